What follows belongs to an exercise in optimizing a design on an open flow for small area; a production flow would make more cautious choices.
At most, simulation tests tie the RTL to the original design; equivalence was not proved.
Order is by start time. A run may have started before the one above it ended, and the first run may already hold edits.
Some runs may be left out. An edit can pass the tests and still lose a function that they never use.
Function not checked in runs 1 to 4: the RTL went through the layout flow alone.
In runs 11 to 15 the design's own scripts or RTL, not TritonCTS, make the clock network.
No driver is modelled on the clock port, so clock power and skew are understated where the tree is cut down; a real chip needs a root buffer or a tree.
Power and IR drop assume default switching activity.

==> design/flow/config.mk <==
export PLATFORM = sky130hd
export DESIGN_NAME = DigitalClock
export DESIGN_NICKNAME = DigitalClock
export VERILOG_FILES = /design/flow/design.v
export SDC_FILE = /design/flow/constraint.sdc
export NUM_CORES = 4
export LEC_CHECK = 0
export ABC_AREA = 1
export ABC_CLOCK_PERIOD_IN_PS = 10000
export CAP_MARGIN = 20
export CORE_MARGIN = 2
export CORE_UTILIZATION = 40
export PLACE_DENSITY = 0.6
export SLEW_MARGIN = 20
==> design/flow/design.v <==
`timescale 1ns / 1ps
module DigitalClock(
    input M_CLOCK,
    input RST,           
    input [3:0] IO_PB,
    input [7:0] IO_DSW,
    output [3:0] IO_SSEGD,
    output [7:0] IO_SSEG,
    output IO_SSEG_COL,
    output [3:0] F_LED,
    output [7:0] IO_LED,
    output reg TX
    );
  assign IO_SSEG_COL = 1'b1;
  assign F_LED = 4'b0000;
  assign IO_LED = ~IO_DSW;
  reg [12:0] SecondsCounter;
  reg [5:0]  HowManySeconds;
  reg        HALFSECONDFLAG;
  reg [2:0]  DigitONE;
  reg [3:0]  DigitTWO;
  reg [2:0]  DigitTHREE;
  reg [3:0]  DigitFOUR;
  wire tick  = SecondsCounter[12] & SecondsCounter[9] & SecondsCounter[8] &
               SecondsCounter[7] & SecondsCounter[3];
  wire pbsmp = (SecondsCounter == 13'd10);
  wire m_clk  = (IO_DSW == 8'b00111111);
  wire m_down = (IO_DSW == 8'b11001110);
  wire m_set  = (IO_DSW == 8'b11001111);
  wire m_sw   = (IO_DSW == 8'b11110010);
  wire m_clr  = (IO_DSW == 8'b11110011);
  wire h60 = HowManySeconds[5] & HowManySeconds[4] & HowManySeconds[3] & HowManySeconds[2];
  wire z4  = (DigitFOUR == 4'd0);
  wire e4  = (DigitFOUR == 4'd9);
  wire z3  = (DigitTHREE == 3'd0);
  wire e3  = (DigitTHREE == 3'd5);
  wire z2  = (DigitTWO == 4'd0);
  wire e2  = (DigitTWO == 4'd9);
  wire ge2 = (DigitTWO >= 4'd2);
  wire z1  = (DigitONE == 3'd0);
  wire tk_clk = tick & m_clk & h60;         
  wire tk_up  = tk_clk | (tick & m_sw);     
  wire tk_dn  = tick & m_down;              
  wire pb_clk = pbsmp & m_clk;
  wire pb_set = pbsmp & m_set;
  wire clr    = pbsmp & m_clr & ~(&IO_PB);
  wire allz = z4 & z3 & z2 & z1;
  wire s4_up10 = tk_up | (pb_set & ~IO_PB[3]);      
  wire s4_up16 = pb_clk & ~IO_PB[3];                 
  wire c4 = tk_up & e4;                              
  wire b4 = tk_dn & z4;                              
  wire i4 = s4_up16 | (s4_up10 & ~e4);
  wire d4 = tk_dn & ~z4;
  wire l4_0 = (s4_up10 & e4) | clr | (tk_dn & allz);
  wire l4_9 = b4 & ~allz;
  wire s3_up6 = c4 | (pb_set & ~IO_PB[2]);
  wire s3_up8 = pb_clk & ~IO_PB[2];
  wire c3 = c4 & e3;
  wire b3 = b4 & z3;
  wire i3 = s3_up8 | (s3_up6 & ~e3);
  wire d3 = b4 & ~z3;
  wire l3_0 = (s3_up6 & e3) | clr | (tk_dn & allz);
  wire l3_5 = b3 & ~allz;
  wire c3clk = c3 & m_clk;
  wire c3sw  = c3 & ~m_clk;
  wire pb2c  = pb_clk & ~IO_PB[1];
  wire pb2s  = pb_set & ~IO_PB[1];
  wire l2_1 = c3clk & ~z1 & ge2;
  wire l2_0 = (c3clk & z1 & e2) | (c3sw & e2) | (pb2s & e2) |
              (pb2c & (DigitONE == 3'd1) & ge2) | clr | (b3 & z2 & z1);
  wire i2 = (c3 | pb2c | pb2s) & ~l2_1 & ~l2_0;
  wire d2 = b3 & ~z2;
  wire l2_9 = b3 & z2 & ~z1;
  wire pb1c = pb_clk & ~IO_PB[0];
  wire pb1s = pb_set & ~IO_PB[0];
  wire l1_0 = l2_1 | (pb1c & (DigitONE == 3'd1)) | (pb1s & (DigitONE == 3'd6)) | clr;
  wire i1 = (c3clk & z1 & e2) | (c3sw & e2) | (pb1c & (DigitONE != 3'd1)) |
            (pb1s & (DigitONE != 3'd6));
  wire d1 = l2_9;
  wire [3:0] n4 = l4_0 ? 4'd0 : l4_9 ? 4'd9 : i4 ? DigitFOUR + 1'b1 : d4 ? DigitFOUR - 1'b1 : DigitFOUR;
  wire [2:0] n3 = l3_0 ? 3'd0 : l3_5 ? 3'd5 : i3 ? DigitTHREE + 1'b1 : d3 ? DigitTHREE - 1'b1 : DigitTHREE;
  wire [3:0] n2 = l2_0 ? 4'd0 : l2_1 ? 4'd1 : l2_9 ? 4'd9 : i2 ? DigitTWO + 1'b1 : d2 ? DigitTWO - 1'b1 : DigitTWO;
  wire [2:0] n1 = l1_0 ? 3'd0 : i1 ? DigitONE + 1'b1 : d1 ? DigitONE - 1'b1 : DigitONE;
  always @(posedge M_CLOCK) begin
    if (RST) begin
      TX <= 1'b0;
      SecondsCounter <= 13'd0;
      HowManySeconds <= 6'd1;
      HALFSECONDFLAG <= 1'b0;
      DigitONE <= 3'd1;
      DigitTWO <= 4'd2;
      DigitTHREE <= 3'd0;
      DigitFOUR <= 4'd0;
    end else begin
      TX <= HALFSECONDFLAG;
      SecondsCounter <= tick ? 13'd0 : SecondsCounter + 1'b1;
      HALFSECONDFLAG <= (SecondsCounter >= 13'd2500);
      if (tick & m_clk) HowManySeconds <= h60 ? 6'd1 : HowManySeconds + 1'b1;
      DigitONE <= n1; DigitTWO <= n2; DigitTHREE <= n3; DigitFOUR <= n4;
    end
  end
  reg  [6:0] P;
  reg  [3:0] V;      
  wire pwrap = P[6] & P[5] & P[2];           
  wire [6:0] M = pwrap ? 7'd0 : P + 1'b1;    
  function [1:0] qpos(input [6:0] m);
    qpos = (m < 7'd25) ? 2'd0 : (m < 7'd50) ? 2'd1 : (m < 7'd75) ? 2'd2 : 2'd3;
  endfunction
  wire [1:0] qm = qpos(M);
  reg  [3:0] vn;
  always @* begin
    case (qm)
      2'd0: vn = (DigitONE == 3'd7) ? 4'd1 : {1'b0, DigitONE};
      2'd1: vn = (DigitTWO > 4'd9) ? 4'd2 : DigitTWO;
      2'd2: vn = (DigitTHREE > 3'd5) ? 4'd0 : {1'b0, DigitTHREE};
      default: vn = (DigitFOUR > 4'd9) ? 4'd0 : DigitFOUR;
    endcase
  end
  always @(posedge M_CLOCK) begin
    if (RST) P <= 7'd101;
    else P <= M;
    V <= vn;
  end
  wire blank = pwrap & P[0];
  wire [1:0] qp = qpos(P);
  assign IO_SSEGD = blank ? 4'b1111 : ~(4'b0001 << qp);
  wire [6:0] seg =
    (V == 4'd0) ? 7'b1000000 :
    (V == 4'd1) ? 7'b1111001 :
    (V == 4'd2) ? 7'b0100100 :
    (V == 4'd3) ? 7'b0110000 :
    (V == 4'd4) ? 7'b0011001 :
    (V == 4'd5) ? 7'b0010010 :
    (V == 4'd6) ? 7'b0000010 :
    (V == 4'd7) ? 7'b1011000 :
    (V == 4'd8) ? 7'b0000000 : 7'b0010000;
  assign IO_SSEG = blank ? 8'hff : {~(TX & (qp == 2'd3)), seg};
endmodule
==> design/flow/run.sh <==
#!/bin/bash
# synth_recipe.tcl (not shown) runs the flow's synth.tcl, then flattens the netlist and writes it again
# the make line also repeats each setting of config.mk as NAME=value (left out here)
make -C /OpenROAD-flow-scripts/flow DESIGN_CONFIG=/design/flow/config.mk WORK_HOME=/design/flow/orfs CLKGATE_MAP_FILE= SYNTH_SCRIPT=/design/flow/synth_recipe.tcl finish
==> design/flow/constraint.sdc <==
create_clock -name core_clock -period 10.0 [get_ports {M_CLOCK}]
set_input_delay 2.0000 -clock core_clock [delete_from_list [all_inputs] [get_ports {M_CLOCK}]]
set_output_delay 2.0000 -clock core_clock [all_outputs]
set_load 0.01 [all_outputs]
==> qor.log, run 1 <==
[status] run status timing/DRC/antenna clean
[placement] Final Wtd Congestion 0.904
[sta] Tightest Pin Transition 550 ps
[worst_hold_path] class of the most critical hold timing path flop to flop
[clocking] maximum level of the CTS H-tree 2
[pwr] peak supply drop 0.0485 mV
[placement] sum of net half-perimeters after detailed placement 6.74 mm
[routing] drt wl/cell 11.6 um
[placement] post-placement setup slack 4950 ps
[clocking] Sinks on Clock Net 46
[worst_setup_path] Worst Setup Start Kind input pin
[placement] PortBufs 34
[sta] summed negative setup slack over all endpoints 0 ps
[sta] final cycle utilization of the critical path 0.505
[worst_setup_path] category of the worst setup path capture point output port
[floorplan] Boundary Pins 40
[pwr] Design Power 492 uW
[clocking] CTS tree built
[logic_synthesis] register bit count reported by yosys 46
[worst_setup_path] classification of the worst setup path input pin to output port
[finish] final-stage net count 626
[logic_synthesis] synth top area cells sky130_fd_sc_hd__dfxtp_1 26%, sky130_fd_sc_hd__nand2_1 12%, sky130_fd_sc_hd__inv_1 12%, sky130_fd_sc_hd__nor2_1 8.7%, sky130_fd_sc_hd__ha_1 5.8%
[clocking] number of CTS-inserted buffers 5
[pwr] Gate power share 0.333
[finish] antenna diode count 0
[worst_setup_path] required arrival time at the worst endpoint 8000 ps
[routing] residual antenna-violating net count after detailed routing 0
[sta] endpoints failing hold 0
[floorplan] die footprint 9460 um^2
[finish] layout cell share with drive strength beyond 1 0.0791
[pwr] power spent charging and discharging nets 176 uW
[pwr] Pint 317 uW
[pwr] total power per unit cell area 122 nW/um^2
[clocking] number of buffers inserted by hold repair at cts 0
[logic_synthesis] share of synthesized area occupied by flip-flops and latches 0.265
[run] count of max-cap constraint violations 0
[floorplan] initial cell density of the core 0.405
[worst_setup_path] critical-path maximum fanout 3
[finish] commonest cells after routing, fill and taps aside 113 x sky130_fd_sc_hd__nand2_1, 108 x sky130_fd_sc_hd__inv_1, 81 x sky130_fd_sc_hd__nor2_1, 46 x sky130_fd_sc_hd__dfxtp_1, 34 x sky130_fd_sc_hd__clkdlybuf4s50_1
[sta] worst clock skew on the final layout 4.74 ps
[worst_setup_path] number of cell instances on the worst register-to-register path 19
[sta] highest attainable clock frequency 198 MHz
[pwr] cell leakage power 0.00193 uW
[global_route] via count of the first global-routing pass 3238
[clocking] post-CTS sizing 0
[routing] Vias 3452
[floorplan] height of the chip 97.3 um
[clocking] clock root buffer master sky130_fd_sc_hd__clkbuf_8
[floorplan] core footprint 8590 um^2
[finish] Layout Area Growth over Synthesis 15.5%
[sta] total count of max-transition violations in the final report 0
[routing] Via density 4.92
[routing] total wire length 8.17 mm
[routing] number of remaining DRC errors 0
[worst_hold_path] number of instances on the worst hold path 2
[clocking] Worst-Skew Late Latency 300 ps
[sta] setup repair after global routing missed its margin false
[global_route] first-pass GRT wire length 14.5 mm
[logic_synthesis] mapped cell area 3480 um^2
[logic_synthesis] post-synthesis instance total 555
[sta] worst hold slack 422 ps
[global_route] total global routing track utilization 0.180
[routing] drt initial violations 170
[pwr] part of the power in registers 0.420
[global_route] leftover overflow at the end of global routing 0
[pwr] Sw Share 0.357
[pwr] share of total power in the clock network 0.247
[logic_synthesis] average size of a mapped cell 6.27 um^2
[logic_synthesis] count of distinct cell types in the synthesized netlist 40
[floorplan] total number of placement rows 34
[clocking] post-CTS setup repair buffer count 0
[routing] total iterations of the first detailed-routing run 5
[global_route] maximum number of pins on one net before global-route repair 17
[logic_synthesis] Synth top area share 0.265
[clocking] CTS clk-pin slew, worst paths 90 ps
[sta] minimum clock period after layout 5050 ps
[global_route] antenna violations before repair 0
[finish] most common cell after layout, fill and taps aside sky130_fd_sc_hd__nand2_1
[logic_synthesis] number of warnings printed during yosys synthesis 1
[sta] number of endpoints failing setup at the final stage 0
[worst_setup_path] critical path arrival 3050 ps
[sta] slew margin rel. 0.630
[floorplan] horizontal die dimension 97.3 um
[clocking] maximum buffer depth of the clock tree 2
[sta] Worst Setup Slack, final 4950 ps
[logic_synthesis] Synth area leader sky130_fd_sc_hd__dfxtp_1
[Yosys cell counts (all sizes together)]
| library cell | instances |
|---|---|
| or2 | 2 |
| nor2 | 92 |
| o21a | 1 |
| nand3b | 3 |
| xor2 | 5 |
| clkinv | 1 |
| nand3 | 41 |
| clkbuf | 1 |
| o221ai | 1 |
| a211oi | 2 |
| conb | 2 |
| nand4 | 16 |
| fa | 3 |
| buf | 5 |
| o21bai | 1 |
| nand2 | 119 |
| ha | 16 |
| nor4 | 3 |
| dfxtp | 46 |
| a31oi | 3 |
| inv | 116 |
| nor3 | 11 |
| a21oi | 23 |
| o21ai | 31 |
| nor3b | 3 |
| a22oi | 1 |
| o211ai | 3 |
| o2111ai | 3 |
| xnor2 | 1 |
[final cells by class]
cell class	count	area, um^2
multi-input combinational	389	2090
tap	108	135
timing repair buffer	34	340
fill	901	4570
sequential	46	921
clock buffer	5	68.8
inverter	117	439
clock inverter	3	23.8
[logic make-up after synthesis]
logic type               count (synthesis)  share of synthesized area
flip-flops                              46                      0.265
AO/OA/AOI/OAI                           69                      0.113
adder cells (fa/ha/maj)                 19                     0.0748
AND/OR/NAND/NOR                        290                      0.393
XOR/XNOR                                 6                     0.0151
buffers and inverters                  123                      0.138
other                                    2                    0.00216
[through the flow]
| step | utilization | cells | area [um^2] |
|---|---|---|---|
| final | 0.468 | 702 | 4020 |
| after global routing | 0.468 | 702 | 4020 |
| after CTS | 0.468 | 702 | 4020 |
| after detailed placement | 0.457 | 694 | 3930 |
| after global placement | 0.457 | 694 | 3930 |
| after floorplan | - | 558 | 3490 |
[worst paths after layout]
path,from,end,slack [ps]
worst max register to register,SecondsCounter[0],DigitFOUR[3],7120
worst min-delay path,HALFSECONDFLAG,TX,420
worst max-delay path,IO_DSW[5],IO_LED[5],4950
worst min register to register,HALFSECONDFLAG,TX,420
[power by group through the flow]
stage | Combinational, uW | Sequential, uW | Clock [uW]
global route | 185 | 209 | 134
global placement | 161 | 211 | 0
finish | 164 | 207 | 122
detailed placement | 164 | 211 | 0
floorplan | 98.0 | 208 | 0
CTS | 164 | 207 | 127
[critical path, stage by stage]
cell and delay [ps]:
sky130_fd_sc_hd__clkdlybuf4s50_1 440, sky130_fd_sc_hd__inv_1 70, sky130_fd_sc_hd__clkdlybuf4s50_1 540
[flip-flops by register name (all words and copies together) (netlist names)]
| signal | cells |
|---|---|
| HowManySeconds | 6 |
| DigitTHREE | 3 |
| DigitTWO | 4 |
| TX | 1 |
| DigitFOUR | 4 |
| SecondsCounter | 13 |
| DigitONE | 3 |
| HALFSECONDFLAG | 1 |
| V | 4 |
| P | 7 |
[metal layers]
metal | part of all wire | GRT usage | vias up
li1 | - | - | 1817
met1 | 0.48 | 0.234 | 1552
met2 | 0.47 | 0.320 | 75
met3 | 0.039 | 0.0273 | 8
met4 | 0.0092 | 0.0342 | 0
met5 | 0 | 0 | -
==> run 2: changes to the inputs <==
--- a/design/flow/design.v
+++ b/design/flow/design.v
@@ -30,57 +30,67 @@
   wire m_sw   = (IO_DSW == 8'b11110010);
   wire m_clr  = (IO_DSW == 8'b11110011);
   wire h60 = HowManySeconds[5] & HowManySeconds[4] & HowManySeconds[3] & HowManySeconds[2];
-  wire z4  = (DigitFOUR == 4'd0);
-  wire e4  = (DigitFOUR == 4'd9);
-  wire z3  = (DigitTHREE == 3'd0);
-  wire e3  = (DigitTHREE == 3'd5);
-  wire z2  = (DigitTWO == 4'd0);
-  wire e2  = (DigitTWO == 4'd9);
-  wire ge2 = (DigitTWO >= 4'd2);
-  wire z1  = (DigitONE == 3'd0);
+  wire [2:0] q1 = DigitONE;
+  wire [3:0] q2 = DigitTWO;
+  wire [2:0] q3 = DigitTHREE;
+  wire [3:0] q4 = DigitFOUR;
+  wire z4  = ~|q4;
+  wire e4  = q4 == 4'd9;
+  wire z3  = ~|q3;
+  wire e3  = q3 == 3'd5;
+  wire z2  = ~|q2;
+  wire e2  = q2 == 4'd9;
+  wire ge2 = |q2[3:1];
+  wire z1  = ~|q1;
+  wire o1  = q1 == 3'd1;
+  wire s1  = q1 == 3'd6;
   wire tk_clk = tick & m_clk & h60;         
   wire tk_up  = tk_clk | (tick & m_sw);     
   wire tk_dn  = tick & m_down;              
   wire pb_clk = pbsmp & m_clk;
   wire pb_set = pbsmp & m_set;
   wire clr    = pbsmp & m_clr & ~(&IO_PB);
-  wire allz = z4 & z3 & z2 & z1;
-  wire s4_up10 = tk_up | (pb_set & ~IO_PB[3]);      
-  wire s4_up16 = pb_clk & ~IO_PB[3];                 
-  wire c4 = tk_up & e4;                              
-  wire b4 = tk_dn & z4;                              
-  wire i4 = s4_up16 | (s4_up10 & ~e4);
-  wire d4 = tk_dn & ~z4;
-  wire l4_0 = (s4_up10 & e4) | clr | (tk_dn & allz);
-  wire l4_9 = b4 & ~allz;
-  wire s3_up6 = c4 | (pb_set & ~IO_PB[2]);
-  wire s3_up8 = pb_clk & ~IO_PB[2];
-  wire c3 = c4 & e3;
-  wire b3 = b4 & z3;
-  wire i3 = s3_up8 | (s3_up6 & ~e3);
-  wire d3 = b4 & ~z3;
-  wire l3_0 = (s3_up6 & e3) | clr | (tk_dn & allz);
-  wire l3_5 = b3 & ~allz;
-  wire c3clk = c3 & m_clk;
-  wire c3sw  = c3 & ~m_clk;
-  wire pb2c  = pb_clk & ~IO_PB[1];
-  wire pb2s  = pb_set & ~IO_PB[1];
-  wire l2_1 = c3clk & ~z1 & ge2;
-  wire l2_0 = (c3clk & z1 & e2) | (c3sw & e2) | (pb2s & e2) |
-              (pb2c & (DigitONE == 3'd1) & ge2) | clr | (b3 & z2 & z1);
-  wire i2 = (c3 | pb2c | pb2s) & ~l2_1 & ~l2_0;
-  wire d2 = b3 & ~z2;
-  wire l2_9 = b3 & z2 & ~z1;
+  wire allz   = z4 & z3 & z2 & z1;
+  wire dnok   = tk_dn & ~allz;
+  wire w4  = tk_up | (pb_set & ~IO_PB[3]);           
+  wire up4 = w4 | (pb_clk & ~IO_PB[3]);
+  wire b4  = dnok & z4;                               
+  wire c4  = tk_up & e4;                              
+  wire [3:0] t4; assign t4[0] = up4 | dnok;
+  assign t4[1] = t4[0] & (q4[0] ^ dnok);
+  assign t4[2] = t4[1] & (q4[1] ^ dnok);
+  assign t4[3] = t4[2] & (q4[2] ^ dnok);
+  wire zall4 = clr | (w4 & e4);
+  wire [3:0] n4 = (q4 ^ t4) & ~{zall4, zall4 | b4, zall4 | b4, zall4};
+  wire w3  = c4 | (pb_set & ~IO_PB[2]);
+  wire up3 = w3 | (pb_clk & ~IO_PB[2]);
+  wire b3  = b4 & z3;
+  wire c3  = c4 & e3;
+  wire [2:0] t3; assign t3[0] = up3 | b4;
+  assign t3[1] = t3[0] & (q3[0] ^ b4);
+  assign t3[2] = t3[1] & (q3[1] ^ b4);
+  wire zall3 = clr | (w3 & e3);
+  wire [2:0] n3 = (q3 ^ t3) & ~{zall3, zall3 | b3, zall3};
+  wire c3h = c3 & m_clk & ~z1;                        
+  wire pb2c = pb_clk & ~IO_PB[1];
+  wire pb2s = pb_set & ~IO_PB[1];
+  wire set1 = c3h & ge2;                              
+  wire up2 = c3 | pb2c | pb2s;
+  wire b2  = b3 & z2;
+  wire [3:0] t2; assign t2[0] = up2 | b3;
+  assign t2[1] = t2[0] & (q2[0] ^ b3);
+  assign t2[2] = t2[1] & (q2[1] ^ b3);
+  assign t2[3] = t2[2] & (q2[2] ^ b3);
+  wire zall2 = clr | set1 | (((c3 & ~c3h) | pb2s) & e2) | (pb2c & o1 & ge2);
+  wire [3:0] n2 = ((q2 ^ t2) & ~{zall2, zall2 | b2, zall2 | b2, zall2}) | {3'b000, set1};
   wire pb1c = pb_clk & ~IO_PB[0];
   wire pb1s = pb_set & ~IO_PB[0];
-  wire l1_0 = l2_1 | (pb1c & (DigitONE == 3'd1)) | (pb1s & (DigitONE == 3'd6)) | clr;
-  wire i1 = (c3clk & z1 & e2) | (c3sw & e2) | (pb1c & (DigitONE != 3'd1)) |
-            (pb1s & (DigitONE != 3'd6));
-  wire d1 = l2_9;
-  wire [3:0] n4 = l4_0 ? 4'd0 : l4_9 ? 4'd9 : i4 ? DigitFOUR + 1'b1 : d4 ? DigitFOUR - 1'b1 : DigitFOUR;
-  wire [2:0] n3 = l3_0 ? 3'd0 : l3_5 ? 3'd5 : i3 ? DigitTHREE + 1'b1 : d3 ? DigitTHREE - 1'b1 : DigitTHREE;
-  wire [3:0] n2 = l2_0 ? 4'd0 : l2_1 ? 4'd1 : l2_9 ? 4'd9 : i2 ? DigitTWO + 1'b1 : d2 ? DigitTWO - 1'b1 : DigitTWO;
-  wire [2:0] n1 = l1_0 ? 3'd0 : i1 ? DigitONE + 1'b1 : d1 ? DigitONE - 1'b1 : DigitONE;
+  wire up1 = (c3 & ~c3h & e2) | pb1c | pb1s;
+  wire [2:0] t1; assign t1[0] = up1 | b2;
+  assign t1[1] = t1[0] & (q1[0] ^ b2);
+  assign t1[2] = t1[1] & (q1[1] ^ b2);
+  wire zall1 = clr | set1 | (pb1c & o1) | (pb1s & s1);
+  wire [2:0] n1 = (q1 ^ t1) & ~{3{zall1}};
   always @(posedge M_CLOCK) begin
     if (RST) begin
       TX <= 1'b0;
==> design/flow/flow/run.sh (new file) <==
#!/bin/bash
# Own layout flow: the standard ORFS flow with two changes,
#  - synthesis maps logic with an area-oriented ABC script (flow/abc_area.script),
#  - port buffers use the smallest buffer cell (sky130_fd_sc_hd__buf_1).
# Everything else (synthesis script, floorplan, power grid, taps, CTS, routing) is
# the standard flow. Each tool's output goes to ORFS's logs under orfs/logs, and
# make's full output to make_finish.log here.
set -euo pipefail
work=$(pwd)
rm -rf "$work/scripts_local"
mkdir -p "$work/scripts_local"
cp -r "$FLOW_HOME/scripts/." "$work/scripts_local/"
cp "$work/flow/abc_area.script" "$work/scripts_local/abc_area.script"
bash "$work/standard.sh" \
  "SCRIPTS_DIR=$work/scripts_local" \
  ABC_AREA=1 \
  "BUFFER_PORTS_ARGS=-buffer_cell sky130_fd_sc_hd__buf_1" \
  finish > "$work/make_finish.log" 2>&1
==> design/flow/flow/abc_area.script (new file) <==
strash
ifraig
dc2
balance; rewrite; refactor; balance; rewrite; rewrite -z; balance; refactor -z; rewrite -z; balance
dch -f
amap
topo
==> design/flow/standard.sh (new file) <==
#!/bin/bash
# synth_recipe.tcl (not shown) runs the flow's synth.tcl, then flattens the netlist and writes it again
# the make line also repeats each setting of config.mk as NAME=value (left out here)
make -C /OpenROAD-flow-scripts/flow DESIGN_CONFIG=/design/flow/config.mk WORK_HOME=/design/flow/orfs CLKGATE_MAP_FILE= SYNTH_SCRIPT=/design/flow/synth_recipe.tcl "${@:-finish}"
--- a/design/flow/config.mk
+++ b/design/flow/config.mk
@@ -5,8 +5,6 @@
 export SDC_FILE = /design/flow/constraint.sdc
 export NUM_CORES = 4
 export LEC_CHECK = 0
-export ABC_AREA = 1
-export ABC_CLOCK_PERIOD_IN_PS = 10000
 export CAP_MARGIN = 20
 export CORE_MARGIN = 2
 export CORE_UTILIZATION = 40
removed: design/flow/run.sh
==> run 2 against run 1 <==
  * Via count down 23%
  * Non-clock buffer count unchanged
  * Fmax up 2.5%
  * First-iteration DRC count down 29%
  * Hold slack better by 46 ps
  * Critical path type is now input pin to flop
  * Critical endpoint is now DigitTWO[2]
==> qor.log, run 2 <==
[status] run status timing/DRC/antenna clean
[worst_setup_path] launch point of the worst reg-to-reg path SecondsCounter[3]
[clocking] number of buffers inserted by hold repair at cts 0
[logic_synthesis] synth top area cells sky130_fd_sc_hd__dfxtp_1 35%, sky130_fd_sc_hd__nor2_1 9.4%, sky130_fd_sc_hd__clkinv_1 8.9%, sky130_fd_sc_hd__nor3_1 5.3%, sky130_fd_sc_hd__o21ai_0 4.3%
[placement] post-placement setup slack 4790 ps
[sta] number of endpoints failing setup at the final stage 0
[worst_setup_path] slowest CP cell sky130_fd_sc_hd__or4_1
[logic_synthesis] Synth top area share 0.346
[worst_setup_path] classification of the worst setup path input pin to flop
[finish] registers with the highest flip-flop counts SecondsCounter (13), P (7), HowManySeconds (6)
[sta] total count of max-transition violations in the final report 0
[sta] worst clock skew on the final layout 8.73 ps
[clocking] CTS clk-pin slew, worst paths 90 ps
[floorplan] die footprint 7330 um^2
[placement] Final Wtd Congestion 0.856
[sta] setup repair after global routing missed its margin false
[finish] Biggest register SecondsCounter
[worst_setup_path] Worst Setup Start Kind input pin
[routing] total iterations of the first detailed-routing run 4
[routing] Via density 5.37
[global_route] first-pass GRT wire length 10.4 mm
[logic_synthesis] Async SR Flop Fraction 0
[logic_synthesis] register bit count reported by yosys 46
[logic_synthesis] mapped cell area 2660 um^2
[clocking] CTS tree built
[logic_synthesis] number of enable flip-flop cells after synthesis 0
[floorplan] height of the chip 85.6 um
[finish] Layout Area Growth over Synthesis 10.9%
[logic_synthesis] count of distinct cell types in the synthesized netlist 39
[worst_setup_path] R2R setup slack 6470 ps
[placement] PortBufs 34
[finish] Sequential Area 921 um^2
[worst_setup_path] category of the worst setup path capture point flop
[clocking] clock root buffer master sky130_fd_sc_hd__clkbuf_8
[floorplan] horizontal die dimension 85.6 um
[global_route] maximum number of pins on one net before global-route repair 14
[logic_synthesis] Synth area leader sky130_fd_sc_hd__dfxtp_1
[worst_setup_path] critical path arrival 5110 ps
[worst_setup_path] critical-path maximum fanout 5
[global_route] via count of the first global-routing pass 2372
[finish] antenna diode count 0
[pwr] peak supply drop 0.0850 mV
[floorplan] initial cell density of the core 0.417
[worst_setup_path] CP dominant cell by count sky130_fd_sc_hd__nor2_1
[floorplan] total number of placement rows 29
[finish] commonest cells after routing, fill and taps aside 67 x sky130_fd_sc_hd__nor2_1, 63 x sky130_fd_sc_hd__clkinv_1, 46 x sky130_fd_sc_hd__dfxtp_1, 34 x sky130_fd_sc_hd__buf_1, 28 x sky130_fd_sc_hd__nor3_1
[worst_hold_path] class of the most critical hold timing path flop to flop
[routing] number of remaining DRC errors 0
[global_route] antenna violations before repair 0
[clocking] maximum level of the CTS H-tree 2
[clocking] post-CTS setup repair buffer count 0
[sta] minimum clock period after layout 4930 ps
[clocking] number of CTS-inserted buffers 5
[clocking] Worst-Skew Late Latency 300 ps
[finish] max FFs per register 13
[logic_synthesis] number of warnings printed during yosys synthesis 1
[routing] total wire length 6.06 mm
[routing] drt initial violations 121
[finish] total area of multi-input combinational cells 1480 um^2
[clocking] maximum buffer depth of the clock tree 2
[placement] sum of net half-perimeters after detailed placement 4.73 mm
[logic_synthesis] dominant register cell in the synthesized netlist sky130_fd_sc_hd__dfxtp_1
[pwr] cell leakage power 0.000942 uW
[pwr] total power per unit cell area 158 nW/um^2
[logic_synthesis] share of synthesized area occupied by flip-flops and latches 0.346
[routing] drt wl/cell 12.2 um
[sta] summed negative setup slack over all endpoints 0 ps
[sta] Tightest Pin Transition 724 ps
[sta] highest attainable clock frequency 203 MHz
[logic_synthesis] post-synthesis instance total 380
[clocking] Sinks on Clock Net 46
[sta] final cycle utilization of the critical path 0.493
[logic_synthesis] most repeated cell in the gate-level netlist after synthesis sky130_fd_sc_hd__nor2_1
[worst_setup_path] Critical Path Source IO_DSW[1]
[clocking] post-CTS sizing 0
[sta] Worst Setup Slack, final 5070 ps
[logic_synthesis] average size of a mapped cell 7.01 um^2
[logic_synthesis] list of most frequent post-synthesis cells 67 x sky130_fd_sc_hd__nor2_1, 63 x sky130_fd_sc_hd__clkinv_1, 46 x sky130_fd_sc_hd__dfxtp_1
[sta] endpoints failing hold 0
[worst_setup_path] required arrival time at the worst endpoint 10180 ps
[global_route] leftover overflow at the end of global routing 0
[worst_hold_path] launch point of the worst hold path HALFSECONDFLAG
[global_route] total global routing track utilization 0.172
[floorplan] Boundary Pins 40
[worst_setup_path] critical path's largest stage delay 520 ps
[finish] most common cell after layout, fill and taps aside sky130_fd_sc_hd__nor2_1
[worst_setup_path] sequence of cells on the critical path buf_1 -> nand4_1 -> or4_1 -> nor2_1 -> clkinv_1 -> nor3_1 -> nor2_1 -> or3_1 -> nor2_1 -> nor4_1 -> clkinv_1 -> o221ai_1 -> a211oi_1 -> nor2_1 -> a2111oi_0
[finish] filler cell count 676
[finish] layout cell share with drive strength beyond 1 0.0167
[sta] slew margin rel. 0.517
[finish] final-stage net count 438
[run] count of max-cap constraint violations 0
[floorplan] core footprint 6390 um^2
[routing] residual antenna-violating net count after detailed routing 0
[routing] Vias 2669
[run 2: per-stage QoR]
step / hold slack [ps] / util / std cells / area (um^2) / total power, uW
after floorplan: 414 / - / 383 / 2680 / 313
after global placement: 450 / 0.448 / 489 / 2860 / 352
after detailed placement: 455 / 0.448 / 489 / 2860 / 353
after CTS: 468 / 0.462 / 497 / 2950 / 472
after global routing: 485 / 0.462 / 497 / 2950 / 501
final: 467 / 0.462 / 497 / 2950 / 466
[run 2: where the power goes]
group	internal (uW)	leakage (uW)	switching [uW]
clock network	55.9	0.0000482	61.8
logic	50.7	0.000521	92.5
registers	194	0.000373	11.0
[run 2: layer usage]
layer,part of all wire,global-route usage,vias to the layer above
met4,0.011,0.0534,0
li1,-,-,1423
met5,0,0,-
met3,0.043,0.0269,7
met1,0.52,0.241,1182
met2,0.43,0.271,57
[run 2: critical path: cells and delay by family]
family	cells	cell delay [ps]
AO/OA/AOI/OAI	3	750
buffers and inverters	3	370
AND/OR/NAND/NOR	9	1970
[run 2: cells by family after synthesis]
kind of cell | count (synthesis) | synth area share
AO/OA/AOI/OAI | 90 | 0.226
XOR/XNOR | 1 | 0.00329
adder cells (fa/ha/maj) | 5 | 0.0235
buffers and inverters | 68 | 0.103
flip-flops | 46 | 0.346
other | 2 | 0.00282
AND/OR/NAND/NOR | 168 | 0.295
[run 2: layout make-up]
type,count,share of cell area
multi-input combinational,269,0.501
timing repair buffer,34,0.0432
tap,77,0.0326
clock buffer,7,0.0292
clock inverter,1,0.00169
inverter,63,0.0801
sequential,46,0.312
[run 2: path summary, 6_finish.rpt]
| kind | end | depth (start not counted) |
|---|---|---|
| min reg2reg | TX | 1 |
| max reg2reg | DigitTWO[2] | 15 |
| min | TX | 1 |
| max | DigitTWO[2] | 15 |
==> run 3: changes to the inputs <==
--- a/design/flow/design.v
+++ b/design/flow/design.v
@@ -109,17 +109,15 @@
       DigitONE <= n1; DigitTWO <= n2; DigitTHREE <= n3; DigitFOUR <= n4;
     end
   end
-  reg  [6:0] P;
-  reg  [3:0] V;      
-  wire pwrap = P[6] & P[5] & P[2];           
-  wire [6:0] M = pwrap ? 7'd0 : P + 1'b1;    
-  function [1:0] qpos(input [6:0] m);
-    qpos = (m < 7'd25) ? 2'd0 : (m < 7'd50) ? 2'd1 : (m < 7'd75) ? 2'd2 : 2'd3;
-  endfunction
-  wire [1:0] qm = qpos(M);
+  reg  [1:0] PP;
+  reg  [4:0] PS;
+  reg  [3:0] V;
+  wire ps_last = PS[4] & PS[3] & (PS[0] | PS[1] | ~(PP[1] & PP[0]));  
+  wire blank = PS[4] & PS[3] & PS[1];
+  wire [1:0] dsel = ps_last ? PP + 1'b1 : PP;    
   reg  [3:0] vn;
   always @* begin
-    case (qm)
+    case (dsel)
       2'd0: vn = (DigitONE == 3'd7) ? 4'd1 : {1'b0, DigitONE};
       2'd1: vn = (DigitTWO > 4'd9) ? 4'd2 : DigitTWO;
       2'd2: vn = (DigitTHREE > 3'd5) ? 4'd0 : {1'b0, DigitTHREE};
@@ -127,13 +125,20 @@
     endcase
   end
   always @(posedge M_CLOCK) begin
-    if (RST) P <= 7'd101;
-    else P <= M;
-    V <= vn;
+    if (RST) begin
+      PP <= 2'd3;
+      PS <= 5'd26;
+      V <= 4'd15;
+    end else begin
+      if (ps_last) begin
+        PS <= 5'd0;
+        PP <= PP + 1'b1;
+      end else
+        PS <= PS + 1'b1;
+      V <= vn;
+    end
   end
-  wire blank = pwrap & P[0];
-  wire [1:0] qp = qpos(P);
-  assign IO_SSEGD = blank ? 4'b1111 : ~(4'b0001 << qp);
+  assign IO_SSEGD = ~(4'b0001 << PP) | {4{blank}};
   wire [6:0] seg =
     (V == 4'd0) ? 7'b1000000 :
     (V == 4'd1) ? 7'b1111001 :
@@ -143,6 +148,7 @@
     (V == 4'd5) ? 7'b0010010 :
     (V == 4'd6) ? 7'b0000010 :
     (V == 4'd7) ? 7'b1011000 :
-    (V == 4'd8) ? 7'b0000000 : 7'b0010000;
-  assign IO_SSEG = blank ? 8'hff : {~(TX & (qp == 2'd3)), seg};
+    (V == 4'd8) ? 7'b0000000 :
+    (V == 4'd9) ? 7'b0010000 : 7'b1111111;
+  assign IO_SSEG = {~(TX & PP[1] & PP[0]), seg};
 endmodule
==> design/flow/flow/abc_area.script (replaced) <==
strash
ifraig
dc2
balance; rewrite; refactor; balance; rewrite; rewrite -z; balance; refactor -z; rewrite -z; balance
balance; rewrite; refactor; balance; rewrite; rewrite -z; balance; refactor -z; rewrite -z; balance
dch -f
amap
topo
--- a/design/flow/config.mk
+++ b/design/flow/config.mk
@@ -8,5 +8,7 @@
 export CAP_MARGIN = 20
 export CORE_MARGIN = 2
 export CORE_UTILIZATION = 40
+export CTS_CLUSTER_DIAMETER = 100
+export CTS_CLUSTER_SIZE = 50
 export PLACE_DENSITY = 0.6
 export SLEW_MARGIN = 20
==> run 3 against run 2 <==
  * Non-clock buffer count did not move
  * Total power rose by 8.0%
  * Global-route usage rose by 0.10 points
  * Sequential power rose by 6%
  * Synthesized cell count fell by 2.6%
  * First-iteration DRC count rose by 5.0%
  * Register-to-register slack got worse by 150 ps
  * Via count fell by 3.6%
  * Die area fell by 1.8%
  * Cell area fell by 1.1%
  * Critical path depth fell by 1
  * Critical path type unchanged
  * Largest power group unchanged
  * Highest routed layer unchanged
==> qor.log, run 3 <==
[sta] worst clock skew on the final layout 8.09 ps
[logic_synthesis] Synth area leader sky130_fd_sc_hd__dfxtp_1
[placement] # placed instances 479
[clocking] Sinks on Clock Net 46
[finish] number of standard cells in the final layout excluding fillers 487
[placement] post-place instance area 2810 um^2
[clocking] Worst-Skew Late Latency 300 ps
[pwr] cell leakage power 0.000997 uW
[placement] PortBufs 34
[routing] met2 wire length 2.47 mm
[worst_setup_path] classification of the worst setup path input pin to flop
[worst_setup_path] critical path's largest stage delay 500 ps
[status] run status timing/DRC/antenna clean
[logic_synthesis] number of warnings printed during yosys synthesis 1
[worst_setup_path] category of the worst setup path capture point flop
[logic_synthesis] count of distinct cell types in the synthesized netlist 39
[clocking] number of buffers inserted by hold repair at cts 0
[routing] drt initial violations 127
[floorplan] horizontal die dimension 84.8 um
[placement] post-placement setup slack 4820 ps
[run] count of max-cap constraint violations 0
[sta] highest attainable clock frequency 204 MHz
[floorplan] die footprint 7190 um^2
[global_route] leftover overflow at the end of global routing 0
[clocking] CTS tree built
[sta] Worst Setup Slack, final 5100 ps
[routing] drt wl/cell 11.7 um
[pwr] share of total power in the clock network 0.273
[pwr] Pint 324 uW
[finish] commonest cells after routing, fill and taps aside 61 x sky130_fd_sc_hd__nor2_1, 52 x sky130_fd_sc_hd__clkinv_1, 46 x sky130_fd_sc_hd__dfxtp_1, 35 x sky130_fd_sc_hd__nand2_1, 34 x sky130_fd_sc_hd__buf_1
[routing] highest metal layer used by the detailed router met4
[sta] minimum clock period after layout 4900 ps
[floorplan] initial cell density of the core 0.411
[worst_setup_path] sequence of cells on the critical path buf_1 -> nand4_1 -> or4_1 -> nor2b_1 -> clkinv_1 -> nor3_1 -> o21ai_0 -> or3_1 -> nor3_1 -> or4_1 -> o211ai_1 -> a211oi_1 -> o21ai_0 -> a21oi_1
[worst_setup_path] slowest CP cell sky130_fd_sc_hd__or4_1
[placement] Final Wtd Congestion 0.852
[sta] final cycle utilization of the critical path 0.490
[pwr] Design Power 504 uW
[global_route] total global routing track utilization 0.173
[finish] Layout Area Growth over Synthesis 11.8%
[finish] design area 2920 um^2
[sta] number of endpoints failing setup at the final stage 0
[routing] Via density 5.28
[clocking] number of CTS-inserted buffers 5
[sta] setup repair after global routing missed its margin false
[pwr] part of the power in registers 0.431
[floorplan] core footprint 6350 um^2
[pwr] power spent charging and discharging nets 179 uW
[routing] DR WL met3 252 um
[floorplan] Boundary Pins 40
[pwr] peak supply drop 0.117 mV
[logic_synthesis] dominant register cell in the synthesized netlist sky130_fd_sc_hd__dfxtp_1
[logic_synthesis] list of most frequent post-synthesis cells 61 x sky130_fd_sc_hd__nor2_1, 52 x sky130_fd_sc_hd__clkinv_1, 46 x sky130_fd_sc_hd__dfxtp_1
[clocking] clock root buffer master sky130_fd_sc_hd__clkbuf_8
[finish] filler cell count 647
[global_route] via count of the first global-routing pass 2384
[pwr] Gate power share 0.296
[sta] total count of max-transition violations in the final report 0
[global_route] first-pass GRT wire length 10.4 mm
[sta] Tightest Pin Transition 649 ps
[logic_synthesis] Synth top area share 0.352
[routing] total wire length 5.71 mm
[logic_synthesis] share of synthesized area occupied by flip-flops and latches 0.352
[global_route] antenna violations before repair 0
[worst_setup_path] required arrival time at the worst endpoint 10240 ps
[logic_synthesis] post-synthesis instance total 370
[clocking] maximum level of the CTS H-tree 2
[logic_synthesis] synth top area cells sky130_fd_sc_hd__dfxtp_1 35%, sky130_fd_sc_hd__nor2_1 8.8%, sky130_fd_sc_hd__clkinv_1 7.5%, sky130_fd_sc_hd__o21ai_0 5.9%, sky130_fd_sc_hd__nand2_1 5.0%
[worst_hold_path] class of the most critical hold timing path flop to flop
[placement] sum of net half-perimeters after detailed placement 4.49 mm
[sta] endpoints failing hold 0
[finish] Biggest register SecondsCounter
[logic_synthesis] most repeated cell in the gate-level netlist after synthesis sky130_fd_sc_hd__nor2_1
[finish] layout cell share with drive strength beyond 1 0.0171
[finish] antenna diode count 0
[floorplan] total number of placement rows 29
[finish] registers with the highest flip-flop counts SecondsCounter (13), HowManySeconds (6), PS (5)
[logic_synthesis] mapped cell area 2610 um^2
[finish] final-stage net count 433
[sta] slew margin rel. 0.568
[worst_setup_path] Worst Setup Start Kind input pin
[clocking] post-CTS setup repair buffer count 0
[finish] most common cell after layout, fill and taps aside sky130_fd_sc_hd__nor2_1
[routing] Vias 2572
[clocking] CTS clk-pin slew, worst paths 90 ps
[pwr] total power per unit cell area 173 nW/um^2
[logic_synthesis] Async SR Flop Fraction 0
[global_route] maximum number of pins on one net before global-route repair 15
[pwr] Sw Share 0.356
[routing] total iterations of the first detailed-routing run 6
[clocking] maximum buffer depth of the clock tree 2
[clocking] post-CTS sizing 0
[worst_setup_path] critical-path maximum fanout 5
[worst_setup_path] critical path arrival 5140 ps
[floorplan] height of the chip 84.8 um
[routing] routed length on met1 2.92 mm
[finish] max FFs per register 13
[logic_synthesis] average size of a mapped cell 7.06 um^2
[logic_synthesis] register bit count reported by yosys 46
[routing] number of remaining DRC errors 0
[sta] summed negative setup slack over all endpoints 0 ps
[routing] residual antenna-violating net count after detailed routing 0
[logic_synthesis] number of enable flip-flop cells after synthesis 0
[run 3: cell count changes in the layout (fill, tap and decap cells not counted), moves of 6 or more]
cell	before	now
sky130_fd_sc_hd__a21oi_1	13	23
sky130_fd_sc_hd__clkinv_1	63	52
sky130_fd_sc_hd__nand2_1	22	35
sky130_fd_sc_hd__nor2_1	67	61
sky130_fd_sc_hd__nor3_1	28	19
sky130_fd_sc_hd__o21ai_0	23	31
[run 3: final timing paths]
check                                  startpoint  depth (start not counted)  slack, ps            to
worst max-delay path                    IO_DSW[1]                         14       5100   DigitONE[2]
worst max register to register  SecondsCounter[3]                         15       6320   DigitONE[2]
worst min register to register       DigitFOUR[0]                          1        450  DigitFOUR[0]
worst min-delay path                 DigitFOUR[0]                          1        450  DigitFOUR[0]
[run 3: cell families (layout without fill, tap and decap cells)]
family / Yosys count / in the layout / share of synthesized area
and+or+nand+nor: 162 / 162 / 0.287
buffers and inverters: 57 / 94 / 0.0891
DFF: 46 / 46 / 0.352
adders and majority gates: 10 / 10 / 0.0479
other: 2 / 5 / 0.00287
AOI/OAI and AO/OA: 93 / 93 / 0.220
[run 3: area by class of cell]
| type | count | area [um^2] | area share |
|---|---|---|---|
| Inverter | 52 | 195 | 0.0668 |
| Sequential cell | 46 | 921 | 0.315 |
| Multi-Input combinational cell | 270 | 1470 | 0.503 |
| Timing Repair Buffer | 34 | 128 | 0.0437 |
| Clock buffer | 6 | 72.6 | 0.0249 |
| Tap cell | 77 | 96.3 | 0.0330 |
| Clock inverter | 2 | 37.5 | 0.0129 |
[run 3: routing by layer]
metal  track usage  up-vias
met5             0        -
met4        0.0534        0
met3        0.0282        5
met2         0.279       62
met1         0.238     1137
li1              -     1368
[run 3: through the flow]
| stage | utilization | hold WS, ps |
|---|---|---|
| 6_report | 0.460 | 447 |
| 3_3_place_gp | 0.443 | 434 |
| 5_1_grt | 0.460 | 464 |
| 2_1_floorplan | - | 414 |
| 3_5_place_dp | 0.443 | 433 |
| 4_1_cts | 0.460 | 449 |
[run 3: critical path, delay by kind of cell]
family / cells / cell delay [ps]
compound gates: 5 / 750
buf+inv: 2 / 320
simple gates: 7 / 2080
[run 3: power by group through the flow]
stage | combinational, uW | sequential [uW] | clock, uW
after global placement | 145 | 221 | 0
final | 149 | 217 | 138
after floorplan | 111 | 218 | 0
after detailed placement | 148 | 222 | 0
after global routing | 174 | 220 | 150
after CTS | 149 | 217 | 142
==> run 4: changes to the inputs <==
--- a/design/flow/config.mk
+++ b/design/flow/config.mk
@@ -8,7 +8,7 @@
 export CAP_MARGIN = 20
 export CORE_MARGIN = 2
 export CORE_UTILIZATION = 40
-export CTS_CLUSTER_DIAMETER = 100
-export CTS_CLUSTER_SIZE = 50
+export CTS_BUF_LIST = sky130_fd_sc_hd__clkbuf_8
+export CTS_CLUSTER_SIZE = 30
 export PLACE_DENSITY = 0.6
 export SLEW_MARGIN = 20
==> run 4 against run 3 <==
  * Still clean on timing, DRC and antenna
  * Critical path depth is the same
  * Sequential share of layout area is the same
  * Global-route usage is the same
  * Area after synthesis did not move
  * First-iteration DRC count unchanged
  * Clock skew about the same
  * Routed wire length barely moved
  * Die area did not move
  * Largest cell class unchanged
==> qor.log, run 4 <==
[worst_hold_path] number of instances on the worst hold path 1
[logic_synthesis] synth top area cells sky130_fd_sc_hd__dfxtp_1 35%, sky130_fd_sc_hd__nor2_1 8.8%, sky130_fd_sc_hd__clkinv_1 7.5%, sky130_fd_sc_hd__o21ai_0 5.9%, sky130_fd_sc_hd__nand2_1 5.0%
[routing] total iterations of the first detailed-routing run 6
[sta] total count of max-transition violations in the final report 0
[logic_synthesis] mapped cell area 2610 um^2
[floorplan] initial cell density of the core 0.411
[worst_setup_path] critical path arrival 5140 ps
[pwr] peak supply drop 0.117 mV
[worst_setup_path] critical-path maximum fanout 5
[routing] drt wl/cell 11.7 um
[worst_hold_path] worst min-delay path endpoint DigitFOUR[0]
[finish] commonest cells after routing, fill and taps aside 61 x sky130_fd_sc_hd__nor2_1, 52 x sky130_fd_sc_hd__clkinv_1, 46 x sky130_fd_sc_hd__dfxtp_1, 35 x sky130_fd_sc_hd__nand2_1, 34 x sky130_fd_sc_hd__buf_1
[routing] number of remaining DRC errors 0
[sta] number of endpoints failing setup at the final stage 0
[worst_setup_path] slowest CP cell sky130_fd_sc_hd__or4_1
[global_route] via count of the first global-routing pass 2384
[clocking] post-CTS setup repair buffer count 0
[routing] Vias 2572
[sta] Tightest Pin Transition 648 ps
[status] run status timing/DRC/antenna clean
[logic_synthesis] number of enable flip-flop cells after synthesis 0
[routing] Via density 5.28
[logic_synthesis] list of most frequent post-synthesis cells 61 x sky130_fd_sc_hd__nor2_1, 52 x sky130_fd_sc_hd__clkinv_1, 46 x sky130_fd_sc_hd__dfxtp_1
[sta] highest attainable clock frequency 204 MHz
[sta] summed negative setup slack over all endpoints 0 ps
[run] count of max-cap constraint violations 0
[worst_setup_path] launch point of the worst reg-to-reg path SecondsCounter[3]
[worst_hold_path] launch point of the worst hold path DigitFOUR[0]
[logic_synthesis] post-synthesis instance total 370
[sta] endpoints failing hold 0
[placement] post-place instance area 2810 um^2
[clocking] maximum level of the CTS H-tree 2
[finish] most common cell after layout, fill and taps aside sky130_fd_sc_hd__nor2_1
[worst_setup_path] classification of the worst setup path input pin to flop
[logic_synthesis] dominant register cell in the synthesized netlist sky130_fd_sc_hd__dfxtp_1
[pwr] cell leakage power 0.00100 uW
[finish] design area 2920 um^2
[floorplan] Boundary Pins 40
[floorplan] die footprint 7190 um^2
[logic_synthesis] share of synthesized area occupied by flip-flops and latches 0.352
[logic_synthesis] most repeated cell in the gate-level netlist after synthesis sky130_fd_sc_hd__nor2_1
[worst_setup_path] category of the worst setup path capture point flop
[global_route] leftover overflow at the end of global routing 0
[worst_setup_path] required arrival time at the worst endpoint 10240 ps
[global_route] antenna violations before repair 0
[global_route] total global routing track utilization 0.173
[worst_setup_path] number of cell instances on the worst register-to-register path 15
[finish] final core occ 0.460
[logic_synthesis] count of distinct cell types in the synthesized netlist 39
[finish] layout cell share with drive strength beyond 1 0.0171
[routing] drt initial violations 127
[worst_hold_path] class of the most critical hold timing path flop to flop
[logic_synthesis] average size of a mapped cell 7.06 um^2
[sta] Worst Setup Slack, final 5100 ps
[logic_synthesis] Async SR Flop Fraction 0
[worst_setup_path] Worst Setup Start Kind input pin
[finish] antenna diode count 0
[floorplan] height of the chip 84.8 um
[sta] slew margin rel. 0.568
[routing] residual antenna-violating net count after detailed routing 0
[worst_setup_path] terminus of the critical flop-to-flop path DigitONE[2]
[worst_setup_path] R2R setup slack 6320 ps
[clocking] Sinks on Clock Net 46
[worst_setup_path] sequence of cells on the critical path buf_1 -> nand4_1 -> or4_1 -> nor2b_1 -> clkinv_1 -> nor3_1 -> o21ai_0 -> or3_1 -> nor3_1 -> or4_1 -> o211ai_1 -> a211oi_1 -> o21ai_0 -> a21oi_1
[sta] worst clock skew on the final layout 7.65 ps
[sta] minimum clock period after layout 4900 ps
[placement] sum of net half-perimeters after detailed placement 4.49 mm
[floorplan] horizontal die dimension 84.8 um
[logic_synthesis] Synth top area share 0.352
[placement] Final Wtd Congestion 0.852
[pwr] total power per unit cell area 172 nW/um^2
[global_route] maximum number of pins on one net before global-route repair 15
[finish] max FFs per register 13
[floorplan] total number of placement rows 29
[placement] PortBufs 34
[logic_synthesis] number of warnings printed during yosys synthesis 1
[finish] Layout Area Growth over Synthesis 11.8%
[clocking] clock root buffer master sky130_fd_sc_hd__clkbuf_8
[clocking] CTS tree built
[routing] total wire length 5.70 mm
[floorplan] core footprint 6350 um^2
[clocking] number of buffers inserted by hold repair at cts 0
[finish] registers with the highest flip-flop counts SecondsCounter (13), HowManySeconds (6), PS (5)
[clocking] CTS clk-pin slew, worst paths 90 ps
[logic_synthesis] register bit count reported by yosys 46
[finish] final-stage net count 433
[clocking] maximum buffer depth of the clock tree 2
[sta] setup repair after global routing missed its margin false
[clocking] number of CTS-inserted buffers 5
[logic_synthesis] Synth area leader sky130_fd_sc_hd__dfxtp_1
[sta] final cycle utilization of the critical path 0.490
[placement] post-placement setup slack 4820 ps
[global_route] first-pass GRT wire length 10.4 mm
[clocking] post-CTS sizing 0
[sta] worst hold slack 447 ps
[finish] Biggest register SecondsCounter
[clocking] Worst-Skew Late Latency 300 ps
[worst_setup_path] critical path's largest stage delay 500 ps
[run 4: cell counts after synthesis]
No cell type changed its count.
[run 4: worst max path at each step]
stage,startpoint,endpoint,slack (ps),depth (start not counted)
after floorplan,IO_DSW[7],DigitONE[2],5340,12
after global placement,IO_DSW[1],DigitONE[2],4930,14
after detailed placement,IO_DSW[1],DigitONE[2],4820,14
after CTS,IO_DSW[1],DigitONE[2],5120,14
after global routing,IO_DSW[1],DigitONE[2],4670,14
final,IO_DSW[1],DigitONE[2],5100,14
[run 4: layout make-up]
| type | instances | area (um^2) |
|---|---|---|
| multi-input combinational | 270 | 1470 |
| sequential | 46 | 921 |
| clock inverter | 3 | 41.3 |
| tap | 77 | 96.3 |
| clock buffer | 5 | 68.8 |
| fill | 647 | 3430 |
| timing repair buffer | 34 | 128 |
| inverter | 52 | 195 |
[run 4: power breakdown]
part           internal, uW  switching [uW]  total, uW  leakage (uW)
clock                  73.6            63.2        137     0.0000556
combinational          48.8             100        149      0.000571
sequential              201            16.2        217      0.000375
[run 4: worst max-delay path, delay by kind of cell]
kind | cells | cell delay, ps
AOI/OAI and AO/OA | 5 | 750
and+or+nand+nor | 7 | 2080
buffers and inverters | 2 | 320
[run 4: logic make-up (layout without fill, tap and decap cells)]
| family | count (synthesis) | count (layout) | synth area share |
|---|---|---|---|
| simple gates | 162 | 162 | 0.287 |
| other cells | 2 | 5 | 0.00287 |
| flops | 46 | 46 | 0.352 |
| compound gates | 93 | 93 | 0.220 |
| fa+ha+maj | 10 | 10 | 0.0479 |
| buf+inv | 57 | 94 | 0.0891 |
[run 4: through the flow]
step	std cells	power, uW
5_1_grt	487	543
6_report	487	503
3_5_place_dp	479	369
3_3_place_gp	479	367
4_1_cts	487	508
2_1_floorplan	373	329
[run 4: layer usage]
layer / vias up / GRT usage / share of wire
met5: - / 0 / 0
met4: 0 / 0.0534 / 0.011
met3: 5 / 0.0282 / 0.049
met2: 65 / 0.279 / 0.43
met1: 1134 / 0.238 / 0.51
li1: 1368 / - / -
==> run 5: changes to the inputs <==
--- a/design/flow/design.v
+++ b/design/flow/design.v
@@ -9,21 +9,23 @@
     output IO_SSEG_COL,
     output [3:0] F_LED,
     output [7:0] IO_LED,
-    output reg TX
+    output TX
     );
   assign IO_SSEG_COL = 1'b1;
   assign F_LED = 4'b0000;
   assign IO_LED = ~IO_DSW;
   reg [12:0] SecondsCounter;
   reg [5:0]  HowManySeconds;
-  reg        HALFSECONDFLAG;
   reg [2:0]  DigitONE;
   reg [3:0]  DigitTWO;
   reg [2:0]  DigitTHREE;
   reg [3:0]  DigitFOUR;
-  wire tick  = SecondsCounter[12] & SecondsCounter[9] & SecondsCounter[8] &
-               SecondsCounter[7] & SecondsCounter[3];
+  wire sc_hi = SecondsCounter[12] & SecondsCounter[9] & SecondsCounter[8] &
+               SecondsCounter[7] & SecondsCounter[3];             
+  wire tick  = sc_hi & ~SecondsCounter[1] & ~SecondsCounter[0];  
+  wire sc_wrap = sc_hi & SecondsCounter[1];                      
   wire pbsmp = (SecondsCounter == 13'd10);
+  assign TX = (SecondsCounter >= 13'd2502);
   wire m_clk  = (IO_DSW == 8'b00111111);
   wire m_down = (IO_DSW == 8'b11001110);
   wire m_set  = (IO_DSW == 8'b11001111);
@@ -93,18 +95,14 @@
   wire [2:0] n1 = (q1 ^ t1) & ~{3{zall1}};
   always @(posedge M_CLOCK) begin
     if (RST) begin
-      TX <= 1'b0;
       SecondsCounter <= 13'd0;
       HowManySeconds <= 6'd1;
-      HALFSECONDFLAG <= 1'b0;
       DigitONE <= 3'd1;
       DigitTWO <= 4'd2;
       DigitTHREE <= 3'd0;
       DigitFOUR <= 4'd0;
     end else begin
-      TX <= HALFSECONDFLAG;
-      SecondsCounter <= tick ? 13'd0 : SecondsCounter + 1'b1;
-      HALFSECONDFLAG <= (SecondsCounter >= 13'd2500);
+      SecondsCounter <= sc_wrap ? 13'd2 : SecondsCounter + 1'b1;
       if (tick & m_clk) HowManySeconds <= h60 ? 6'd1 : HowManySeconds + 1'b1;
       DigitONE <= n1; DigitTWO <= n2; DigitTHREE <= n3; DigitFOUR <= n4;
     end
==> design/flow/flow/run.sh (replaced) <==
#!/bin/bash
# Own layout flow: the standard ORFS flow (standard.sh) with these changes:
#  - synthesis maps logic with an area-oriented ABC script (flow/abc_area.script),
#  - port buffers use the smallest buffer cell (sky130_fd_sc_hd__buf_1),
#  - clock tree synthesis takes its arguments from flow/cts_args.txt
#    (no dummy loads, chosen buffer list and clustering).
# Synthesis script, floorplan, power grid, taps, placement and routing are the
# standard flow's. Each tool's output goes to ORFS's logs under orfs/logs, and
# make's full output to make_finish.log here.
set -euo pipefail
work=$(pwd)
rm -rf "$work/scripts_local"
mkdir -p "$work/scripts_local"
cp -r "$FLOW_HOME/scripts/." "$work/scripts_local/"
cp "$work/flow/abc_area.script" "$work/scripts_local/abc_area.script"
cts_args=$(tr '\n' ' ' < "$work/flow/cts_args.txt")
bash "$work/standard.sh" \
  "SCRIPTS_DIR=$work/scripts_local" \
  ABC_AREA=1 \
  "BUFFER_PORTS_ARGS=-buffer_cell sky130_fd_sc_hd__buf_1" \
  "CTS_ARGS=$cts_args" \
  finish > "$work/make_finish.log" 2>&1
==> design/flow/flow/cts_args.txt (new file) <==
-sink_clustering_enable -repair_clock_nets -dont_use_dummy_load -buf_list sky130_fd_sc_hd__clkbuf_8 -sink_clustering_size 50
--- a/design/flow/config.mk
+++ b/design/flow/config.mk
@@ -8,7 +8,5 @@
 export CAP_MARGIN = 20
 export CORE_MARGIN = 2
 export CORE_UTILIZATION = 40
-export CTS_BUF_LIST = sky130_fd_sc_hd__clkbuf_8
-export CTS_CLUSTER_SIZE = 30
 export PLACE_DENSITY = 0.6
 export SLEW_MARGIN = 20
==> run 5 against run 4 <==
  * Critical path depth did not move
  * Register-to-register slack got worse by 380 ps
  * Non-clock buffer count did not move
  * Fmax fell by 0.14%
  * Clock power fell by 27%
  * Worst setup slack got worse by 6.7 ps
  * Sequential power fell by 3%
  * Still clean
  * Die area fell by 0.68%
  * Utilization fell by 0.69 points
  * Via count rose by 2.3%
==> qor.log, run 5 <==
[worst_setup_path] R2R setup slack 5940 ps
[clocking] CTS tree built
[pwr] peak supply drop 0.0889 mV
[routing] drt initial violations 123
[clocking] maximum level of the CTS H-tree 2
[worst_hold_path] class of the most critical hold timing path flop to flop
[finish] registers with the highest flip-flop counts SecondsCounter (13), HowManySeconds (6), PS (5)
[worst_setup_path] sequence of cells on the critical path buf_1 -> nand4_1 -> or2_0 -> nor2_1 -> clkinv_1 -> nor3_1 -> a41oi_1 -> or2_0 -> nor2_1 -> nor2_1 -> nor3_1 -> o22ai_1 -> a221o_1 -> a211oi_1
[global_route] via count of the first global-routing pass 2317
[worst_setup_path] classification of the worst setup path input pin to flop
[logic_synthesis] number of enable flip-flop cells after synthesis 0
[clocking] maximum buffer depth of the clock tree 2
[logic_synthesis] number of warnings printed during yosys synthesis 1
[pwr] cell leakage power 0.000954 uW
[logic_synthesis] most repeated cell in the gate-level netlist after synthesis sky130_fd_sc_hd__nor2_1
[worst_setup_path] Critical Path Source IO_DSW[1]
[worst_setup_path] required arrival time at the worst endpoint 10200 ps
[global_route] total global routing track utilization 0.170
[placement] Final Wtd Congestion 0.825
[sta] endpoints failing hold 0
[finish] most common cell after layout, fill and taps aside sky130_fd_sc_hd__nor2_1
[clocking] post-CTS setup repair buffer count 0
[worst_setup_path] category of the worst setup path capture point flop
[routing] Via density 5.38
[worst_setup_path] critical-path maximum fanout 6
[placement] PortBufs 34
[clocking] Worst-Skew Late Latency 300 ps
[logic_synthesis] synth top area cells sky130_fd_sc_hd__dfxtp_1 34%, sky130_fd_sc_hd__nor2_1 9.1%, sky130_fd_sc_hd__clkinv_1 7.7%, sky130_fd_sc_hd__o21ai_0 5.8%, sky130_fd_sc_hd__nand2_1 5.6%
[sta] minimum clock period after layout 4910 ps
[worst_setup_path] cell family with most CP delay simple AND/OR/NAND/NOR gates
[clocking] number of CTS-inserted buffers 5
[routing] Vias 2632
[sta] total count of max-transition violations in the final report 0
[finish] Biggest register SecondsCounter
[global_route] maximum number of pins on one net before global-route repair 14
[routing] total iterations of the first detailed-routing run 5
[floorplan] core footprint 6310 um^2
[floorplan] initial cell density of the core 0.411
[status] run status timing/DRC/antenna clean
[finish] commonest cells after routing, fill and taps aside 63 x sky130_fd_sc_hd__nor2_1, 53 x sky130_fd_sc_hd__clkinv_1, 44 x sky130_fd_sc_hd__dfxtp_1, 39 x sky130_fd_sc_hd__nand2_1, 34 x sky130_fd_sc_hd__buf_1
[logic_synthesis] average size of a mapped cell 6.92 um^2
[worst_setup_path] WP buf/inv 2
[sta] Tightest Pin Transition 763 ps
[logic_synthesis] register bit count reported by yosys 44
[worst_setup_path] end of the critical path DigitTWO[3]
[sta] worst hold slack 473 ps
[sta] final cycle utilization of the critical path 0.491
[logic_synthesis] share of synthesized area occupied by flip-flops and latches 0.340
[finish] Layout Area Growth over Synthesis 10.3%
[worst_setup_path] Stages on worst setup path 14
[logic_synthesis] count of distinct cell types in the synthesized netlist 36
[logic_synthesis] mapped cell area 2590 um^2
[routing] residual antenna-violating net count after detailed routing 0
[pwr] Design Power 451 uW
[finish] max FFs per register 13
[logic_synthesis] dominant register cell in the synthesized netlist sky130_fd_sc_hd__dfxtp_1
[worst_setup_path] slowest CP cell sky130_fd_sc_hd__or2_0
[clocking] post-CTS sizing 0
[logic_synthesis] list of most frequent post-synthesis cells 63 x sky130_fd_sc_hd__nor2_1, 53 x sky130_fd_sc_hd__clkinv_1, 44 x sky130_fd_sc_hd__dfxtp_1
[sta] worst clock skew on the final layout 15.6 ps
[logic_synthesis] post-synthesis instance total 375
[finish] antenna diode count 0
[worst_setup_path] terminus of the critical flop-to-flop path DigitTWO[3]
[floorplan] Boundary Pins 40
[clocking] Sinks on Clock Net 44
[sta] setup repair after global routing missed its margin false
[sta] number of endpoints failing setup at the final stage 0
[clocking] CTS clk-pin slew, worst paths 80 ps
[global_route] first-pass GRT wire length 10.1 mm
[worst_setup_path] launch point of the worst reg-to-reg path SecondsCounter[3]
[placement] sum of net half-perimeters after detailed placement 4.71 mm
[floorplan] height of the chip 84.5 um
[sta] slew margin rel. 0.478
[pwr] total power per unit cell area 158 nW/um^2
[clocking] clock root buffer master sky130_fd_sc_hd__clkbuf_8
[floorplan] die footprint 7140 um^2
[run] count of max-cap constraint violations 0
[sta] summed negative setup slack over all endpoints 0 ps
[clocking] number of buffers inserted by hold repair at cts 0
[global_route] leftover overflow at the end of global routing 0
[routing] total wire length 5.84 mm
[finish] layout cell share with drive strength beyond 1 0.0121
[floorplan] horizontal die dimension 84.5 um
[routing] drt wl/cell 11.9 um
[routing] number of remaining DRC errors 0
[logic_synthesis] Synth area leader sky130_fd_sc_hd__dfxtp_1
[sta] highest attainable clock frequency 204 MHz
[finish] final-stage net count 437
[worst_setup_path] CP dominant cell by count sky130_fd_sc_hd__nor2_1
[logic_synthesis] Synth top area share 0.340
[floorplan] total number of placement rows 29
[worst_setup_path] critical path arrival 5110 ps
[global_route] antenna violations before repair 0
[worst_setup_path] number of cell instances on the worst register-to-register path 15
[worst_setup_path] Worst Setup Start Kind input pin
[logic_synthesis] Async SR Flop Fraction 0
[worst_setup_path] critical path's largest stage delay 320 ps
==> run 5: cell families after synthesis <==
kind of cell | Yosys count | share of synthesized area
AOI/OAI and AO/OA | 91 | 0.223
xor gates and xnor gates | 1 | 0.00338
adders and majority gates | 9 | 0.0434
buffers and inverters | 58 | 0.0912
DFF | 44 | 0.340
other | 2 | 0.00290
and+or+nand+nor | 170 | 0.296
==> run 5: per-layer routing <==
metal / vias up / routed length, um / track usage / share of wire
li1: 1388 / - / - / -
met1: 1175 / 2990 / 0.237 / 0.51
met2: 59 / 2480 / 0.263 / 0.42
met3: 10 / 271 / 0.0275 / 0.046
met4: 0 / 107 / 0.0664 / 0.018
met5: - / 0 / 0 / 0
==> run 5: power breakdown <==
group	switching (uW)	internal, uW
clock	54.4	45.1
combinational	95.3	46.2
sequential	17.0	193
==> run 5: stage by stage <==
step	instance area, um^2	util	cells	worst slack, ps
6_report	2860	0.453	489	5090
3_3_place_gp	2790	0.442	484	4960
4_1_cts	2860	0.453	489	5140
5_1_grt	2860	0.453	489	4650
3_5_place_dp	2790	0.442	484	4820
2_1_floorplan	2610	-	378	5450
==> run 5: worst min path at each step <==
stage,from,endpoint,slack [ps],cells past startpoint
finish,SecondsCounter[0],SecondsCounter[0],470,1
global route,SecondsCounter[0],SecondsCounter[0],510,1
CTS,SecondsCounter[0],SecondsCounter[0],480,1
detailed placement,SecondsCounter[0],SecondsCounter[0],460,1
global placement,HowManySeconds[5],HowManySeconds[5],450,2
floorplan,SecondsCounter[0],SecondsCounter[0],430,1
==> run 5: final cells by class <==
type	instances	area [um^2]
fillers	671	3450
multi-input cells	276	1490
flip-flops and latches	44	881
inverters	53	199
repair buffers	34	128
well taps	77	96.3
clock buffers	5	68.8
==> run 6: changes to the inputs <==
==> design/flow/flow/cts_args.txt (replaced) <==
-sink_clustering_enable -repair_clock_nets -dont_use_dummy_load -buf_list sky130_fd_sc_hd__clkbuf_16 -sink_clustering_size 50 -sink_clustering_max_diameter 500
==> run 6 against run 5 <==
  * Non-clock buffer count did not move
  * Critical path depth did not move
  * Register-to-register slack barely moved
  * Cell area rose by 2.0%
  * Worst setup slack got worse by 38 ps
  * Cell count did not move
  * Die area did not move
  * Critical path type unchanged
  * Largest cell class unchanged
  * Highest routed layer unchanged
==> qor.log, run 6 <==
[status] run status timing/DRC/antenna clean
[clocking] number of buffers inserted by hold repair at cts 0
[sta] total count of max-transition violations in the final report 0
[worst_hold_path] worst min-delay path endpoint SecondsCounter[0]
[logic_synthesis] Synth area leader sky130_fd_sc_hd__dfxtp_1
[global_route] leftover overflow at the end of global routing 0
[logic_synthesis] most repeated cell in the gate-level netlist after synthesis sky130_fd_sc_hd__nor2_1
[sta] setup repair after global routing missed its margin false
[global_route] first-pass GRT wire length 10.1 mm
[global_route] GRT met2 Usage 0.266
[routing] residual antenna-violating net count after detailed routing 0
[worst_setup_path] Worst Setup Start Kind input pin
[pwr] power spent charging and discharging nets 172 uW
[logic_synthesis] average size of a mapped cell 6.92 um^2
[clocking] CTS clk-pin slew, worst paths 60 ps
[worst_setup_path] terminus of the critical flop-to-flop path DigitTWO[3]
[pwr] share of total power in the clock network 0.296
[finish] antenna diode count 0
[floorplan] height of the chip 84.5 um
[worst_setup_path] launch point of the worst reg-to-reg path SecondsCounter[3]
[finish] commonest cells after routing, fill and taps aside 63 x sky130_fd_sc_hd__nor2_1, 53 x sky130_fd_sc_hd__clkinv_1, 44 x sky130_fd_sc_hd__dfxtp_1, 39 x sky130_fd_sc_hd__nand2_1, 34 x sky130_fd_sc_hd__buf_1
[clocking] maximum buffer depth of the clock tree 2
[worst_setup_path] critical-path maximum fanout 6
[placement] post-place instance area 2790 um^2
[logic_synthesis] share of synthesized area occupied by flip-flops and latches 0.340
[finish] design area 2920 um^2
[worst_hold_path] number of instances on the worst hold path 1
[sta] endpoints failing hold 0
[clocking] post-CTS setup repair buffer count 0
[finish] Biggest register SecondsCounter
[finish] registers with the highest flip-flop counts SecondsCounter (13), HowManySeconds (6), PS (5)
[logic_synthesis] dominant register cell in the synthesized netlist sky130_fd_sc_hd__dfxtp_1
[worst_setup_path] number of cell instances on the worst register-to-register path 15
[worst_setup_path] category of the worst setup path capture point flop
[sta] summed negative setup slack over all endpoints 0 ps
[pwr] Design Power 500 uW
[logic_synthesis] count of distinct cell types in the synthesized netlist 36
[routing] total wire length 5.84 mm
[floorplan] horizontal die dimension 84.5 um
[floorplan] total number of placement rows 29
[pwr] Pint 328 uW
[logic_synthesis] list of most frequent post-synthesis cells 63 x sky130_fd_sc_hd__nor2_1, 53 x sky130_fd_sc_hd__clkinv_1, 44 x sky130_fd_sc_hd__dfxtp_1
[worst_setup_path] R2R setup slack 5950 ps
[sta] worst clock skew on the final layout 8.41 ps
[sta] final cycle utilization of the critical path 0.494
[placement] sum of net half-perimeters after detailed placement 4.71 mm
[global_route] met3 Usage GRT 0.0305
[worst_setup_path] classification of the worst setup path input pin to flop
[finish] number of standard cells in the final layout excluding fillers 489
[finish] Layout Area Growth over Synthesis 12.4%
[logic_synthesis] number of enable flip-flop cells after synthesis 0
[global_route] antenna violations before repair 0
[global_route] GRT busiest layer met2
[pwr] total power per unit cell area 171 nW/um^2
[routing] number of remaining DRC errors 0
[logic_synthesis] Async SR Flop Fraction 0
[finish] Sequential Area 881 um^2
[global_route] maximum number of pins on one net before global-route repair 14
[run] count of max-cap constraint violations 0
[clocking] clock root buffer master sky130_fd_sc_hd__clkbuf_16
[floorplan] Boundary Pins 40
[routing] Vias 2622
[routing] total iterations of the first detailed-routing run 4
[clocking] maximum level of the CTS H-tree 2
[worst_setup_path] Critical Path Source IO_DSW[1]
[logic_synthesis] number of warnings printed during yosys synthesis 1
[floorplan] initial cell density of the core 0.411
[pwr] part of the power in registers 0.421
[worst_hold_path] launch point of the worst hold path SecondsCounter[0]
[clocking] post-CTS sizing 0
[floorplan] die footprint 7140 um^2
[pwr] Gate power share 0.283
[global_route] via count of the first global-routing pass 2329
[clocking] number of CTS-inserted buffers 5
[clocking] Sinks on Clock Net 44
[logic_synthesis] mapped cell area 2590 um^2
[pwr] cell leakage power 0.000979 uW
[worst_hold_path] class of the most critical hold timing path flop to flop
[pwr] peak supply drop 0.106 mV
[routing] drt initial violations 110
[pwr] Sw Share 0.344
[global_route] GR met1 Demand/Resource 0.235
[sta] minimum clock period after layout 4940 ps
[finish] final-stage net count 437
[logic_synthesis] Synth top area share 0.340
[placement] # placed instances 484
[placement] Final Wtd Congestion 0.825
[worst_setup_path] required arrival time at the worst endpoint 10190 ps
[sta] Tightest Pin Transition 763 ps
[sta] highest attainable clock frequency 202 MHz
[logic_synthesis] register bit count reported by yosys 44
[finish] total area of multi-input combinational cells 1490 um^2
[logic_synthesis] post-synthesis instance total 375
[finish] layout cell share with drive strength beyond 1 0.0121
[finish] max FFs per register 13
[sta] number of endpoints failing setup at the final stage 0
[global_route] total global routing track utilization 0.169
[routing] Via density 5.36
[clocking] Worst-Skew Late Latency 280 ps
[routing] drt wl/cell 11.9 um
[floorplan] core footprint 6310 um^2
[placement] PortBufs 34
[finish] filler cell count 659
[finish] most common cell after layout, fill and taps aside sky130_fd_sc_hd__nor2_1
[logic_synthesis] synth top area cells sky130_fd_sc_hd__dfxtp_1 34%, sky130_fd_sc_hd__nor2_1 9.1%, sky130_fd_sc_hd__clkinv_1 7.7%, sky130_fd_sc_hd__o21ai_0 5.8%, sky130_fd_sc_hd__nand2_1 5.6%
[clocking] CTS tree built
[worst_setup_path] critical path arrival 5130 ps
[sta] slew margin rel. 0.478
-- run 6: cell counts after synthesis --
Identical to the previous run, type by type.
-- run 6: per-layer routing --
metal  wire, um  part of all wire
met1       2970              0.51
met3        275             0.047
met4        108             0.018
met2       2480              0.43
met5          0                 0
-- run 6: metrics by stage --
step | utilization | setup slack (ps) | hold WS [ps]
6_report | 0.462 | 5060 | 468
5_1_grt | 0.462 | 4630 | 502
4_1_cts | 0.462 | 5110 | 474
3_5_place_dp | 0.442 | 4820 | 459
3_3_place_gp | 0.442 | 4960 | 453
2_1_floorplan | - | 5450 | 434
-- run 6: power by group through the flow --
| stage | combinational (uW) | clock (uW) | sequential (uW) |
|---|---|---|---|
| after CTS | 144 | 151 | 210 |
| after detailed placement | 143 | 0 | 214 |
| after floorplan | 106 | 0 | 210 |
| after global placement | 141 | 0 | 213 |
| final | 141 | 148 | 210 |
| after global routing | 166 | 160 | 213 |
-- run 6: worst max path at each step --
stage                              to  cells after the start
after CTS                 DigitONE[2]                     13
after detailed placement  DigitONE[2]                     13
after floorplan           DigitONE[2]                     12
after global placement    DigitONE[2]                     13
after global routing      DigitONE[2]                     13
final                     DigitTWO[3]                     14
-- run 6: worst max-delay path: stages --
cell	delay, ps
sky130_fd_sc_hd__buf_1	160
sky130_fd_sc_hd__nand4_1	230
sky130_fd_sc_hd__or2_0	330
sky130_fd_sc_hd__nor2_1	300
sky130_fd_sc_hd__clkinv_1	140
sky130_fd_sc_hd__nor3_1	260
sky130_fd_sc_hd__a41oi_1	100
sky130_fd_sc_hd__or2_0	270
sky130_fd_sc_hd__nor2_1	250
sky130_fd_sc_hd__nor2_1	90
sky130_fd_sc_hd__nor3_1	280
sky130_fd_sc_hd__o22ai_1	180
sky130_fd_sc_hd__a221o_1	310
sky130_fd_sc_hd__a211oi_1	230
-- run 6: cell type report --
type | instances | share of cell area
Timing Repair Buffer | 34 | 0.0438
Multi-Input combinational cell | 276 | 0.510
Sequential cell | 44 | 0.302
Tap cell | 77 | 0.0330
Clock buffer | 5 | 0.0429
Inverter | 53 | 0.0682
-- run 6: cells by family after synthesis --
family,synth area share
xor gates and xnor gates,0.00338
buffers and inverters,0.0912
AOI/OAI and AO/OA,0.223
adders and majority gates,0.0434
other,0.00290
and+or+nand+nor,0.296
DFF,0.340
==> run 7: changes to the inputs <==
==> design/flow/flow/cts_args.txt (replaced) <==
-sink_clustering_enable -repair_clock_nets -dont_use_dummy_load -buf_list {sky130_fd_sc_hd__clkbuf_4 sky130_fd_sc_hd__clkbuf_8}
==> run 7 against run 6 <==
  * Global-route usage grew 0.12 points
  * Utilization decreased by 0.89 points
  * Hold slack gained 5.1 ps
  * Via count is 0.38% higher
  * Critical endpoint unchanged
==> qor.log, run 7 <==
[worst_setup_path] R2R setup slack 5940 ps
[routing] number of remaining DRC errors 0
[clocking] post-CTS setup repair buffer count 0
[placement] post-place instance area 2790 um^2
[finish] number of standard cells in the final layout excluding fillers 489
[worst_setup_path] sequence of cells on the critical path buf_1 -> nand4_1 -> or2_0 -> nor2_1 -> clkinv_1 -> nor3_1 -> a41oi_1 -> or2_0 -> nor2_1 -> nor2_1 -> nor3_1 -> o22ai_1 -> a221o_1 -> a211oi_1
[logic_synthesis] Async SR Flop Fraction 0
[clocking] post-CTS sizing 0
[sta] minimum clock period after layout 4910 ps
[worst_setup_path] Critical Path Source IO_DSW[1]
[logic_synthesis] mapped cell area 2590 um^2
[worst_setup_path] Worst Setup Start Kind input pin
[logic_synthesis] count of distinct cell types in the synthesized netlist 36
[placement] # placed instances 484
[clocking] maximum buffer depth of the clock tree 2
[routing] Vias 2632
[clocking] maximum level of the CTS H-tree 2
[clocking] clock root buffer master sky130_fd_sc_hd__clkbuf_8
[logic_synthesis] average size of a mapped cell 6.92 um^2
[finish] most common cell after layout, fill and taps aside sky130_fd_sc_hd__nor2_1
[worst_setup_path] required arrival time at the worst endpoint 10200 ps
[sta] Tightest Pin Transition 763 ps
[sta] setup repair after global routing missed its margin false
[floorplan] die footprint 7140 um^2
[finish] Layout Area Growth over Synthesis 10.3%
[pwr] cell leakage power 0.000954 uW
[global_route] via count of the first global-routing pass 2317
[finish] max FFs per register 13
[routing] total wire length 5.84 mm
[worst_setup_path] CP dominant cell by count sky130_fd_sc_hd__nor2_1
[finish] final core occ 0.453
[worst_setup_path] slowest CP cell sky130_fd_sc_hd__or2_0
[worst_setup_path] critical-path maximum fanout 6
[routing] drt initial violations 123
[floorplan] height of the chip 84.5 um
[sta] summed negative setup slack over all endpoints 0 ps
[logic_synthesis] Synth top area share 0.340
[logic_synthesis] most repeated cell in the gate-level netlist after synthesis sky130_fd_sc_hd__nor2_1
[pwr] total power per unit cell area 158 nW/um^2
[placement] sum of net half-perimeters after detailed placement 4.71 mm
[finish] commonest cells after routing, fill and taps aside 63 x sky130_fd_sc_hd__nor2_1, 53 x sky130_fd_sc_hd__clkinv_1, 44 x sky130_fd_sc_hd__dfxtp_1, 39 x sky130_fd_sc_hd__nand2_1, 34 x sky130_fd_sc_hd__buf_1
[clocking] number of buffers inserted by hold repair at cts 0
[logic_synthesis] Synth area leader sky130_fd_sc_hd__dfxtp_1
[worst_hold_path] worst min-delay path endpoint SecondsCounter[0]
[finish] Biggest register SecondsCounter
[worst_setup_path] classification of the worst setup path input pin to flop
[finish] final-stage net count 437
[pwr] peak supply drop 0.0889 mV
[worst_setup_path] critical path's largest stage delay 320 ps
[finish] registers with the highest flip-flop counts SecondsCounter (13), HowManySeconds (6), PS (5)
[worst_hold_path] number of instances on the worst hold path 1
[placement] PortBufs 34
[finish] layout cell share with drive strength beyond 1 0.0121
[finish] antenna diode count 0
[floorplan] initial cell density of the core 0.411
[worst_setup_path] critical path arrival 5110 ps
[sta] endpoints failing hold 0
[worst_setup_path] terminus of the critical flop-to-flop path DigitTWO[3]
[logic_synthesis] post-synthesis instance total 375
[finish] design area 2860 um^2
[global_route] total global routing track utilization 0.170
[floorplan] total number of placement rows 29
[status] run status timing/DRC/antenna clean
[clocking] Sinks on Clock Net 44
[sta] highest attainable clock frequency 204 MHz
[routing] Via density 5.38
[sta] slew margin rel. 0.478
[logic_synthesis] dominant register cell in the synthesized netlist sky130_fd_sc_hd__dfxtp_1
[worst_setup_path] WP buf/inv 2
[worst_setup_path] cell family with most CP delay simple AND/OR/NAND/NOR gates
[floorplan] Boundary Pins 40
[placement] Final Wtd Congestion 0.825
[sta] total count of max-transition violations in the final report 0
[routing] drt wl/cell 11.9 um
[sta] final cycle utilization of the critical path 0.491
[placement] post-placement setup slack 4820 ps
[global_route] maximum number of pins on one net before global-route repair 14
[sta] worst clock skew on the final layout 15.6 ps
[logic_synthesis] register bit count reported by yosys 44
[logic_synthesis] list of most frequent post-synthesis cells 63 x sky130_fd_sc_hd__nor2_1, 53 x sky130_fd_sc_hd__clkinv_1, 44 x sky130_fd_sc_hd__dfxtp_1
[routing] total iterations of the first detailed-routing run 5
[logic_synthesis] number of enable flip-flop cells after synthesis 0
[floorplan] core footprint 6310 um^2
[clocking] CTS tree built
[logic_synthesis] number of warnings printed during yosys synthesis 1
[clocking] CTS clk-pin slew, worst paths 80 ps
[clocking] Worst-Skew Late Latency 300 ps
[logic_synthesis] synth top area cells sky130_fd_sc_hd__dfxtp_1 34%, sky130_fd_sc_hd__nor2_1 9.1%, sky130_fd_sc_hd__clkinv_1 7.7%, sky130_fd_sc_hd__o21ai_0 5.8%, sky130_fd_sc_hd__nand2_1 5.6%
[clocking] number of CTS-inserted buffers 5
[worst_hold_path] class of the most critical hold timing path flop to flop
[global_route] antenna violations before repair 0
[worst_hold_path] launch point of the worst hold path SecondsCounter[0]
[routing] residual antenna-violating net count after detailed routing 0
[sta] number of endpoints failing setup at the final stage 0
[worst_setup_path] launch point of the worst reg-to-reg path SecondsCounter[3]
[worst_setup_path] number of cell instances on the worst register-to-register path 15
[sta] Worst Setup Slack, final 5090 ps
[global_route] leftover overflow at the end of global routing 0
[floorplan] horizontal die dimension 84.5 um
[worst_setup_path] category of the worst setup path capture point flop
[global_route] first-pass GRT wire length 10.1 mm
[logic_synthesis] share of synthesized area occupied by flip-flops and latches 0.340
[run] count of max-cap constraint violations 0
run 7: cell counts after synthesis:
No cell type changed its count.
run 7: area by class of cell:
class / instances / area (um^2)
clock buffer: 5 / 68.8
fill: 671 / 3450
inverter: 53 / 199
multi-input combinational: 276 / 1490
sequential: 44 / 881
tap: 77 / 96.3
timing repair buffer: 34 / 128
run 7: through the flow:
stage	hold WS (ps)	total power, uW
detailed placement	459	357
finish	473	451
global placement	453	354
global route	507	491
floorplan	434	317
CTS	479	457
run 7: worst max-delay path by stage:
stage	to	depth (start not counted)	slack (ps)
CTS	DigitONE[2]	13	5140
global route	DigitTWO[3]	14	4650
global placement	DigitONE[2]	13	4960
finish	DigitTWO[3]	14	5090
floorplan	DigitONE[2]	12	5450
detailed placement	DigitONE[2]	13	4820
run 7: report_power, final:
group | switching [uW] | internal, uW | total (uW)
clock network | 54.4 | 45.1 | 99.5
registers | 17.0 | 193 | 210
logic | 95.3 | 46.2 | 142
run 7: cells by family after synthesis:
kind of cell	Yosys count	share of synthesized area
AOI/OAI and AO/OA	91	0.223
other	2	0.00290
xor gates and xnor gates	1	0.00338
and+or+nand+nor	170	0.296
buffers and inverters	58	0.0912
adders and majority gates	9	0.0434
DFF	44	0.340
run 7: per-layer routing:
metal  GRT usage  vias up  wire length (um)
li1            -     1388                 -
met1       0.237     1175              2990
met2       0.263       59              2480
met3      0.0275       10               271
met4      0.0664        0               107
met5           0        -                 0
==> run 8: changes to the inputs <==
==> design/flow/flow/abc_area.script (replaced) <==
strash
ifraig
dc2
balance; rewrite; refactor; balance; rewrite; rewrite -z; balance; refactor -z; rewrite -z; balance
&get -n
&deepsyn -T 30
&put
dch -f
amap
topo
==> design/flow/flow/cts_args.txt (replaced) <==
-sink_clustering_enable -repair_clock_nets -dont_use_dummy_load -buf_list sky130_fd_sc_hd__clkbuf_4 -root_buf sky130_fd_sc_hd__clkbuf_8
--- a/design/flow/config.mk
+++ b/design/flow/config.mk
@@ -7,6 +7,6 @@
 export LEC_CHECK = 0
 export CAP_MARGIN = 20
 export CORE_MARGIN = 2
-export CORE_UTILIZATION = 40
-export PLACE_DENSITY = 0.6
+export CORE_UTILIZATION = 65
+export PLACE_DENSITY = 0.8
 export SLEW_MARGIN = 20
==> run 8 against run 7 <==
  * Routed wire length is 8.1% lower
  * Sequential cell count did not move
  * First-iteration DRC count down 9.8%
  * Critical path depth is 2 higher
  * Critical endpoint is now DigitONE[2]
  * Largest power group unchanged
==> qor.log, run 8 <==
[sta] minimum clock period after layout 5110 ps
[logic_synthesis] mapped cell area 2540 um^2
[logic_synthesis] dominant register cell in the synthesized netlist sky130_fd_sc_hd__dfxtp_1
[logic_synthesis] post-synthesis instance total 365
[logic_synthesis] average size of a mapped cell 6.97 um^2
[logic_synthesis] synth top area cells sky130_fd_sc_hd__dfxtp_1 35%, sky130_fd_sc_hd__nor2_1 10%, sky130_fd_sc_hd__clkinv_1 8.7%, sky130_fd_sc_hd__nand2_1 4.7%, sky130_fd_sc_hd__ha_1 4.4%
[sta] endpoints failing hold 0
[floorplan] height of the chip 66.6 um
[global_route] leftover overflow at the end of global routing 0
[global_route] maximum number of pins on one net before global-route repair 14
[worst_setup_path] category of the worst setup path capture point flop
[worst_setup_path] Worst Setup Start Kind input pin
[finish] commonest cells after routing, fill and taps aside 71 x sky130_fd_sc_hd__nor2_1, 59 x sky130_fd_sc_hd__clkinv_1, 44 x sky130_fd_sc_hd__dfxtp_1, 34 x sky130_fd_sc_hd__buf_1, 32 x sky130_fd_sc_hd__nand2_1
[finish] layout cell share with drive strength beyond 1 0.0124
[finish] antenna diode count 0
[routing] Via density 5.71
[worst_setup_path] CP dominant cell by count sky130_fd_sc_hd__nor2_1
[routing] total wire length 5.37 mm
[logic_synthesis] most repeated cell in the gate-level netlist after synthesis sky130_fd_sc_hd__nor2_1
[floorplan] core footprint 3720 um^2
[global_route] via count of the first global-routing pass 2247
[pwr] peak supply drop 0.101 mV
[worst_setup_path] critical-path maximum fanout 6
[placement] Final Wtd Congestion 0.916
[routing] Vias 2569
[clocking] CTS clk-pin slew, worst paths 70 ps
[worst_setup_path] slowest CP cell sky130_fd_sc_hd__or4_1
[worst_hold_path] class of the most critical hold timing path flop to flop
[floorplan] horizontal die dimension 66.6 um
[clocking] post-CTS sizing 0
[placement] # placed instances 445
[worst_setup_path] sequence of cells on the critical path buf_1 -> nand2_1 -> or4_1 -> nor2_1 -> clkinv_1 -> nor4_1 -> nor2_1 -> or2_0 -> or3_1 -> o32ai_1 -> nand2_1 -> clkinv_1 -> nor3_1 -> nor2_1 -> nor2_1 -> a211oi_1
[finish] total area of multi-input combinational cells 1420 um^2
[global_route] antenna violations before repair 0
[clocking] CTS tree built
[clocking] number of CTS-inserted buffers 5
[sta] number of endpoints failing setup at the final stage 0
[routing] total iterations of the first detailed-routing run 7
[floorplan] total number of placement rows 22
[logic_synthesis] list of most frequent post-synthesis cells 71 x sky130_fd_sc_hd__nor2_1, 59 x sky130_fd_sc_hd__clkinv_1, 44 x sky130_fd_sc_hd__dfxtp_1
[clocking] post-CTS setup repair buffer count 0
[routing] number of remaining DRC errors 0
[floorplan] die footprint 4430 um^2
[logic_synthesis] Synth area leader sky130_fd_sc_hd__dfxtp_1
[sta] highest attainable clock frequency 196 MHz
[logic_synthesis] Synth top area share 0.346
[placement] PortBufs 34
[sta] total count of max-transition violations in the final report 0
[routing] drt initial violations 111
[sta] worst clock skew on the final layout 15.3 ps
[finish] registers with the highest flip-flop counts SecondsCounter (13), HowManySeconds (6), PS (5)
[sta] Tightest Pin Transition 697 ps
[global_route] first-pass GRT wire length 9.32 mm
[logic_synthesis] count of distinct cell types in the synthesized netlist 37
[worst_setup_path] required arrival time at the worst endpoint 10210 ps
[finish] number of standard cells in the final layout excluding fillers 450
[sta] setup repair after global routing missed its margin false
[logic_synthesis] number of enable flip-flop cells after synthesis 0
[status] run status timing/DRC/antenna clean
[pwr] total power per unit cell area 172 nW/um^2
[placement] sum of net half-perimeters after detailed placement 4.39 mm
[worst_setup_path] classification of the worst setup path input pin to flop
[clocking] clock root buffer master sky130_fd_sc_hd__clkbuf_8
[finish] most common cell after layout, fill and taps aside sky130_fd_sc_hd__nor2_1
[floorplan] Boundary Pins 40
[logic_synthesis] share of synthesized area occupied by flip-flops and latches 0.346
[finish] filler cell count 304
[finish] max FFs per register 13
[clocking] maximum buffer depth of the clock tree 2
[worst_setup_path] critical path arrival 5320 ps
[clocking] maximum level of the CTS H-tree 2
[floorplan] initial cell density of the core 0.685
[clocking] Worst-Skew Late Latency 290 ps
[routing] residual antenna-violating net count after detailed routing 0
[sta] summed negative setup slack over all endpoints 0 ps
[global_route] total global routing track utilization 0.273
[finish] Sequential Area 881 um^2
[logic_synthesis] register bit count reported by yosys 44
[routing] drt wl/cell 11.9 um
[pwr] cell leakage power 0.000939 uW
[clocking] Sinks on Clock Net 44
[logic_synthesis] number of warnings printed during yosys synthesis 1
[sta] slew margin rel. 0.529
[sta] final cycle utilization of the critical path 0.511
[worst_setup_path] critical path's largest stage delay 580 ps
[clocking] number of buffers inserted by hold repair at cts 0
[logic_synthesis] Async SR Flop Fraction 0
[finish] Layout Area Growth over Synthesis 9.05%
[finish] final-stage net count 427
[run] count of max-cap constraint violations 0
[finish] Biggest register SecondsCounter
## run 8: cell count changes in the layout (fill, tap and decap cells not counted), moves of 3 or more
cell / previous run / this run
sky130_fd_sc_hd__nor3_1: 28 / 16
sky130_fd_sc_hd__nand2_1: 39 / 32
sky130_fd_sc_hd__nor2_1: 63 / 71
sky130_fd_sc_hd__nand2b_1: 0 / 5
sky130_fd_sc_hd__o21ai_0: 30 / 21
sky130_fd_sc_hd__a211oi_1: 9 / 13
sky130_fd_sc_hd__clkinv_1: 53 / 59
sky130_fd_sc_hd__or4_1: 6 / 3
## run 8: path summary, 6_finish.rpt
check / start / endpoint / slack [ps] / cells past startpoint
worst max-delay path: IO_DSW[5] / DigitONE[2] / 4890 / 16
worst min-delay path: PS[0] / PS[0] / 480 / 1
worst max register to register: SecondsCounter[3] / DigitONE[2] / 6250 / 17
worst min register to register: PS[0] / PS[0] / 480 / 1
## run 8: cell type report
| class | instances | share of cell area |
|---|---|---|
| sequential | 44 | 0.317 |
| multi-input combinational | 260 | 0.510 |
| inverter | 59 | 0.0798 |
| timing repair buffer | 34 | 0.0460 |
| tap | 48 | 0.0216 |
| clock buffer | 5 | 0.0248 |
## run 8: cell families (layout without fill, tap and decap cells)
group,Yosys count,count (layout),share of synthesized area
other,2,5,0.00295
and+or+nand+nor,162,162,0.286
buffers and inverters,64,98,0.102
AOI/OAI and AO/OA,84,84,0.219
DFF,44,44,0.346
adders and majority gates,9,9,0.0442
## run 8: critical path, delay by kind of cell
kind | cells | cell delay [ps]
AOI/OAI and AO/OA | 2 | 450
buffers and inverters | 3 | 410
and+or+nand+nor | 11 | 2450
## run 8: power by group
group / internal (uW) / switching (uW) / leakage [uW]
registers: 197 / 19.9 / 0.000358
logic: 63.1 / 102 / 0.000544
clock network: 44.9 / 50.5 / 0.0000359
total: 305 / 172 / 0.000939
## run 8: metrics by stage
| step | utilization | hold WS, ps | total power [uW] | setup slack [ps] | instance area, um^2 |
|---|---|---|---|---|---|
| 4_1_cts | 0.747 | 487 | 481 | 4930 | 2780 |
| 3_5_place_dp | 0.728 | 469 | 387 | 4630 | 2710 |
| 2_1_floorplan | - | 429 | 342 | 5130 | 2560 |
| 6_report | 0.747 | 482 | 477 | 4890 | 2780 |
| 5_1_grt | 0.747 | 499 | 518 | 4430 | 2780 |
| 3_3_place_gp | 0.728 | 443 | 382 | 4810 | 2710 |
## run 8: per-layer routing
metal | GRT usage | vias to the layer above | share of wire
met3 | 0.0659 | 9 | 0.060
met4 | 0.0791 | 0 | 0.014
met5 | 0 | - | 0
met2 | 0.458 | 89 | 0.45
li1 | - | 1335 | -
met1 | 0.347 | 1136 | 0.48
==> run 9: changes to the inputs <==
==> design/flow/flow/cts_args.txt (replaced) <==
-sink_clustering_enable -repair_clock_nets -dont_use_dummy_load -buf_list sky130_fd_sc_hd__clkbuf_8
==> run 9 against run 8 <==
  * Largest power group unchanged
  * Worst setup slack did not move
  * Cell area did not move
  * Total power did not move
  * Area after synthesis did not move
==> qor.log, run 9 <==
[worst_setup_path] critical-path maximum fanout 6
[global_route] GRT met2 Usage 0.458
[logic_synthesis] count of distinct cell types in the synthesized netlist 37
[finish] antenna diode count 0
[worst_setup_path] number of cell instances on the worst register-to-register path 17
[clocking] maximum buffer depth of the clock tree 2
[pwr] cell leakage power 0.000939 uW
[sta] minimum clock period after layout 5110 ps
[finish] layout cell share with drive strength beyond 1 0.0124
[worst_setup_path] Critical Path Source IO_DSW[5]
[sta] Tightest Pin Transition 697 ps
[run] count of max-cap constraint violations 0
[floorplan] total number of placement rows 22
[logic_synthesis] share of synthesized area occupied by flip-flops and latches 0.346
[global_route] leftover overflow at the end of global routing 0
[floorplan] initial cell density of the core 0.685
[routing] Vias 2569
[placement] post-placement setup slack 4630 ps
[floorplan] core footprint 3720 um^2
[finish] Layout Area Growth over Synthesis 9.05%
[global_route] maximum number of pins on one net before global-route repair 14
[finish] max FFs per register 13
[worst_setup_path] required arrival time at the worst endpoint 10210 ps
[sta] endpoints failing hold 0
[logic_synthesis] dominant register cell in the synthesized netlist sky130_fd_sc_hd__dfxtp_1
[finish] filler cell count 304
[routing] residual antenna-violating net count after detailed routing 0
[clocking] number of CTS-inserted buffers 5
[logic_synthesis] synth top area cells sky130_fd_sc_hd__dfxtp_1 35%, sky130_fd_sc_hd__nor2_1 10%, sky130_fd_sc_hd__clkinv_1 8.7%, sky130_fd_sc_hd__nand2_1 4.7%, sky130_fd_sc_hd__ha_1 4.4%
[worst_setup_path] launch point of the worst reg-to-reg path SecondsCounter[3]
[global_route] GR met1 Demand/Resource 0.347
[clocking] CTS tree built
[sta] slew margin rel. 0.529
[pwr] total power per unit cell area 172 nW/um^2
[floorplan] Boundary Pins 40
[sta] number of endpoints failing setup at the final stage 0
[sta] worst hold slack 482 ps
[routing] Via density 5.71
[global_route] total global routing track utilization 0.273
[sta] final cycle utilization of the critical path 0.511
[floorplan] die footprint 4430 um^2
[finish] final-stage net count 427
[global_route] via count of the first global-routing pass 2247
[worst_setup_path] terminus of the critical flop-to-flop path DigitONE[2]
[clocking] post-CTS sizing 0
[worst_setup_path] Worst Setup Start Kind input pin
[clocking] post-CTS setup repair buffer count 0
[sta] Worst Setup Slack, final 4890 ps
[routing] total wire length 5.37 mm
[worst_setup_path] R2R setup slack 6250 ps
[routing] total iterations of the first detailed-routing run 7
[global_route] first-pass GRT wire length 9.32 mm
[placement] post-place instance area 2710 um^2
[logic_synthesis] most repeated cell in the gate-level netlist after synthesis sky130_fd_sc_hd__nor2_1
[clocking] number of buffers inserted by hold repair at cts 0
[worst_setup_path] category of the worst setup path capture point flop
[clocking] Worst-Skew Late Latency 290 ps
[floorplan] horizontal die dimension 66.6 um
[placement] # placed instances 445
[sta] worst clock skew on the final layout 15.3 ps
[worst_hold_path] worst min-delay path endpoint PS[0]
[logic_synthesis] register bit count reported by yosys 44
[finish] commonest cells after routing, fill and taps aside 71 x sky130_fd_sc_hd__nor2_1, 59 x sky130_fd_sc_hd__clkinv_1, 44 x sky130_fd_sc_hd__dfxtp_1, 34 x sky130_fd_sc_hd__buf_1, 32 x sky130_fd_sc_hd__nand2_1
[finish] Biggest register SecondsCounter
[sta] highest attainable clock frequency 196 MHz
[status] run status timing/DRC/antenna clean
[logic_synthesis] average size of a mapped cell 6.97 um^2
[routing] number of remaining DRC errors 0
[clocking] Sinks on Clock Net 44
[placement] sum of net half-perimeters after detailed placement 4.39 mm
[global_route] antenna violations before repair 0
[logic_synthesis] mapped cell area 2540 um^2
[finish] number of standard cells in the final layout excluding fillers 450
[worst_hold_path] class of the most critical hold timing path flop to flop
[finish] design area 2780 um^2
[clocking] maximum level of the CTS H-tree 2
[finish] most common cell after layout, fill and taps aside sky130_fd_sc_hd__nor2_1
[logic_synthesis] post-synthesis instance total 365
[global_route] met3 Usage GRT 0.0659
[floorplan] height of the chip 66.6 um
[clocking] CTS clk-pin slew, worst paths 70 ps
[sta] setup repair after global routing missed its margin false
[global_route] GRT busiest layer met2
[pwr] peak supply drop 0.101 mV
[worst_hold_path] number of instances on the worst hold path 1
[sta] total count of max-transition violations in the final report 0
[logic_synthesis] number of enable flip-flop cells after synthesis 0
[sta] summed negative setup slack over all endpoints 0 ps
[logic_synthesis] list of most frequent post-synthesis cells 71 x sky130_fd_sc_hd__nor2_1, 59 x sky130_fd_sc_hd__clkinv_1, 44 x sky130_fd_sc_hd__dfxtp_1
[routing] drt wl/cell 11.9 um
[logic_synthesis] Synth top area share 0.346
[logic_synthesis] Async SR Flop Fraction 0
[placement] PortBufs 34
[logic_synthesis] Synth area leader sky130_fd_sc_hd__dfxtp_1
[finish] registers with the highest flip-flop counts SecondsCounter (13), HowManySeconds (6), PS (5)
[worst_setup_path] critical path arrival 5320 ps
[clocking] clock root buffer master sky130_fd_sc_hd__clkbuf_8
[routing] drt initial violations 111
[worst_setup_path] classification of the worst setup path input pin to flop
[worst_hold_path] launch point of the worst hold path PS[0]
[logic_synthesis] number of warnings printed during yosys synthesis 1
[placement] Final Wtd Congestion 0.916
## run 9: critical path, stage by stage
cell,delay [ps]
sky130_fd_sc_hd__buf_1,130
sky130_fd_sc_hd__nand2_1,80
sky130_fd_sc_hd__or4_1,580
sky130_fd_sc_hd__nor2_1,330
sky130_fd_sc_hd__clkinv_1,190
sky130_fd_sc_hd__nor4_1,390
sky130_fd_sc_hd__nor2_1,130
sky130_fd_sc_hd__or2_0,240
sky130_fd_sc_hd__or3_1,330
sky130_fd_sc_hd__o32ai_1,310
sky130_fd_sc_hd__nand2_1,120
sky130_fd_sc_hd__clkinv_1,90
sky130_fd_sc_hd__nor3_1,60
sky130_fd_sc_hd__nor2_1,130
sky130_fd_sc_hd__nor2_1,60
sky130_fd_sc_hd__a211oi_1,140
## run 9: worst max-delay path by stage
stage                        to  cells past startpoint
floorplan           DigitONE[2]                     16
global placement    DigitONE[2]                     16
detailed placement  DigitONE[2]                     16
CTS                 DigitONE[2]                     16
global route        DigitONE[2]                     16
finish              DigitONE[2]                     16
## run 9: logic make-up (layout without fill, tap and decap cells)
kind of cell    after synthesis  after routing  share of synthesized area
compound gates               84             84                      0.219
fa+ha+maj                     9              9                     0.0442
buf+inv                      64             98                      0.102
flops                        44             44                      0.346
other cells                   2              5                    0.00295
simple gates                162            162                      0.286
## run 9: layout make-up
| type | instances | area, um^2 | share of cell area |
|---|---|---|---|
| multi-input cells | 260 | 1420 | 0.510 |
| flip-flops and latches | 44 | 881 | 0.317 |
| inverters | 59 | 221 | 0.0798 |
| repair buffers | 34 | 128 | 0.0460 |
| clock buffers | 5 | 68.8 | 0.0248 |
| well taps | 48 | 60.1 | 0.0216 |
## run 9: metrics by stage
stage,power [uW],utilization
floorplan,342,-
global placement,382,0.728
detailed placement,387,0.728
CTS,481,0.747
global route,518,0.747
finish,477,0.747
## run 9: where the power goes
group | internal [uW] | switching [uW]
clock | 44.9 | 50.5
sequential | 197 | 19.9
combinational | 63.1 | 102
total | 305 | 172
## run 9: per-layer routing
metal / part of all wire / up-vias
li1: - / 1335
met1: 0.48 / 1136
met2: 0.45 / 89
met3: 0.060 / 9
met4: 0.014 / 0
met5: 0 / -
==> run 10: changes to the inputs <==
==> design/flow/flow/cts_args.txt (replaced) <==
-sink_clustering_enable -repair_clock_nets -dont_use_dummy_load -buf_list sky130_fd_sc_hd__clkbuf_4 -root_buf sky130_fd_sc_hd__clkbuf_8
--- a/design/flow/config.mk
+++ b/design/flow/config.mk
@@ -7,6 +7,6 @@
 export LEC_CHECK = 0
 export CAP_MARGIN = 20
 export CORE_MARGIN = 2
-export CORE_UTILIZATION = 65
-export PLACE_DENSITY = 0.8
+export CORE_UTILIZATION = 40
+export PLACE_DENSITY = 0.6
 export SLEW_MARGIN = 20
==> run 10 against run 9 <==
  * Sequential cell count stayed put
  * Worst setup slack worse by 7.7 ps
  * Synthesized cell count stayed put
  * Area after synthesis stayed put
  * Largest power group unchanged
  * Largest cell class unchanged
  * Clock power is 4.2% higher
==> qor.log, run 10 <==
[clocking] maximum level of the CTS H-tree 2
[pwr] Gate power share 0.344
[clocking] Sinks on Clock Net 44
[logic_synthesis] register bit count reported by yosys 44
[sta] slew margin rel. 0.526
[logic_synthesis] count of distinct cell types in the synthesized netlist 37
[sta] Worst Setup Slack, final 4880 ps
[finish] registers with the highest flip-flop counts SecondsCounter (13), HowManySeconds (6), PS (5)
[placement] post-placement setup slack 4630 ps
[worst_setup_path] classification of the worst setup path input pin to flop
[logic_synthesis] Async SR Flop Fraction 0
[logic_synthesis] Synth area leader sky130_fd_sc_hd__dfxtp_1
[sta] endpoints failing hold 0
[placement] PortBufs 34
[finish] max FFs per register 13
[clocking] number of buffers inserted by hold repair at cts 0
[placement] post-place instance area 2740 um^2
[routing] drt initial violations 81
[pwr] peak supply drop 0.158 mV
[sta] number of endpoints failing setup at the final stage 0
[clocking] post-CTS sizing 0
[finish] Biggest register SecondsCounter
[pwr] total power per unit cell area 171 nW/um^2
[logic_synthesis] average size of a mapped cell 6.97 um^2
[global_route] first-pass GRT wire length 10.1 mm
[floorplan] die footprint 7020 um^2
[worst_setup_path] critical-path maximum fanout 6
[routing] drt wl/cell 11.7 um
[pwr] power spent charging and discharging nets 177 uW
[finish] total area of multi-input combinational cells 1420 um^2
[finish] Layout Area Growth over Synthesis 10.5%
[floorplan] total number of placement rows 29
[global_route] leftover overflow at the end of global routing 0
[finish] commonest cells after routing, fill and taps aside 71 x sky130_fd_sc_hd__nor2_1, 59 x sky130_fd_sc_hd__clkinv_1, 44 x sky130_fd_sc_hd__dfxtp_1, 34 x sky130_fd_sc_hd__buf_1, 32 x sky130_fd_sc_hd__nand2_1
[routing] total iterations of the first detailed-routing run 4
[worst_setup_path] Worst Setup Start Kind input pin
[worst_setup_path] number of cell instances on the worst register-to-register path 17
[floorplan] initial cell density of the core 0.408
[finish] filler cell count 646
[pwr] Sw Share 0.367
[global_route] via count of the first global-routing pass 2306
[worst_setup_path] critical path arrival 5320 ps
[logic_synthesis] number of enable flip-flop cells after synthesis 0
[pwr] share of total power in the clock network 0.206
[routing] total wire length 5.59 mm
[logic_synthesis] share of synthesized area occupied by flip-flops and latches 0.346
[logic_synthesis] synth top area cells sky130_fd_sc_hd__dfxtp_1 35%, sky130_fd_sc_hd__nor2_1 10%, sky130_fd_sc_hd__clkinv_1 8.7%, sky130_fd_sc_hd__nand2_1 4.7%, sky130_fd_sc_hd__ha_1 4.4%
[worst_hold_path] worst min-delay path endpoint SecondsCounter[0]
[clocking] Worst-Skew Late Latency 290 ps
[pwr] part of the power in registers 0.450
[placement] sum of net half-perimeters after detailed placement 4.47 mm
[routing] residual antenna-violating net count after detailed routing 0
[clocking] number of CTS-inserted buffers 5
[routing] Via density 5.21
[logic_synthesis] list of most frequent post-synthesis cells 71 x sky130_fd_sc_hd__nor2_1, 59 x sky130_fd_sc_hd__clkinv_1, 44 x sky130_fd_sc_hd__dfxtp_1
[floorplan] horizontal die dimension 83.8 um
[status] run status timing/DRC/antenna clean
[finish] layout cell share with drive strength beyond 1 0.0124
[sta] final cycle utilization of the critical path 0.512
[worst_setup_path] terminus of the critical flop-to-flop path DigitONE[2]
[routing] Vias 2497
[placement] # placed instances 474
[worst_hold_path] number of instances on the worst hold path 1
[sta] highest attainable clock frequency 195 MHz
[pwr] Pint 305 uW
[finish] design area 2810 um^2
[sta] Tightest Pin Transition 702 ps
[run] count of max-cap constraint violations 0
[floorplan] Boundary Pins 40
[routing] number of remaining DRC errors 0
[clocking] maximum buffer depth of the clock tree 2
[finish] final-stage net count 427
[global_route] total global routing track utilization 0.172
[finish] number of standard cells in the final layout excluding fillers 479
[clocking] post-CTS setup repair buffer count 0
[logic_synthesis] most repeated cell in the gate-level netlist after synthesis sky130_fd_sc_hd__nor2_1
[sta] worst clock skew on the final layout 7.05 ps
[worst_hold_path] class of the most critical hold timing path flop to flop
[worst_hold_path] launch point of the worst hold path SecondsCounter[0]
[floorplan] height of the chip 83.8 um
[global_route] antenna violations before repair 0
[worst_setup_path] required arrival time at the worst endpoint 10210 ps
[floorplan] core footprint 6240 um^2
[pwr] cell leakage power 0.000939 uW
[clocking] CTS tree built
[logic_synthesis] mapped cell area 2540 um^2
[sta] setup repair after global routing missed its margin false
[clocking] CTS clk-pin slew, worst paths 80 ps
[clocking] clock root buffer master sky130_fd_sc_hd__clkbuf_8
[sta] minimum clock period after layout 5120 ps
[logic_synthesis] Synth top area share 0.346
[finish] most common cell after layout, fill and taps aside sky130_fd_sc_hd__nor2_1
[worst_setup_path] category of the worst setup path capture point flop
[finish] Sequential Area 881 um^2
[global_route] maximum number of pins on one net before global-route repair 13
[worst_setup_path] launch point of the worst reg-to-reg path SecondsCounter[3]
[logic_synthesis] dominant register cell in the synthesized netlist sky130_fd_sc_hd__dfxtp_1
[placement] Final Wtd Congestion 0.881
[logic_synthesis] number of warnings printed during yosys synthesis 1
[worst_setup_path] R2R setup slack 6280 ps
[sta] total count of max-transition violations in the final report 0
[finish] antenna diode count 0
[sta] summed negative setup slack over all endpoints 0 ps
[logic_synthesis] post-synthesis instance total 365
## run 10: how the worst max path moves through the flow
stage          startpoint          end  slack, ps
4_1_cts         IO_DSW[4]  DigitONE[2]       4930
3_3_place_gp    IO_DSW[4]  DigitONE[2]       4790
3_5_place_dp    IO_DSW[4]  DigitONE[2]       4630
2_1_floorplan   IO_DSW[6]  DigitONE[2]       5130
5_1_grt         IO_DSW[5]  DigitONE[2]       4500
6_report        IO_DSW[4]  DigitONE[2]       4880
## run 10: critical path, stage by stage
cell	delay, ps
sky130_fd_sc_hd__buf_1	130
sky130_fd_sc_hd__nand2_1	70
sky130_fd_sc_hd__or4_1	580
sky130_fd_sc_hd__nor2_1	320
sky130_fd_sc_hd__clkinv_1	180
sky130_fd_sc_hd__nor4_1	380
sky130_fd_sc_hd__nor2_1	110
sky130_fd_sc_hd__or2_0	240
sky130_fd_sc_hd__or3_1	340
sky130_fd_sc_hd__o32ai_1	330
sky130_fd_sc_hd__nand2_1	120
sky130_fd_sc_hd__clkinv_1	90
sky130_fd_sc_hd__nor3_1	60
sky130_fd_sc_hd__nor2_1	140
sky130_fd_sc_hd__nor2_1	70
sky130_fd_sc_hd__a211oi_1	160
## run 10: per-stage QoR
step	power (uW)	hold slack, ps	util
after floorplan	342	429	-
after global placement	385	447	0.439
after detailed placement	389	454	0.439
after CTS	490	472	0.450
after global routing	529	495	0.450
final	482	461	0.450
## run 10: per-layer routing
layer  up-vias  global-route usage  share of wire
met4         0              0.0587         0.0095
met5         -                   0              0
met2        72               0.270           0.43
met3         4              0.0366          0.051
li1       1322                   -              -
met1      1099               0.235           0.51
## run 10: power groups by stage
stage,clock network (uW),registers (uW),logic [uW]
floorplan,0,217,125
global placement,0,221,164
detailed placement,0,221,168
CTS,105,217,168
global route,113,222,195
finish,99.5,217,166
## run 10: kinds of logic after synthesis
logic type | Yosys count | synth area share
flops | 44 | 0.346
simple gates | 162 | 0.286
buf+inv | 64 | 0.102
fa+ha+maj | 9 | 0.0442
other cells | 2 | 0.00295
compound gates | 84 | 0.219
## run 10: area by class of cell
| type | instances | area share |
|---|---|---|
| clock buffer | 5 | 0.0245 |
| inverter | 59 | 0.0788 |
| multi-input combinational | 260 | 0.504 |
| sequential | 44 | 0.313 |
| tap | 77 | 0.0343 |
| timing repair buffer | 34 | 0.0454 |
==> run 11: changes to the inputs <==
==> design/flow/flow/run.sh (replaced) <==
#!/bin/bash
# Own layout flow: the standard ORFS flow (standard.sh) with these changes:
#  - synthesis maps logic with an area-oriented ABC script (flow/abc_area.script),
#  - port buffers use the smallest buffer cell (sky130_fd_sc_hd__buf_1),
#  - the clock tree is built by flow/manual_cts.tcl (a root buffer and a few leaf
#    buffers, as set in flow/clock_tree.txt) instead of TritonCTS;
#    the rest of the CTS step (placement legalisation, timing repair) is unchanged.
# Synthesis script, floorplan, power grid, taps, placement and routing are the
# standard flow's. Each tool's output goes to ORFS's logs under orfs/logs, and
# make's full output to make_finish.log here.
set -euo pipefail
work=$(pwd)
rm -rf "$work/scripts_local"
mkdir -p "$work/scripts_local"
cp -r "$FLOW_HOME/scripts/." "$work/scripts_local/"
cp "$work/flow/abc_area.script" "$work/scripts_local/abc_area.script"
read -r nleaf leaf root < "$work/flow/clock_tree.txt"
sed -e "s/@NLEAF@/$nleaf/g" -e "s/@LEAF@/$leaf/g" -e "s/@ROOT@/$root/g" \
  "$work/flow/manual_cts.tcl" > "$work/scripts_local/manual_cts.tcl"
sed -i 's|^log_cmd clock_tree_synthesis {\*}\$cts_args$|source $::env(SCRIPTS_DIR)/manual_cts.tcl|' "$work/scripts_local/cts.tcl"
grep -q 'manual_cts.tcl' "$work/scripts_local/cts.tcl"
bash "$work/standard.sh" \
  "SCRIPTS_DIR=$work/scripts_local" \
  ABC_AREA=1 \
  "BUFFER_PORTS_ARGS=-buffer_cell sky130_fd_sc_hd__buf_1" \
  finish > "$work/make_finish.log" 2>&1
==> design/flow/flow/clock_tree.txt (new file) <==
2 sky130_fd_sc_hd__clkbuf_8 sky130_fd_sc_hd__clkbuf_4
==> design/flow/flow/manual_cts.tcl (new file) <==
# Clock distribution for a small design, used instead of TritonCTS: the clock
# pins are split into @NLEAF@ groups by position (columns of the core), each
# group is driven by one @LEAF@ placed at the centre of its flip-flops, and
# the leaf buffers are driven by one @ROOT@ on the clock port (or, with one
# group, the leaf buffer takes the clock port directly).
set mcts_block [ord::get_db_block]
set mcts_port_net [$mcts_block findNet M_CLOCK]
set mcts_nleaf @NLEAF@
set mcts_leaf [[ord::get_db] findMaster @LEAF@]
set mcts_root [[ord::get_db] findMaster @ROOT@]
set sinks {}
foreach iterm [$mcts_port_net getITerms] {
  set loc [[$iterm getInst] getLocation]
  lappend sinks [list [lindex $loc 0] [lindex $loc 1] $iterm]
}
set sinks [lsort -integer -index 0 $sinks]
set n [llength $sinks]
set per [expr {int(ceil(double($n) / $mcts_nleaf))}]
if { $mcts_nleaf > 1 } {
  set rinst [odb::dbInst_create $mcts_block $mcts_root clkbuf_manual_root]
  set rnet [odb::dbNet_create $mcts_block clknet_manual_root]
  $rnet setSigType CLOCK
  [$rinst findITerm A] connect $mcts_port_net
  [$rinst findITerm X] connect $rnet
  set leaf_in $rnet
} else {
  set leaf_in $mcts_port_net
}
set rx 0
set ry 0
for {set g 0} {$g < $mcts_nleaf} {incr g} {
  set group [lrange $sinks [expr {$g * $per}] [expr {($g + 1) * $per - 1}]]
  if { [llength $group] == 0 } { continue }
  set inst [odb::dbInst_create $mcts_block $mcts_leaf clkbuf_manual_$g]
  set net [odb::dbNet_create $mcts_block clknet_manual_$g]
  $net setSigType CLOCK
  set sx 0
  set sy 0
  foreach s $group {
    set iterm [lindex $s 2]
    set sx [expr {$sx + [lindex $s 0]}]
    set sy [expr {$sy + [lindex $s 1]}]
    $iterm disconnect
    $iterm connect $net
  }
  set cx [expr {int($sx / [llength $group])}]
  set cy [expr {int($sy / [llength $group])}]
  [$inst findITerm A] connect $leaf_in
  [$inst findITerm X] connect $net
  $inst setLocation $cx $cy
  $inst setPlacementStatus PLACED
  set rx [expr {$rx + $cx}]
  set ry [expr {$ry + $cy}]
  puts "manual CTS: group $g has [llength $group] clock pins"
}
if { $mcts_nleaf > 1 } {
  $rinst setLocation [expr {int($rx / $mcts_nleaf)}] [expr {int($ry / $mcts_nleaf)}]
  $rinst setPlacementStatus PLACED
}
set_propagated_clock [all_clocks]
--- a/design/flow/config.mk
+++ b/design/flow/config.mk
@@ -7,6 +7,6 @@
 export LEC_CHECK = 0
 export CAP_MARGIN = 20
 export CORE_MARGIN = 2
-export CORE_UTILIZATION = 40
-export PLACE_DENSITY = 0.6
+export CORE_UTILIZATION = 70
+export PLACE_DENSITY = 0.85
 export SLEW_MARGIN = 20
removed: design/flow/flow/cts_args.txt
==> run 11 against run 10 <==
  * Area after synthesis unchanged
  * Combinational power about the same
  * Synthesized cell count unchanged
  * Cell count down 6.9%
  * Cell area down 2.6%
  * Critical path depth unchanged
  * Largest cell class unchanged
  * Highest routed layer unchanged
  * Sequential power about the same
  * Sequential share of layout area up 0.83 points
  * Register-to-register slack better by 50 ps
  * First-iteration DRC count up 62%
  * Global-route usage up 11 points
  * Die area down 41%
==> qor.log, run 11 <==
[floorplan] die footprint 4130 um^2
[sta] total count of max-transition violations in the final report 0
[sta] Tightest Pin Transition 770 ps
[logic_synthesis] post-synthesis instance total 365
[routing] total wire length 5.34 mm
[finish] most common cell after layout, fill and taps aside sky130_fd_sc_hd__nor2_1
[worst_setup_path] classification of the worst setup path input pin to flop
[routing] Via density 5.70
[routing] number of remaining DRC errors 0
[run] count of max-cap constraint violations 0
[finish] antenna diode count 0
[logic_synthesis] Synth area leader sky130_fd_sc_hd__dfxtp_1
[worst_setup_path] required arrival time at the worst endpoint 10260 ps
[pwr] total power per unit cell area 166 nW/um^2
[logic_synthesis] number of enable flip-flop cells after synthesis 0
[routing] total iterations of the first detailed-routing run 4
[placement] post-place instance area 2700 um^2
[worst_hold_path] worst min-delay path endpoint SecondsCounter[0]
[floorplan] horizontal die dimension 64.3 um
[worst_setup_path] slowest CP cell sky130_fd_sc_hd__or4_1
[worst_setup_path] WP buf/inv 3
[worst_setup_path] Worst Setup Start Kind input pin
[worst_setup_path] number of cell instances on the worst register-to-register path 17
[pwr] peak supply drop 0.112 mV
[logic_synthesis] most repeated cell in the gate-level netlist after synthesis sky130_fd_sc_hd__nor2_1
[clocking] post-CTS sizing 0
[pwr] cell leakage power 0.000922 uW
[worst_setup_path] launch point of the worst reg-to-reg path SecondsCounter[3]
[finish] filler cell count 266
[worst_hold_path] class of the most critical hold timing path flop to flop
[routing] Vias 2543
[sta] summed negative setup slack over all endpoints 0 ps
[logic_synthesis] dominant register cell in the synthesized netlist sky130_fd_sc_hd__dfxtp_1
[worst_setup_path] terminus of the critical flop-to-flop path DigitONE[2]
[floorplan] initial cell density of the core 0.745
[placement] # placed instances 443
[logic_synthesis] register bit count reported by yosys 44
[finish] Biggest register SecondsCounter
[logic_synthesis] number of warnings printed during yosys synthesis 1
[clocking] post-CTS setup repair buffer count 0
[sta] slew margin rel. 0.480
[clocking] Worst-Skew Late Latency 330 ps
[finish] final-stage net count 425
[finish] max FFs per register 13
[worst_setup_path] CP dominant cell by count sky130_fd_sc_hd__nor2_1
[clocking] number of buffers inserted by hold repair at cts 0
[floorplan] total number of placement rows 21
[finish] number of standard cells in the final layout excluding fillers 446
[sta] worst clock skew on the final layout 7.87 ps
[global_route] first-pass GRT wire length 9.58 mm
[sta] final cycle utilization of the critical path 0.499
[worst_setup_path] category of the worst setup path capture point flop
[pwr] Design Power 455 uW
[global_route] via count of the first global-routing pass 2278
[status] run status timing/DRC/antenna clean
[finish] Sequential Area 881 um^2
[routing] drt initial violations 131
[worst_setup_path] sequence of cells on the critical path buf_1 -> nand2_1 -> or4_1 -> nor2_1 -> clkinv_1 -> nor4_1 -> nor2_1 -> or2_0 -> or3_1 -> o32ai_1 -> nand2_1 -> clkinv_1 -> nor3_1 -> nor2_1 -> nor2_1 -> a211oi_1
[finish] commonest cells after routing, fill and taps aside 71 x sky130_fd_sc_hd__nor2_1, 59 x sky130_fd_sc_hd__clkinv_1, 44 x sky130_fd_sc_hd__dfxtp_1, 34 x sky130_fd_sc_hd__buf_1, 32 x sky130_fd_sc_hd__nand2_1
[logic_synthesis] average size of a mapped cell 6.97 um^2
[logic_synthesis] mapped cell area 2540 um^2
[finish] registers with the highest flip-flop counts SecondsCounter (13), HowManySeconds (6), PS (5)
[logic_synthesis] Synth top area share 0.346
[worst_setup_path] R2R setup slack 6330 ps
[logic_synthesis] share of synthesized area occupied by flip-flops and latches 0.346
[placement] Final Wtd Congestion 0.871
[sta] endpoints failing hold 0
[worst_setup_path] critical path's largest stage delay 570 ps
[logic_synthesis] Async SR Flop Fraction 0
[global_route] antenna violations before repair 0
[finish] design area 2740 um^2
[logic_synthesis] synth top area cells sky130_fd_sc_hd__dfxtp_1 35%, sky130_fd_sc_hd__nor2_1 10%, sky130_fd_sc_hd__clkinv_1 8.7%, sky130_fd_sc_hd__nand2_1 4.7%, sky130_fd_sc_hd__ha_1 4.4%
[global_route] total global routing track utilization 0.278
[clocking] CTS clk-pin slew, worst paths 130 ps
[worst_hold_path] number of instances on the worst hold path 1
[global_route] maximum number of pins on one net before global-route repair 23
[finish] final core occ 0.802
[logic_synthesis] list of most frequent post-synthesis cells 71 x sky130_fd_sc_hd__nor2_1, 59 x sky130_fd_sc_hd__clkinv_1, 44 x sky130_fd_sc_hd__dfxtp_1
[worst_setup_path] cell family with most CP delay simple AND/OR/NAND/NOR gates
[finish] total area of multi-input combinational cells 1420 um^2
[sta] number of endpoints failing setup at the final stage 0
[finish] layout cell share with drive strength beyond 1 0.00750
[placement] sum of net half-perimeters after detailed placement 4.32 mm
[floorplan] Boundary Pins 40
[floorplan] core footprint 3420 um^2
[placement] PortBufs 34
[global_route] leftover overflow at the end of global routing 0
[routing] drt wl/cell 12.0 um
[logic_synthesis] count of distinct cell types in the synthesized netlist 37
[sta] minimum clock period after layout 4990 ps
[finish] Layout Area Growth over Synthesis 7.62%
[sta] setup repair after global routing missed its margin false
[sta] highest attainable clock frequency 201 MHz
[worst_setup_path] critical path arrival 5250 ps
[routing] residual antenna-violating net count after detailed routing 0
[floorplan] height of the chip 64.3 um
[worst_hold_path] launch point of the worst hold path SecondsCounter[0]
[worst_setup_path] critical-path maximum fanout 6
[run 11: changes by cell type in the layout (fill, tap and decap cells not counted)]
cell / change
sky130_fd_sc_hd__clkbuf_8: -3
sky130_fd_sc_hd__clkbuf_4: +1
[run 11: worst register-to-register path, stage by stage (launching register included)]
cell	delay [ps]
sky130_fd_sc_hd__dfxtp_1	400
sky130_fd_sc_hd__clkinv_1	120
sky130_fd_sc_hd__nor2_1	110
sky130_fd_sc_hd__nand3_1	110
sky130_fd_sc_hd__or3_1	360
sky130_fd_sc_hd__nor2_1	310
sky130_fd_sc_hd__clkinv_1	180
sky130_fd_sc_hd__nor4_1	400
sky130_fd_sc_hd__nor2_1	110
sky130_fd_sc_hd__or2_0	240
sky130_fd_sc_hd__or3_1	330
sky130_fd_sc_hd__o32ai_1	310
sky130_fd_sc_hd__nand2_1	120
sky130_fd_sc_hd__clkinv_1	90
sky130_fd_sc_hd__nor3_1	60
sky130_fd_sc_hd__nor2_1	130
sky130_fd_sc_hd__nor2_1	60
sky130_fd_sc_hd__a211oi_1	140
[run 11: kinds of logic (layout without fill, tap and decap cells)]
logic type,Yosys count,count (layout),synth area share
compound gates,84,84,0.219
simple gates,162,162,0.286
flops,44,44,0.346
fa+ha+maj,9,9,0.0442
buf+inv,64,96,0.102
other cells,2,5,0.00295
[run 11: final cells by class]
| class | count | area share |
|---|---|---|
| inverter | 59 | 0.0809 |
| sequential | 44 | 0.322 |
| tap | 46 | 0.0210 |
| timing repair buffer | 34 | 0.0466 |
| buffer | 3 | 0.0128 |
| multi-input combinational | 260 | 0.517 |
[run 11: power breakdown]
part / internal (uW) / switching, uW
clock: 23.3 / 48.0
sequential: 197 / 20.1
combinational: 63.5 / 103
total: 284 / 171
[run 11: metrics by stage]
step                hold WS, ps  setup slack, ps
finish                      473             5010
global route                527             4690
CTS                         483             5050
detailed placement          453             4700
global placement            442             4830
floorplan                   429             5130
[run 11: worst max path at each step]
| stage | startpoint | endpoint | slack (ps) | cells past startpoint |
|---|---|---|---|---|
| global placement | IO_DSW[5] | DigitONE[2] | 4830 | 16 |
| CTS | IO_DSW[5] | DigitONE[2] | 5050 | 16 |
| floorplan | IO_DSW[6] | DigitONE[2] | 5130 | 16 |
| detailed placement | IO_DSW[5] | DigitONE[2] | 4700 | 16 |
| global route | IO_DSW[4] | DigitONE[2] | 4690 | 16 |
| finish | IO_DSW[5] | DigitONE[2] | 5010 | 16 |
[run 11: per-layer routing]
metal | wire length, um | GRT usage | vias up
li1 | - | - | 1319
met1 | 2540 | 0.393 | 1118
met2 | 2380 | 0.479 | 99
met3 | 368 | 0.0229 | 7
met4 | 52 | 0.0293 | 0
met5 | 0 | 0 | -
==> run 12: changes to the inputs <==
--- a/design/flow/design.v
+++ b/design/flow/design.v
@@ -27,10 +27,12 @@
   wire pbsmp = (SecondsCounter == 13'd10);
   assign TX = (SecondsCounter >= 13'd2502);
   wire m_clk  = (IO_DSW == 8'b00111111);
-  wire m_down = (IO_DSW == 8'b11001110);
-  wire m_set  = (IO_DSW == 8'b11001111);
-  wire m_sw   = (IO_DSW == 8'b11110010);
-  wire m_clr  = (IO_DSW == 8'b11110011);
+  wire g_ds   = (IO_DSW[7:1] == 7'b1100111);    
+  wire g_sc   = (IO_DSW[7:1] == 7'b1111001);    
+  wire m_down = g_ds & ~IO_DSW[0];
+  wire m_set  = g_ds & IO_DSW[0];
+  wire m_sw   = g_sc & ~IO_DSW[0];
+  wire m_clr  = g_sc & IO_DSW[0];
   wire h60 = HowManySeconds[5] & HowManySeconds[4] & HowManySeconds[3] & HowManySeconds[2];
   wire [2:0] q1 = DigitONE;
   wire [3:0] q2 = DigitTWO;
==> design/flow/flow/abc_area.script (replaced) <==
strash
ifraig
&get -n
&deepsyn -T 30 -I 10
&put
dch -f
amap
topo
==> design/flow/flow/clock_tree.txt (replaced) <==
3 sky130_fd_sc_hd__clkbuf_8 sky130_fd_sc_hd__clkbuf_2
==> run 12 against run 11 <==
  * Sequential cell count unchanged
  * Clock power up 14%
  * Fmax fell by 5.8%
  * Critical path type unchanged
==> qor.log, run 12 <==
[worst_setup_path] Critical Path Source IO_DSW[0]
[logic_synthesis] Synth area leader sky130_fd_sc_hd__dfxtp_1
[sta] minimum clock period after layout 5290 ps
[logic_synthesis] average size of a mapped cell 6.90 um^2
[worst_setup_path] required arrival time at the worst endpoint 10230 ps
[floorplan] core footprint 3390 um^2
[routing] residual antenna-violating net count after detailed routing 0
[placement] PortBufs 34
[logic_synthesis] number of warnings printed during yosys synthesis 1
[logic_synthesis] number of enable flip-flop cells after synthesis 0
[finish] layout cell share with drive strength beyond 1 0.0100
[worst_setup_path] end of the critical path DigitONE[1]
[floorplan] height of the chip 63.9 um
[logic_synthesis] compound-gate portion of the synthesized area 0.184
[worst_hold_path] class of the most critical hold timing path flop to flop
[sta] highest attainable clock frequency 189 MHz
[sta] total count of max-transition violations in the final report 0
[sta] endpoints failing hold 0
[logic_synthesis] adder and majority gate portion of the synthesized area 0.0448
[logic_synthesis] synth top area cells sky130_fd_sc_hd__dfxtp_1 35%, sky130_fd_sc_hd__nor2_1 11%, sky130_fd_sc_hd__clkinv_1 8.2%, sky130_fd_sc_hd__nand2_1 5.1%, sky130_fd_sc_hd__ha_1 4.5%
[placement] sum of net half-perimeters after detailed placement 4.56 mm
[global_route] leftover overflow at the end of global routing 0
[routing] Vias 2640
[status] run status timing/DRC/antenna clean
[floorplan] total number of placement rows 21
[logic_synthesis] Synth top area share 0.351
[floorplan] die footprint 4080 um^2
[logic_synthesis] parity-gate share of the synthesized area counting xor and xnor cells 0
[clocking] number of buffers inserted by hold repair at cts 0
[finish] Biggest register SecondsCounter
[clocking] post-CTS sizing 0
[pwr] total power per unit cell area 162 nW/um^2
[global_route] maximum number of pins on one net before global-route repair 16
[routing] drt wl/cell 13.1 um
[routing] total wire length 5.83 mm
[worst_setup_path] classification of the worst setup path input pin to flop
[run] count of max-cap constraint violations 0
[sta] final cycle utilization of the critical path 0.529
[finish] Layout Area Growth over Synthesis 8.17%
[finish] commonest cells after routing, fill and taps aside 73 x sky130_fd_sc_hd__nor2_1, 55 x sky130_fd_sc_hd__clkinv_1, 44 x sky130_fd_sc_hd__dfxtp_1, 34 x sky130_fd_sc_hd__nand2_1, 34 x sky130_fd_sc_hd__buf_1
[logic_synthesis] share of synthesized area occupied by flip-flops and latches 0.351
[finish] max FFs per register 13
[worst_setup_path] launch point of the worst reg-to-reg path SecondsCounter[9]
[placement] Final Wtd Congestion 0.937
[worst_setup_path] number of cell instances on the worst register-to-register path 15
[logic_synthesis] mapped cell area 2510 um^2
[finish] final-stage net count 425
[pwr] Design Power 441 uW
[worst_setup_path] Worst Setup Start Kind input pin
[logic_synthesis] count of distinct cell types in the synthesized netlist 36
[routing] total iterations of the first detailed-routing run 5
[logic_synthesis] list of most frequent post-synthesis cells 73 x sky130_fd_sc_hd__nor2_1, 55 x sky130_fd_sc_hd__clkinv_1, 44 x sky130_fd_sc_hd__dfxtp_1
[routing] Via density 5.92
[logic_synthesis] Async SR Flop Fraction 0
[logic_synthesis] post-synthesis instance total 364
[worst_setup_path] category of the worst setup path capture point flop
[floorplan] horizontal die dimension 63.9 um
[worst_setup_path] critical path's largest stage delay 460 ps
[worst_hold_path] number of instances on the worst hold path 1
[pwr] cell leakage power 0.000954 uW
[floorplan] Boundary Pins 40
[logic_synthesis] register bit count reported by yosys 44
[sta] setup repair after global routing missed its margin false
[sta] worst clock skew on the final layout 15.5 ps
[finish] antenna diode count 0
[global_route] via count of the first global-routing pass 2427
[worst_setup_path] slowest CP cell sky130_fd_sc_hd__or4_1
[clocking] CTS clk-pin slew, worst paths 100 ps
[floorplan] initial cell density of the core 0.741
[logic_synthesis] basic-gate share of the synthesized area counting and, or, nand and nor cells 0.320
[worst_setup_path] sequence of cells on the critical path buf_1 -> clkinv_1 -> nor4_1 -> nand3_1 -> nor2_1 -> clkinv_1 -> nor3_1 -> a21oi_1 -> or3_1 -> or4_1 -> or3_1 -> o21ai_0 -> nor2b_1 -> nor2_1 -> a21oi_1 -> nor2_1
[logic_synthesis] largest family of logic cells by synthesized area simple AND/OR/NAND/NOR gates
[routing] number of remaining DRC errors 0
[global_route] antenna violations before repair 0
[finish] most common cell after layout, fill and taps aside sky130_fd_sc_hd__nor2_1
[clocking] Worst-Skew Late Latency 340 ps
[routing] drt initial violations 249
[sta] summed negative setup slack over all endpoints 0 ps
[worst_setup_path] critical-path maximum fanout 5
[global_route] total global routing track utilization 0.297
[worst_setup_path] critical path arrival 5530 ps
[sta] number of endpoints failing setup at the final stage 0
[worst_setup_path] R2R setup slack 5640 ps
[worst_setup_path] terminus of the critical flop-to-flop path DigitONE[1]
[logic_synthesis] most repeated cell in the gate-level netlist after synthesis sky130_fd_sc_hd__nor2_1
[logic_synthesis] dominant register cell in the synthesized netlist sky130_fd_sc_hd__dfxtp_1
[logic_synthesis] share of synthesized area spent on multiplexers 0
[pwr] peak supply drop 0.124 mV
[finish] registers with the highest flip-flop counts SecondsCounter (13), HowManySeconds (6), PS (5)
[global_route] first-pass GRT wire length 10.1 mm
[clocking] post-CTS setup repair buffer count 0
[worst_setup_path] CP dominant cell by count sky130_fd_sc_hd__nor2_1
==> run 12: cell types whose count changed after synthesis, sizes merged, moves of 3 or more <==
cell	before	now
nor2b	0	4
a211oi	13	10
nor3	16	21
clkinv	59	55
==> run 12: worst min path at each step <==
stage / endpoint / from / slack, ps
CTS: PS[0] / PS[0] / 480
global route: HowManySeconds[3] / HowManySeconds[3] / 500
finish: PS[0] / PS[0] / 480
detailed placement: PS[0] / PS[0] / 460
global placement: PS[0] / PS[0] / 450
floorplan: PS[0] / PS[0] / 430
==> run 12: layout make-up <==
class | instances | area [um^2]
Buffer | 4 | 46.3
Timing Repair Buffer | 34 | 128
Sequential cell | 44 | 881
Multi-Input combinational cell | 263 | 1400
Tap cell | 46 | 57.6
Inverter | 55 | 206
Fill cell | 250 | 673
==> run 12: cells by family after synthesis <==
| kind of cell | after synthesis |
|---|---|
| flip-flops | 44 |
| other | 2 |
| AO/OA/AOI/OAI | 72 |
| buffers and inverters | 60 |
| adder cells (fa/ha/maj) | 9 |
| AND/OR/NAND/NOR | 177 |
==> run 12: critical path: cells and delay by family <==
family | cells | cell delay (ps)
AOI/OAI and AO/OA | 3 | 390
buffers and inverters | 3 | 490
and+or+nand+nor | 10 | 2650
==> run 12: routing by layer <==
metal	track usage	part of all wire	vias to the layer above
met4	0.0516	0.012	0
met5	0	0	-
met1	0.376	0.43	1175
li1	-	-	1316
met3	0.0317	0.086	12
met2	0.546	0.47	137
==> run 12: report_power, final <==
part / switching (uW) / total, uW / leakage (uW) / internal [uW]
sequential: 16.5 / 209 / 0.000359 / 193
clock: 51.8 / 81.6 / 0.0000257 / 29.8
combinational: 97.2 / 150 / 0.000569 / 52.8
total: 165 / 441 / 0.000954 / 275
==> run 12: metrics by stage <==
stage / hold slack [ps] / cells / utilization / setup WS (ps) / instance area, um^2
final: 476 / 446 / 0.801 / 4710 / 2720
after global routing: 505 / 446 / 0.801 / 4310 / 2720
after CTS: 481 / 446 / 0.801 / 4820 / 2720
after detailed placement: 461 / 442 / 0.788 / 4460 / 2670
after global placement: 449 / 442 / 0.788 / 4660 / 2670
after floorplan: 433 / 367 / - / 4970 / 2520
==> run 13: changes to the inputs <==
--- a/design/flow/config.mk
+++ b/design/flow/config.mk
@@ -7,6 +7,6 @@
 export LEC_CHECK = 0
 export CAP_MARGIN = 20
 export CORE_MARGIN = 2
-export CORE_UTILIZATION = 70
-export PLACE_DENSITY = 0.85
+export CORE_UTILIZATION = 40
+export PLACE_DENSITY = 0.6
 export SLEW_MARGIN = 20
==> run 13 against run 12 <==
  * Worst setup slack lost 40 ps
  * Cell area grew 1.3%
  * Area after synthesis is the same
  * Sequential cell count is the same
  * Clock power grew 0.6%
  * Utilization shrank 34 points
  * Register-to-register slack is essentially flat
  * Die area grew 70%
  * Combinational power is essentially flat
  * Fmax shrank 0.75%
  * Clock skew shrank 5.6 ps
  * Total power is essentially flat
  * Critical path type unchanged
  * Largest cell class unchanged
==> qor.log, run 13 <==
[logic_synthesis] number of enable flip-flop cells after synthesis 0
[finish] Layout Area Growth over Synthesis 9.62%
[routing] number of remaining DRC errors 0
[worst_hold_path] worst min-delay path endpoint PS[0]
[logic_synthesis] post-synthesis instance total 364
[pwr] cell leakage power 0.000954 uW
[logic_synthesis] list of most frequent post-synthesis cells 73 x sky130_fd_sc_hd__nor2_1, 55 x sky130_fd_sc_hd__clkinv_1, 44 x sky130_fd_sc_hd__dfxtp_1
[worst_setup_path] terminus of the critical flop-to-flop path DigitONE[1]
[status] run status timing/DRC/antenna clean
[routing] total wire length 5.81 mm
[logic_synthesis] compound-gate portion of the synthesized area 0.184
[finish] antenna diode count 0
[finish] layout cell share with drive strength beyond 1 0.0100
[placement] PortBufs 34
[sta] worst clock skew on the final layout 9.84 ps
[floorplan] core footprint 5990 um^2
[worst_setup_path] number of cell instances on the worst register-to-register path 15
[finish] final core occ 0.459
[logic_synthesis] Synth top area share 0.351
[logic_synthesis] dominant register cell in the synthesized netlist sky130_fd_sc_hd__dfxtp_1
[logic_synthesis] parity-gate share of the synthesized area counting xor and xnor cells 0
[sta] highest attainable clock frequency 187 MHz
[finish] commonest cells after routing, fill and taps aside 73 x sky130_fd_sc_hd__nor2_1, 55 x sky130_fd_sc_hd__clkinv_1, 44 x sky130_fd_sc_hd__dfxtp_1, 34 x sky130_fd_sc_hd__nand2_1, 34 x sky130_fd_sc_hd__buf_1
[logic_synthesis] basic-gate share of the synthesized area counting and, or, nand and nor cells 0.320
[pwr] total power per unit cell area 160 nW/um^2
[sta] worst hold slack 470 ps
[clocking] post-CTS sizing 0
[routing] drt wl/cell 12.2 um
[global_route] antenna violations before repair 0
[placement] Final Wtd Congestion 0.865
[floorplan] horizontal die dimension 83.2 um
[floorplan] die footprint 6930 um^2
[worst_hold_path] number of instances on the worst hold path 1
[sta] setup repair after global routing missed its margin false
[run] count of max-cap constraint violations 0
[floorplan] Boundary Pins 40
[worst_setup_path] launch point of the worst reg-to-reg path SecondsCounter[9]
[logic_synthesis] number of warnings printed during yosys synthesis 1
[finish] most common cell after layout, fill and taps aside sky130_fd_sc_hd__nor2_1
[clocking] post-CTS setup repair buffer count 0
[worst_setup_path] Worst Setup Start Kind input pin
[global_route] maximum number of pins on one net before global-route repair 16
[routing] residual antenna-violating net count after detailed routing 0
[worst_setup_path] required arrival time at the worst endpoint 10220 ps
[worst_setup_path] R2R setup slack 5650 ps
[sta] number of endpoints failing setup at the final stage 0
[logic_synthesis] Synth area leader sky130_fd_sc_hd__dfxtp_1
[floorplan] total number of placement rows 28
[worst_setup_path] classification of the worst setup path input pin to flop
[placement] sum of net half-perimeters after detailed placement 4.65 mm
[sta] final cycle utilization of the critical path 0.533
[routing] total iterations of the first detailed-routing run 4
[global_route] leftover overflow at the end of global routing 0
[global_route] total global routing track utilization 0.168
[floorplan] height of the chip 83.2 um
[clocking] Worst-Skew Late Latency 350 ps
[logic_synthesis] share of synthesized area spent on multiplexers 0
[logic_synthesis] mapped cell area 2510 um^2
[logic_synthesis] share of synthesized area occupied by flip-flops and latches 0.351
[worst_hold_path] launch point of the worst hold path PS[0]
[clocking] CTS clk-pin slew, worst paths 80 ps
[routing] Vias 2490
[sta] summed negative setup slack over all endpoints 0 ps
[clocking] number of buffers inserted by hold repair at cts 0
[logic_synthesis] average size of a mapped cell 6.90 um^2
[worst_hold_path] class of the most critical hold timing path flop to flop
[global_route] first-pass GRT wire length 10.2 mm
[placement] post-placement setup slack 4400 ps
[sta] Worst Setup Slack, final 4670 ps
[finish] final-stage net count 425
[finish] Biggest register SecondsCounter
[sta] minimum clock period after layout 5330 ps
[logic_synthesis] register bit count reported by yosys 44
[sta] total count of max-transition violations in the final report 0
[pwr] peak supply drop 0.123 mV
[floorplan] initial cell density of the core 0.419
[worst_setup_path] category of the worst setup path capture point flop
[finish] number of standard cells in the final layout excluding fillers 475
[logic_synthesis] adder and majority gate portion of the synthesized area 0.0448
[logic_synthesis] count of distinct cell types in the synthesized netlist 36
[logic_synthesis] most repeated cell in the gate-level netlist after synthesis sky130_fd_sc_hd__nor2_1
[logic_synthesis] largest family of logic cells by synthesized area simple AND/OR/NAND/NOR gates
[placement] # placed instances 471
[finish] max FFs per register 13
[sta] endpoints failing hold 0
[routing] Via density 5.24
[logic_synthesis] synth top area cells sky130_fd_sc_hd__dfxtp_1 35%, sky130_fd_sc_hd__nor2_1 11%, sky130_fd_sc_hd__clkinv_1 8.2%, sky130_fd_sc_hd__nand2_1 5.1%, sky130_fd_sc_hd__ha_1 4.5%
[global_route] via count of the first global-routing pass 2237
[finish] registers with the highest flip-flop counts SecondsCounter (13), HowManySeconds (6), PS (5)
[worst_setup_path] critical path arrival 5560 ps
[worst_setup_path] critical-path maximum fanout 5
[routing] drt initial violations 214
[logic_synthesis] Async SR Flop Fraction 0
run 13: worst max path at each step:
stage | end | slack (ps) | from | cells after the start
after detailed placement | DigitONE[1] | 4400 | IO_DSW[0] | 16
after CTS | DigitONE[1] | 4720 | IO_DSW[0] | 16
after global placement | DigitONE[1] | 4610 | IO_DSW[0] | 16
final | DigitONE[1] | 4670 | IO_DSW[0] | 16
after global routing | DigitONE[2] | 4150 | IO_DSW[0] | 14
after floorplan | DigitONE[1] | 4970 | IO_DSW[0] | 15
run 13: logic make-up (layout without fill, tap and decap cells):
family	count (synthesis)	count (layout)
other cells	2	5
compound gates	72	72
fa+ha+maj	9	9
flops	44	44
buf+inv	60	93
simple gates	177	177
run 13: per-layer routing:
| metal | share of wire | up-vias | wire length, um | global-route usage |
|---|---|---|---|---|
| met3 | 0.049 | 8 | 287 | 0.0129 |
| met4 | 0.020 | 0 | 116 | 0.0343 |
| met5 | 0 | - | 0 | 0 |
| li1 | - | 1313 | - | - |
| met1 | 0.49 | 1101 | 2840 | 0.232 |
| met2 | 0.44 | 68 | 2560 | 0.290 |
run 13: critical path, cell delays in order:
cell                       delay (ps)
sky130_fd_sc_hd__buf_1            120
sky130_fd_sc_hd__clkinv_1         140
sky130_fd_sc_hd__nor4_1           350
sky130_fd_sc_hd__nand3_1          180
sky130_fd_sc_hd__nor2_1           310
sky130_fd_sc_hd__clkinv_1         180
sky130_fd_sc_hd__nor3_1           270
sky130_fd_sc_hd__a21oi_1          110
sky130_fd_sc_hd__or3_1            380
sky130_fd_sc_hd__or4_1            470
sky130_fd_sc_hd__or3_1            350
sky130_fd_sc_hd__o21ai_0          160
sky130_fd_sc_hd__nor2b_1          250
sky130_fd_sc_hd__nor2_1            90
sky130_fd_sc_hd__a21oi_1          160
sky130_fd_sc_hd__nor2_1            50
run 13: area by class of cell:
type | instances | area [um^2]
timing repair buffer | 34 | 128
multi-input combinational | 263 | 1400
tap | 75 | 93.8
sequential | 44 | 881
fill | 636 | 3240
inverter | 55 | 206
buffer | 4 | 46.3
run 13: power breakdown:
part / switching (uW) / internal, uW / total, uW
sequential: 16.0 / 193 / 209
clock: 52.3 / 29.8 / 82.1
combinational: 97.4 / 53.1 / 150
run 13: through the flow:
stage / power (uW) / instance area (um^2)
after global routing: 481 / 2750
after floorplan: 322 / 2520
final: 441 / 2750
after global placement: 362 / 2710
after CTS: 446 / 2750
after detailed placement: 364 / 2710
==> run 14: changes to the inputs <==
--- a/design/flow/flow/run.sh
+++ b/design/flow/flow/run.sh
@@ -2,6 +2,7 @@
 # Own layout flow: the standard ORFS flow (standard.sh) with these changes:
 #  - synthesis maps logic with an area-oriented ABC script (flow/abc_area.script),
 #  - port buffers use the smallest buffer cell (sky130_fd_sc_hd__buf_1),
+#  - constant outputs share one tie-high and one tie-low cell (no tie fanout repair),
 #  - the clock tree is built by flow/manual_cts.tcl (a root buffer and a few leaf
 #    buffers, as set in flow/clock_tree.txt) instead of TritonCTS;
 #    the rest of the CTS step (placement legalisation, timing repair) is unchanged.
@@ -22,5 +23,6 @@
 bash "$work/standard.sh" \
   "SCRIPTS_DIR=$work/scripts_local" \
   ABC_AREA=1 \
+  SKIP_REPAIR_TIE_FANOUT=1 \
   "BUFFER_PORTS_ARGS=-buffer_cell sky130_fd_sc_hd__buf_1" \
   finish > "$work/make_finish.log" 2>&1
==> run 14 against run 13 <==
  * Synthesized cell count did not move
  * Worst setup slack improved by 57 ps
  * Via count fell by 1.4%
  * First-iteration DRC count fell by 49%
  * Critical endpoint unchanged
  * Largest cell class unchanged
==> qor.log, run 14 <==
[logic_synthesis] average size of a mapped cell 6.90 um^2
[sta] minimum clock period after layout 5280 ps
[logic_synthesis] mapped cell area 2510 um^2
[global_route] first-pass GRT wire length 9.89 mm
[floorplan] initial cell density of the core 0.419
[sta] summed negative setup slack over all endpoints 0 ps
[pwr] cell leakage power 0.000945 uW
[worst_setup_path] number of cell instances on the worst register-to-register path 15
[logic_synthesis] share of synthesized area occupied by flip-flops and latches 0.351
[worst_setup_path] category of the worst setup path capture point flop
[logic_synthesis] post-synthesis instance total 364
[floorplan] horizontal die dimension 83.2 um
[worst_hold_path] class of the most critical hold timing path flop to flop
[finish] most common cell after layout, fill and taps aside sky130_fd_sc_hd__nor2_1
[finish] registers with the highest flip-flop counts SecondsCounter (13), HowManySeconds (6), PS (5)
[routing] Vias 2455
[pwr] total power per unit cell area 161 nW/um^2
[pwr] peak supply drop 0.150 mV
[worst_setup_path] slowest CP cell sky130_fd_sc_hd__or4_1
[sta] endpoints failing hold 0
[logic_synthesis] number of enable flip-flop cells after synthesis 0
[worst_setup_path] CP dominant cell by count sky130_fd_sc_hd__nor2_1
[logic_synthesis] number of warnings printed during yosys synthesis 1
[global_route] via count of the first global-routing pass 2233
[logic_synthesis] list of most frequent post-synthesis cells 73 x sky130_fd_sc_hd__nor2_1, 55 x sky130_fd_sc_hd__clkinv_1, 44 x sky130_fd_sc_hd__dfxtp_1
[sta] worst clock skew on the final layout 15.4 ps
[finish] Biggest register SecondsCounter
[logic_synthesis] dominant register cell in the synthesized netlist sky130_fd_sc_hd__dfxtp_1
[floorplan] Boundary Pins 40
[routing] drt wl/cell 12.1 um
[placement] post-placement setup slack 4420 ps
[routing] Via density 5.20
[clocking] post-CTS setup repair buffer count 0
[finish] final core occ 0.458
[worst_setup_path] Worst Setup Start Kind input pin
[clocking] number of buffers inserted by hold repair at cts 0
[logic_synthesis] synth top area cells sky130_fd_sc_hd__dfxtp_1 35%, sky130_fd_sc_hd__nor2_1 11%, sky130_fd_sc_hd__clkinv_1 8.2%, sky130_fd_sc_hd__nand2_1 5.1%, sky130_fd_sc_hd__ha_1 4.5%
[worst_setup_path] critical path's largest stage delay 480 ps
[clocking] CTS clk-pin slew, worst paths 90 ps
[finish] layout cell share with drive strength beyond 1 0.0101
[logic_synthesis] count of distinct cell types in the synthesized netlist 36
[worst_setup_path] critical path arrival 5510 ps
[floorplan] total number of placement rows 28
[floorplan] height of the chip 83.2 um
[routing] drt initial violations 109
[routing] total iterations of the first detailed-routing run 4
[run] count of max-cap constraint violations 0
[logic_synthesis] most repeated cell in the gate-level netlist after synthesis sky130_fd_sc_hd__nor2_1
[worst_setup_path] required arrival time at the worst endpoint 10230 ps
[finish] commonest cells after routing, fill and taps aside 73 x sky130_fd_sc_hd__nor2_1, 55 x sky130_fd_sc_hd__clkinv_1, 44 x sky130_fd_sc_hd__dfxtp_1, 34 x sky130_fd_sc_hd__nand2_1, 34 x sky130_fd_sc_hd__buf_1
[worst_setup_path] terminus of the critical flop-to-flop path DigitONE[1]
[worst_setup_path] R2R setup slack 5670 ps
[worst_setup_path] end of the critical path DigitONE[1]
[logic_synthesis] Synth area leader sky130_fd_sc_hd__dfxtp_1
[floorplan] core footprint 5990 um^2
[sta] final cycle utilization of the critical path 0.528
[logic_synthesis] Synth top area share 0.351
[status] run status timing/DRC/antenna clean
[routing] residual antenna-violating net count after detailed routing 0
[global_route] maximum number of pins on one net before global-route repair 16
[worst_setup_path] critical-path maximum fanout 5
[placement] Final Wtd Congestion 0.904
[global_route] total global routing track utilization 0.162
[logic_synthesis] Async SR Flop Fraction 0
[worst_setup_path] sequence of cells on the critical path buf_1 -> clkinv_1 -> nor4_1 -> nand3_1 -> nor2_1 -> clkinv_1 -> nor3_1 -> a21oi_1 -> or3_1 -> or4_1 -> or3_1 -> o21ai_0 -> nor2b_1 -> nor2_1 -> a21oi_1 -> nor2_1
[worst_hold_path] number of instances on the worst hold path 1
[routing] total wire length 5.70 mm
[finish] max FFs per register 13
[pwr] Design Power 442 uW
[clocking] post-CTS sizing 0
[floorplan] die footprint 6930 um^2
[finish] final-stage net count 422
[placement] PortBufs 34
[worst_setup_path] launch point of the worst reg-to-reg path SecondsCounter[9]
[placement] sum of net half-perimeters after detailed placement 4.58 mm
[sta] highest attainable clock frequency 190 MHz
[logic_synthesis] register bit count reported by yosys 44
[sta] total count of max-transition violations in the final report 0
[sta] number of endpoints failing setup at the final stage 0
[global_route] antenna violations before repair 0
[global_route] leftover overflow at the end of global routing 0
[worst_setup_path] classification of the worst setup path input pin to flop
[sta] Worst Setup Slack, final 4720 ps
[finish] antenna diode count 0
[worst_setup_path] Critical Path Source IO_DSW[0]
[clocking] Worst-Skew Late Latency 360 ps
[finish] Layout Area Growth over Synthesis 9.17%
[routing] number of remaining DRC errors 0
[sta] setup repair after global routing missed its margin false
run 14: changes by cell type in the layout (fill, tap and decap cells not counted), sizes merged:
cell,change
conb,-3
run 14: layout make-up:
type / count / area, um^2
fill: 629 / 3250
multi-input combinational: 260 / 1390
sequential: 44 / 881
inverter: 55 / 206
timing repair buffer: 34 / 128
tap: 75 / 93.8
buffer: 4 / 46.3
run 14: cell families after synthesis:
kind of cell | synth area share
simple gates | 0.320
flops | 0.351
other cells | 0.00299
compound gates | 0.184
fa+ha+maj | 0.0448
buf+inv | 0.0972
run 14: worst max-delay path, delay by kind of cell:
kind / cells / cell delay (ps)
and+or+nand+nor: 10 / 2680
buffers and inverters: 3 / 440
AOI/OAI and AO/OA: 3 / 400
run 14: power by group:
part           total, uW  internal (uW)  leakage (uW)  switching (uW)
registers            209            193      0.000359            16.1
clock network       85.0           29.8     0.0000257            55.2
logic                148           52.9      0.000560            95.5
total                442            275      0.000945             167
run 14: through the flow:
step / instances / hold slack, ps / instance area [um^2]
2_1_floorplan: 364 / 433 / 2510
3_3_place_gp: 468 / 455 / 2700
3_5_place_dp: 468 / 458 / 2700
4_1_cts: 472 / 479 / 2740
5_1_grt: 472 / 513 / 2740
6_report: 472 / 471 / 2740
run 14: how the worst min path moves through the flow:
stage           from  endpoint
6_report       PS[0]     PS[0]
5_1_grt        PS[0]     PS[0]
4_1_cts        PS[0]     PS[0]
3_5_place_dp   PS[0]     PS[0]
3_3_place_gp   PS[0]     PS[0]
2_1_floorplan  PS[0]     PS[0]
run 14: routing by layer:
layer | share of wire | track usage | vias up
met3 | 0.044 | 0.0139 | 8
met2 | 0.46 | 0.284 | 53
met1 | 0.48 | 0.222 | 1075
li1 | - | - | 1319
met5 | 0 | 0 | -
met4 | 0.013 | 0.0194 | 0
==> run 15: changes to the inputs <==
--- a/design/flow/flow/run.sh
+++ b/design/flow/flow/run.sh
@@ -1,6 +1,7 @@
 #!/bin/bash
 # Own layout flow: the standard ORFS flow (standard.sh) with these changes:
-#  - synthesis maps logic with an area-oriented ABC script (flow/abc_area.script),
+#  - synthesis maps logic with several area-oriented ABC scripts
+#    (flow/abc_cand_*.script) and keeps the smallest result (flow/best_abc.tcl),
 #  - port buffers use the smallest buffer cell (sky130_fd_sc_hd__buf_1),
 #  - constant outputs share one tie-high and one tie-low cell (no tie fanout repair),
 #  - the clock tree is built by flow/manual_cts.tcl (a root buffer and a few leaf
@@ -14,7 +15,9 @@
 rm -rf "$work/scripts_local"
 mkdir -p "$work/scripts_local"
 cp -r "$FLOW_HOME/scripts/." "$work/scripts_local/"
-cp "$work/flow/abc_area.script" "$work/scripts_local/abc_area.script"
+cp "$work"/flow/abc_cand_*.script "$work/flow/best_abc.tcl" "$work/scripts_local/"
+sed -i 's|^  log_cmd abc {\*}\$abc_args$|  source $::env(SCRIPTS_DIR)/best_abc.tcl|' "$work/scripts_local/synth.tcl"
+grep -q 'best_abc.tcl' "$work/scripts_local/synth.tcl"
 read -r nleaf leaf root < "$work/flow/clock_tree.txt"
 sed -e "s/@NLEAF@/$nleaf/g" -e "s/@LEAF@/$leaf/g" -e "s/@ROOT@/$root/g" \
   "$work/flow/manual_cts.tcl" > "$work/scripts_local/manual_cts.tcl"
==> design/flow/flow/abc_cand_1.script (new file) <==
strash
ifraig
dc2
balance; rewrite; refactor; balance; rewrite; rewrite -z; balance; refactor -z; rewrite -z; balance
balance; rewrite; refactor; balance; rewrite; rewrite -z; balance; refactor -z; rewrite -z; balance
dch -f
amap
topo
==> design/flow/flow/abc_cand_2.script (new file) <==
strash
ifraig
dc2
balance; rewrite; refactor; balance; rewrite; rewrite -z; balance; refactor -z; rewrite -z; balance
&get -n
&deepsyn -T 30
&put
dch -f
amap
topo
==> design/flow/flow/abc_cand_3.script (new file) <==
strash
ifraig
&get -n
&deepsyn -T 30 -I 10
&put
dch -f
amap
topo
==> design/flow/flow/abc_cand_4.script (new file) <==
strash
dc2
balance; rewrite; refactor; balance; rewrite; rewrite -z; balance; refactor -z; rewrite -z; balance
balance; rewrite; refactor; balance; rewrite; rewrite -z; balance; refactor -z; rewrite -z; balance
dch -f
map -a
topo
==> design/flow/flow/abc_cand_5.script (new file) <==
strash
ifraig
&get -n
&deepsyn -T 60 -I 20
&put
dch -f
amap
topo
==> design/flow/flow/best_abc.tcl (new file) <==
# Logic mapping: run ABC with each candidate script (abc_cand_*.script) on the
# same design and keep the mapping with the smallest cell area. Flip-flops are
# mapped before this step and ABC leaves them unchanged.
design -save pre_abc
set best_area -1
set best_name ""
foreach cand [lsort [glob $::env(SCRIPTS_DIR)/abc_cand_*.script]] {
  design -load pre_abc
  set name [file rootname [file tail $cand]]
  set args [lreplace $abc_args 1 1 $cand]
  log_cmd abc {*}$args
  opt_clean
  set statf $::env(OBJECTS_DIR)/$name.stat
  tee -q -o $statf stat {*}$lib_args
  set fp [open $statf r]
  set txt [read $fp]
  close $fp
  if { ![regexp {Chip area for module [^:]*:\s*([0-9.]+)} $txt -> area] } {
    error "no area for $name"
  }
  puts "ABC candidate $name: area $area"
  design -save $name
  if { $best_area < 0 || $area < $best_area } {
    set best_area $area
    set best_name $name
  }
}
puts "ABC candidate chosen: $best_name (area $best_area)"
design -load $best_name
removed: design/flow/flow/abc_area.script
==> run 15 against run 14 <==
  * Via count is 0.69% lower
  * Still clean
  * Register-to-register slack better by 20 ps
  * Routed wire length hardly changed
  * Critical endpoint unchanged
  * Total power is 0.71% lower
==> qor.log, run 15 <==
[clocking] Worst-Skew Late Latency 340 ps
[pwr] power spent charging and discharging nets 164 uW
[pwr] cell leakage power 0.000945 uW
[pwr] share of total power in the clock network 0.189
[status] run status timing/DRC/antenna clean
[logic_synthesis] post-synthesis instance total 364
[finish] Layout Area Growth over Synthesis 9.17%
[finish] commonest cells after routing, fill and taps aside 73 x sky130_fd_sc_hd__nor2_1, 55 x sky130_fd_sc_hd__clkinv_1, 44 x sky130_fd_sc_hd__dfxtp_1, 34 x sky130_fd_sc_hd__nand2_1, 34 x sky130_fd_sc_hd__buf_1
[routing] drt wl/cell 12.1 um
[clocking] post-CTS setup repair buffer count 0
[floorplan] horizontal die dimension 83.2 um
[logic_synthesis] basic-gate share of the synthesized area counting and, or, nand and nor cells 0.320
[floorplan] die footprint 6930 um^2
[worst_setup_path] Worst Setup Start Kind input pin
[routing] routed length on met1 2.75 mm
[logic_synthesis] number of warnings printed during yosys synthesis 1
[global_route] via count of the first global-routing pass 2269
[finish] registers with the highest flip-flop counts SecondsCounter (13), HowManySeconds (6), PS (5)
[logic_synthesis] Synth top area share 0.351
[finish] antenna diode count 0
[routing] residual antenna-violating net count after detailed routing 0
[logic_synthesis] Async SR Flop Fraction 0
[worst_setup_path] required arrival time at the worst endpoint 10220 ps
[pwr] Sw Share 0.373
[placement] Final Wtd Congestion 0.903
[sta] setup repair after global routing missed its margin false
[routing] DR WL met3 242 um
[floorplan] height of the chip 83.2 um
[global_route] total global routing track utilization 0.162
[finish] filler cell count 636
[finish] layout cell share with drive strength beyond 1 0.0101
[routing] highest metal layer used by the detailed router met4
[worst_setup_path] critical-path maximum fanout 5
[logic_synthesis] share of synthesized area occupied by flip-flops and latches 0.351
[logic_synthesis] most repeated cell in the gate-level netlist after synthesis sky130_fd_sc_hd__nor2_1
[finish] max FFs per register 13
[sta] endpoints failing hold 0
[finish] design area 2740 um^2
[sta] number of endpoints failing setup at the final stage 0
[run] count of max-cap constraint violations 0
[routing] Via density 5.17
[clocking] CTS clk-pin slew, worst paths 90 ps
[placement] sum of net half-perimeters after detailed placement 4.55 mm
[routing] Vias 2438
[logic_synthesis] register bit count reported by yosys 44
[logic_synthesis] synth top area cells sky130_fd_sc_hd__dfxtp_1 35%, sky130_fd_sc_hd__nor2_1 11%, sky130_fd_sc_hd__clkinv_1 8.2%, sky130_fd_sc_hd__nand2_1 5.1%, sky130_fd_sc_hd__ha_1 4.5%
[floorplan] core footprint 5990 um^2
[placement] PortBufs 34
[finish] final-stage net count 422
[routing] met2 wire length 2.66 mm
[finish] most common cell after layout, fill and taps aside sky130_fd_sc_hd__nor2_1
[worst_setup_path] critical path arrival 5470 ps
[pwr] Pint 276 uW
[sta] minimum clock period after layout 5250 ps
[logic_synthesis] mapped cell area 2510 um^2
[logic_synthesis] dominant register cell in the synthesized netlist sky130_fd_sc_hd__dfxtp_1
[global_route] leftover overflow at the end of global routing 0
[global_route] first-pass GRT wire length 9.89 mm
[clocking] post-CTS sizing 0
[pwr] peak supply drop 0.149 mV
[logic_synthesis] number of enable flip-flop cells after synthesis 0
[logic_synthesis] count of distinct cell types in the synthesized netlist 36
[finish] Biggest register SecondsCounter
[sta] total count of max-transition violations in the final report 0
[pwr] Gate power share 0.336
[floorplan] initial cell density of the core 0.419
[pwr] total power per unit cell area 160 nW/um^2
[sta] final cycle utilization of the critical path 0.525
[routing] number of remaining DRC errors 0
[pwr] Design Power 439 uW
[logic_synthesis] share of synthesized area spent on multiplexers 0
[pwr] part of the power in registers 0.475
[routing] total iterations of the first detailed-routing run 4
[finish] total area of multi-input combinational cells 1390 um^2
[global_route] antenna violations before repair 0
[sta] highest attainable clock frequency 190 MHz
[sta] worst clock skew on the final layout 8.78 ps
[logic_synthesis] parity-gate share of the synthesized area counting xor and xnor cells 0
[sta] summed negative setup slack over all endpoints 0 ps
[routing] drt initial violations 83
[placement] post-place instance area 2700 um^2
[logic_synthesis] adder and majority gate portion of the synthesized area 0.0448
[floorplan] total number of placement rows 28
[worst_hold_path] class of the most critical hold timing path flop to flop
[global_route] maximum number of pins on one net before global-route repair 16
[worst_setup_path] category of the worst setup path capture point flop
[logic_synthesis] average size of a mapped cell 6.90 um^2
[clocking] number of buffers inserted by hold repair at cts 0
[floorplan] Boundary Pins 40
[worst_setup_path] classification of the worst setup path input pin to flop
[logic_synthesis] largest family of logic cells by synthesized area simple AND/OR/NAND/NOR gates
[finish] Sequential Area 881 um^2
[logic_synthesis] Synth area leader sky130_fd_sc_hd__dfxtp_1
[logic_synthesis] list of most frequent post-synthesis cells 73 x sky130_fd_sc_hd__nor2_1, 55 x sky130_fd_sc_hd__clkinv_1, 44 x sky130_fd_sc_hd__dfxtp_1
[routing] total wire length 5.70 mm
[logic_synthesis] compound-gate portion of the synthesized area 0.184
## run 15: cell counts in the layout (fill, tap and decap cells not counted)
No cell type changed its count.
## run 15: cell families (layout without fill, tap and decap cells)
group | after synthesis | after routing
compound gates | 72 | 72
fa+ha+maj | 9 | 9
flops | 44 | 44
simple gates | 177 | 177
buf+inv | 60 | 93
other cells | 2 | 2
## run 15: per-layer routing
layer	GRT usage	vias up
li1	-	1314
met1	0.215	1067
met2	0.295	53
met3	0.0139	4
met4	0.0149	0
met5	0	-
## run 15: final timing paths
check	from	end	slack [ps]	depth (start not counted)
hold / removal	PS[0]	PS[0]	480	1
setup / recovery	IO_DSW[0]	DigitONE[1]	4750	16
setup reg to reg	SecondsCounter[9]	DigitONE[1]	5690	15
hold reg to reg	PS[0]	PS[0]	480	1
## run 15: stage by stage
step	util	hold slack, ps	worst slack [ps]	cells
2_1_floorplan	-	433	4970	364
3_3_place_gp	0.450	455	4620	468
3_5_place_dp	0.450	458	4460	468
4_1_cts	0.458	479	4800	472
5_1_grt	0.458	505	4420	472
6_report	0.458	476	4750	472
## run 15: power by group through the flow
stage                     sequential, uW  clock, uW  combinational, uW
after CTS                            209       86.9                148
after global routing                 211       93.2                173
after detailed placement             213          0                147
after global placement               213          0                145
after floorplan                      209          0                113
final                                209       83.1                147
## run 15: layout make-up
type	count	share of cell area
Timing Repair Buffer	34	0.0466
Inverter	55	0.0753
Multi-Input combinational cell	260	0.506
Tap cell	75	0.0342
Buffer	4	0.0169
Sequential cell	44	0.321
## run 15: critical path, cell delays in order
cell and delay [ps]:
sky130_fd_sc_hd__buf_1 120, sky130_fd_sc_hd__clkinv_1 140, sky130_fd_sc_hd__nor4_1 300, sky130_fd_sc_hd__nand3_1 180, sky130_fd_sc_hd__nor2_1 310, sky130_fd_sc_hd__clkinv_1 170, sky130_fd_sc_hd__nor3_1 260, sky130_fd_sc_hd__a21oi_1 100
sky130_fd_sc_hd__or3_1 380, sky130_fd_sc_hd__or4_1 480, sky130_fd_sc_hd__or3_1 360, sky130_fd_sc_hd__o21ai_0 150, sky130_fd_sc_hd__nor2b_1 250, sky130_fd_sc_hd__nor2_1 90, sky130_fd_sc_hd__a21oi_1 140, sky130_fd_sc_hd__nor2_1 50

port drivers added, routing unchanged:
In the flow no input, the clock included, has a driving cell. The finished layouts below were timed again as built, in two steps. Step 1: set_driving_cell puts a clkbuf_16 on M_CLOCK and a buf_2 on each other input, an assumption about the parent block. Step 2 times the ports against the registers' clock, not the clock port: input delays grow and output delays shrink by t, the midpoint of the rising clock arrivals with the driver on. Three values: no drivers, after step 1, after step 2; two values: the first two.
| run | t, ns | setup slack, ns | worst hold slack (ns) |
|---|---|---|---|
| run 1 | 0.333 | 4.953 / 4.929 / 4.929 | 0.422 / 0.422 / 0.422 |
| run 2 | 0.324 | 5.075 / 5.084 / 4.760 | 0.467 / 0.467 / 0.467 |
| run 3 | 0.325 | 5.101 / 5.109 / 4.784 | 0.447 / 0.447 / 0.447 |
| run 4 | 0.324 | 5.101 / 5.109 / 4.785 | 0.447 / 0.447 / 0.447 |
| run 5 | 0.317 | 5.094 / 5.103 / 4.786 | 0.473 / 0.473 / 0.473 |
| run 6 | 0.308 | 5.056 / 5.066 / 4.758 | 0.468 / 0.468 / 0.468 |
| run 7 | 0.317 | 5.094 / 5.103 / 4.786 | 0.473 / 0.473 / 0.473 |
| run 8 | 0.314 | 4.892 / 4.898 / 4.585 | 0.482 / 0.482 / 0.482 |
| run 9 | 0.314 | 4.892 / 4.898 / 4.585 | 0.482 / 0.482 / 0.482 |
| run 10 | 0.315 | 4.885 / 4.893 / 4.579 | 0.461 / 0.461 / 0.461 |
| run 11 | 0.354 | 5.015 / 5.017 / 4.663 | 0.473 / 0.473 / 0.473 |
| run 12 | 0.360 | 4.706 / 4.711 / 4.350 | 0.476 / 0.476 / 0.476 |
| run 13 | 0.368 | 4.666 / 4.666 / 4.298 | 0.470 / 0.470 / 0.470 |
| run 14 | 0.378 | 4.723 / 4.722 / 4.344 | 0.471 / 0.471 / 0.471 |
| run 15 | 0.362 | 4.747 / 4.746 / 4.384 | 0.476 / 0.476 / 0.476 |
After both steps every run listed still meets setup and hold. For run 14, which loses most, drivers alone change the setup slack by -0.001 ns; drivers and shift together by -0.379 ns.
